This design comes from an exercise in tuning for small area on the open sky130 flow, not from production work.
Where RTL was checked, it was by simulation tests only, not by an equivalence proof against the original.
Order is by start time. A run may have started before the one above it ended, and the first run may already hold edits.
Not every run is shown, and edits may drop behaviour that the tests do not exercise.
The RTL of runs 5 to 8 was laid out without a check of its function.
No activity file was given, so power comes from the tool's default toggle rates.

--- flow/config.mk ---
export PLATFORM = sky130hd
export DESIGN_NAME = dctqtop
export DESIGN_NICKNAME = dctqtop
export VERILOG_FILES = /design/flow/design.v
export SDC_FILE = /design/flow/constraint.sdc
export NUM_CORES = 4
export LEC_CHECK = 0
export CAP_MARGIN = 20
export CORE_MARGIN = 2
export CORE_UTILIZATION = 40
export SLEW_MARGIN = 20
--- flow/constraint.sdc ---
create_clock -name core_clock -period 8.0 [get_ports {clk}]
set_input_delay 1.6000 -clock core_clock [delete_from_list [all_inputs] [get_ports {clk}]]
set_output_delay 1.6000 -clock core_clock [all_outputs]
set_load 0.01 [all_outputs]
--- flow/design.v ---
module ram_rc(
 clk,
 rnw,
 be,
 ra,
 wa,
 di,
 din_valid,
 dout
 ) ;
 input clk ;
 input rnw ;             
 input [7:0] be ;        
 input [2:0] ra, wa ;    
 input [63:0] di ;
 input din_valid ;
 output [63:0] dout ;    
 reg [63:0] dout ;
 reg [63:0] mem [0:7] ;
 wire [63:0] col ;
 integer k ;
 always @ (posedge clk)
 begin
  if (din_valid && rnw)
   for (k = 0; k < 8; k = k + 1)
    if (be[k])
     mem[wa][8*k +: 8] <= di[8*k +: 8] ;
 end
 genvar r ;
 generate
  for (r = 0; r < 8; r = r + 1) begin : g_col
   wire [63:0] row = mem[r] ;
   assign col[63-8*r -: 8] = row[63-8*ra -: 8] ;
  end
 endgenerate
 always @ (posedge clk)
  dout <= col ;
endmodule
module dualram(
clk,  
 rnw, 
 be, 
 ra, 
 wa, 
 di, 
 din_valid, 
 dout 
 ) ; 
 input clk ;  
 input rnw ;  
 input din_valid ;  
 input [7:0] be ;  
 input [2:0] ra, wa ;  
 input [63:0] di ;  
 output [63:0] dout ;  
 wire switch_bank;  
 wire [63:0] do1 ; 
 wire [63:0] do2 ; 
 wire [63:0] do_next ; 
 reg [63:0] dout;  
reg rnw_delay ; 
assign switch_bank = ~rnw; 
ram_rc ram1 ( .clk(clk),  
 .rnw(rnw),  
 .be(be),  
 .ra(ra), 
 .wa(wa), 
 .di(di), 
 .din_valid(din_valid), 
 .dout(do1) 
 ) ; 
ram_rc ram2( .clk(clk),  
 .rnw(switch_bank),  
.be(be),  
 .ra(ra), 
 .wa(wa), 
 .di(di), 
 .din_valid(din_valid), 
 .dout(do2) 
 ) ; 
assign do_next = (rnw_delay) ? do2 : do1 ;  
always @ (posedge clk) 
begin 
rnw_delay <= rnw ;  
 dout <= do_next ;  
end 
endmodule
module romc(
clk, 
addr1, 
addr2, 
dout1, 
dout2 
); 
input clk ;  
 input [2:0] addr1 ; 
 input [2:0] addr2 ; 
 output [63:0] dout1; 
 output [63:0] dout2; 
 reg [63:0] dout1_next ;
 reg [63:0] dout2_next ; 
 reg [63:0] dout1_reg1 ;  
 reg [63:0] dout2_reg1 ; 
 reg [63:0] dout1;  
 reg [63:0] dout2;  
 wire [63:0] loc0 ;  
 wire [63:0] loc1 ; 
 wire [63:0] loc2 ; 
 wire [63:0] loc3 ; 
 wire [63:0] loc4 ; 
 wire [63:0] loc5 ; 
 wire [63:0] loc6 ; 
 wire [63:0] loc7 ; 
 assign loc0 = 64'h5B5B5B5B5B5B5B5B ;  
 assign loc1 = 64'h7E6A4719E7B99682 ;  
 assign loc2 = 64'h7631CF8A8ACF3176 ;  
 assign loc3 = 64'h6AE782B9477E1996 ;  
 assign loc4 = 64'h5BA5A55B5BA5A55B ; 
 assign loc5 = 64'h4782196A96E77EB9 ; 
 assign loc6 = 64'h318A76CFCF768A31 ; 
 assign loc7 = 64'h19B96A827E9647E7 ; 
 always @ (loc0 or loc1 or loc2 or loc3 or loc4 or loc5 or loc6 or loc7 or 
 addr1 or addr2) 
begin 
 case (addr1)  
 3'b000 : dout1_next = loc0 ; 
 3'b001 : dout1_next = loc1 ; 
 3'b010 : dout1_next = loc2 ; 
 3'b011 : dout1_next = loc3 ; 
 3'b100 : dout1_next = loc4 ; 
 3'b101 : dout1_next = loc5 ; 
 3'b110 : dout1_next = loc6 ; 
 3'b111 : dout1_next = loc7 ; 
 default : dout1_next = loc0 ; 
 endcase 
 case(addr2)  
 3'b000 : dout2_next = loc0 ; 
 3'b001 : dout2_next = loc1 ; 
 3'b010 : dout2_next = loc2 ; 
 3'b011 : dout2_next = loc3 ;
  3'b100 : dout2_next = loc4 ; 
 3'b101 : dout2_next = loc5 ; 
 3'b110 : dout2_next = loc6 ; 
 3'b111 : dout2_next = loc7 ; 
 default : dout2_next = loc0 ; 
endcase 
end 
always @ (posedge clk)  
begin 
 dout1_reg1 <= dout1_next ;  
 dout2_reg1 <= dout2_next ; 
end 
always @ (posedge clk)  
begin 
 dout1 <= dout1_reg1 ;  
 dout2 <= dout2_reg1 ;  
end 
endmodule
module romq(clk,a,d);
input clk;  
 input [5:0] a;  
 output [7:0] d;  
 reg [7:0] d;  
 reg [7:0] d_next ; 
 reg [63:0] mem_data ;  
wire [63:0] loc0 ; 
wire [63:0] loc1 ; 
 wire [63:0] loc2 ; 
 wire [63:0] loc3 ; 
 wire [63:0] loc4 ; 
 wire [63:0] loc5 ; 
 wire [63:0] loc6 ; 
 wire [63:0] loc7 ; 
 assign loc0 = 64'hFF806C5D4F4C473C ; 
 assign loc1 = 64'h80805D554C473C37 ; 
 assign loc2 = 64'h6C5D4F4C473C3C36 ; 
 assign loc3 = 64'h5D5D4F4C473C3733 ; 
 assign loc4 = 64'h5D4F4C47403B332B ; 
 assign loc5 = 64'h4F4C47403B332B23 ; 
 assign loc6 = 64'h4F4C473C362D251E ; 
 assign loc7 = 64'h4C473B362D251E19 ; 
always @ (*) 
begin 
 case (a[5:3])  
 3'd0 : mem_data = loc0 ; 
 3'd1 : mem_data = loc1 ; 
 3'd2 : mem_data = loc2 ; 
 3'd3 : mem_data = loc3 ; 
 3'd4 : mem_data = loc4 ; 
 3'd5 : mem_data = loc5 ; 
 3'd6 : mem_data = loc6 ; 
 default : mem_data = loc7 ; 
 endcase 
 case (a[2:0])  
 3'd0 : d_next = mem_data [63:56] ; 
 3'd1 : d_next = mem_data [55:48] ; 
 3'd2 : d_next = mem_data [47:40] ; 
 3'd3 : d_next = mem_data [39:32] ; 
 3'd4 : d_next = mem_data [31:24] ; 
 3'd5 : d_next = mem_data [23:16] ; 
 3'd6 : d_next = mem_data [15:8] ; 
 default : d_next = mem_data [7:0] ; 
 endcase 
end 
always @ (posedge clk) 
 d <= d_next ;  
endmodule
module mult11sx8s(
clk,  
 n1, 
 n2, 
 result 
 ) ;
 input clk ; 
input [10:0] n1 ; 
input [7:0] n2 ; 
output [18:0] result ; 
wire n1orn2z ;  
wire [10:0] p1 ;  
wire [10:0] p2 ; 
wire [10:0] p3 ; 
wire [10:0] p4 ; 
wire [10:0] p5 ; 
wire [10:0] p6 ; 
wire [10:0] p7 ; 
wire [10:0] p8 ; 
wire [6:0] s11a ; 
wire [6:0] s12a ; 
wire [6:0] s13a ; 
wire [6:0] s14a ; 
wire [5:0] s11b ; 
wire [5:0] s12b ; 
wire [5:0] s13b ; 
wire [5:0] s14b ; 
wire [12:0] s11 ; 
wire [12:0] s12 ; 
wire [12:0] s13 ; 
wire [12:0] s14 ; 
wire [7:0] s21a ; 
wire [7:0] s22a ; 
wire [6:0] s21b ; 
wire [6:0] s22b ;
wire [14:0] s21 ; 
wire [14:0] s22 ; 
wire [8:0] s31a ; 
wire [7:0] s31b ; 
wire [17:0] s31 ; 
wire res_sign ; 
wire [18:0] res ; 
reg [10:0] n1_mag ;  
reg [7:0] n2_mag ; 
reg [10:0] p1_reg1 ; 
reg [10:0] p2_reg1 ; 
reg [10:0] p3_reg1 ; 
reg [10:0] p4_reg1 ; 
reg [10:0] p5_reg1 ; 
reg [10:0] p6_reg1 ; 
reg [10:0] p7_reg1 ; 
reg [10:0] p8_reg1 ; 
reg [6:0] s11a_reg2 ; 
reg [6:0] s12a_reg2 ; 
reg [6:0] s13a_reg2 ; 
reg [6:0] s14a_reg2 ; 
reg n1_reg1; 
reg n1_reg2; 
reg n1_reg3; 
reg n1_reg4; 
reg n1_reg5; 
reg n1_reg6; 
reg n1_reg7; 
reg n2_reg1; 
reg n2_reg2; 
reg n2_reg3; 
reg n2_reg4; 
reg n2_reg5; 
reg n2_reg6; 
reg n2_reg7; 
reg n1orn2z_reg1 ; 
reg n1orn2z_reg2 ; 
reg n1orn2z_reg3 ; 
reg n1orn2z_reg4 ; 
reg n1orn2z_reg5 ; 
reg n1orn2z_reg6 ; 
reg n1orn2z_reg7 ; 
reg [10:0] p1_reg2 ; 
reg [10:0] p2_reg2 ; 
reg [10:0] p3_reg2 ; 
reg [10:0] p4_reg2 ; 
reg [10:0] p5_reg2 ; 
reg [10:0] p6_reg2 ; 
reg [10:0] p7_reg2 ; 
reg [10:0] p8_reg2 ; 
reg [12:0] s11_reg3 ; 
reg [12:0] s12_reg3 ; 
reg [12:0] s13_reg3 ; 
reg [12:0] s14_reg3 ; 
reg [12:0] s11_reg4 ; 
reg [12:0] s12_reg4 ; 
reg [12:0] s13_reg4 ; 
reg [12:0] s14_reg4 ; 
reg [7:0] s21a_reg4 ; 
reg [7:0] s22a_reg4 ; 
reg [14:0] s21_reg5 ; 
reg [14:0] s22_reg5 ; 
reg [14:0] s21_reg6 ; 
reg [14:0] s22_reg6 ; 
reg [8:0] s31a_reg6 ; 
reg [17:0] s31_reg7 ; 
reg [18:0] result ; 
always @(n1) 
begin 
if(n1[10] == 1'b0) 
n1_mag = n1[10:0] ; 
else 
n1_mag = ~n1[10:0] + 1 ;  
end 
always @(n2) 
begin 
if(n2[7] == 1'b0) 
n2_mag = n2[7:0] ; 
else 
n2_mag = ~n2[7:0] + 1 ;  
end 
assign n1orn2z = ((n1 == 11'b0)||(n2 == 7'b0)) ?1'b1:1'b0 ; 
assign p1 = n1_mag[10:0] & {11{n2_mag[0]}}; 
assign p2 = n1_mag[10:0] & {11{n2_mag[1]}} ; 
assign p3 = n1_mag[10:0] & {11{n2_mag[2]}} ; 
assign p4 = n1_mag[10:0] & {11{n2_mag[3]}} ;
assign p5 = n1_mag[10:0] & {11{n2_mag[4]}} ; 
assign p6 = n1_mag[10:0] & {11{n2_mag[5]}} ; 
assign p7 = n1_mag[10:0] & {11{n2_mag[6]}} ; 
assign p8 = n1_mag[10:0] & {11{n2_mag[7]}} ;
always @ (posedge clk)  
begin 
p1_reg1 <= p1 ; 
p2_reg1 <= p2 ; 
p3_reg1 <= p3 ; 
p4_reg1 <= p4 ; 
p5_reg1 <= p5 ; 
p6_reg1 <= p6 ; 
p7_reg1 <= p7 ; 
p8_reg1 <= p8 ; 
n1_reg1 <= n1[10] ;  
n2_reg1 <= n2[7] ; 
n1orn2z_reg1 <= n1orn2z ;  
end
assign s11a[6:0] = p1_reg1[6:1] + p2_reg1[5:0] ; 
assign s12a[6:0] = p3_reg1[6:1] + p4_reg1[5:0] ; 
assign s13a[6:0] = p5_reg1[6:1] + p6_reg1[5:0] ; 
assign s14a[6:0] = p7_reg1[6:1] + p8_reg1[5:0] ; 
always @ (posedge clk)  
begin 
s11a_reg2 <= s11a ;  
s12a_reg2 <= s12a ; 
s13a_reg2 <= s13a ; 
s14a_reg2 <= s14a ; 
p1_reg2[10:7] <= p1_reg1[10:7] ;  
p2_reg2[10:6] <= p2_reg1[10:6] ; 
p3_reg2[10:7] <= p3_reg1[10:7] ; 
p4_reg2[10:6] <= p4_reg1[10:6] ; 
p5_reg2[10:7] <= p5_reg1[10:7] ; 
p6_reg2[10:6] <= p6_reg1[10:6] ; 
p7_reg2[10:7] <= p7_reg1[10:7] ;
p8_reg2[10:6] <= p8_reg1[10:6] ; 
p1_reg2[0] <= p1_reg1[0] ;  
p3_reg2[0] <= p3_reg1[0] ;  
p5_reg2[0] <= p5_reg1[0] ; 
p7_reg2[0] <= p7_reg1[0] ; 
n1_reg2 <= n1_reg1 ;  
n2_reg2 <= n2_reg1 ; 
n1orn2z_reg2 <= n1orn2z_reg1 ; 
end 
assign s11b[5:0] = {1'b0, p1_reg2[10:7]} + p2_reg2[10:6] + s11a_reg2[6] ; 
assign s12b[5:0] = {1'b0, p3_reg2[10:7]} + p4_reg2[10:6] + s12a_reg2[6] ; 
assign s13b[5:0] = {1'b0, p5_reg2[10:7]} + p6_reg2[10:6] + s13a_reg2[6] ; 
assign s14b[5:0] = {1'b0, p7_reg2[10:7]} + p8_reg2[10:6] + s14a_reg2[6] ; 
assign s11[12:0] = {s11b, s11a_reg2[5:0], p1_reg2[0]} ; 
assign s12[12:0] = {s12b, s12a_reg2[5:0], p3_reg2[0]} ; 
assign s13[12:0] = {s13b, s13a_reg2[5:0], p5_reg2[0]} ; 
assign s14[12:0] = {s14b, s14a_reg2[5:0], p7_reg2[0]} ;
always @ (posedge clk) 
begin 
s11_reg3 <= s11;  
s12_reg3 <= s12; 
s13_reg3 <= s13; 
s14_reg3 <= s14; 
n1_reg3 <= n1_reg2; 
n2_reg3 <= n2_reg2; 
n1orn2z_reg3 <= n1orn2z_reg2; 
end 
assign s21a[7:0] = s11_reg3[8:2] + s12_reg3[6:0] ;  
assign s22a[7:0] = s13_reg3[8:2] + s14_reg3[6:0] ;  
always @ (posedge clk)  
begin 
s11_reg4[12:9] <= s11_reg3[12:9] ;  
s11_reg4[1:0] <= s11_reg3[1:0] ; 
s12_reg4[12:7] <= s12_reg3[12:7] ; 
s13_reg4[12:9] <= s13_reg3[12:9] ; 
s13_reg4[1:0] <= s13_reg3[1:0] ; 
s14_reg4[12:7] <= s14_reg3[12:7] ; 
s21a_reg4 <= s21a ; 
s22a_reg4 <= s22a ; 
n1_reg4 <= n1_reg3 ; 
n2_reg4 <= n2_reg3 ; 
n1orn2z_reg4 <= n1orn2z_reg3 ; 
end
assign s21b[6:0] = {2'b0, s11_reg4[12:9]} +s12_reg4[12:7] + s21a_reg4[7]; 
assign s22b[6:0] = {2'b0, s13_reg4[12:9]} +s14_reg4[12:7] + s22a_reg4[7]; 
assign s21[14:0] = {s21b[5:0], s21a_reg4[6:0], s11_reg4[1:0]} ; 
assign s22[14:0] = {s22b[5:0], s22a_reg4[6:0], s13_reg4[1:0]} ; 
always @ (posedge clk)  
begin 
s21_reg5 <= s21 ;  
s22_reg5 <= s22 ; 
n1_reg5 <= n1_reg4 ; 
n2_reg5 <= n2_reg4 ; 
n1orn2z_reg5 <= n1orn2z_reg4 ; 
end
assign s31a[8:0] = s21_reg5[11:4] + s22_reg5[7:0] ; 
always @ (posedge clk)  
begin 
s21_reg6 [14:12] <= s21_reg5[14:12] ;  
s22_reg6 [14:8] <= s22_reg5[14:8] ; 
s21_reg6 [3:0] <= s21_reg5[3:0] ; 
s31a_reg6 <= s31a ;  
n1_reg6 <= n1_reg5 ; 
n2_reg6 <= n2_reg5 ; 
n1orn2z_reg6<= n1orn2z_reg5 ; 
end 
assign s31b[7:0] = {4'b0, s21_reg6[14:12]} + s22_reg6[14:8] + s31a_reg6[8] ; 
assign s31[17:0] = {s31b[5:0], s31a_reg6[7:0], s21_reg6[3:0]} ; 
always @ (posedge clk)  
begin 
n1_reg7 <= n1_reg6 ;  
n2_reg7 <= n2_reg6 ; 
s31_reg7 <= s31 ; 
n1orn2z_reg7 <= n1orn2z_reg6 ; 
end 
assign res_sign = n1_reg7^n2_reg7 ;  
assign res[18:0] = (res_sign ) ? {1'b1, (~s31_reg7 + 1'b1)}:{1'b0, s31_reg7} ; 
always @ (posedge clk)  
begin 
if (n1orn2z_reg7 == 1'b1) 
result[18:0] <= 19'b0 ; 
else 
result[18:0] <= res ;  
end 
endmodule
module mult8ux8s(
 clk,
 n1,
 n2,
 result
 ) ;
 input clk ;
 input [7:0] n1 ;        
 input [7:0] n2 ;        
 output [15:0] result ;
 wire [18:0] res ;
 mult11sx8s u0 ( .clk(clk),
  .n1({3'b000, n1}),
  .n2(n2),
  .result(res)
  ) ;
 assign result = res[15:0] ;
endmodule
module mult12sx8u(
 clk,
 n1,
 n2,
 dctq
 ) ;
 input clk ;
 input [11:0] n1 ;
 input [7:0] n2 ;
 output [8:0] dctq ;
 reg [8:0] dctq ;
 reg [11:0] n1_mag ;
 reg [11:0] n1_mag_reg1 ;
 reg [7:0] n2_reg1 ;
 reg sign_reg1, sign_reg2, sign_reg3 ;
 reg [15:0] pl_reg2 ;        
 reg [15:0] ph_reg2 ;        
 reg [19:0] prod_reg3 ;      
 reg [19:0] res_reg4 ;       
 reg [19:0] res_reg5 ;
 reg [19:0] res_reg6 ;
 reg [19:0] res_reg7 ;
 always @ (n1)
 begin
  if (n1[11] == 1'b0)
   n1_mag = n1 ;
  else
   n1_mag = ~n1 + 1 ;
 end
 always @ (posedge clk)    
 begin
  n1_mag_reg1 <= n1_mag ;
  n2_reg1 <= n2 ;
  sign_reg1 <= n1[11] ;
 end
 always @ (posedge clk)    
 begin
  pl_reg2 <= n1_mag_reg1 * n2_reg1[3:0] ;
  ph_reg2 <= n1_mag_reg1 * n2_reg1[7:4] ;
  sign_reg2 <= sign_reg1 ;
 end
 always @ (posedge clk)    
 begin
  prod_reg3 <= {4'b0, pl_reg2} + {ph_reg2, 4'b0} ;
  sign_reg3 <= sign_reg2 ;
 end
 always @ (posedge clk)    
 begin
  res_reg4 <= sign_reg3 ? (~prod_reg3 + 1'b1) : prod_reg3 ;
  res_reg5 <= res_reg4 ;
  res_reg6 <= res_reg5 ;
  res_reg7 <= res_reg6 ;
 end
 always @ (posedge clk)    
  dctq <= res_reg7[19:11] ;
endmodule
module adder12s(
clk, 
n0, 
n1, 
n2, 
n3, 
n4, 
n5, 
n6, 
n7, 
sum 
) ;
input clk ; 
input [11:0] n0 ; 
input [11:0] n1 ; 
input [11:0] n2 ; 
input [11:0] n3 ; 
input [11:0] n4 ; 
input [11:0] n5 ; 
input [11:0] n6 ; 
input [11:0] n7 ; 
output [14:0] sum ;
wire [7:0] s00_lsb ; 
wire [7:0] s01_lsb ; 
wire [7:0] s02_lsb ; 
wire [7:0] s03_lsb ; 
wire [5:0] s00_msb ; 
wire [5:0] s01_msb ; 
wire [5:0] s02_msb ; 
wire [5:0] s03_msb ; 
wire [7:0] s10_lsb ; 
wire [7:0] s11_lsb ; 
wire [6:0] s10_msb ; 
wire [6:0] s11_msb ; 
wire [7:0] s20_lsb ; 
reg [11:7] n0_reg1 ; 
reg [11:7] n1_reg1 ; 
reg [11:7] n2_reg1 ; 
reg [11:7] n3_reg1 ; 
reg [11:7] n4_reg1 ; 
reg [11:7] n5_reg1 ; 
reg [11:7] n6_reg1 ; 
reg [11:7] n7_reg1 ; 
reg [7:0] s00_lsbreg1 ; 
reg [7:0] s01_lsbreg1 ; 
reg [7:0] s02_lsbreg1 ; 
reg [7:0] s03_lsbreg1 ; 
reg [5:0] s00_msbreg2 ; 
reg [5:0] s01_msbreg2 ; 
reg [5:0] s02_msbreg2 ; 
reg [5:0] s03_msbreg2 ; 
reg [6:0] s00_lsbreg2 ; 
reg [6:0] s01_lsbreg2 ; 
reg [6:0] s02_lsbreg2 ; 
reg [6:0] s03_lsbreg2 ; 
reg [7:0] s10_lsbreg3 ; 
reg [7:0] s11_lsbreg3 ; 
reg [5:0] s00_msbreg3 ;
reg [5:0] s01_msbreg3 ; 
reg [5:0] s02_msbreg3 ; 
reg [5:0] s03_msbreg3 ; 
reg [6:0] s10_lsbreg4 ; 
reg [6:0] s11_lsbreg4 ; 
reg [6:0] s10_msbreg4 ; 
reg [6:0] s11_msbreg4 ; 
reg [6:0] s10_msbreg5 ; 
reg [6:0] s11_msbreg5 ; 
reg s20_lsbreg5cy ; 
reg [6:0] s20_lsbreg5 ; 
assign s00_lsb[7:0] = n0[6:0]+n1[6:0] ; 
assign s01_lsb[7:0] = n2[6:0]+n3[6:0] ; 
assign s02_lsb[7:0] = n4[6:0]+n5[6:0] ; 
assign s03_lsb[7:0] = n6[6:0]+n7[6:0] ; 
always @ (posedge clk) 
begin 
 n0_reg1[11:7] <= n0[11:7] ; 
 n1_reg1[11:7] <= n1[11:7] ; 
 n2_reg1[11:7] <= n2[11:7] ; 
 n3_reg1[11:7] <= n3[11:7] ; 
 n4_reg1[11:7] <= n4[11:7] ; 
 n5_reg1[11:7] <= n5[11:7] ; 
 n6_reg1[11:7] <= n6[11:7] ; 
 n7_reg1[11:7] <= n7[11:7] ; 
 s00_lsbreg1[7:0] <= s00_lsb[7:0] ; 
 s01_lsbreg1[7:0] <= s01_lsb[7:0] ; 
 s02_lsbreg1[7:0] <= s02_lsb[7:0] ; 
 s03_lsbreg1[7:0] <= s03_lsb[7:0] ; 
end 
assign s00_msb[5:0] = {n0_reg1[11], n0_reg1[11:7]}+ 
 {n1_reg1[11], n1_reg1[11:7]}+s00_lsbreg1[7]; 
assign s01_msb[5:0] = {n2_reg1[11], n2_reg1[11:7]}+ 
 {n3_reg1[11], n3_reg1[11:7]}+s01_lsbreg1[7]; 
 assign s02_msb[5:0] = {n4_reg1[11], n4_reg1[11:7]}+ 
 {n5_reg1[11], n5_reg1[11:7]}+s02_lsbreg1[7]; 
assign s03_msb[5:0] = {n6_reg1[11], n6_reg1[11:7]}+ 
 {n7_reg1[11], n7_reg1[11:7]}+s03_lsbreg1[7]; 
always @ (posedge clk) 
begin 
 s00_msbreg2[5:0] <= s00_msb[5:0] ;  
 s01_msbreg2[5:0] <= s01_msb[5:0] ; 
 s02_msbreg2[5:0] <= s02_msb[5:0] ; 
 s03_msbreg2[5:0] <= s03_msb[5:0] ; 
 s00_lsbreg2[6:0] <= s00_lsbreg1[6:0] ;  
 s01_lsbreg2[6:0] <= s01_lsbreg1[6:0] ; 
 s02_lsbreg2[6:0] <= s02_lsbreg1[6:0] ; 
 s03_lsbreg2[6:0] <= s03_lsbreg1[6:0] ; 
end 
assign s10_lsb[7:0] = s00_lsbreg2[6:0]+s01_lsbreg2[6:0] ; 
assign s11_lsb[7:0] = s02_lsbreg2[6:0] +s03_lsbreg2[6:0] ; 
always @ (posedge clk) 
begin 
 s10_lsbreg3[7:0] <= s10_lsb[7:0] ;  
 s11_lsbreg3[7:0] <= s11_lsb[7:0] ; 
 s00_msbreg3[5:0] <= s00_msbreg2[5:0] ;
 s01_msbreg3[5:0] <= s01_msbreg2[5:0] ; 
 s02_msbreg3[5:0] <= s02_msbreg2[5:0] ; 
 s03_msbreg3[5:0] <= s03_msbreg2[5:0] ; 
end 
assign s10_msb[6:0] = {s00_msbreg3[5], 
 s00_msbreg3[5:0]}+{s01_msbreg3[5], 
 s01_msbreg3[5:0]}+s10_lsbreg3[7] ; 
assign s11_msb[6:0] = {s02_msbreg3[5], s02_msbreg3[5:0]}+ 
 {s03_msbreg3[5], s03_msbreg3[5:0]}+ 
 s11_lsbreg3[7] ; 
 always @ (posedge clk)
 begin 
 s10_lsbreg4[6:0] <= s10_lsbreg3[6:0] ;  
 s11_lsbreg4[6:0] <= s11_lsbreg3[6:0] ; 
 s10_msbreg4[6:0] <= s10_msb[6:0] ;  
 s11_msbreg4[6:0] <= s11_msb[6:0] ; 
end
assign s20_lsb[7:0] = s10_lsbreg4[6:0]+ s11_lsbreg4[6:0] ; 
always @ (posedge clk) 
begin 
 s10_msbreg5[6:0] <= s10_msbreg4[6:0];  
 s11_msbreg5[6:0] <= s11_msbreg4[6:0] ; 
 s20_lsbreg5cy <= s20_lsb[7];  
 s20_lsbreg5[6:0] <= s20_lsb[6:0]; 
end 
assign sum[14:0] = {({s10_msbreg5[6], s10_msbreg5[6:0]}+ 
 {s11_msbreg5[6], s11_msbreg5[6:0]}+ 
 s20_lsbreg5cy), s20_lsbreg5[6:0]}; 
endmodule
module Adder14rs ( clk, 
n0, 
n1, 
n2, 
n3, 
n4, 
n5, 
n6, 
n7, 
sum 
 ) ; 
input clk ; 
input [13:0] n0 ; 
input [13:0] n1 ; 
input [13:0] n2 ; 
input [13:0] n3 ; 
input [13:0] n4 ; 
input [13:0] n5 ; 
input [13:0] n6 ; 
input [13:0] n7 ; 
output [16:0] sum ; 
wire [7:0] s00_lsb ; 
wire [7:0] s01_lsb ; 
wire [7:0] s02_lsb ; 
wire [7:0] s03_lsb ; 
wire [7:0] s00_msb ; 
wire [7:0] s01_msb ; 
wire [7:0] s02_msb ; 
wire [7:0] s03_msb ; 
wire [7:0] s10_lsb ; 
wire [7:0] s11_lsb ; 
wire [8:0] s10_msb ; 
wire [8:0] s11_msb ; 
wire [7:0] s20_lsb ; 
reg [13:7] n0_reg1 ; 
reg [13:7] n1_reg1 ; 
reg [13:7] n2_reg1 ; 
reg [13:7] n3_reg1 ; 
reg [13:7] n4_reg1 ; 
reg [13:7] n5_reg1 ; 
reg [13:7] n6_reg1 ; 
reg [13:7] n7_reg1 ; 
reg [7:0] s00_lsbreg1 ; 
reg [7:0] s01_lsbreg1 ; 
reg [7:0] s02_lsbreg1 ; 
reg [7:0] s03_lsbreg1 ; 
reg [7:0] s00_msbreg2 ; 
reg [7:0] s01_msbreg2 ; 
reg [7:0] s02_msbreg2 ; 
reg [7:0] s03_msbreg2 ; 
reg [6:0] s00_lsbreg2 ; 
reg [6:0] s01_lsbreg2 ; 
reg [6:0] s02_lsbreg2 ; 
reg [6:0] s03_lsbreg2 ; 
reg [7:0] s10_lsbreg3 ; 
reg [7:0] s11_lsbreg3 ; 
reg [7:0] s00_msbreg3 ; 
reg [7:0] s01_msbreg3 ; 
reg [7:0] s02_msbreg3 ; 
reg [7:0] s03_msbreg3 ; 
reg [8:0] s10_lsbreg4 ; 
reg [8:0] s11_lsbreg4 ; 
reg [8:0] s10_msbreg4 ; 
reg [8:0] s11_msbreg4 ; 
reg [8:0] s10_msbreg5 ; 
reg [8:0] s11_msbreg5 ; 
reg s20_lsbreg5cy ; 
reg [6:0] s20_lsbreg5 ; 
assign s00_lsb[7:0] = n0[6:0]+n1[6:0] ; 
assign s01_lsb[7:0] = n2[6:0]+n3[6:0] ; 
assign s02_lsb[7:0] = n4[6:0]+n5[6:0] ; 
assign s03_lsb[7:0] = n6[6:0]+n7[6:0] ; 
always @ (posedge clk) 
begin 
 n0_reg1[13:7] <= n0[13:7] ; 
 n1_reg1[13:7] <= n1[13:7] ; 
 n2_reg1[13:7] <= n2[13:7] ; 
 n3_reg1[13:7] <= n3[13:7] ; 
 n4_reg1[13:7] <= n4[13:7] ; 
 n5_reg1[13:7] <= n5[13:7] ; 
 n6_reg1[13:7] <= n6[13:7] ; 
 n7_reg1[13:7] <= n7[13:7] ; 
 s00_lsbreg1[7:0] <= s00_lsb[7:0] ; 
 s01_lsbreg1[7:0] <= s01_lsb[7:0] ; 
 s02_lsbreg1[7:0] <= s02_lsb[7:0] ; 
 s03_lsbreg1[7:0] <= s03_lsb[7:0] ; 
end 
assign s00_msb[7:0] = {n0_reg1[13], n0_reg1[13:7]}+ 
 {n1_reg1[13], n1_reg1[13:7]}+s00_lsbreg1[7]; 
assign s01_msb[7:0] = {n2_reg1[13], n2_reg1[13:7]}+{n3_reg1[13], n3_reg1[13:7]}+s01_lsbreg1[7]; 
assign s02_msb[7:0] = {n4_reg1[13], n4_reg1[13:7]}+ {n5_reg1[13], n5_reg1[13:7]}+s02_lsbreg1[7]; 
assign s03_msb[7:0] = {n6_reg1[13], n6_reg1[13:7]}+ {n7_reg1[13], n7_reg1[13:7]}+s03_lsbreg1[7]; 
always @ (posedge clk) 
begin 
 s00_msbreg2[7:0] <= s00_msb[7:0] ;  
 s01_msbreg2[7:0] <= s01_msb[7:0] ; 
 s02_msbreg2[7:0] <= s02_msb[7:0] ; 
 s03_msbreg2[7:0] <= s03_msb[7:0] ; 
 s00_lsbreg2[6:0] <= s00_lsbreg1[6:0] ;  
 s01_lsbreg2[6:0] <= s01_lsbreg1[6:0] ; 
 s02_lsbreg2[6:0] <= s02_lsbreg1[6:0] ; 
 s03_lsbreg2[6:0] <= s03_lsbreg1[6:0] ; 
end 
assign s10_lsb[7:0] = s00_lsbreg2[6:0]+s01_lsbreg2[6:0] ; 
assign s11_lsb[7:0] = s02_lsbreg2[6:0] +s03_lsbreg2[6:0] ; 
always @ (posedge clk) 
begin 
 s10_lsbreg3[7:0] <= s10_lsb[7:0] ;  
 s11_lsbreg3[7:0] <= s11_lsb[7:0] ; 
 s00_msbreg3[7:0] <= s00_msbreg2[7:0] ;
 s01_msbreg3[7:0] <= s01_msbreg2[7:0] ; 
 s02_msbreg3[7:0] <= s02_msbreg2[7:0] ; 
 s03_msbreg3[7:0] <= s03_msbreg2[7:0] ; 
end 
assign s10_msb[8:0] = {s00_msbreg3[7], s00_msbreg3[7:0]}+{s01_msbreg3[7], s01_msbreg3[7:0]}+s10_lsbreg3[7] ; 
assign s11_msb[8:0] = {s02_msbreg3[7], s02_msbreg3[7:0]}+ {s03_msbreg3[7], s03_msbreg3[7:0]}+ s11_lsbreg3[7] ; 
always @ (posedge clk) 
begin 
 s10_lsbreg4[6:0] <= s10_lsbreg3[6:0] ;  
 s11_lsbreg4[6:0] <= s11_lsbreg3[6:0] ; 
 s10_msbreg4[8:0] <= s10_msb[8:0] ;  
 s11_msbreg4[8:0] <= s11_msb[8:0] ; 
end 
assign s20_lsb[7:0] = s10_lsbreg4[6:0]+ s11_lsbreg4[6:0] ; 
always @ (posedge clk) 
begin 
 s10_msbreg5[8:0] <= s10_msbreg4[8:0];  
 s11_msbreg5[8:0] <= s11_msbreg4[8:0] ; 
 s20_lsbreg5cy <= s20_lsb[7];  
 s20_lsbreg5[6:0] <= s20_lsb[6:0]; 
end 
assign sum[16:0] = {({s10_msbreg5[8], s10_msbreg5[8:0]}+{s11_msbreg5[8], s11_msbreg5[8:0]}+ s20_lsbreg5cy), s20_lsbreg5[6:0]}; 
endmodule 
module adder14sr(
 clk,
 n0,
 n1,
 n2,
 n3,
 n4,
 n5,
 n6,
 n7,
 dct
 ) ;
 input clk ;
 input [13:0] n0 ;
 input [13:0] n1 ;
 input [13:0] n2 ;
 input [13:0] n3 ;
 input [13:0] n4 ;
 input [13:0] n5 ;
 input [13:0] n6 ;
 input [13:0] n7 ;
 output [11:0] dct ;
 reg [11:0] dct ;
 wire [16:0] sum ;
 Adder14rs add0 ( .clk(clk),
  .n0(n0), .n1(n1), .n2(n2), .n3(n3),
  .n4(n4), .n5(n5), .n6(n6), .n7(n7),
  .sum(sum)
  ) ;
 always @ (posedge clk)
  dct <= sum[15:4] ;
endmodule
module dctreg2x8xn(
clk, 
wa,  
din, 
enreg, 
qr0, 
qr1, 
qr2, 
qr3, 
qr4, 
qr5, 
qr6, 
qr7 
); 
parameter WIDTH = 11 ;  
output [(WIDTH-1):0] qr0; 
output [(WIDTH-1):0] qr1; 
output [(WIDTH-1):0] qr2; 
output [(WIDTH-1):0] qr3; 
output [(WIDTH-1):0] qr4; 
output [(WIDTH-1):0] qr5; 
output [(WIDTH-1):0] qr6; 
output [(WIDTH-1):0] qr7; 
input [(WIDTH-1):0] din; 
input [2:0] wa; 
input enreg; 
input clk; 
reg [(WIDTH-1):0] qr0; 
reg [(WIDTH-1):0] qr1; 
reg [(WIDTH-1):0] qr2; 
reg [(WIDTH-1):0] qr3; 
reg [(WIDTH-1):0] qr4; 
reg [(WIDTH-1):0] qr5; 
reg [(WIDTH-1):0] qr6; 
reg [(WIDTH-1):0] qr7; 
reg [(WIDTH-1):0] q0; 
reg [(WIDTH-1):0] q1; 
reg [(WIDTH-1):0] q2; 
reg [(WIDTH-1):0] q3; 
reg [(WIDTH-1):0] q4; 
reg [(WIDTH-1):0] q5; 
reg [(WIDTH-1):0] q6; 
always @ (posedge clk) 
begin 
if (enreg) 
begin 
case (wa) 
3'b000: q0 <= din;  
3'b001: q1 <= din;  
3'b010: q2 <= din;  
3'b011: q3 <= din; 
3'b100: q4 <= din; 
3'b101: q5 <= din; 
3'b110: q6 <= din;  
3'b111: 
 begin 
 qr0 <= q0;  
 qr1 <= q1;  
 qr2 <= q2; 
 qr3 <= q3; 
 qr4 <= q4; 
 qr5 <= q5; 
 qr6 <= q6; 
 qr7 <= din; 
 end 
endcase 
end
end
endmodule
module dctq_controller(
clk,  
 reset_n, 
 start, 
 hold, 
 ready, 
 rnw, 
 dctq_valid, 
 encnt2, 
 cnt1_reg, 
cnt2_reg, 
cnt3_reg, 
 cnt4_reg, 
 addr 
 ); 
 input clk ; 
input reset_n ; 
input start ; 
input hold ; 
output ready ; 
output rnw ; 
output dctq_valid ; 
output encnt2 ; 
output [5:0] cnt1_reg ; 
output [2:0] cnt2_reg ; 
output [2:0] cnt3_reg ; 
output [5:0] cnt4_reg ; 
output [5:0] addr ; 
reg ready ; 
reg rnw ; 
reg dctq_valid ; 
reg dctq_valid_prev ; 
reg start_reg1 ; 
reg cnt_0 ; 
reg [5:0] cnt1_reg ; 
reg [2:0] cnt2_reg ; 
reg [2:0] cnt3_reg ; 
reg [5:0] cnt4_reg ; 
reg [5:0] addr ; 
reg encnt1 ; 
reg encnt2 ; 
reg encnt3 ; 
reg encnt4 ; 
reg encnt5 ; 
wire start_next1 ; 
wire encnt1_next ; 
wire discnt1_next; 
wire swrnw1 ; 
wire swrnw2 ; 
wire swon_ready ; 
wire [5:0] cnt1_next ; 
wire [2:0] cnt2_next ; 
wire [2:0] cnt3_next ; 
wire [5:0] cnt4_next ; 
wire [5:0] cnt5_next ;
assign cnt1_next = cnt1_reg + 1 ;  
assign cnt2_next = cnt2_reg + 1 ; 
assign cnt3_next = cnt3_reg + 1 ; 
assign cnt4_next = cnt4_reg + 1 ; 
assign cnt5_next = addr + 1 ; 
assign encnt1_next = ((start_reg1 == 1'b1)&&(cnt1_reg == 0)) ? 1'b1 : 1'b0 ; 
assign discnt1_next = ((start_reg1 == 1'b0)&&(cnt1_reg == 6'd63)) ? 1'b1:1'b0 ;
always @ (posedge clk or negedge reset_n) 
begin  
 if (reset_n == 1'b0) 
 encnt1 <= 1'b0 ; 
 else if (hold == 1'b1) 
 encnt1 <= encnt1 ; 
 else if (encnt1_next == 1'b1) 
 encnt1 <= 1'b1 ; 
else if (discnt1_next == 1'b1) 
 encnt1 <= 1'b0 ; 
else 
 encnt1 <= encnt1 ; 
 end 
 always @ (posedge clk or negedge reset_n) 
begin  
 if (reset_n == 1'b0) 
 encnt2 <= 1'b0 ; 
 else if (hold == 1'b1) 
 encnt2 <= encnt2 ; 
 else if (discnt1_next == 1'b1) 
 encnt2 <= 1'b0 ; 
 else if (cnt1_reg == 6'd14) 
 encnt2 <= 1'b1 ; 
 else 
 encnt2 <= encnt2 ; 
end 
always @ (posedge clk or negedge reset_n) 
begin  
 if (reset_n == 1'b0) 
 encnt3 <= 1'b0 ; 
 else if (hold == 1'b1) 
 encnt3 <= encnt3 ; 
 else if (discnt1_next == 1'b1 ) 
 encnt3 <= 1'b0 ; 
 else if (cnt1_reg == 6'd20) 
 encnt3 <= 1'b1 ; 
 else
 encnt3 <= encnt3 ; 
 end
 always @ (posedge clk or negedge reset_n) 
begin  
 if (reset_n == 1'b0) 
 encnt4 <= 1'b0 ; 
 else if (hold == 1'b1) 
 encnt4 <= encnt4 ; 
 else if (discnt1_next == 1'b1) 
 encnt4 <= 1'b0 ; 
 else if (cnt1_reg == 6'd35) 
 encnt4 <= 1'b1 ; 
 else 
 encnt4 <= encnt4 ; 
end 
always @ (posedge clk or negedge reset_n) 
begin  
 if (reset_n == 1'b0) 
 encnt5 <= 1'b0 ; 
 else if (hold == 1'b1) 
 encnt5 <= encnt5 ; 
 else if (discnt1_next == 1'b1) 
 encnt5 <= 1'b0 ; 
 else if (cnt1_reg == 6'd44) 
 encnt5 <= 1'b1 ; 
 else 
 encnt5 <= encnt5 ; 
end
always @ (posedge clk or negedge reset_n) 
begin  
 if (reset_n == 1'b0) 
 cnt1_reg <= 6'd00 ; 
 else if (hold == 1'b1) 
 cnt1_reg <= cnt1_reg ; 
 else if (encnt1 == 1'b1) 
 cnt1_reg <= cnt1_next ; 
 else 
 cnt1_reg <= cnt1_reg ; 
end 
always @ (posedge clk or negedge reset_n) 
begin
 if (reset_n == 1'b0) 
 cnt2_reg <= 6'd00 ; 
 else if (hold == 1'b1) 
 cnt2_reg <= cnt2_reg ; 
 else if (encnt2 == 1'b1) 
 cnt2_reg <= cnt2_next ; 
 else 
 cnt2_reg <= cnt2_reg ; 
end 
always @ (posedge clk or negedge reset_n) 
begin  
 if (reset_n == 1'b0) 
 cnt3_reg <= 6'd00 ; 
else if (hold == 1'b1) 
 cnt3_reg <= cnt3_reg ; 
else if (encnt3 == 1'b1) 
 cnt3_reg <= cnt3_next ; 
else 
 cnt3_reg <= cnt3_reg ; 
end 
always @ (posedge clk or negedge reset_n) 
begin  
 if (reset_n == 1'b0) 
 cnt4_reg <= 6'd00 ; 
 else if (hold == 1'b1) 
 cnt4_reg <= cnt4_reg ; 
 else if (encnt4 == 1'b1) 
 cnt4_reg <= cnt4_next ; 
 else 
 cnt4_reg <= cnt4_reg ; 
end 
always @ (posedge clk or negedge reset_n) 
begin  
 if (reset_n == 1'b0) 
 addr <= 6'd00 ; 
 else if (hold == 1'b1) 
 addr <= addr ; 
 else if (encnt5 == 1'b1) 
 addr <= cnt5_next ; 
 else 
 addr <= addr ; 
end 
assign swrnw1 = ((start_reg1 == 1'b1)&&(cnt1_reg == 0)&&(cnt_0 == 1'b1)) 
? 1'b1 : 1'b0 ; 
assign swrnw2 = ((start_reg1 == 1'b1)&&(cnt1_reg == 63)) ?1'b1 : 1'b0 ; 
always @ (posedge clk or negedge reset_n) 
begin 
 if (reset_n == 1'b0) 
 begin 
 cnt_0 <= 1'b1 ; 
 rnw <= 1'b1 ; 
 end 
 else if (hold == 1'b1) 
 rnw <= rnw ; 
 else if (swrnw1) 
 begin 
 cnt_0 <= 1'b0 ; 
 rnw <= !rnw ;  
 end 
 else if (swrnw2) 
 rnw <= !rnw ;  
 else 
 rnw <= rnw ; 
end
assign swon_ready = ((start_reg1 == 1'b1)&&(cnt1_reg ==6'd01)) ? 1'b1 : 1'b0 ; 
always @ (posedge clk or negedge reset_n) 
begin 
 if (reset_n == 1'b0) 
 ready <= 1'b1; 
 else if (hold == 1'b1) 
 ready <= ready ; 
 else if (swon_ready) 
 ready <= 1'b1; 
 else 
 ready <= !start_reg1 ; 
end 
always @ (posedge clk or negedge reset_n) 
begin 
 if (reset_n == 1'b0) 
 begin 
 dctq_valid_prev <= 1'b0 ; 
 dctq_valid <= 1'b0 ; 
 end 
 else if (hold == 1'b1)  
 begin
 dctq_valid <= 1'b0 ;  
 end 
 else if (cnt1_reg == 6'd44)  
 begin 
 dctq_valid <= 1'b1 ; 
 dctq_valid_prev <= 1'b1 ; 
 end 
 else if (hold == 1'b0) 
 dctq_valid <= dctq_valid_prev ; 
 else 
 dctq_valid <= dctq_valid ; 
end 
assign start_next1 = (start == 1'b1)&&(cnt1_reg == 0) ; 
always @ (posedge clk or negedge reset_n) 
begin 
if (reset_n == 1'b0) 
 start_reg1 <= 1'b0 ; 
else if (hold == 1'b1) 
 start_reg1 <= start_reg1 ; 
else if (start_next1) 
 start_reg1 <= 1'b1 ; 
else if ((start == 1'b0)&&(cnt1_reg == 6'd62)) 
 start_reg1 <= 1'b0 ; 
else 
 start_reg1 <= start_reg1 ; 
end 
endmodule
module dctqtop(  
 clk,  
 reset_n, 
 start, 
 di, 
 din_valid, 
 wa, 
 be, 
 hold, 
 ready, 
 dctq, 
 dctq_valid, 
 addr 
 ); 
input clk ; 
input reset_n ; 
input start ; 
input din_valid ; 
input hold ; 
input [63:0] di ; 
input [2:0] wa ; 
input [7:0] be ; 
output ready ; 
output [8:0] dctq ; 
output dctq_valid ; 
output [5:0] addr ; 
wire ready ;  
wire [8:0] dctq ; 
wire dctq_valid ; 
wire [5:0] addr ; 
wire rnw ; 
wire encnt2 ; 
wire [15:0] result1 ; 
wire [15:0] result2 ; 
wire [15:0] result3 ; 
wire [15:0] result4 ; 
wire [15:0] result5 ; 
wire [15:0] result6 ; 
wire [15:0] result7 ; 
wire [15:0] result8 ; 
wire [14:0] sum1 ; 
wire [11:0] dct ; 
wire [63:0] d0 ; 
wire [63:0] d1 ; 
wire [63:0] d2 ; 
wire [10:0] qr0 ; 
wire [10:0] qr1 ; 
wire [10:0] qr2 ; 
wire [10:0] qr3 ; 
wire [10:0] qr4 ; 
wire [10:0] qr5 ; 
wire [10:0] qr6 ; 
wire [10:0] qr7 ; 
wire [18:0] res1 ; 
wire [18:0] res2 ; 
wire [18:0] res3 ; 
wire [18:0] res4 ; 
wire [18:0] res5 ; 
wire [18:0] res6 ; 
wire [18:0] res7 ; 
wire [18:0] res8 ; 
wire [5:0] cnt1_reg ; 
wire [2:0] cnt2_reg ; 
wire [2:0] cnt3_reg ; 
wire [5:0] cnt4_reg ; 
wire [7:0] qout ;
dualram dualram1 ( .clk(clk), 
 .rnw(rnw), 
 .be(be), 
 .ra(cnt1_reg[2:0]), 
 .wa(wa), 
 .di(di), 
 .din_valid(din_valid), 
 .dout(d0) 
 );
 romc romc1 ( .clk(clk), 
 .addr1(cnt1_reg[5:3]), 
 .addr2(cnt3_reg[2:0]), 
 .dout1(d1), 
 .dout2(d2) 
 ) ; 
 mult8ux8s u11( .clk(clk), 
 .n1(d0[63:56]), 
 .n2(d1[63:56]), 
 .result(result1)  
 ) ; 
mult8ux8s u12( .clk(clk), 
 .n1(d0[55:48]), 
 .n2(d1[55:48]), 
 .result(result2)  
 ) ;
 mult8ux8s u13( .clk(clk), 
 .n1(d0[47:40]), 
 .n2(d1[47:40]), 
 .result(result3)  
 ) ; 
mult8ux8s u14( .clk(clk), 
 .n1(d0[39:32]), 
 .n2(d1[39:32]), 
 .result(result4)  
 ) ; 
mult8ux8s u15( .clk(clk), 
 .n1(d0[31:24]), 
 .n2(d1[31:24]), 
 .result(result5)  
 ) ; 
mult8ux8s u16( .clk(clk), 
 .n1(d0[23:16]), 
 .n2(d1[23:16]), 
 .result(result6)  
 ) ; 
mult8ux8s u17( .clk(clk), 
 .n1(d0[15:8]), 
 .n2(d1[15:8]), 
 .result(result7)  
 ) ; 
 mult8ux8s u18( .clk(clk), 
 .n1(d0[7:0]), 
 .n2(d1[7:0]), 
 .result(result8)  
 ) ; 
adder12s adder12s1( 
 .clk(clk), 
 .n0(result1[15:4]),  
 .n1(result2[15:4]),  
 .n2(result3[15:4]),  
 .n3(result4[15:4]), 
 .n4(result5[15:4]), 
 .n5(result6[15:4]), 
 .n6(result7[15:4]), 
 .n7(result8[15:4]), 
 .sum(sum1) 
 ) ;
 dctreg2x8xn #(11) dctreg1(  
 .clk(clk), 
 .din(sum1[14:4]), 
 .wa(cnt2_reg[2:0]), 
 .enreg(encnt2), 
 .qr0(qr0),  
 .qr1(qr1),  
 .qr2(qr2), 
 .qr3(qr3), 
 .qr4(qr4), 
 .qr5(qr5), 
 .qr6(qr6), 
 .qr7(qr7)  
 ); 
mult11sx8s u21( .clk(clk), 
 .n1(qr0), 
 .n2(d2[63:56]),  
 .result(res1)  
 ) ; 
mult11sx8s u22( .clk(clk), 
 .n1(qr1),  
 .n2(d2[55:48]), 
 .result(res2) 
) ; 
mult11sx8s u23( .clk(clk), 
 .n1(qr2),  
 .n2(d2[47:40]), 
 .result(res3) 
 ) ;
mult11sx8s u24( .clk(clk), 
 .n1(qr3),  
 .n2(d2[39:32]), 
 .result (res4) 
 ) ; 
mult11sx8s u25( .clk(clk), 
 .n1(qr4),  
 .n2(d2[31:24]), 
 .result(res5) 
 ) ; 
mult11sx8s u26( .clk(clk), 
 .n1(qr5),  
 .n2(d2[23:16]), 
 .result(res6) 
 ) ; 
mult11sx8s u27( .clk(clk), 
 .n1(qr6),  
 .n2(d2[15:8]), 
 .result(res7) 
 ) ; 
mult11sx8s u28( .clk(clk), 
 .n1(qr7),  
 .n2(d2[7:0]),  
 .result(res8)  
 ) ; 
adder14sr adder14sr1( .clk(clk), 
 .n0(res1[18:5]),  
 .n1(res2[18:5]), 
 .n2(res3[18:5]), 
 .n3(res4[18:5]), 
 .n4(res5[18:5]), 
 .n5(res6[18:5]), 
 .n6(res7[18:5]), 
 .n7(res8[18:5]), 
 .dct(dct[11:0]) 
 ) ;
romq romq1 (  
.clk(clk), 
 .a(cnt4_reg), 
 .d(qout) 
 ); 
mult12sx8u u31 ( .clk(clk), 
 .n1(dct[11:0]), 
 .n2(qout), 
 .dctq(dctq) 
 );
dctq_controller dctq_control1 ( .clk(clk), 
 .reset_n(reset_n), 
 .start(start), 
 .hold(hold), 
 .ready(ready), 
 .rnw(rnw), 
 .dctq_valid(dctq_valid), 
 .encnt2(encnt2), 
 .cnt1_reg(cnt1_reg), 
 .cnt2_reg(cnt2_reg), 
 .cnt3_reg(cnt3_reg), 
 .cnt4_reg(cnt4_reg), 
 .addr(addr)  
 );  
endmodule
--- flow/run.sh ---
#!/bin/bash
# synth_recipe.tcl (not shown) runs the flow's synth.tcl, then flattens the netlist and writes it again
# the make line also repeats each setting of config.mk as NAME=value (left out here)
make -C /OpenROAD-flow-scripts/flow DESIGN_CONFIG=/design/flow/config.mk WORK_HOME=/design/flow/orfs CLKGATE_MAP_FILE= SYNTH_SCRIPT=/design/flow/synth_recipe.tcl finish
==> flow_summary.yaml, run 1 <==
global_route:
  gr-usage-met1: 0.195
  use_met2: 0.279
  grt_pass1_vias: 117250
  overflow: 0
  grt_use_total: 0.161
  busiest_layer: "met2"
  antenna_found_initial: 49
  grt_pass1_wl_um: 697000
  global_route.usage.met3: 0.0299
  grt_max_degree: 91
worst_setup_path:
  reg2reg_from: "dctq_control1.cnt1_reg[0]$_DFFE_PN0P_"
  critPathKind: "flip-flop to flip-flop"
  cp.arrival_ns: 5.05
  start_kind: "flip-flop"
  worstSetupEndpointType: "flip-flop"
  ff2ff_path_depth: 9
  r2r_end: "dualram1.ram2.dout[20]$_DFF_P_"
  reg2reg_slack_ns: 3.82
  cp.required_ns: 8.87
  critPathMaxFanout: 63
final_layout:
  mostFrequentLayoutCells: "5,785 x dfxtp_1, 1,519 x inv_1, 1,344 x nor2_1"
  fillers: 49764
  layout_commonest_cell: "dfxtp_1"
  top_regs: "dualram1.ram1.mem (512), dualram1.ram2.mem (512)"
  fin_cells: 25857
  drive_above_1_share: 0.0824
  fin_nets: 19390
  syn_to_final_growth_pct: 14.7
worst_hold_path:
  hold_path.class: "flip-flop to flip-flop"
  hp-start: "u14.u0.p2_reg1[7]$_DFF_P_"
  hold_path_end: "u14.u0.p2_reg2[7]$_DFF_P_"
  holdPathStages: 0
synth:
  async_reset_ff_frac: 0.00499
  synth-seq-area-share: 0.677
  syn_avg_cell_area_sq_um: 13.1
  ys_seq_elements: 7010
  netlist.area_leader.share: 0.515
  ys_types: 76
  netlist_area_sq_um: 225000
  synth_area_leaders: "dfxtp_1 51%, edfxtp_1 16%, ha_1 6.7%, fa_1 3.1%, xnor2_1 2.7%"
  synth_edf_count: 1189
  yosysWarningCount: 11
  dominantRegCellSynth: "dfxtp_1"
  syn_inst: 17225
  synth_top_area_cell: "dfxtp_1"
clock_network:
  cts_htree_levels: 6
  cts_tree: "built"
  cts_hold_buffers: 0
  ctsResizeCount: 0
  clock_latency_ns: 1.07
  clkTransAtPathRegs_ns: 0.06
  cts_setup_buffers: 0
  cts_max_path_buffers: 4
  clockRootBuffer: "clkbuf_16"
  numCtsBuffers: 688
  cts.sinks: 7010
routing:
  routed_via_density: 4.55
  drc: 0
  num_vias: 117756
  drt_iter0_markers: 7701
  wirelength_um: 466000
  ant_nets: 0
  route.detailed.wl_per_inst_um: 18.0
  first_pass_iters: 6
placement:
  dp.final_hpwl_um: 316000
  dp_cells: 24544
  place.gp.congestion: 0.827
  portBuffers: 96
floorplanning:
  fp-row-count: 275
  io_pins: 97
  die-area_sq_um: 569000
  core_sq_um: 561000
  die_w_um: 754
  start_util: 0.401
  die_y_um: 754
pwr:
  switchingPower_w: 0.0146
  clockPowerShare: 0.466
  combPwrFrac: 0.018
  p_per_area_nw_per_um2: 272
  p_int_w: 0.0557
  p_seq_frac: 0.516
  peakVddDrop_uv: 220
  leakagePower_nw: 110
  p_sw_frac: 0.208
sta:
  setup_viol: 0
  layout_min_cycle_time_ns: 4.18
  slew-limit-headroom: 0.179
  setup_tns_ns: 0
  maxSlewViolCount: 0
  min_period_over_period: 0.522
  skew_ns: 0.0802
  finalHoldViolations: 0
  rsz0062_at_grt: "false"
  max_freq_mhz: 239
  worst_pin_slew_ns: 1.23
flow_run:
  cap_violations: 0
status:
  status: "complete, no violations"
==> power groups by stage <==
stage / combinational [W] / clock, W / sequential [W]
3_5_place_dp: 0.00125 / 0 / 0.0370
6_report: 0.00126 / 0.0328 / 0.0363
4_1_cts: 0.00126 / 0.0335 / 0.0363
3_3_place_gp: 0.00124 / 0 / 0.0370
5_1_grt: 0.00137 / 0.0350 / 0.0363
2_1_floorplan: 0.000707 / 0 / 0.0370
==> critical path, stage by stage, from the launching register on <==
cell	delay [ns]
dfrtp_4	0.43
clkinv_2	0.71
ha_4	1.02
buf_4	0.90
mux2i_1	0.31
nor2_1	0.07
a21oi_1	0.16
nor2_1	0.05
a21oi_1	0.14
o21ai_0	0.09
==> cells by family (layout without fill, tap and decap cells) <==
kind of cell / count (synthesis) / count (layout) / synth area share
simple gates: 2990 / 2990 / 0.0621
compound gates: 2240 / 2240 / 0.0609
buf+inv: 1854 / 2963 / 0.0310
other cells: 1 / 45 / 0.0000167
fa+ha+maj: 1555 / 1555 / 0.0981
mux: 353 / 353 / 0.0232
xor+xnor: 1222 / 1222 / 0.0475
flops: 7010 / 7010 / 0.677
==> layout make-up <==
class,count,area (sq um),share of cell area
multi-input combinational,8363,65900,0.255
timing repair buffer,161,1120,0.00435
tap,7479,9360,0.0362
antenna,42,105,0.000407
inverter,1532,5750,0.0223
clock buffer,941,19300,0.0747
clock inverter,329,4350,0.0168
sequential,7010,152000,0.590
==> layer usage <==
metal | part of all wire | wire, um | up-vias
met5 | 0.00012 | 55 | -
met4 | 0.046 | 21200 | 8
met3 | 0.066 | 30700 | 1009
met2 | 0.49 | 227000 | 3195
met1 | 0.40 | 187000 | 55581
li1 | - | - | 57963
==> metrics by stage <==
step / utilization / instance area (sq um) / total power, W / hold slack (ns) / worst slack (ns)
after global routing: 0.460 / 258000 / 0.0726 / 0.266 / 3.58
after CTS: 0.460 / 258000 / 0.0711 / 0.262 / 3.86
final: 0.461 / 258000 / 0.0703 / 0.284 / 3.82
after detailed placement: 0.418 / 234000 / 0.0383 / 0.312 / 3.11
after global placement: 0.418 / 234000 / 0.0383 / 0.310 / 3.19
after floorplan: - / 225000 / 0.0377 / 0.310 / 4.56
==> how the worst max path moves through the flow <==
stage	startpoint	end	slack [ns]	depth (start not counted)
5_1_grt	dctq_control1.cnt1_reg[0]$_DFFE_PN0P_	dualram1.ram2.dout[20]$_DFF_P_	3.58	9
4_1_cts	dctq_control1.cnt1_reg[0]$_DFFE_PN0P_	dualram1.ram2.dout[20]$_DFF_P_	3.86	9
2_1_floorplan	u31.n2_reg1[3]$_DFF_P_	u31.pl_reg2[13]$_DFF_P_	4.56	12
6_report	dctq_control1.cnt1_reg[0]$_DFFE_PN0P_	dualram1.ram2.dout[20]$_DFF_P_	3.82	9
3_3_place_gp	din_valid	dualram1.ram2.mem[3][20]$_DFFE_PP_	3.19	4
3_5_place_dp	din_valid	dualram1.ram2.mem[6][60]$_DFFE_PP_	3.11	4
==> cell usage after synthesis (all sizes together) (128+ instances only) <==
cell type,number
dfxtp,5786
inv,1523
nor2,1345
ha,1204
edfxtp,1189
a21oi,895
xnor2,703
nand2,548
xor2,519
a21o,458
nor2b,445
o21ai,411
fa,350
and2,288
clkbuf,282
o21bai,218
mux2i,153
mux4,128
==> inputs of run 2 (changes only) <==
==> flow/design.v (replaced) <==
module ram_rc(
 clk,
 we,
 be,
 ra,
 wa,
 di,
 dout
 ) ;
 input clk ;
 input we ;              
 input [7:0] be ;        
 input [2:0] ra, wa ;    
 input [63:0] di ;
 output [63:0] dout ;    
 genvar r, b ;
 generate
  for (r = 0; r < 8; r = r + 1) begin : g_row
   reg [63:0] q ;
   for (b = 0; b < 8; b = b + 1) begin : g_byte
    always @ (posedge clk)
     if (we && (wa == r) && be[b])
      q[8*b +: 8] <= di[8*b +: 8] ;
   end
   assign dout[63-8*r -: 8] = q[63-8*ra -: 8] ;
  end
 endgenerate
endmodule
module dualram(
 clk,
 rnw,
 be,
 ra,
 wa,
 di,
 din_valid,
 dout
 ) ;
 input clk ;
 input rnw ;             
 input din_valid ;
 input [7:0] be ;
 input [2:0] ra, wa ;
 input [63:0] di ;
 output [63:0] dout ;
 wire [63:0] do1 ;
 wire [63:0] do2 ;
 ram_rc ram1 ( .clk(clk), .we(din_valid & rnw), .be(be), .ra(ra), .wa(wa),
  .di(di), .dout(do1) ) ;
 ram_rc ram2 ( .clk(clk), .we(din_valid & ~rnw), .be(be), .ra(ra), .wa(wa),
  .di(di), .dout(do2) ) ;
 assign dout = rnw ? do2 : do1 ;
endmodule
module romc(
 addr,
 dout
 ) ;
 input [2:0] addr ;
 output [63:0] dout ;
 reg [63:0] dout ;
 always @ (*)
  case (addr)
   3'd0 : dout = 64'h5B5B5B5B5B5B5B5B ;
   3'd1 : dout = 64'h7E6A4719E7B99682 ;
   3'd2 : dout = 64'h7631CF8A8ACF3176 ;
   3'd3 : dout = 64'h6AE782B9477E1996 ;
   3'd4 : dout = 64'h5BA5A55B5BA5A55B ;
   3'd5 : dout = 64'h4782196A96E77EB9 ;
   3'd6 : dout = 64'h318A76CFCF768A31 ;
   default : dout = 64'h19B96A827E9647E7 ;
  endcase
endmodule
module romq(a,d);
 input [5:0] a ;
 output [7:0] d ;
 reg [7:0] d ;
 reg [63:0] mem_data ;
 always @ (*)
 begin
  case (a[5:3])
   3'd0 : mem_data = 64'hFF806C5D4F4C473C ;
   3'd1 : mem_data = 64'h80805D554C473C37 ;
   3'd2 : mem_data = 64'h6C5D4F4C473C3C36 ;
   3'd3 : mem_data = 64'h5D5D4F4C473C3733 ;
   3'd4 : mem_data = 64'h5D4F4C47403B332B ;
   3'd5 : mem_data = 64'h4F4C47403B332B23 ;
   3'd6 : mem_data = 64'h4F4C473C362D251E ;
   default : mem_data = 64'h4C473B362D251E19 ;
  endcase
  d = mem_data[63-8*a[2:0] -: 8] ;
 end
endmodule
module mult11sx8s(
 q,
 c,
 odd,
 dct
 ) ;
 input [87:0] q ;
 input [63:0] c ;
 input odd ;
 output [11:0] dct ;
 wire signed [21:0] p ;
 wire [7:0] m ;
 wire signed [22:0] t ;
 wire signed [11:0] u [0:3] ;
 wire [4:0] ml [0:7] ;
 genvar j ;
 generate
  for (j = 0; j < 4; j = j + 1) begin : g_bf
   wire [11:0] a = {q[87-11*j], q[87-11*j -: 11]} ;
   wire [11:0] b = {q[11*j+10], q[11*j +: 11]} ;
   assign u[j] = odd ? a - b : a + b ;
  end
  for (j = 0; j < 8; j = j + 1) begin : g_lo
   assign ml[j] = q[81-11*j -: 5] * c[60-8*j -: 5] ;
  end
 endgenerate
 wire signed [7:0] k0 = c[63:56] ;
 wire signed [7:0] k1 = c[55:48] ;
 wire signed [7:0] k2 = c[47:40] ;
 wire signed [7:0] k3 = c[39:32] ;
 wire signed [8:0] ms ;
 assign p = k0 * u[0] + k1 * u[1] + k2 * u[2] + k3 * u[3] ;
 assign m = ml[0] + ml[1] + ml[2] + ml[3] + ml[4] + ml[5] + ml[6] + ml[7] ;
 assign ms = {1'b0, m} ;
 assign t = p - ms ;
 assign dct = t[20:9] ;
endmodule
module mult8ux8s(
 x,
 c,
 odd,
 din
 ) ;
 input [63:0] x ;
 input [63:0] c ;
 input odd ;
 output [10:0] din ;
 wire signed [19:0] p ;
 wire [6:0] m ;
 wire signed [20:0] t ;
 wire signed [9:0] u [0:3] ;
 wire [3:0] ml [0:7] ;
 genvar r ;
 generate
  for (r = 0; r < 4; r = r + 1) begin : g_bf
   wire [9:0] a = {2'b00, x[63-8*r -: 8]} ;
   wire [9:0] b = {2'b00, x[8*r +: 8]} ;
   assign u[r] = odd ? a - b : a + b ;
  end
  for (r = 0; r < 8; r = r + 1) begin : g_lo
   assign ml[r] = x[59-8*r -: 4] * c[59-8*r -: 4] ;
  end
 endgenerate
 wire signed [7:0] k0 = c[63:56] ;
 wire signed [7:0] k1 = c[55:48] ;
 wire signed [7:0] k2 = c[47:40] ;
 wire signed [7:0] k3 = c[39:32] ;
 wire signed [7:0] ms ;
 assign p = k0 * u[0] + k1 * u[1] + k2 * u[2] + k3 * u[3] ;
 assign m = ml[0] + ml[1] + ml[2] + ml[3] + ml[4] + ml[5] + ml[6] + ml[7] ;
 assign ms = {1'b0, m} ;
 assign t = p - ms ;
 assign din = t[18:8] ;
endmodule
module mult12sx8u(
 n1,
 n2,
 dctq
 ) ;
 input [11:0] n1 ;
 input [7:0] n2 ;
 output [8:0] dctq ;
 wire signed [20:0] prod ;
 wire signed [11:0] a = n1 ;
 wire signed [8:0] b = {1'b0, n2} ;
 assign prod = a * b ;
 assign dctq = prod[19:11] ;
endmodule
module dctreg2x8xn(
clk, 
wa,  
din, 
enreg, 
qr0, 
qr1, 
qr2, 
qr3, 
qr4, 
qr5, 
qr6, 
qr7 
); 
parameter WIDTH = 11 ;  
output [(WIDTH-1):0] qr0; 
output [(WIDTH-1):0] qr1; 
output [(WIDTH-1):0] qr2; 
output [(WIDTH-1):0] qr3; 
output [(WIDTH-1):0] qr4; 
output [(WIDTH-1):0] qr5; 
output [(WIDTH-1):0] qr6; 
output [(WIDTH-1):0] qr7; 
input [(WIDTH-1):0] din; 
input [2:0] wa; 
input enreg; 
input clk; 
reg [(WIDTH-1):0] qr0; 
reg [(WIDTH-1):0] qr1; 
reg [(WIDTH-1):0] qr2; 
reg [(WIDTH-1):0] qr3; 
reg [(WIDTH-1):0] qr4; 
reg [(WIDTH-1):0] qr5; 
reg [(WIDTH-1):0] qr6; 
reg [(WIDTH-1):0] qr7; 
reg [(WIDTH-1):0] q0; 
reg [(WIDTH-1):0] q1; 
reg [(WIDTH-1):0] q2; 
reg [(WIDTH-1):0] q3; 
reg [(WIDTH-1):0] q4; 
reg [(WIDTH-1):0] q5; 
reg [(WIDTH-1):0] q6; 
always @ (posedge clk) 
begin 
if (enreg) 
begin 
case (wa) 
3'b000: q0 <= din;  
3'b001: q1 <= din;  
3'b010: q2 <= din;  
3'b011: q3 <= din; 
3'b100: q4 <= din; 
3'b101: q5 <= din; 
3'b110: q6 <= din;  
3'b111: 
 begin 
 qr0 <= q0;  
 qr1 <= q1;  
 qr2 <= q2; 
 qr3 <= q3; 
 qr4 <= q4; 
 qr5 <= q5; 
 qr6 <= q6; 
 qr7 <= din; 
 end 
endcase 
end
end
endmodule
module dctq_controller(
clk,  
 reset_n, 
 start, 
 hold, 
 ready, 
 rnw, 
 dctq_valid, 
 encnt2, 
 cnt1_reg, 
cnt2_reg, 
cnt3_reg, 
 cnt4_reg, 
 addr 
 ); 
 input clk ; 
input reset_n ; 
input start ; 
input hold ; 
output ready ; 
output rnw ; 
output dctq_valid ; 
output encnt2 ; 
output [5:0] cnt1_reg ; 
output [2:0] cnt2_reg ; 
output [2:0] cnt3_reg ; 
output [5:0] cnt4_reg ; 
output [5:0] addr ; 
reg ready ; 
reg rnw ; 
reg dctq_valid ; 
reg dctq_valid_prev ; 
reg start_reg1 ; 
reg cnt_0 ; 
reg [5:0] cnt1_reg ; 
reg [2:0] cnt2_reg ; 
reg [2:0] cnt3_reg ; 
reg [5:0] cnt4_reg ; 
reg [5:0] addr ; 
reg encnt1 ; 
reg encnt2 ; 
reg encnt3 ; 
reg encnt4 ; 
reg encnt5 ; 
wire start_next1 ; 
wire encnt1_next ; 
wire discnt1_next; 
wire swrnw1 ; 
wire swrnw2 ; 
wire swon_ready ; 
wire [5:0] cnt1_next ; 
wire [2:0] cnt2_next ; 
wire [2:0] cnt3_next ; 
wire [5:0] cnt4_next ; 
wire [5:0] cnt5_next ;
assign cnt1_next = cnt1_reg + 1 ;  
assign cnt2_next = cnt2_reg + 1 ; 
assign cnt3_next = cnt3_reg + 1 ; 
assign cnt4_next = cnt4_reg + 1 ; 
assign cnt5_next = addr + 1 ; 
assign encnt1_next = ((start_reg1 == 1'b1)&&(cnt1_reg == 0)) ? 1'b1 : 1'b0 ; 
assign discnt1_next = ((start_reg1 == 1'b0)&&(cnt1_reg == 6'd63)) ? 1'b1:1'b0 ;
always @ (posedge clk or negedge reset_n) 
begin  
 if (reset_n == 1'b0) 
 encnt1 <= 1'b0 ; 
 else if (hold == 1'b1) 
 encnt1 <= encnt1 ; 
 else if (encnt1_next == 1'b1) 
 encnt1 <= 1'b1 ; 
else if (discnt1_next == 1'b1) 
 encnt1 <= 1'b0 ; 
else 
 encnt1 <= encnt1 ; 
 end 
 always @ (posedge clk or negedge reset_n) 
begin  
 if (reset_n == 1'b0) 
 encnt2 <= 1'b0 ; 
 else if (hold == 1'b1) 
 encnt2 <= encnt2 ; 
 else if (discnt1_next == 1'b1) 
 encnt2 <= 1'b0 ; 
 else if (cnt1_reg == 6'd14) 
 encnt2 <= 1'b1 ; 
 else 
 encnt2 <= encnt2 ; 
end 
always @ (posedge clk or negedge reset_n) 
begin  
 if (reset_n == 1'b0) 
 encnt3 <= 1'b0 ; 
 else if (hold == 1'b1) 
 encnt3 <= encnt3 ; 
 else if (discnt1_next == 1'b1 ) 
 encnt3 <= 1'b0 ; 
 else if (cnt1_reg == 6'd20) 
 encnt3 <= 1'b1 ; 
 else
 encnt3 <= encnt3 ; 
 end
 always @ (posedge clk or negedge reset_n) 
begin  
 if (reset_n == 1'b0) 
 encnt4 <= 1'b0 ; 
 else if (hold == 1'b1) 
 encnt4 <= encnt4 ; 
 else if (discnt1_next == 1'b1) 
 encnt4 <= 1'b0 ; 
 else if (cnt1_reg == 6'd35) 
 encnt4 <= 1'b1 ; 
 else 
 encnt4 <= encnt4 ; 
end 
always @ (posedge clk or negedge reset_n) 
begin  
 if (reset_n == 1'b0) 
 encnt5 <= 1'b0 ; 
 else if (hold == 1'b1) 
 encnt5 <= encnt5 ; 
 else if (discnt1_next == 1'b1) 
 encnt5 <= 1'b0 ; 
 else if (cnt1_reg == 6'd44) 
 encnt5 <= 1'b1 ; 
 else 
 encnt5 <= encnt5 ; 
end
always @ (posedge clk or negedge reset_n) 
begin  
 if (reset_n == 1'b0) 
 cnt1_reg <= 6'd00 ; 
 else if (hold == 1'b1) 
 cnt1_reg <= cnt1_reg ; 
 else if (encnt1 == 1'b1) 
 cnt1_reg <= cnt1_next ; 
 else 
 cnt1_reg <= cnt1_reg ; 
end 
always @ (posedge clk or negedge reset_n) 
begin
 if (reset_n == 1'b0) 
 cnt2_reg <= 6'd00 ; 
 else if (hold == 1'b1) 
 cnt2_reg <= cnt2_reg ; 
 else if (encnt2 == 1'b1) 
 cnt2_reg <= cnt2_next ; 
 else 
 cnt2_reg <= cnt2_reg ; 
end 
always @ (posedge clk or negedge reset_n) 
begin  
 if (reset_n == 1'b0) 
 cnt3_reg <= 6'd00 ; 
else if (hold == 1'b1) 
 cnt3_reg <= cnt3_reg ; 
else if (encnt3 == 1'b1) 
 cnt3_reg <= cnt3_next ; 
else 
 cnt3_reg <= cnt3_reg ; 
end 
always @ (posedge clk or negedge reset_n) 
begin  
 if (reset_n == 1'b0) 
 cnt4_reg <= 6'd00 ; 
 else if (hold == 1'b1) 
 cnt4_reg <= cnt4_reg ; 
 else if (encnt4 == 1'b1) 
 cnt4_reg <= cnt4_next ; 
 else 
 cnt4_reg <= cnt4_reg ; 
end 
always @ (posedge clk or negedge reset_n) 
begin  
 if (reset_n == 1'b0) 
 addr <= 6'd00 ; 
 else if (hold == 1'b1) 
 addr <= addr ; 
 else if (encnt5 == 1'b1) 
 addr <= cnt5_next ; 
 else 
 addr <= addr ; 
end 
assign swrnw1 = ((start_reg1 == 1'b1)&&(cnt1_reg == 0)&&(cnt_0 == 1'b1)) 
? 1'b1 : 1'b0 ; 
assign swrnw2 = ((start_reg1 == 1'b1)&&(cnt1_reg == 63)) ?1'b1 : 1'b0 ; 
always @ (posedge clk or negedge reset_n) 
begin 
 if (reset_n == 1'b0) 
 begin 
 cnt_0 <= 1'b1 ; 
 rnw <= 1'b1 ; 
 end 
 else if (hold == 1'b1) 
 rnw <= rnw ; 
 else if (swrnw1) 
 begin 
 cnt_0 <= 1'b0 ; 
 rnw <= !rnw ;  
 end 
 else if (swrnw2) 
 rnw <= !rnw ;  
 else 
 rnw <= rnw ; 
end
assign swon_ready = ((start_reg1 == 1'b1)&&(cnt1_reg ==6'd01)) ? 1'b1 : 1'b0 ; 
always @ (posedge clk or negedge reset_n) 
begin 
 if (reset_n == 1'b0) 
 ready <= 1'b1; 
 else if (hold == 1'b1) 
 ready <= ready ; 
 else if (swon_ready) 
 ready <= 1'b1; 
 else 
 ready <= !start_reg1 ; 
end 
always @ (posedge clk or negedge reset_n) 
begin 
 if (reset_n == 1'b0) 
 begin 
 dctq_valid_prev <= 1'b0 ; 
 dctq_valid <= 1'b0 ; 
 end 
 else if (hold == 1'b1)  
 begin
 dctq_valid <= 1'b0 ;  
 end 
 else if (cnt1_reg == 6'd44)  
 begin 
 dctq_valid <= 1'b1 ; 
 dctq_valid_prev <= 1'b1 ; 
 end 
 else if (hold == 1'b0) 
 dctq_valid <= dctq_valid_prev ; 
 else 
 dctq_valid <= dctq_valid ; 
end 
assign start_next1 = (start == 1'b1)&&(cnt1_reg == 0) ; 
always @ (posedge clk or negedge reset_n) 
begin 
if (reset_n == 1'b0) 
 start_reg1 <= 1'b0 ; 
else if (hold == 1'b1) 
 start_reg1 <= start_reg1 ; 
else if (start_next1) 
 start_reg1 <= 1'b1 ; 
else if ((start == 1'b0)&&(cnt1_reg == 6'd62)) 
 start_reg1 <= 1'b0 ; 
else 
 start_reg1 <= start_reg1 ; 
end 
endmodule
module dctqtop(
 clk,
 reset_n,
 start,
 di,
 din_valid,
 wa,
 be,
 hold,
 ready,
 dctq,
 dctq_valid,
 addr
 ) ;
 input clk ;
 input reset_n ;
 input start ;
 input din_valid ;
 input hold ;
 input [63:0] di ;
 input [2:0] wa ;
 input [7:0] be ;
 output ready ;
 output [8:0] dctq ;
 output dctq_valid ;
 output [5:0] addr ;
 wire rnw ;
 wire encnt2 ;
 wire [5:0] cnt1_reg ;
 wire [2:0] cnt2_reg ;
 wire [2:0] cnt3_reg ;
 wire [5:0] cnt4_reg ;
 wire [63:0] col ;
 wire [63:0] c1 ;
 wire [63:0] c2 ;
 wire [10:0] din_next ;
 wire [10:0] qr0, qr1, qr2, qr3, qr4, qr5, qr6, qr7 ;
 wire [11:0] dct_next ;
 wire [7:0] qout ;
 wire [8:0] dctq_next ;
 reg [15*11-1:0] din_pipe ;    
 reg [2:0] cnt3_d1, cnt3_d2 ;   
 reg [13*12-1:0] dct_pipe ;    
 reg [9*9-1:0] dctq_pipe ;     
 dualram dualram1 ( .clk(clk), .rnw(rnw), .be(be), .ra(cnt1_reg[2:0]),
  .wa(wa), .di(di), .din_valid(din_valid), .dout(col) ) ;
 romc romc1 ( .addr(cnt1_reg[5:3]), .dout(c1) ) ;
 mult8ux8s first ( .x(col), .c(c1), .odd(cnt1_reg[3]), .din(din_next) ) ;
 always @ (posedge clk)
  din_pipe <= {din_pipe[14*11-1:0], din_next} ;
 dctreg2x8xn #(11) dctreg1 ( .clk(clk), .din(din_pipe[15*11-1 -: 11]),
  .wa(cnt2_reg), .enreg(encnt2),
  .qr0(qr0), .qr1(qr1), .qr2(qr2), .qr3(qr3),
  .qr4(qr4), .qr5(qr5), .qr6(qr6), .qr7(qr7) ) ;
 always @ (posedge clk)
 begin
  cnt3_d1 <= cnt3_reg ;
  cnt3_d2 <= cnt3_d1 ;
 end
 romc romc2 ( .addr(cnt3_d2), .dout(c2) ) ;
 mult11sx8s second ( .q({qr0, qr1, qr2, qr3, qr4, qr5, qr6, qr7}), .c(c2),
  .odd(cnt3_d2[0]), .dct(dct_next) ) ;
 always @ (posedge clk)
  dct_pipe <= {dct_pipe[12*12-1:0], dct_next} ;
 romq romq1 ( .a(cnt4_reg), .d(qout) ) ;
 mult12sx8u quant ( .n1(dct_pipe[13*12-1 -: 12]), .n2(qout), .dctq(dctq_next) ) ;
 always @ (posedge clk)
  dctq_pipe <= {dctq_pipe[8*9-1:0], dctq_next} ;
 assign dctq = dctq_pipe[9*9-1 -: 9] ;
 dctq_controller dctq_control1 ( .clk(clk), .reset_n(reset_n), .start(start),
  .hold(hold), .ready(ready), .rnw(rnw), .dctq_valid(dctq_valid),
  .encnt2(encnt2), .cnt1_reg(cnt1_reg), .cnt2_reg(cnt2_reg),
  .cnt3_reg(cnt3_reg), .cnt4_reg(cnt4_reg), .addr(addr) ) ;
endmodule
==> run 2 against run 1 <==
Effect of this change:
- count of clock-buffer cells in the layout down 734
- clock skew down 0.012 ns
- utilization up 3.1 points
- the layout now fails its checks (negative setup slack)
- final area down 54%
==> flow_summary.yaml, run 2 <==
synth:
  synth_top_family_by_area: "adder cells"
  ys_seq_elements: 1632
  netlist.area_leader.share: 0.367
  netlist_top_cells_count: "1,189 x edfxtp_1, 1,163 x inv_1, 798 x fa_1"
  async_reset_ff_frac: 0.0214
  synth-compound-area-share: 0.0502
  dominantRegCellSynth: "edfxtp_1"
  synth_top_area_cell: "edfxtp_1"
  syn_inst: 7933
  netlist_area_sq_um: 97300
  ys_types: 84
  syn_avg_cell_area_sq_um: 12.3
  synthAdderAreaFrac: 0.245
  synth-seq-area-share: 0.460
  synth-simple-area-share: 0.0873
  synth_area_leaders: "edfxtp_1 37%, fa_1 16%, dfxtp_1 8.4%, ha_1 8.1%, mux4_2 4.5%"
  synth_edf_count: 1189
  synthMuxAreaShare: 0.0615
  synth_xor_area_frac: 0.0400
  yosysWarningCount: 8
  synth.most_common_cell: "edfxtp_1"
worst_setup_path:
  crit_path_top_delay_cell: "dfstp_4"
  ff2ff_path_depth: 46
  cp.required_ns: 8.66
  worstSetupEndpointType: "flip-flop"
  critPathMaxFanout: 8
  path_buf_inv: 9
  critical_path.most_common_cell: "fa_1"
  path_delay_family: "adder cells"
  start_kind: "flip-flop"
  cp.arrival_ns: 11.40
  slowest_delay_ns: 0.67
  critPathKind: "flip-flop to flip-flop"
  cp.depth: 46
sta:
  finalHoldViolations: 0
  rsz0062_at_grt: "true"
  max_freq_mhz: 93.1
  slew-limit-headroom: 0.181
  worst_pin_slew_ns: 1.23
  layout_min_cycle_time_ns: 10.74
  min_period_over_period: 1.34
  setup_slack_ns: -2.74
  setup_viol: 23
  maxSlewViolCount: 0
  skew_ns: 0.0678
routing:
  ant_nets: 0
  num_vias: 63544
  wirelength_um: 258000
  route.met2.wl_um: 126000
  drt_iter0_markers: 5033
  m1WireLength_um: 107000
  top_layer: "met4"
  wl_met3_um: 15700
  routed_via_density: 5.02
  route.detailed.wl_per_inst_um: 20.4
  drc: 0
  first_pass_iters: 5
clock_network:
  cts_tree: "built"
  cts.sinks: 1632
  cts_max_path_buffers: 3
  clkTransAtPathRegs_ns: 0.06
  cts_htree_levels: 4
  clockRootBuffer: "clkbuf_16"
  clock_latency_ns: 0.80
  numCtsBuffers: 164
status:
  failed_checks: "negative setup slack"
  status: "complete, but fails checks"
global_route:
  antenna_found_initial: 10
  grt_use_total: 0.208
  overflow: 0
  grt_pass1_vias: 66396
  grt_max_degree: 66
  grt_pass1_wl_um: 395000
floorplanning:
  die_w_um: 497
  start_util: 0.401
  fp-row-count: 181
  die-area_sq_um: 247000
  die_y_um: 497
  core_sq_um: 243000
  io_pins: 97
final_layout:
  top_regs: "dualram1.ram1.g_row.q (512), dualram1.ram2.g_row.q (512), din_pipe (165)"
  fin_nets: 10828
  multi_input_area_sq_um: 48700
  ff_latch_area_sq_um: 44800
  drive_above_1_share: 0.228
  layout_commonest_cell: "buf_4"
  syn_to_final_growth_pct: 22.4
  postLayoutCoreUtil: 0.491
  final_area_sq_um: 119000
  mostFrequentLayoutCells: "1,298 x buf_4, 1,189 x edfxtp_1, 1,145 x inv_1"
  fillers: 21244
placement:
  place.gp.congestion: 0.905
  placed_area_sq_um: 111000
  portBuffers: 96
  dp.final_hpwl_um: 200000
worst_hold_path:
  hold_path.class: "flip-flop to flip-flop"
  holdPathStages: 0
flow_run:
  cap_violations: 0
run 2: final cells by class:
class                      instances  area share
inverter                        1176      0.0371
sequential                      1632       0.376
multi-input combinational       4881       0.409
clock buffer                     207      0.0368
timing repair buffer            1466       0.100
clock inverter                    94     0.00782
tap                             3202      0.0336
antenna                            8    0.000168
run 2: worst paths after layout:
path / from / end / slack [ns]
max in group asynchronous: reset_n / dctq_control1.cnt1_reg[0]$_DFFE_PN0P_ / 6.45
worst min-delay path: dct_pipe[142]$_DFF_P_ / dct_pipe[154]$_DFF_P_ / 0.27
worst max-delay path: dctq_control1.rnw$_DFFE_PN1P_ / din_pipe[10]$_DFF_P_ / -2.74
worst max register to register: dctq_control1.rnw$_DFFE_PN1P_ / din_pipe[10]$_DFF_P_ / -2.74
min in group asynchronous: reset_n / dctq_control1.dctq_valid$_DFF_PN0_ / 0.94
worst min register to register: dct_pipe[142]$_DFF_P_ / dct_pipe[154]$_DFF_P_ / 0.27
run 2: per-layer routing:
layer  track usage  vias up
met5             0        -
met4        0.0666        0
met3        0.0289      360
met2         0.352     1895
met1         0.276    32081
li1              -    29208
run 2: kinds of logic after synthesis:
| family | after synthesis |
|---|---|
| AOI/OAI and AO/OA | 791 |
| and+or+nand+nor | 1865 |
| xor gates and xnor gates | 441 |
| DFF | 1632 |
| adders and majority gates | 1427 |
| muxes | 354 |
| buffers and inverters | 1421 |
| other | 2 |
run 2: through the flow:
| stage | TNS [ns] | hold WS (ns) | cells | worst slack (ns) |
|---|---|---|---|---|
| after floorplan | -40.70 | 0.310 | 7934 | -2.60 |
| after global placement | -52.67 | 0.310 | 12253 | -3.06 |
| after detailed placement | -55.04 | 0.312 | 12253 | -3.09 |
| after CTS | -48.67 | 0.272 | 12618 | -2.71 |
| after global routing | -57.03 | 0.276 | 12659 | -3.12 |
| final | -48.99 | 0.274 | 12666 | -2.74 |
run 2: timing repair:
| item | 4_1_cts | 5_1_grt |
|---|---|---|
| pin swaps | 94 | 112 |
| hold buffers | 0 | 0 |
| cloned | 4 | 0 |
| setup buffers | 66 | 45 |
| gates resized for setup | 178 | 157 |
| setup endpoints to repair | 23 | 23 |
Power of run 2 is not shown: default switching activity piles up to over one toggle a cycle in this logic, so the estimate is an artifact.
--- run 3: outline of the changes from run 2 ---
flow/design.v: 575 -> 2928 lines; modules unchanged: 4
  mult11sx8s: edited, 37 -> 726 lines, shown in part
  mult8ux8s: edited, 37 -> 629 lines, not shown
  mult12sx8u: edited, 14 -> 176 lines
  adder12s: new, 395 lines, not shown
  adder14rs: new, 536 lines, not shown
  dctqtop: edited, 74 -> 92 lines
  removed: romc, romq
==> module mult11sx8s, changes in run 3, first 62 of 762 lines <==
@@ -1,37 +1,726 @@
-module mult11sx8s(
- q,
- c,
- odd,
- dct
- ) ;
- input [87:0] q ;
- input [63:0] c ;
- input odd ;
+module mult11sx8s(u, msum, k, dct) ;
+ input [47:0] u ;
+ input [7:0] msum ;
+ input [2:0] k ;
  output [11:0] dct ;
- wire signed [21:0] p ;
- wire [7:0] m ;
- wire signed [22:0] t ;
- wire signed [11:0] u [0:3] ;
- wire [4:0] ml [0:7] ;
- genvar j ;
- generate
-  for (j = 0; j < 4; j = j + 1) begin : g_bf
-   wire [11:0] a = {q[87-11*j], q[87-11*j -: 11]} ;
-   wire [11:0] b = {q[11*j+10], q[11*j +: 11]} ;
-   assign u[j] = odd ? a - b : a + b ;
-  end
-  for (j = 0; j < 8; j = j + 1) begin : g_lo
-   assign ml[j] = q[81-11*j -: 5] * c[60-8*j -: 5] ;
-  end
- endgenerate
- wire signed [7:0] k0 = c[63:56] ;
- wire signed [7:0] k1 = c[55:48] ;
- wire signed [7:0] k2 = c[47:40] ;
- wire signed [7:0] k3 = c[39:32] ;
- wire signed [8:0] ms ;
- assign p = k0 * u[0] + k1 * u[1] + k2 * u[2] + k3 * u[3] ;
- assign m = ml[0] + ml[1] + ml[2] + ml[3] + ml[4] + ml[5] + ml[6] + ml[7] ;
- assign ms = {1'b0, m} ;
- assign t = p - ms ;
- assign dct = t[20:9] ;
+ wire bn0_0 = 8'b00111111 >> k ;
+ wire b10_0 = 8'b11110001 >> k ;
+ wire b20_0 = 8'b00001110 >> k ;
+ wire bn0_1 = 8'b10011001 >> k ;
+ wire b10_1 = 8'b00011001 >> k ;
+ wire b20_1 = 8'b10100100 >> k ;
+ wire bn0_2 = 8'b01001100 >> k ;
+ wire b10_2 = 8'b01001100 >> k ;
+ wire b20_2 = 8'b10010001 >> k ;
+ wire b10_3 = 8'b01110001 >> k ;
+ wire b20_3 = 8'b00001110 >> k ;
+ wire bn1_0 = 8'b01101011 >> k ;
+ wire b11_0 = 8'b10011101 >> k ;
+ wire b21_0 = 8'b01100010 >> k ;
+ wire bn1_1 = 8'b11000011 >> k ;
+ wire b11_1 = 8'b01110011 >> k ;
+ wire b21_1 = 8'b10001000 >> k ;
+ wire bn1_2 = 8'b00011110 >> k ;
+ wire b11_2 = 8'b01000110 >> k ;
+ wire b21_2 = 8'b00011001 >> k ;
+ wire bn1_3 = 8'b11110000 >> k ;
==> module mult12sx8u as of run 3 <==
module mult12sx8u(dct, a, dctq) ;
 input [11:0] dct ;
 input [5:0] a ;
 output [8:0] dctq ;
 wire qn0 = 64'h4e95f5ead494a051 >> a ;
 wire q10 = 64'hb665f5ebd716ac59 >> a ;
 wire q20 = 64'h4890000000800000 >> a ;
 wire qn1 = 64'h952a52a52b6b54ac >> a ;
 wire q11 = 64'h356af2e5ab6b5cac >> a ;
 wire q21 = 64'h8a1404085090a040 >> a ;
 wire qn2 = 64'h3870e0c0c0818004 >> a ;
 wire q12 = 64'h193363c6cc8d9834 >> a ;
 wire q22 = 64'he0c0800103020408 >> a ;
 wire qn3 = 64'h0000000000000302 >> a ;
 wire q13 = 64'h3f7ffffffffefcf8 >> a ;
 wire q23 = 64'h0000000000010306 >> a ;
 wire q14 = 64'h0000000000000303 >> a ;
 wire t_w1 = ((q10 & dct[0])) ^ qn0 ;
 wire t_w2 = ((q10 & dct[1]) | (q20 & dct[0])) ^ qn0 ;
 wire t_w3 = ((q10 & dct[2]) | (q20 & dct[1])) ^ qn0 ;
 wire t_w4 = ((q10 & dct[3]) | (q20 & dct[2])) ^ qn0 ;
 wire t_w5 = ((q10 & dct[4]) | (q20 & dct[3])) ^ qn0 ;
 wire t_w6 = ((q10 & dct[5]) | (q20 & dct[4])) ^ qn0 ;
 wire t_w7 = ((q10 & dct[6]) | (q20 & dct[5])) ^ qn0 ;
 wire t_w8 = ((q10 & dct[7]) | (q20 & dct[6])) ^ qn0 ;
 wire t_w9 = ((q10 & dct[8]) | (q20 & dct[7])) ^ qn0 ;
 wire t_w10 = ((q10 & dct[9]) | (q20 & dct[8])) ^ qn0 ;
 wire t_w11 = ((q10 & dct[10]) | (q20 & dct[9])) ^ qn0 ;
 wire t_w12 = ((q10 & dct[11]) | (q20 & dct[10])) ^ qn0 ;
 wire t_w13 = ((q10 & dct[11]) | (q20 & dct[11])) ^ qn0 ;
 wire t_w14 = ~t_w13 ;
 wire t_w15 = ((q11 & dct[0])) ^ qn1 ;
 wire t_w16 = ((q11 & dct[1]) | (q21 & dct[0])) ^ qn1 ;
 wire t_w17 = ((q11 & dct[2]) | (q21 & dct[1])) ^ qn1 ;
 wire t_w18 = ((q11 & dct[3]) | (q21 & dct[2])) ^ qn1 ;
 wire t_w19 = ((q11 & dct[4]) | (q21 & dct[3])) ^ qn1 ;
 wire t_w20 = ((q11 & dct[5]) | (q21 & dct[4])) ^ qn1 ;
 wire t_w21 = ((q11 & dct[6]) | (q21 & dct[5])) ^ qn1 ;
 wire t_w22 = ((q11 & dct[7]) | (q21 & dct[6])) ^ qn1 ;
 wire t_w23 = ((q11 & dct[8]) | (q21 & dct[7])) ^ qn1 ;
 wire t_w24 = ((q11 & dct[9]) | (q21 & dct[8])) ^ qn1 ;
 wire t_w25 = ((q11 & dct[10]) | (q21 & dct[9])) ^ qn1 ;
 wire t_w26 = ((q11 & dct[11]) | (q21 & dct[10])) ^ qn1 ;
 wire t_w27 = ((q11 & dct[11]) | (q21 & dct[11])) ^ qn1 ;
 wire t_w28 = ~t_w27 ;
 wire t_w29 = ((q12 & dct[0])) ^ qn2 ;
 wire t_w30 = ((q12 & dct[1]) | (q22 & dct[0])) ^ qn2 ;
 wire t_w31 = ((q12 & dct[2]) | (q22 & dct[1])) ^ qn2 ;
 wire t_w32 = ((q12 & dct[3]) | (q22 & dct[2])) ^ qn2 ;
 wire t_w33 = ((q12 & dct[4]) | (q22 & dct[3])) ^ qn2 ;
 wire t_w34 = ((q12 & dct[5]) | (q22 & dct[4])) ^ qn2 ;
 wire t_w35 = ((q12 & dct[6]) | (q22 & dct[5])) ^ qn2 ;
 wire t_w36 = ((q12 & dct[7]) | (q22 & dct[6])) ^ qn2 ;
 wire t_w37 = ((q12 & dct[8]) | (q22 & dct[7])) ^ qn2 ;
 wire t_w38 = ((q12 & dct[9]) | (q22 & dct[8])) ^ qn2 ;
 wire t_w39 = ((q12 & dct[10]) | (q22 & dct[9])) ^ qn2 ;
 wire t_w40 = ((q12 & dct[11]) | (q22 & dct[10])) ^ qn2 ;
 wire t_w41 = ((q12 & dct[11]) | (q22 & dct[11])) ^ qn2 ;
 wire t_w42 = ~t_w41 ;
 wire t_w43 = ((q13 & dct[0])) ^ qn3 ;
 wire t_w44 = ((q13 & dct[1]) | (q23 & dct[0])) ^ qn3 ;
 wire t_w45 = ((q13 & dct[2]) | (q23 & dct[1])) ^ qn3 ;
 wire t_w46 = ((q13 & dct[3]) | (q23 & dct[2])) ^ qn3 ;
 wire t_w47 = ((q13 & dct[4]) | (q23 & dct[3])) ^ qn3 ;
 wire t_w48 = ((q13 & dct[5]) | (q23 & dct[4])) ^ qn3 ;
 wire t_w49 = ((q13 & dct[6]) | (q23 & dct[5])) ^ qn3 ;
 wire t_w50 = ((q13 & dct[7]) | (q23 & dct[6])) ^ qn3 ;
 wire t_w51 = ((q13 & dct[8]) | (q23 & dct[7])) ^ qn3 ;
 wire t_w52 = ((q13 & dct[9]) | (q23 & dct[8])) ^ qn3 ;
 wire t_w53 = ((q13 & dct[10]) | (q23 & dct[9])) ^ qn3 ;
 wire t_w54 = ((q13 & dct[11]) | (q23 & dct[10])) ^ qn3 ;
 wire t_w55 = ((q13 & dct[11]) | (q23 & dct[11])) ^ qn3 ;
 wire t_w56 = ~t_w55 ;
 wire t_w57 = (q14 & dct[0]) ;
 wire t_w58 = (q14 & dct[1]) ;
 wire t_w59 = (q14 & dct[2]) ;
 wire t_w60 = (q14 & dct[3]) ;
 wire t_w61 = (q14 & dct[4]) ;
 wire t_w62 = (q14 & dct[5]) ;
 wire t_w63 = (q14 & dct[6]) ;
 wire t_w64 = (q14 & dct[7]) ;
 wire t_w65 = (q14 & dct[8]) ;
 wire t_w66 = (q14 & dct[9]) ;
 wire t_w67 = (q14 & dct[10]) ;
 wire t_w68 = (q14 & dct[11]) ;
 wire t_w69 = (q14 & dct[11]) ;
 wire t_w70 = qn3 ^ t_w43 ;
 wire t_w71 = qn3 & t_w43 ;
 wire t_w72 = t_w44 ^ t_w32 ;
 wire t_w73 = t_w44 & t_w32 ;
 wire t_w74 = t_w57 ^ t_w45 ^ t_w33 ;
 wire t_w75 = (t_w57 & t_w45) | (t_w57 & t_w33) | (t_w45 & t_w33) ;
 wire t_w76 = t_w58 ^ t_w46 ^ t_w34 ;
 wire t_w77 = (t_w58 & t_w46) | (t_w58 & t_w34) | (t_w46 & t_w34) ;
 wire t_w78 = t_w59 ^ t_w47 ^ t_w35 ;
 wire t_w79 = (t_w59 & t_w47) | (t_w59 & t_w35) | (t_w47 & t_w35) ;
 wire t_w80 = t_w60 ^ t_w48 ^ t_w36 ;
 wire t_w81 = (t_w60 & t_w48) | (t_w60 & t_w36) | (t_w48 & t_w36) ;
 wire t_w82 = ~(t_w61 ^ t_w49) ;
 wire t_w83 = t_w61 | t_w49 ;
 wire t_w84 = t_w37 ^ t_w25 ;
 wire t_w85 = t_w37 & t_w25 ;
 wire t_w86 = ~(t_w62 ^ t_w50) ;
 wire t_w87 = t_w62 | t_w50 ;
 wire t_w88 = t_w38 ^ t_w26 ;
 wire t_w89 = t_w38 & t_w26 ;
 wire t_w90 = t_w63 ^ t_w51 ^ t_w39 ;
 wire t_w91 = (t_w63 & t_w51) | (t_w63 & t_w39) | (t_w51 & t_w39) ;
 wire t_w92 = ~t_w64 ;
 wire t_w93 = qn2 ^ t_w29 ;
 wire t_w94 = qn2 & t_w29 ;
 wire t_w95 = t_w30 ^ t_w18 ;
 wire t_w96 = t_w30 & t_w18 ;
 wire t_w97 = t_w70 ^ t_w31 ^ t_w19 ;
 wire t_w98 = (t_w70 & t_w31) | (t_w70 & t_w19) | (t_w31 & t_w19) ;
 wire t_w99 = t_w71 ^ t_w72 ^ t_w20 ;
 wire t_w100 = (t_w71 & t_w72) | (t_w71 & t_w20) | (t_w72 & t_w20) ;
 wire t_w101 = t_w73 ^ t_w74 ^ t_w21 ;
 wire t_w102 = (t_w73 & t_w74) | (t_w73 & t_w21) | (t_w74 & t_w21) ;
 wire t_w103 = t_w75 ^ t_w76 ^ t_w22 ;
 wire t_w104 = (t_w75 & t_w76) | (t_w75 & t_w22) | (t_w76 & t_w22) ;
 wire t_w105 = t_w77 ^ t_w78 ^ t_w23 ;
 wire t_w106 = (t_w77 & t_w78) | (t_w77 & t_w23) | (t_w78 & t_w23) ;
 wire t_w107 = t_w79 ^ t_w80 ^ t_w24 ;
 wire t_w108 = (t_w79 & t_w80) | (t_w79 & t_w24) | (t_w80 & t_w24) ;
 wire t_w109 = t_w81 ^ t_w84 ^ t_w82 ;
 wire t_w110 = (t_w81 & t_w84) | (t_w81 & t_w82) | (t_w84 & t_w82) ;
 wire t_w111 = t_w85 ^ t_w83 ^ t_w88 ;
 wire t_w112 = (t_w85 & t_w83) | (t_w85 & t_w88) | (t_w83 & t_w88) ;
 wire t_w113 = t_w89 ^ t_w87 ^ t_w90 ;
 wire t_w114 = (t_w89 & t_w87) | (t_w89 & t_w90) | (t_w87 & t_w90) ;
 wire t_w115 = t_w91 ^ t_w92 ^ t_w52 ;
 wire t_w116 = (t_w91 & t_w92) | (t_w91 & t_w52) | (t_w92 & t_w52) ;
 wire t_w117 = t_w64 ^ t_w65 ^ t_w53 ;
 wire t_w118 = (t_w64 & t_w65) | (t_w64 & t_w53) | (t_w65 & t_w53) ;
 wire t_w119 = ~t_w66 ;
 wire t_w120 = qn1 ^ t_w15 ;
 wire t_w121 = qn1 & t_w15 ;
 wire t_w122 = t_w16 ^ t_w4 ;
 wire t_w123 = t_w16 & t_w4 ;
 wire t_w124 = t_w93 ^ t_w17 ^ t_w5 ;
 wire t_w125 = (t_w93 & t_w17) | (t_w93 & t_w5) | (t_w17 & t_w5) ;
 wire t_w126 = t_w94 ^ t_w95 ^ t_w6 ;
 wire t_w127 = (t_w94 & t_w95) | (t_w94 & t_w6) | (t_w95 & t_w6) ;
 wire t_w128 = t_w96 ^ t_w97 ^ t_w7 ;
 wire t_w129 = (t_w96 & t_w97) | (t_w96 & t_w7) | (t_w97 & t_w7) ;
 wire t_w130 = t_w98 ^ t_w99 ^ t_w8 ;
 wire t_w131 = (t_w98 & t_w99) | (t_w98 & t_w8) | (t_w99 & t_w8) ;
 wire t_w132 = t_w100 ^ t_w101 ^ t_w9 ;
 wire t_w133 = (t_w100 & t_w101) | (t_w100 & t_w9) | (t_w101 & t_w9) ;
 wire t_w134 = t_w102 ^ t_w103 ^ t_w10 ;
 wire t_w135 = (t_w102 & t_w103) | (t_w102 & t_w10) | (t_w103 & t_w10) ;
 wire t_w136 = t_w104 ^ t_w105 ^ t_w11 ;
 wire t_w137 = (t_w104 & t_w105) | (t_w104 & t_w11) | (t_w105 & t_w11) ;
 wire t_w138 = t_w106 ^ t_w107 ^ t_w12 ;
 wire t_w139 = (t_w106 & t_w107) | (t_w106 & t_w12) | (t_w107 & t_w12) ;
 wire t_w140 = t_w108 ^ t_w109 ^ t_w14 ;
 wire t_w141 = (t_w108 & t_w109) | (t_w108 & t_w14) | (t_w109 & t_w14) ;
 wire t_w142 = t_w110 ^ t_w111 ^ t_w86 ;
 wire t_w143 = (t_w110 & t_w111) | (t_w110 & t_w86) | (t_w111 & t_w86) ;
 wire t_w144 = t_w112 ^ t_w113 ^ t_w28 ;
 wire t_w145 = (t_w112 & t_w113) | (t_w112 & t_w28) | (t_w113 & t_w28) ;
 wire t_w146 = t_w114 ^ t_w115 ^ t_w40 ;
 wire t_w147 = (t_w114 & t_w115) | (t_w114 & t_w40) | (t_w115 & t_w40) ;
 wire t_w148 = t_w116 ^ t_w117 ^ t_w42 ;
 wire t_w149 = (t_w116 & t_w117) | (t_w116 & t_w42) | (t_w117 & t_w42) ;
 wire t_w150 = t_w118 ^ t_w119 ^ t_w54 ;
 wire t_w151 = (t_w118 & t_w119) | (t_w118 & t_w54) | (t_w119 & t_w54) ;
 wire t_w152 = t_w66 ^ t_w67 ^ t_w56 ;
 wire t_w153 = (t_w66 & t_w67) | (t_w66 & t_w56) | (t_w67 & t_w56) ;
 wire t_w154 = ~t_w68 ;
 wire [19:0] t_ra = {t_w154, t_w152, t_w150, t_w148, t_w146, t_w144, t_w142, t_w140, t_w138, t_w136, t_w134, t_w132, t_w130, t_w128, t_w126, t_w124, t_w122, t_w3, t_w2, t_w1} ;
 wire [19:0] t_rb = {t_w153, t_w151, t_w149, t_w147, t_w145, t_w143, t_w141, t_w139, t_w137, t_w135, t_w133, t_w131, t_w129, t_w127, t_w125, t_w123, t_w121, t_w120, 1'b0, qn0} ;
 wire [19:0] t_sum = t_ra + t_rb ;
 assign dctq = t_sum[19:11] ;
endmodule
==> module dctqtop as of run 3 <==
module dctqtop(
 clk,
 reset_n,
 start,
 di,
 din_valid,
 wa,
 be,
 hold,
 ready,
 dctq,
 dctq_valid,
 addr
 ) ;
 input clk ;
 input reset_n ;
 input start ;
 input din_valid ;
 input hold ;
 input [63:0] di ;
 input [2:0] wa ;
 input [7:0] be ;
 output ready ;
 output [8:0] dctq ;
 output dctq_valid ;
 output [5:0] addr ;
 wire rnw ;
 wire encnt2 ;
 wire [5:0] cnt1_reg ;
 wire [2:0] cnt2_reg ;
 wire [2:0] cnt3_reg ;
 wire [5:0] cnt4_reg ;
 wire [63:0] col ;
 wire [39:0] u1 ;
 wire [6:0] ms1 ;
 wire [10:0] din_next ;
 wire [10:0] qr0, qr1, qr2, qr3, qr4, qr5, qr6, qr7 ;
 wire [47:0] u2 ;
 wire [7:0] ms2 ;
 wire [11:0] dct_next ;
 wire [8:0] dctq_next ;
 reg [39:0] u1_reg ;           
 reg [6:0] ms1_reg ;           
 reg [2:0] k1_reg ;            
 reg [14*11-1:0] din_pipe ;    
 reg [2:0] cnt3_d1, cnt3_d2 ;  
 reg [47:0] u2_reg ;           
 reg [7:0] ms2_reg ;           
 reg [2:0] k2_reg ;            
 reg [12*12-1:0] dct_pipe ;    
 reg [9*9-1:0] dctq_pipe ;     
 dualram dualram1 ( .clk(clk), .rnw(rnw), .be(be), .ra(cnt1_reg[2:0]),
  .wa(wa), .di(di), .din_valid(din_valid), .dout(col) ) ;
 adder12s first_a ( .x(col), .k(cnt1_reg[5:3]), .u(u1), .msum(ms1) ) ;
 always @ (posedge clk)
 begin
  u1_reg <= u1 ;
  ms1_reg <= ms1 ;
  k1_reg <= cnt1_reg[5:3] ;
 end
 mult8ux8s first_b ( .u(u1_reg), .msum(ms1_reg), .k(k1_reg), .din(din_next) ) ;
 always @ (posedge clk)
  din_pipe <= {din_pipe[13*11-1:0], din_next} ;
 dctreg2x8xn #(11) dctreg1 ( .clk(clk), .din(din_pipe[14*11-1 -: 11]),
  .wa(cnt2_reg), .enreg(encnt2),
  .qr0(qr0), .qr1(qr1), .qr2(qr2), .qr3(qr3),
  .qr4(qr4), .qr5(qr5), .qr6(qr6), .qr7(qr7) ) ;
 always @ (posedge clk)
 begin
  cnt3_d1 <= cnt3_reg ;
  cnt3_d2 <= cnt3_d1 ;
 end
 adder14rs second_a ( .q({qr0, qr1, qr2, qr3, qr4, qr5, qr6, qr7}),
  .k(cnt3_d2), .u(u2), .msum(ms2) ) ;
 always @ (posedge clk)
 begin
  u2_reg <= u2 ;
  ms2_reg <= ms2 ;
  k2_reg <= cnt3_d2 ;
 end
 mult11sx8s second_b ( .u(u2_reg), .msum(ms2_reg), .k(k2_reg), .dct(dct_next) ) ;
 always @ (posedge clk)
  dct_pipe <= {dct_pipe[11*12-1:0], dct_next} ;
 mult12sx8u quant ( .dct(dct_pipe[12*12-1 -: 12]), .a(cnt4_reg), .dctq(dctq_next) ) ;
 always @ (posedge clk)
  dctq_pipe <= {dctq_pipe[8*9-1:0], dctq_next} ;
 assign dctq = dctq_pipe[9*9-1 -: 9] ;
 dctq_controller dctq_control1 ( .clk(clk), .reset_n(reset_n), .start(start),
  .hold(hold), .ready(ready), .rnw(rnw), .dctq_valid(dctq_valid),
  .encnt2(encnt2), .cnt1_reg(cnt1_reg), .cnt2_reg(cnt2_reg),
  .cnt3_reg(cnt3_reg), .cnt4_reg(cnt4_reg), .addr(addr) ) ;
endmodule
==> run 3 against run 2 <==
Effect of this change:
- the run now finishes clean
- setup slack better by 3.1 ns
- first-iteration DRC count is 11% higher
- count of clock-buffer cells in the layout is 25 higher
- final cell count is 26% lower
- global-route usage is 0.93 points higher
- synthesized cell count is 21% lower
- wire length is 8.1% lower
- sequential cell count is 86 higher
- sequential share of layout area is 11 points higher
- synthesized area is 12% lower
- highest routed layer is now met5
- final area is 19% lower
- worst hold slack better by 0.034 ns
==> flow_summary.yaml, run 3 <==
sta:
  max_freq_mhz: 131
  rsz0062_at_grt: "false"
  setup_viol: 0
  worst_pin_slew_ns: 1.15
  skew_ns: 0.0624
  maxSlewViolCount: 0
  layout_min_cycle_time_ns: 7.65
  setup_slack_ns: 0.348
  slew-limit-headroom: 0.234
  finalHoldViolations: 0
  min_period_over_period: 0.957
  whs_ns: 0.308
  setup_tns_ns: 0
pwr:
  p_seq_frac: 0.531
  p_int_w: 0.0143
  p_sw_frac: 0.206
  combPwrFrac: 0.012
  p_per_area_nw_per_um2: 187
  leakagePower_nw: 36.0
  switchingPower_w: 0.00370
  clockPowerShare: 0.458
  peakVddDrop_uv: 221
worst_setup_path:
  slowest_delay_ns: 0.92
  start_kind: "flip-flop"
  crit_path_top_delay_cell: "dfstp_4"
  r2r_end: "ms1_reg[5]$_DFF_P_"
  cp.required_ns: 8.67
  cp.arrival_ns: 8.32
  critical_path.most_common_cell: "fa_1"
  crit_chain: "mux4_1 -> mux2_2 -> a211oi_1 -> o22ai_1 -> and2_1 -> ha_1 -> inv_1 -> fa_1 -> inv_1 -> fa_1 -> inv_1 -> fa_1 -> fa_1 -> inv_1 -> fa_1 -> fa_1 -> fa_1 -> fa_1 -> fa_1"
  reg2reg_slack_ns: 0.35
  critPathKind: "flip-flop to flip-flop"
  reg2reg_from: "dctq_control1.rnw$_DFFE_PN1P_"
  worstSetupEndpointType: "flip-flop"
  critPathMaxFanout: 25
  ff2ff_path_depth: 19
final_layout:
  top_regs: "dualram1.ram1.g_row.q (512), dualram1.ram2.g_row.q (512), din_pipe (154)"
  fin_cells: 9335
  mostFrequentLayoutCells: "1,189 x edfxtp_1, 740 x inv_1, 527 x fa_1"
  layout_commonest_cell: "edfxtp_1"
  drive_above_1_share: 0.115
  syn_to_final_growth_pct: 11.9
  fin_nets: 7180
  final_area_sq_um: 96300
synth:
  dominantRegCellSynth: "edfxtp_1"
  ys_seq_elements: 1718
  syn_inst: 6277
  syn_avg_cell_area_sq_um: 13.7
  synth_area_leaders: "edfxtp_1 41%, fa_1 12%, dfxtp_1 11%, mux4_2 5.0%, xnor2_1 4.5%"
  netlist_top_cells_count: "1,189 x edfxtp_1, 740 x inv_1, 527 x fa_1"
  synth_edf_count: 1189
  netlist_area_sq_um: 86100
  synth-seq-area-share: 0.540
  netlist.area_leader.share: 0.415
  async_reset_ff_frac: 0.0204
  synth_top_area_cell: "edfxtp_1"
  yosysWarningCount: 4
  synth.most_common_cell: "edfxtp_1"
  ys_types: 93
floorplanning:
  core_sq_um: 214000
  die_w_um: 468
  start_util: 0.402
  die-area_sq_um: 219000
  fp-row-count: 170
  io_pins: 97
  die_y_um: 468
worst_hold_path:
  hp-start: "dctq_pipe[15]$_DFF_P_"
  holdPathStages: 0
  hold_path_end: "dctq_pipe[24]$_DFF_P_"
  hold_path.class: "flip-flop to flip-flop"
flow_run:
  cap_violations: 0
clock_network:
  cts_tree: "built"
  clockRootBuffer: "clkbuf_16"
  clock_latency_ns: 0.86
  cts_htree_levels: 4
  cts_setup_buffers: 0
  clkTransAtPathRegs_ns: 0.06
  cts.sinks: 1718
  cts_max_path_buffers: 3
  numCtsBuffers: 174
  cts_hold_buffers: 0
placement:
  placed_area_sq_um: 90400
  portBuffers: 96
  place.gp.congestion: 0.973
  pre_cts_ws_ns: 0.0549
  dp_cells: 9010
  dp.final_hpwl_um: 174000
global_route:
  antenna_found_initial: 28
  grt_pass1_vias: 51236
  overflow: 0
  grt_pass1_wl_um: 349000
  grt_max_degree: 72
  grt_use_total: 0.217
routing:
  ant_nets: 0
  route.detailed.wl_per_inst_um: 25.4
  drc: 0
  drt_iter0_markers: 5605
  first_pass_iters: 6
  routed_via_density: 5.37
  wirelength_um: 237000
  num_vias: 50131
status:
  status: "complete, no violations"
==> run 3: changes by cell type after synthesis, moves of 52 or more <==
cell and change:
fa_1 -271, nor2_1 -456, nand2b_1 -60, nand2_1 -323, dfxtp_1 +86, ha_1 -404
nor3_1 -52, and2_1 -60, a22oi_1 +325, inv_1 -423, xnor2_1 +110, a21oi_1 -131
o21ai_1 -58, o21bai_1 -61
==> run 3: routing by layer <==
metal,GRT usage,wire length [um]
met5,0,151
met4,0.0705,7940
met3,0.0400,18800
met2,0.335,108000
met1,0.310,102000
==> run 3: timing repair <==
item                                   in CTS  in global routing
resized for setup                           0                  4
setup endpoints to repair                   0                  5
endpoints found under the hold margin       0                  0
==> run 3: through the flow <==
stage          utilization  power (W)
2_1_floorplan            -    0.00975
3_3_place_gp         0.422    0.00993
3_5_place_dp         0.422    0.00994
4_1_cts              0.449     0.0181
5_1_grt              0.450     0.0185
6_report             0.450     0.0180
==> run 3: area by class of cell <==
type                    instances  area (sq um)
clock inverters                88          1050
well taps                    2838          3550
clock buffers                 232          4850
flip-flops and latches       1718         46500
multi-input cells            3421         35100
repair buffers                283          2420
diodes                          5          12.5
fillers                     18977        118000
inverters                     750          2820
==> run 3: cells by family (layout without fill, tap and decap cells) <==
kind of cell	count (synthesis)	in the layout	synth area share
xor+xnor	593	593	0.0605
buf+inv	1138	1353	0.0540
compound gates	889	889	0.0717
flops	1718	1718	0.540
fa+ha+maj	752	752	0.155
simple gates	812	812	0.0458
mux	375	375	0.0728
other cells	0	5	0
==> run 3: power groups by stage <==
| stage | clock (W) | sequential, W | combinational (W) |
|---|---|---|---|
| after detailed placement | 0 | 0.00974 | 0.000208 |
| after global placement | 0 | 0.00973 | 0.000202 |
| after global routing | 0.00871 | 0.00954 | 0.000216 |
| after CTS | 0.00838 | 0.00955 | 0.000208 |
| final | 0.00823 | 0.00955 | 0.000207 |
| after floorplan | 0 | 0.00973 | 0.0000230 |
==> run 3: critical path: cells and delay by family, from the launching register on <==
family                   cells  cell delay (ns)
adder cells (fa/ha/maj)     10             4.47
flip-flops                   1             0.92
buffers and inverters        4             0.24
AO/OA/AOI/OAI                2             0.64
multiplexers                 2             0.96
AND/OR/NAND/NOR              1             0.24
==> run 3: worst max path at each step <==
| stage | start | endpoint | slack, ns | depth (start not counted) |
|---|---|---|---|---|
| final | dctq_control1.rnw$_DFFE_PN1P_ | ms1_reg[5]$_DFF_P_ | 0.35 | 19 |
| after global routing | cnt3_d2[1]$_DFF_P_ | ms2_reg[6]$_DFF_P_ | 0.01 | 24 |
| after CTS | cnt3_d2[1]$_DFF_P_ | ms2_reg[6]$_DFF_P_ | 0.08 | 24 |
| after detailed placement | cnt3_d2[1]$_DFF_P_ | ms2_reg[6]$_DFF_P_ | 0.05 | 24 |
| after global placement | cnt3_d2[1]$_DFF_P_ | ms2_reg[6]$_DFF_P_ | 0.07 | 24 |
| after floorplan | k2_reg[1]$_DFF_P_ | dct_pipe[10]$_DFF_P_ | 0.02 | 30 |
==> inputs of run 4 (changes only) <==
--- a/flow/config.mk
+++ b/flow/config.mk
@@ -7,5 +7,5 @@
 export LEC_CHECK = 0
 export CAP_MARGIN = 20
 export CORE_MARGIN = 2
-export CORE_UTILIZATION = 40
+export CORE_UTILIZATION = 65
 export SLEW_MARGIN = 20
==> run 4 against run 3 <==
Effect of this change:
- count of clock-buffer cells in the layout fell by 21
- first-iteration DRC count increased by 9.9%
- sequential power barely moved
- final cell count down 12%
- global-route usage rose by 12 points
- synthesized cell count did not move
- critical path depth is 1 higher
- via count increased by 1.1%
- total power fell by 1.2%
- highest routed layer unchanged
- largest cell class unchanged
- worst hold slack got worse by 0.047 ns
- synthesized area unchanged
- sequential share of layout area grew 0.79 points
==> flow_summary.yaml, run 4 <==
status:
  status: "complete, no violations"
worst_setup_path:
  reg2reg_from: "dctq_control1.rnw$_DFFE_PN1P_"
  cp.required_ns: 8.67
  cp.arrival_ns: 8.41
  critPathMaxFanout: 23
  worstSetupEndpointType: "flip-flop"
  reg2reg_slack_ns: 0.25
  critPathKind: "flip-flop to flip-flop"
  start_kind: "flip-flop"
  r2r_end: "ms1_reg[5]$_DFF_P_"
  ff2ff_path_depth: 20
synth:
  syn_inst: 6277
  synth-seq-area-share: 0.540
  synth_xor_area_frac: 0.0605
  synth_top_area_cell: "edfxtp_1"
  synth_top_family_by_area: "adder cells"
  synth-compound-area-share: 0.0717
  yosysWarningCount: 4
  netlist.area_leader.share: 0.415
  synthAdderAreaFrac: 0.155
  synth-simple-area-share: 0.0458
  synth_edf_count: 1189
  ys_seq_elements: 1718
  synthMuxAreaShare: 0.0728
  ys_types: 93
  netlist_top_cells_count: "1,189 x edfxtp_1, 740 x inv_1, 527 x fa_1"
  syn_avg_cell_area_sq_um: 13.7
  async_reset_ff_frac: 0.0204
  netlist_area_sq_um: 86100
  synth.most_common_cell: "edfxtp_1"
  dominantRegCellSynth: "edfxtp_1"
  synth_area_leaders: "edfxtp_1 41%, fa_1 12%, dfxtp_1 11%, mux4_2 5.0%, xnor2_1 4.5%"
final_layout:
  layout_commonest_cell: "edfxtp_1"
  top_regs: "dualram1.ram1.g_row.q (512), dualram1.ram2.g_row.q (512), din_pipe (154)"
  drive_above_1_share: 0.113
  fin_cells: 8240
  mostFrequentLayoutCells: "1,189 x edfxtp_1, 740 x inv_1, 527 x fa_1"
  postLayoutCoreUtil: 0.721
  fin_nets: 7169
  syn_to_final_growth_pct: 10.1
sta:
  maxSlewViolCount: 0
  skew_ns: 0.0939
  layout_min_cycle_time_ns: 7.75
  min_period_over_period: 0.968
  rsz0062_at_grt: "false"
  whs_ns: 0.261
  setup_viol: 0
  max_freq_mhz: 129
  worst_pin_slew_ns: 1.31
  slew-limit-headroom: 0.122
  finalHoldViolations: 0
  setup_slack_ns: 0.254
  setup_tns_ns: 0
clock_network:
  ctsResizeCount: 0
  clkTransAtPathRegs_ns: 0.06
  cts_tree: "built"
  cts_max_path_buffers: 3
  cts_hold_buffers: 0
  cts.sinks: 1718
  cts_htree_levels: 4
  numCtsBuffers: 169
  cts_setup_buffers: 0
  clockRootBuffer: "clkbuf_16"
  clock_latency_ns: 0.82
global_route:
  grt_pass1_wl_um: 336000
  antenna_found_initial: 15
  grt_pass1_vias: 51835
  grt_max_degree: 78
  overflow: 0
  grt_use_total: 0.340
pwr:
  p_seq_frac: 0.537
  switchingPower_w: 0.00369
  leakagePower_nw: 35.8
  p_per_area_nw_per_um2: 188
  p_int_w: 0.0141
  peakVddDrop_uv: 221
  clockPowerShare: 0.452
  p_sw_frac: 0.208
  combPwrFrac: 0.011
placement:
  dp.final_hpwl_um: 163000
  pre_cts_ws_ns: 0.315
  dp_cells: 7920
  place.gp.congestion: 0.976
  portBuffers: 96
floorplanning:
  core_sq_um: 131000
  die-area_sq_um: 135000
  fp-row-count: 133
  io_pins: 97
  start_util: 0.655
  die_w_um: 368
  die_y_um: 368
routing:
  route.detailed.wl_per_inst_um: 27.2
  wirelength_um: 224000
  drt_iter0_markers: 6161
  routed_via_density: 6.15
  drc: 0
  first_pass_iters: 9
  num_vias: 50706
  ant_nets: 0
worst_hold_path:
  hp-start: "din_pipe[88]$_DFF_P_"
  holdPathStages: 0
  hold_path_end: "din_pipe[99]$_DFF_P_"
  hold_path.class: "flip-flop to flip-flop"
flow_run:
  cap_violations: 0
-- run 4: worst max path at each step --
stage	depth (start not counted)	endpoint	slack [ns]	startpoint
floorplan	30	dct_pipe[10]$_DFF_P_	0.02	k2_reg[1]$_DFF_P_
global placement	20	ms1_reg[5]$_DFF_P_	0.41	dctq_control1.rnw$_DFFE_PN1P_
detailed placement	20	ms1_reg[5]$_DFF_P_	0.31	dctq_control1.rnw$_DFFE_PN1P_
CTS	20	ms1_reg[5]$_DFF_P_	0.24	dctq_control1.rnw$_DFFE_PN1P_
global route	28	dct_pipe[10]$_DFF_P_	0.007	k2_reg[0]$_DFF_P_
finish	20	ms1_reg[5]$_DFF_P_	0.25	dctq_control1.rnw$_DFFE_PN1P_
-- run 4: worst max-delay path, stage by stage, from the launching register on --
cell	delay [ns]
dfstp_4	0.84
buf_12	0.27
mux4_2	0.53
nor3b_1	0.15
a211oi_1	0.57
o22ai_1	0.30
and2_1	0.22
ha_1	0.27
inv_1	0.05
fa_1	0.51
inv_1	0.06
fa_1	0.53
inv_1	0.05
fa_1	0.50
fa_1	0.49
inv_1	0.05
fa_1	0.49
fa_1	0.45
fa_1	0.39
fa_1	0.41
fa_1	0.44
-- run 4: area by class of cell --
cell class,instances,area (sq um)
multi-input cells,3421,35100
well taps,1755,2200
repair buffers,277,2420
clock inverters,98,1190
fillers,8728,36700
flip-flops and latches,1718,46500
diodes,10,25.0
clock buffers,211,4510
inverters,750,2820
-- run 4: power by group through the flow --
stage	registers (W)	clock network [W]	logic [W]
final	0.00955	0.00803	0.000194
after floorplan	0.00973	0	0.0000230
after detailed placement	0.00974	0	0.000191
after CTS	0.00955	0.00813	0.000192
after global routing	0.00954	0.00846	0.000202
after global placement	0.00973	0	0.000185
-- run 4: metrics by stage --
| stage | power (W) | area, sq um |
|---|---|---|
| 2_1_floorplan | 0.00975 | 86100 |
| 3_3_place_gp | 0.00992 | 89000 |
| 3_5_place_dp | 0.00993 | 89000 |
| 4_1_cts | 0.0179 | 94700 |
| 5_1_grt | 0.0182 | 94700 |
| 6_report | 0.0178 | 94700 |
-- run 4: cell families after synthesis --
kind of cell	count (synthesis)
flip-flops	1718
buffers and inverters	1138
AO/OA/AOI/OAI	889
AND/OR/NAND/NOR	812
adder cells (fa/ha/maj)	752
XOR/XNOR	593
multiplexers	375
-- run 4: layer usage --
metal,global-route usage,vias to the layer above,share of wire
met1,0.475,25766,0.39
li1,-,21873,-
met5,0,-,0.00024
met2,0.531,2649,0.47
met4,0.138,8,0.044
met3,0.0634,410,0.095
--- run 5: outline of the changes from run 4 ---
flow/design.v: 2928 -> 2936 lines; modules unchanged: 4
  mult11sx8s: edited, 726 -> 724 lines, shown in part
  mult8ux8s: edited, 629 -> 629 lines, not shown
  mult12sx8u: edited, 176 -> 186 lines
  adder12s: edited, 395 -> 395 lines
  adder14rs: edited, 536 -> 536 lines
  dctqtop: edited, 92 -> 92 lines
==> module mult11sx8s as of run 5, first 54 of 724 lines <==
module mult11sx8s(u, msum, k, dct) ;
 input [47:0] u ;
 input [2:0] msum ;
 input [2:0] k ;
 output [11:0] dct ;
 wire bn0_0 = 8'b00111111 >> k ;
 wire b10_0 = 8'b11110001 >> k ;
 wire b20_0 = 8'b00001110 >> k ;
 wire bn0_1 = 8'b10011001 >> k ;
 wire b10_1 = 8'b00011001 >> k ;
 wire b20_1 = 8'b10100100 >> k ;
 wire bn0_2 = 8'b01001100 >> k ;
 wire b10_2 = 8'b01001100 >> k ;
 wire b20_2 = 8'b10010001 >> k ;
 wire b10_3 = 8'b01110001 >> k ;
 wire b20_3 = 8'b00001110 >> k ;
 wire bn1_0 = 8'b01101011 >> k ;
 wire b11_0 = 8'b10011101 >> k ;
 wire b21_0 = 8'b01100010 >> k ;
 wire bn1_1 = 8'b11000011 >> k ;
 wire b11_1 = 8'b01110011 >> k ;
 wire b21_1 = 8'b10001000 >> k ;
 wire bn1_2 = 8'b00011110 >> k ;
 wire b11_2 = 8'b01000110 >> k ;
 wire b21_2 = 8'b00011001 >> k ;
 wire bn1_3 = 8'b11110000 >> k ;
 wire b11_3 = 8'b10010101 >> k ;
 wire b21_3 = 8'b01100010 >> k ;
 wire bn2_0 = 8'b11001111 >> k ;
 wire b12_0 = 8'b00110111 >> k ;
 wire b22_0 = 8'b11001000 >> k ;
 wire bn2_1 = 8'b10100001 >> k ;
 wire b12_1 = 8'b10011001 >> k ;
 wire b22_1 = 8'b01100010 >> k ;
 wire bn2_2 = 8'b11010000 >> k ;
 wire b12_2 = 8'b11000100 >> k ;
 wire b22_2 = 8'b00110001 >> k ;
 wire bn2_3 = 8'b00011100 >> k ;
 wire b12_3 = 8'b00010111 >> k ;
 wire b22_3 = 8'b11001000 >> k ;
 wire bn3_0 = 8'b11110101 >> k ;
 wire b13_0 = 8'b01011011 >> k ;
 wire b23_0 = 8'b10100100 >> k ;
 wire bn3_1 = 8'b00111111 >> k ;
 wire b13_1 = 8'b10110101 >> k ;
 wire b23_1 = 8'b00001010 >> k ;
 wire bn3_2 = 8'b00100000 >> k ;
 wire b13_2 = 8'b01100100 >> k ;
 wire b23_2 = 8'b00010011 >> k ;
 wire bn3_3 = 8'b11001100 >> k ;
 wire b13_3 = 8'b01011001 >> k ;
 wire b23_3 = 8'b10100100 >> k ;
 wire t_w1 = ((b10_0 & u[36])) ^ bn0_0 ;
 wire t_w2 = ((b10_0 & u[37]) | (b20_0 & u[36])) ^ bn0_0 ;
==> module mult12sx8u, changes in run 5 <==
@@ -169,8 +169,18 @@
  wire t_w152 = t_w66 ^ t_w67 ^ t_w56 ;
  wire t_w153 = (t_w66 & t_w67) | (t_w66 & t_w56) | (t_w67 & t_w56) ;
  wire t_w154 = ~t_w68 ;
- wire [19:0] t_ra = {t_w154, t_w152, t_w150, t_w148, t_w146, t_w144, t_w142, t_w140, t_w138, t_w136, t_w134, t_w132, t_w130, t_w128, t_w126, t_w124, t_w122, t_w3, t_w2, t_w1} ;
- wire [19:0] t_rb = {t_w153, t_w151, t_w149, t_w147, t_w145, t_w143, t_w141, t_w139, t_w137, t_w135, t_w133, t_w131, t_w129, t_w127, t_w125, t_w123, t_w121, t_w120, 1'b0, qn0} ;
- wire [19:0] t_sum = t_ra + t_rb ;
- assign dctq = t_sum[19:11] ;
+ wire t_w155 = (t_w1 & qn0) | (t_w1 & 1'b0) | (qn0 & 1'b0) ;
+ wire t_w156 = (t_w2 & 1'b0) | (t_w2 & t_w155) | (1'b0 & t_w155) ;
+ wire t_w157 = (t_w3 & t_w120) | (t_w3 & t_w156) | (t_w120 & t_w156) ;
+ wire t_w158 = (t_w122 & t_w121) | (t_w122 & t_w157) | (t_w121 & t_w157) ;
+ wire t_w159 = (t_w124 & t_w123) | (t_w124 & t_w158) | (t_w123 & t_w158) ;
+ wire t_w160 = (t_w126 & t_w125) | (t_w126 & t_w159) | (t_w125 & t_w159) ;
+ wire t_w161 = (t_w128 & t_w127) | (t_w128 & t_w160) | (t_w127 & t_w160) ;
+ wire t_w162 = (t_w130 & t_w129) | (t_w130 & t_w161) | (t_w129 & t_w161) ;
+ wire t_w163 = (t_w132 & t_w131) | (t_w132 & t_w162) | (t_w131 & t_w162) ;
+ wire t_w164 = (t_w134 & t_w133) | (t_w134 & t_w163) | (t_w133 & t_w163) ;
+ wire t_w165 = (t_w136 & t_w135) | (t_w136 & t_w164) | (t_w135 & t_w164) ;
+ wire [8:0] t_ra = {t_w154, t_w152, t_w150, t_w148, t_w146, t_w144, t_w142, t_w140, t_w138} ;
+ wire [8:0] t_rb = {t_w153, t_w151, t_w149, t_w147, t_w145, t_w143, t_w141, t_w139, t_w137} ;
+ assign dctq = t_ra + t_rb + t_w165 ;
 endmodule
==> module adder12s, changes in run 5 <==
@@ -2,7 +2,7 @@
  input [63:0] x ;
  input [2:0] k ;
  output [39:0] u ;    
- output [6:0] msum ;
+ output [2:0] msum ;    
  wire odd = k[0] ;
  wire u0_s0 = x[56] ^ (x[0] ^ odd) ^ odd ;
  wire u0_c0 = (x[56] & (x[0] ^ odd)) | (x[56] & odd) | ((x[0] ^ odd) & odd) ;
@@ -391,5 +391,5 @@
  wire ms_w61 = 1'b0 ^ 1'b0 ^ ms_w60 ;
  wire ms_w62 = (1'b0 & 1'b0) | (1'b0 & ms_w60) | (1'b0 & ms_w60) ;
  wire [6:0] ms_sum = {ms_w61, ms_w59, ms_w57, ms_w55, ms_w53, ms_w51, ms_w49} ;
- assign msum = ms_sum[6:0] ;
+ assign msum = ms_sum[6:4] ;
 endmodule
==> module adder14rs, changes in run 5 <==
@@ -2,7 +2,7 @@
  input [87:0] q ;
  input [2:0] k ;
  output [47:0] u ;    
- output [7:0] msum ;
+ output [2:0] msum ;    
  wire odd = k[0] ;
  wire u0_s0 = q[77] ^ (q[0] ^ odd) ^ odd ;
  wire u0_c0 = (q[77] & (q[0] ^ odd)) | (q[77] & odd) | ((q[0] ^ odd) & odd) ;
@@ -532,5 +532,5 @@
  wire ms_w75 = 1'b0 ^ 1'b0 ^ ms_w74 ;
  wire ms_w76 = (1'b0 & 1'b0) | (1'b0 & ms_w74) | (1'b0 & ms_w74) ;
  wire [7:0] ms_sum = {ms_w75, ms_w73, ms_w71, ms_w69, ms_w67, ms_w65, ms_w63, ms_w61} ;
- assign msum = ms_sum[7:0] ;
+ assign msum = ms_sum[7:5] ;
 endmodule
==> module dctqtop, changes in run 5 <==
@@ -32,20 +32,20 @@
  wire [5:0] cnt4_reg ;
  wire [63:0] col ;
  wire [39:0] u1 ;
- wire [6:0] ms1 ;
+ wire [2:0] ms1 ;
  wire [10:0] din_next ;
  wire [10:0] qr0, qr1, qr2, qr3, qr4, qr5, qr6, qr7 ;
  wire [47:0] u2 ;
- wire [7:0] ms2 ;
+ wire [2:0] ms2 ;
  wire [11:0] dct_next ;
  wire [8:0] dctq_next ;
  reg [39:0] u1_reg ;           
- reg [6:0] ms1_reg ;           
+ reg [2:0] ms1_reg ;           
  reg [2:0] k1_reg ;            
  reg [14*11-1:0] din_pipe ;    
  reg [2:0] cnt3_d1, cnt3_d2 ;  
  reg [47:0] u2_reg ;           
- reg [7:0] ms2_reg ;           
+ reg [2:0] ms2_reg ;           
  reg [2:0] k2_reg ;            
  reg [12*12-1:0] dct_pipe ;    
  reg [9*9-1:0] dctq_pipe ;     
--- a/flow/config.mk
+++ b/flow/config.mk
@@ -8,4 +8,5 @@
 export CAP_MARGIN = 20
 export CORE_MARGIN = 2
 export CORE_UTILIZATION = 65
+export CTS_BUF_LIST = sky130_fd_sc_hd__clkbuf_4 sky130_fd_sc_hd__clkbuf_8
 export SLEW_MARGIN = 20
==> run 5 against run 4 <==
Effect of this change:
- synthesized area down 0.68%
- fmax up 0.70%
- global-route usage down 0.22 points
- wire length down 0.24%
- sequential cell count down 9
- final cell count up 2.0%
- non-clock buffer count up 76
- critical endpoint is now dct_pipe[10]$_DFF_P_
- largest cell class unchanged
- highest routed layer unchanged
==> flow_summary.yaml, run 5 <==
global_route:
  grt_pass1_vias: 51485
  grt_use_total: 0.337
  grt_max_degree: 90
  antenna_found_initial: 20
  overflow: 0
  grt_pass1_wl_um: 331000
pwr:
  peakVddDrop_uv: 208
  leakagePower_nw: 36.2
  p_seq_frac: 0.554
  combPwrFrac: 0.011
  switchingPower_w: 0.00346
  clockPowerShare: 0.435
  p_per_area_nw_per_um2: 181
  p_int_w: 0.0137
  p_sw_frac: 0.201
synth:
  synth.most_common_cell: "edfxtp_1"
  synth_top_area_cell: "edfxtp_1"
  dominantRegCellSynth: "edfxtp_1"
  netlist_top_cells_count: "1,189 x edfxtp_1, 688 x inv_1, 520 x fa_1"
  async_reset_ff_frac: 0.0205
  netlist_area_sq_um: 85500
  syn_avg_cell_area_sq_um: 13.8
  synth_edf_count: 1189
  synth-seq-area-share: 0.542
  ys_types: 94
  ys_seq_elements: 1709
  yosysWarningCount: 4
  syn_inst: 6201
  synth_area_leaders: "edfxtp_1 42%, fa_1 12%, dfxtp_1 11%, mux4_2 4.6%, xnor2_1 4.4%"
  netlist.area_leader.share: 0.418
clock_network:
  cts_htree_levels: 5
  cts_tree: "built"
  cts_max_path_buffers: 4
  clock_latency_ns: 1.00
  clkTransAtPathRegs_ns: 0.06
  numCtsBuffers: 280
  clockRootBuffer: "clkbuf_8"
  cts_hold_buffers: 0
  cts.sinks: 1709
sta:
  min_period_over_period: 0.962
  max_freq_mhz: 130
  skew_ns: 0.0987
  worst_pin_slew_ns: 1.29
  setup_viol: 0
  rsz0062_at_grt: "true"
  maxSlewViolCount: 0
  whs_ns: 0.289
  setup_slack_ns: 0.308
  finalHoldViolations: 0
  layout_min_cycle_time_ns: 7.69
  slew-limit-headroom: 0.140
placement:
  place.gp.congestion: 0.963
  dp.final_hpwl_um: 163000
  pre_cts_ws_ns: 0.0808
  portBuffers: 96
floorplanning:
  fp-row-count: 133
  io_pins: 97
  core_sq_um: 131000
  die-area_sq_um: 134000
  start_util: 0.653
  die_y_um: 367
  die_w_um: 367
worst_setup_path:
  crit_path_top_delay_cell: "fa_1"
  ff2ff_path_depth: 32
  path_buf_inv: 3
  start_kind: "flip-flop"
  critPathKind: "flip-flop to flip-flop"
  slowest_delay_ns: 0.57
  critPathMaxFanout: 7
  cp.arrival_ns: 8.57
  cp.required_ns: 8.88
  worstSetupEndpointType: "flip-flop"
  cp.depth: 32
  path_delay_family: "adder cells"
  critical_path.most_common_cell: "fa_1"
final_layout:
  drive_above_1_share: 0.159
  fin_nets: 7254
  syn_to_final_growth_pct: 10.7
  mostFrequentLayoutCells: "1,189 x edfxtp_1, 685 x inv_1, 517 x fa_1"
  layout_commonest_cell: "edfxtp_1"
  top_regs: "dualram1.ram1.g_row.q (512), dualram1.ram2.g_row.q (512), din_pipe (154)"
status:
  status: "complete, no violations"
routing:
  ant_nets: 0
  routed_via_density: 6.08
  num_vias: 51066
  first_pass_iters: 9
  route.detailed.wl_per_inst_um: 26.6
  wirelength_um: 224000
  drt_iter0_markers: 6130
  drc: 0
worst_hold_path:
  hold_path.class: "flip-flop to flip-flop"
  holdPathStages: 0
flow_run:
  cap_violations: 0
-- run 5: power groups by stage --
stage	clock [W]	combinational, W	sequential [W]
finish	0.00746	0.000197	0.00950
global route	0.00795	0.000202	0.00950
CTS	0.00757	0.000193	0.00950
detailed placement	0	0.000193	0.00969
global placement	0	0.000187	0.00969
floorplan	0	0.0000214	0.00968
-- run 5: cell type report --
cell class / count / area [sq um]
sequential: 1709 / 46300
fill: 8841 / 36300
multi-input combinational: 3399 / 34900
clock buffer: 391 / 4870
timing repair buffer: 353 / 3030
inverter: 704 / 2650
tap: 1755 / 2200
clock inverter: 83 / 601
antenna: 9 / 22.5
timing repair inverter: 1 / 5.00
-- run 5: kinds of logic after synthesis --
family | share of synthesized area
AOI/OAI and AO/OA | 0.0743
xor gates and xnor gates | 0.0589
adders and majority gates | 0.153
buffers and inverters | 0.0530
DFF | 0.542
muxes | 0.0724
and+or+nand+nor | 0.0469
-- run 5: metrics by stage --
step                instance area (sq um)  setup TNS, ns   util  total power [W]  cells
floorplan                           85600        -0.0876      -          0.00970   6201
global placement                    88900              0  0.678          0.00987   7905
detailed placement                  88900              0  0.679          0.00988   7906
CTS                                 94300              0  0.720           0.0173   8380
global route                        94600        -0.0832  0.722           0.0177   8398
finish                              94600              0  0.722           0.0172   8404
-- run 5: path summary, 6_finish.rpt --
path,startpoint,to,slack (ns)
min in group asynchronous,reset_n,dctq_control1.cnt4_reg[5]$_DFFE_PN0P_,0.77
hold / removal,din_pipe[142]$_DFF_P_,din_pipe[153]$_DFF_P_,0.29
setup / recovery,k2_reg[1]$_DFF_P_,dct_pipe[10]$_DFF_P_,0.31
max in group asynchronous,reset_n,dctq_control1.cnt1_reg[0]$_DFFE_PN0P_,6.45
hold reg to reg,din_pipe[142]$_DFF_P_,din_pipe[153]$_DFF_P_,0.29
setup reg to reg,k2_reg[1]$_DFF_P_,dct_pipe[10]$_DFF_P_,0.31
-- run 5: timing repair --
item,in CTS,in global routing
setup endpoints to repair,0,9
gates resized for setup,0,44
endpoints found under the hold margin,0,0
buffers inserted,0,12
-- run 5: metal layers --
metal	global-route usage	routed length (um)	vias to the layer above
li1	-	-	22184
met1	0.467	86600	25718
met2	0.528	105000	2661
met3	0.0633	20800	497
met4	0.151	11200	6
met5	0	47	-
==> inputs of run 6 (changes only) <==
--- a/flow/config.mk
+++ b/flow/config.mk
@@ -8,5 +8,5 @@
 export CAP_MARGIN = 20
 export CORE_MARGIN = 2
 export CORE_UTILIZATION = 65
-export CTS_BUF_LIST = sky130_fd_sc_hd__clkbuf_4 sky130_fd_sc_hd__clkbuf_8
+export CTS_BUF_LIST = sky130_fd_sc_hd__clkbuf_8
 export SLEW_MARGIN = 20
==> run 6 against run 5 <==
Effect of this change:
- critical endpoint unchanged
- global-route usage is essentially flat
- utilization fell by 0.25 points
- total power is 2.2% lower
- wire length hardly changed
- sequential share of layout area is 0.17 points higher
- final cell count hardly changed
- highest routed layer unchanged
- largest cell class unchanged
- still clean on timing, DRC and antenna
- sequential power about the same
- largest power group unchanged
==> flow_summary.yaml, run 6 <==
routing:
  route.detailed.wl_per_inst_um: 26.6
  m1WireLength_um: 86900
  ant_nets: 0
  wirelength_um: 224000
  route.met2.wl_um: 105000
  drt_iter0_markers: 6388
  top_layer: "met5"
  wl_met3_um: 21100
  routed_via_density: 6.08
  first_pass_iters: 8
  num_vias: 51087
  drc: 0
worst_setup_path:
  worstSetupEndpointType: "flip-flop"
  path_delay_family: "adder cells"
  reg2reg_slack_ns: 0.33
  ff2ff_path_depth: 32
  reg2reg_from: "k2_reg[1]$_DFF_P_"
  start_kind: "flip-flop"
  cp.arrival_ns: 8.52
  path_buf_inv: 3
  critPathMaxFanout: 7
  critPathKind: "flip-flop to flip-flop"
  crit_path_end: "dct_pipe[10]$_DFF_P_"
  cp.depth: 32
  critical_path.most_common_cell: "fa_1"
  crit_path_top_delay_cell: "fa_1"
  slowest_delay_ns: 0.57
  cp.required_ns: 8.85
  r2r_end: "dct_pipe[10]$_DFF_P_"
  crit_start: "k2_reg[1]$_DFF_P_"
synth:
  synth_area_leaders: "edfxtp_1 42%, fa_1 12%, dfxtp_1 11%, mux4_2 4.6%, xnor2_1 4.4%"
  netlist.area_leader.share: 0.418
  ys_seq_elements: 1709
  synth_top_area_cell: "edfxtp_1"
  synth-seq-area-share: 0.542
  synth.most_common_cell: "edfxtp_1"
  dominantRegCellSynth: "edfxtp_1"
  netlist_top_cells_count: "1,189 x edfxtp_1, 688 x inv_1, 520 x fa_1"
  syn_inst: 6201
  syn_avg_cell_area_sq_um: 13.8
  ys_types: 94
  async_reset_ff_frac: 0.0205
  synth_edf_count: 1189
  netlist_area_sq_um: 85500
  yosysWarningCount: 4
sta:
  skew_ns: 0.106
  layout_min_cycle_time_ns: 7.67
  worst_pin_slew_ns: 1.28
  finalHoldViolations: 0
  rsz0062_at_grt: "true"
  max_freq_mhz: 130
  min_period_over_period: 0.958
  setup_viol: 0
  slew-limit-headroom: 0.145
  maxSlewViolCount: 0
placement:
  place.gp.congestion: 0.963
  dp.final_hpwl_um: 163000
  portBuffers: 96
  dp_cells: 7906
global_route:
  antenna_found_initial: 22
  grt_max_degree: 90
  grt_pass1_vias: 51469
  overflow: 0
  grt_use_total: 0.337
  grt_pass1_wl_um: 331000
clock_network:
  clockRootBuffer: "clkbuf_8"
  cts_htree_levels: 5
  cts_tree: "built"
  cts.sinks: 1709
  clkTransAtPathRegs_ns: 0.06
  numCtsBuffers: 280
  cts_hold_buffers: 0
  clock_latency_ns: 0.98
  cts_max_path_buffers: 4
pwr:
  p_per_area_nw_per_um2: 178
  leakagePower_nw: 36.3
  total_power_w: 0.0168
  peakVddDrop_uv: 208
worst_hold_path:
  hold_path.class: "flip-flop to flip-flop"
floorplanning:
  io_pins: 97
  core_sq_um: 131000
  die_y_um: 367
  die-area_sq_um: 134000
  fp-row-count: 133
  start_util: 0.653
  die_w_um: 367
final_layout:
  drive_above_1_share: 0.146
  mostFrequentLayoutCells: "1,189 x edfxtp_1, 767 x inv_1, 517 x fa_1"
  syn_to_final_growth_pct: 10.3
  layout_commonest_cell: "edfxtp_1"
  fin_nets: 7251
  postLayoutCoreUtil: 0.720
  fin_cells: 8401
  top_regs: "dualram1.ram1.g_row.q (512), dualram1.ram2.g_row.q (512), din_pipe (154)"
status:
  status: "complete, no violations"
flow_run:
  cap_violations: 0
[run 6: kinds of logic (layout without fill, tap and decap cells)]
group | count (synthesis) | count (layout) | share of synthesized area
simple gates | 841 | 841 | 0.0469
flops | 1709 | 1709 | 0.542
xor+xnor | 573 | 573 | 0.0589
compound gates | 893 | 893 | 0.0743
buf+inv | 1093 | 1529 | 0.0530
mux | 357 | 357 | 0.0724
other cells | 0 | 9 | 0
fa+ha+maj | 735 | 735 | 0.153
[run 6: what timing repair did]
item                                    in CTS  in global routing
buffers inserted                             0                  9
gates resized for setup                      0                 45
endpoints found under the setup margin       0                  8
[run 6: per-layer routing]
layer,up-vias,GRT usage
met5,-,0
li1,22194,-
met2,2698,0.529
met4,6,0.145
met1,25699,0.466
met3,490,0.0631
[run 6: how the worst min path moves through the flow]
| stage | depth (start not counted) | slack [ns] | start | end |
|---|---|---|---|---|
| final | 0 | 0.29 | din_pipe[125]$_DFF_P_ | din_pipe[136]$_DFF_P_ |
| after global routing | 0 | 0.29 | din_pipe[122]$_DFF_P_ | din_pipe[133]$_DFF_P_ |
| after CTS | 0 | 0.28 | din_pipe[122]$_DFF_P_ | din_pipe[133]$_DFF_P_ |
| after detailed placement | 0 | 0.31 | dct_pipe[88]$_DFF_P_ | dct_pipe[100]$_DFF_P_ |
| after global placement | 0 | 0.31 | dctq_pipe[54]$_DFF_P_ | dctq_pipe[63]$_DFF_P_ |
| after floorplan | 0 | 0.31 | cnt3_d1[0]$_DFF_P_ | cnt3_d2[0]$_DFF_P_ |
[run 6: final cells by class]
class                      instances  area [sq um]
antenna                            9          22.5
timing repair buffer             350          3020
fill                            8911         36700
tap                             1755          2200
clock inverter                   165           908
multi-input combinational       3399         34900
inverter                         704          2650
timing repair inverter             1          5.00
sequential                      1709         46300
clock buffer                     309          4250
[run 6: report_power, final]
group | internal, W | switching (W) | leakage [nW]
clock network | 0.00379 | 0.00329 | 2.96
registers | 0.00949 | 0.0000116 | 15.2
logic | 0.0000393 | 0.000158 | 18.1
[run 6: through the flow]
| step | worst slack, ns | TNS (ns) | area [sq um] | hold WS, ns |
|---|---|---|---|---|
| finish | 0.333 | 0 | 94300 | 0.288 |
| global route | -0.0328 | -0.0328 | 94300 | 0.286 |
| CTS | 0.0978 | 0 | 94000 | 0.285 |
| detailed placement | 0.0808 | 0 | 88900 | 0.312 |
| global placement | 0.165 | 0 | 88900 | 0.310 |
| floorplan | -0.0876 | -0.0876 | 85600 | 0.310 |
==> inputs of run 7 (changes only) <==
--- a/flow/config.mk
+++ b/flow/config.mk
@@ -8,5 +8,6 @@
 export CAP_MARGIN = 20
 export CORE_MARGIN = 2
 export CORE_UTILIZATION = 65
-export CTS_BUF_LIST = sky130_fd_sc_hd__clkbuf_8
+export CTS_CLUSTER_DIAMETER = 80
+export CTS_CLUSTER_SIZE = 30
 export SLEW_MARGIN = 20
==> run 7 against run 6 <==
Effect of this change:
- still clean on timing, DRC and antenna
- synthesized cell count did not move
- fmax barely moved
- final area fell by 2.7%
- global-route usage fell by 0.58 points
- setup slack improved by 0.0062 ns
- largest cell class unchanged
- critical path type unchanged
- critical path depth is the same
- wire length is 1.7% lower
- total power shrank 13%
- synthesized area did not move
- sequential share of layout area rose by 1.4 points
==> flow_summary.yaml, run 7 <==
worst_setup_path:
  ff2ff_path_depth: 32
  critPathMaxFanout: 7
  critPathKind: "flip-flop to flip-flop"
  slowest_delay_ns: 0.57
  cp.arrival_ns: 8.29
  worstSetupEndpointType: "flip-flop"
  reg2reg_from: "k2_reg[1]$_DFF_P_"
  critical_path.most_common_cell: "fa_1"
  start_kind: "flip-flop"
  reg2reg_slack_ns: 0.34
  cp.required_ns: 8.63
  crit_path_top_delay_cell: "fa_1"
  r2r_end: "dct_pipe[10]$_DFF_P_"
  crit_start: "k2_reg[1]$_DFF_P_"
  crit_path_end: "dct_pipe[10]$_DFF_P_"
sta:
  max_freq_mhz: 131
  whs_ns: 0.301
  finalHoldViolations: 0
  setup_viol: 0
  layout_min_cycle_time_ns: 7.66
  slew-limit-headroom: 0.168
  maxSlewViolCount: 0
  setup_tns_ns: 0
  skew_ns: 0.0702
  min_period_over_period: 0.958
  worst_pin_slew_ns: 1.24
pwr:
  p_seq_frac: 0.648
  total_power_w: 0.0146
  combPwrFrac: 0.013
  p_sw_frac: 0.206
  peakVddDrop_uv: 189
  p_int_w: 0.0116
  switchingPower_w: 0.00301
  p_per_area_nw_per_um2: 159
  leakagePower_nw: 34.6
  clockPowerShare: 0.338
final_layout:
  mostFrequentLayoutCells: "1,189 x edfxtp_1, 685 x inv_1, 517 x fa_1"
  syn_to_final_growth_pct: 7.33
  top_regs: "dualram1.ram1.g_row.q (512), dualram1.ram2.g_row.q (512), din_pipe (154)"
  layout_commonest_cell: "edfxtp_1"
  fin_nets: 7049
  drive_above_1_share: 0.116
  fillers: 9148
synth:
  synth.most_common_cell: "edfxtp_1"
  netlist_area_sq_um: 85500
  syn_avg_cell_area_sq_um: 13.8
  synth-seq-area-share: 0.542
  yosysWarningCount: 4
  synth_top_area_cell: "edfxtp_1"
  netlist.area_leader.share: 0.418
  async_reset_ff_frac: 0.0205
  syn_inst: 6201
  synth_edf_count: 1189
  ys_types: 94
  ys_seq_elements: 1709
  netlist_top_cells_count: "1,189 x edfxtp_1, 688 x inv_1, 520 x fa_1"
  dominantRegCellSynth: "edfxtp_1"
  synth_area_leaders: "edfxtp_1 42%, fa_1 12%, dfxtp_1 11%, mux4_2 4.6%, xnor2_1 4.4%"
floorplanning:
  start_util: 0.653
  core_sq_um: 131000
  die-area_sq_um: 134000
  fp-row-count: 133
  io_pins: 97
  die_y_um: 367
  die_w_um: 367
worst_hold_path:
  hold_path.class: "flip-flop to flip-flop"
routing:
  ant_nets: 0
  drc: 0
  drt_iter0_markers: 6183
  route.detailed.wl_per_inst_um: 27.3
  num_vias: 49696
  routed_via_density: 6.17
  first_pass_iters: 6
  wirelength_um: 220000
global_route:
  grt_use_total: 0.331
  grt_pass1_vias: 49567
  grt_max_degree: 90
  overflow: 0
  antenna_found_initial: 18
  grt_pass1_wl_um: 325000
placement:
  place.gp.congestion: 0.963
  portBuffers: 96
  dp.final_hpwl_um: 163000
clock_network:
  cts_hold_buffers: 0
  clockRootBuffer: "clkbuf_16"
  clock_latency_ns: 0.74
  cts_tree: "built"
  numCtsBuffers: 79
  cts_max_path_buffers: 3
  cts_htree_levels: 3
  clkTransAtPathRegs_ns: 0.10
  cts.sinks: 1709
flow_run:
  cap_violations: 0
status:
  status: "complete, no violations"
==> run 7: timing repair <==
item	CTS	global route
buffers inserted	0	8
resized for setup	0	42
setup endpoints to repair	0	8
==> run 7: critical path: cells and delay by family (launching register included) <==
family / cells / cell delay, ns
xor gates and xnor gates: 2 / 0.24
adders and majority gates: 11 / 4.67
buffers and inverters: 3 / 0.15
AOI/OAI and AO/OA: 13 / 1.71
DFF: 1 / 0.38
and+or+nand+nor: 3 / 0.46
==> run 7: kinds of logic after synthesis <==
| logic type | share of synthesized area |
|---|---|
| adder cells (fa/ha/maj) | 0.153 |
| XOR/XNOR | 0.0589 |
| AO/OA/AOI/OAI | 0.0743 |
| AND/OR/NAND/NOR | 0.0469 |
| multiplexers | 0.0724 |
| flip-flops | 0.542 |
| buffers and inverters | 0.0530 |
==> run 7: worst min path at each step <==
stage	start	to	slack, ns	depth (start not counted)
2_1_floorplan	cnt3_d1[0]$_DFF_P_	cnt3_d2[0]$_DFF_P_	0.31	0
3_3_place_gp	dctq_pipe[54]$_DFF_P_	dctq_pipe[63]$_DFF_P_	0.31	0
3_5_place_dp	dct_pipe[88]$_DFF_P_	dct_pipe[100]$_DFF_P_	0.31	0
4_1_cts	din_pipe[112]$_DFF_P_	din_pipe[123]$_DFF_P_	0.30	0
5_1_grt	din_pipe[112]$_DFF_P_	din_pipe[123]$_DFF_P_	0.30	0
6_report	din_pipe[112]$_DFF_P_	din_pipe[123]$_DFF_P_	0.30	0
==> run 7: final cells by class <==
class | instances | area (sq um) | share of cell area
repair buffers | 349 | 3000 | 0.0327
clock buffers | 94 | 2090 | 0.0227
multi-input cells | 3399 | 34900 | 0.381
clock inverters | 38 | 568 | 0.00619
well taps | 1755 | 2200 | 0.0239
inverters | 704 | 2650 | 0.0289
diodes | 7 | 17.5 | 0.000191
flip-flops and latches | 1709 | 46300 | 0.505
repair inverters | 1 | 5.00 | 0.0000545
==> run 7: power by group through the flow <==
stage / Clock [W] / Combinational, W / Sequential, W
3_5_place_dp: 0 / 0.000193 / 0.00969
5_1_grt: 0.00530 / 0.000202 / 0.00949
4_1_cts: 0.00502 / 0.000193 / 0.00949
6_report: 0.00495 / 0.000196 / 0.00949
2_1_floorplan: 0 / 0.0000214 / 0.00968
3_3_place_gp: 0 / 0.000187 / 0.00969
==> run 7: metal layers <==
| metal | routed length, um | GRT usage | vias up |
|---|---|---|---|
| met5 | 41 | 0 | - |
| met4 | 9750 | 0.126 | 6 |
| met3 | 19900 | 0.0542 | 369 |
| met2 | 104000 | 0.529 | 2426 |
| met1 | 85600 | 0.463 | 25212 |
| li1 | - | - | 21683 |
==> run 7: per-stage QoR <==
stage | area, sq um | utilization | instances | setup WS (ns)
after floorplan | 85600 | - | 6201 | -0.0876
after CTS | 91500 | 0.699 | 8038 | 0.0843
after global routing | 91700 | 0.700 | 8050 | -0.00953
after detailed placement | 88900 | 0.679 | 7906 | 0.0808
after global placement | 88900 | 0.678 | 7905 | 0.165
final | 91800 | 0.701 | 8056 | 0.339
==> inputs of run 8 (changes only) <==
--- a/flow/config.mk
+++ b/flow/config.mk
@@ -8,6 +8,6 @@
 export CAP_MARGIN = 20
 export CORE_MARGIN = 2
 export CORE_UTILIZATION = 65
-export CTS_CLUSTER_DIAMETER = 80
-export CTS_CLUSTER_SIZE = 30
+export CTS_CLUSTER_DIAMETER = 60
+export CTS_CLUSTER_SIZE = 25
 export SLEW_MARGIN = 20
==> run 8 against run 7 <==
Effect of this change:
- synthesized cell count is the same
- clock power up 23%
- synthesized area stayed put
- critical path depth unchanged
- count of clock-buffer cells in the layout is 22 higher
- sequential share of layout area shrank 0.68 points
- global-route usage increased by 0.24 points
- register-to-register slack got worse by 0.11 ns
- critical path type unchanged
==> flow_summary.yaml, run 8 <==
floorplanning:
  core_sq_um: 131000
  start_util: 0.653
  die_w_um: 367
  fp-row-count: 133
  die-area_sq_um: 134000
  die_y_um: 367
  io_pins: 97
sta:
  maxSlewViolCount: 0
  rsz0062_at_grt: "true"
  slew-limit-headroom: 0.158
  setup_viol: 0
  layout_min_cycle_time_ns: 7.77
  min_period_over_period: 0.971
  worst_pin_slew_ns: 1.26
  whs_ns: 0.322
  skew_ns: 0.103
  max_freq_mhz: 129
  finalHoldViolations: 0
flow_run:
  cap_violations: 0
synth:
  yosysWarningCount: 4
  synth.most_common_cell: "edfxtp_1"
  netlist_top_cells_count: "1,189 x edfxtp_1, 688 x inv_1, 520 x fa_1"
  ys_seq_elements: 1709
  synth_edf_count: 1189
  netlist.area_leader.share: 0.418
  netlist_area_sq_um: 85500
  synth-seq-area-share: 0.542
  synth_top_area_cell: "edfxtp_1"
  syn_inst: 6201
  dominantRegCellSynth: "edfxtp_1"
  async_reset_ff_frac: 0.0205
  syn_avg_cell_area_sq_um: 13.8
  synth_area_leaders: "edfxtp_1 42%, fa_1 12%, dfxtp_1 11%, mux4_2 4.6%, xnor2_1 4.4%"
  ys_types: 94
final_layout:
  mostFrequentLayoutCells: "1,189 x edfxtp_1, 685 x inv_1, 517 x fa_1"
  fin_nets: 7081
  layout_commonest_cell: "edfxtp_1"
  syn_to_final_growth_pct: 8.80
  drive_above_1_share: 0.126
  fillers: 8977
  final_area_sq_um: 93000
  top_regs: "dualram1.ram1.g_row.q (512), dualram1.ram2.g_row.q (512), din_pipe (154)"
pwr:
  total_power_w: 0.0158
  leakagePower_nw: 35.2
  p_per_area_nw_per_um2: 170
  peakVddDrop_uv: 256
routing:
  ant_nets: 0
  drt_iter0_markers: 6102
  route.detailed.wl_per_inst_um: 27.3
  routed_via_density: 6.16
  wirelength_um: 222000
  first_pass_iters: 9
  num_vias: 50075
  drc: 0
global_route:
  grt_pass1_vias: 50200
  overflow: 0
  antenna_found_initial: 17
  grt_use_total: 0.333
  grt_pass1_wl_um: 327000
  grt_max_degree: 90
worst_setup_path:
  cp.arrival_ns: 8.44
  worstSetupEndpointType: "flip-flop"
  critPathMaxFanout: 7
  critical_path.most_common_cell: "fa_1"
  cp.required_ns: 8.67
  start_kind: "flip-flop"
  crit_path_top_delay_cell: "fa_1"
  slowest_delay_ns: 0.57
  critPathKind: "flip-flop to flip-flop"
placement:
  portBuffers: 96
  placed_area_sq_um: 88900
  place.gp.congestion: 0.963
  dp.final_hpwl_um: 163000
clock_network:
  numCtsBuffers: 106
  cts_tree: "built"
  cts.sinks: 1709
  clock_latency_ns: 0.79
  clockRootBuffer: "clkbuf_16"
  cts_max_path_buffers: 3
  clkTransAtPathRegs_ns: 0.09
  cts_hold_buffers: 0
  cts_htree_levels: 3
status:
  status: "complete, no violations"
worst_hold_path:
  hold_path.class: "flip-flop to flip-flop"
run 8: cell counts after synthesis:
No cell type changed its count.
run 8: metal layers:
layer  wire, um  global-route usage
met2     105000               0.530
met4      10600               0.135
met5         60                   0
met1      85700               0.464
met3      20500              0.0558
run 8: cell families after synthesis:
family	after synthesis	synth area share
multiplexers	357	0.0724
adder cells (fa/ha/maj)	735	0.153
XOR/XNOR	573	0.0589
AND/OR/NAND/NOR	841	0.0469
buffers and inverters	1093	0.0530
AO/OA/AOI/OAI	893	0.0743
flip-flops	1709	0.542
run 8: stage by stage:
| stage | worst slack (ns) | TNS, ns | cells | utilization |
|---|---|---|---|---|
| 2_1_floorplan | -0.0876 | -0.0876 | 6201 | - |
| 3_3_place_gp | 0.165 | 0 | 7905 | 0.678 |
| 3_5_place_dp | 0.0808 | 0 | 7906 | 0.679 |
| 4_1_cts | 0.0403 | 0 | 8101 | 0.708 |
| 5_1_grt | -0.0936 | -0.112 | 8120 | 0.710 |
| 6_report | 0.229 | 0 | 8125 | 0.710 |
run 8: path summary, 6_finish.rpt:
path,start,cells past startpoint,end,slack [ns]
max,k2_reg[1]$_DFF_P_,32,dct_pipe[10]$_DFF_P_,0.23
min,din_pipe[82]$_DFF_P_,0,din_pipe[93]$_DFF_P_,0.32
max reg2reg,k2_reg[1]$_DFF_P_,32,dct_pipe[10]$_DFF_P_,0.23
min reg2reg,din_pipe[82]$_DFF_P_,0,din_pipe[93]$_DFF_P_,0.32
max in group asynchronous,reset_n,1,dctq_control1.cnt1_reg[0]$_DFFE_PN0P_,6.30
min in group asynchronous,reset_n,1,dctq_control1.cnt4_reg[5]$_DFFE_PN0P_,0.97
run 8: where the power goes:
| group | internal [W] | leakage (nW) | switching [W] | total (W) |
|---|---|---|---|---|
| Sequential | 0.00947 | 15.2 | 0.0000119 | 0.00949 |
| Combinational | 0.0000393 | 18.1 | 0.000157 | 0.000196 |
| Clock | 0.00288 | 1.85 | 0.00323 | 0.00610 |
| Total | 0.0124 | 35.2 | 0.00340 | 0.0158 |
run 8: cell type report:
| type | count | area [sq um] | share of cell area |
|---|---|---|---|
| timing repair inverter | 1 | 5.00 | 0.0000538 |
| clock inverter | 79 | 1110 | 0.0120 |
| multi-input combinational | 3399 | 34900 | 0.375 |
| tap | 1755 | 2200 | 0.0236 |
| inverter | 704 | 2650 | 0.0285 |
| antenna | 8 | 20.0 | 0.000215 |
| timing repair buffer | 354 | 3040 | 0.0327 |
| sequential | 1709 | 46300 | 0.498 |
| clock buffer | 116 | 2740 | 0.0295 |
run 8: timing repair:
action,in CTS,in global routing
setup endpoints to repair,0,8
setup buffers,0,13
resized for setup,0,46
endpoints found under the hold margin,0,0
run 8: critical path: cells and delay by family, from the launching register on:
family / cells / cell delay, ns
adders and majority gates: 11 / 4.69
AOI/OAI and AO/OA: 13 / 1.81
and+or+nand+nor: 3 / 0.47
DFF: 1 / 0.39
xor gates and xnor gates: 2 / 0.25
buffers and inverters: 3 / 0.15
==> inputs of run 9 (changes only) <==
--- a/flow/design.v
+++ b/flow/design.v
@@ -2,27 +2,26 @@
  clk,
  we,
  be,
- ra,
  wa,
  di,
- dout
+ q
  ) ;
  input clk ;
  input we ;              
  input [7:0] be ;        
- input [2:0] ra, wa ;    
+ input [2:0] wa ;        
  input [63:0] di ;
- output [63:0] dout ;    
+ output [511:0] q ;      
  genvar r, b ;
  generate
   for (r = 0; r < 8; r = r + 1) begin : g_row
-   reg [63:0] q ;
+   reg [63:0] row ;
    for (b = 0; b < 8; b = b + 1) begin : g_byte
     always @ (posedge clk)
      if (we && (wa == r) && be[b])
-      q[8*b +: 8] <= di[8*b +: 8] ;
+      row[8*b +: 8] <= di[8*b +: 8] ;
    end
-   assign dout[63-8*r -: 8] = q[63-8*ra -: 8] ;
+   assign q[511-64*r -: 64] = row ;
   end
  endgenerate
 endmodule
@@ -30,7 +29,7 @@
  clk,
  rnw,
  be,
- ra,
+ sel,
  wa,
  di,
  din_valid,
@@ -40,16 +39,29 @@
  input rnw ;             
  input din_valid ;
  input [7:0] be ;
- input [2:0] ra, wa ;
+ input [15:0] sel ;
+ input [2:0] wa ;
  input [63:0] di ;
- output [63:0] dout ;
- wire [63:0] do1 ;
- wire [63:0] do2 ;
- ram_rc ram1 ( .clk(clk), .we(din_valid & rnw), .be(be), .ra(ra), .wa(wa),
-  .di(di), .dout(do1) ) ;
- ram_rc ram2 ( .clk(clk), .we(din_valid & ~rnw), .be(be), .ra(ra), .wa(wa),
-  .di(di), .dout(do2) ) ;
- assign dout = rnw ? do2 : do1 ;
+ output [63:0] dout ;    
+ wire [511:0] q1 ;
+ wire [511:0] q2 ;
+ ram_rc ram1 ( .clk(clk), .we(din_valid & rnw), .be(be), .wa(wa),
+  .di(di), .q(q1) ) ;
+ ram_rc ram2 ( .clk(clk), .we(din_valid & ~rnw), .be(be), .wa(wa),
+  .di(di), .q(q2) ) ;
+ genvar r, b, c ;
+ generate
+  for (r = 0; r < 8; r = r + 1) begin : g_row
+   for (b = 0; b < 8; b = b + 1) begin : g_bit
+    wire [15:0] cand ;
+    for (c = 0; c < 8; c = c + 1) begin : g_col
+     assign cand[c] = q1[511-64*r-8*c-7+b] ;
+     assign cand[8+c] = q2[511-64*r-8*c-7+b] ;
+    end
+    assign dout[63-8*r-7+b] = |(cand & sel) ;
+   end
+  end
+ endgenerate
 endmodule
 module mult11sx8s(u, msum, k, dct) ;
  input [47:0] u ;
@@ -2603,7 +2615,8 @@
 cnt2_reg, 
 cnt3_reg, 
  cnt4_reg, 
- addr 
+ addr, 
+ rsel 
  ); 
  input clk ; 
 input reset_n ; 
@@ -2618,6 +2631,10 @@
 output [2:0] cnt3_reg ; 
 output [5:0] cnt4_reg ; 
 output [5:0] addr ; 
+output [15:0] rsel ;  
+reg [15:0] rsel ; 
+wire [5:0] cnt1_n ; 
+wire rnw_n ; 
 reg ready ; 
 reg rnw ; 
 reg dctq_valid ; 
@@ -2794,6 +2811,15 @@
  else 
  rnw <= rnw ; 
 end
+assign cnt1_n = (hold == 1'b0 && encnt1 == 1'b1) ? cnt1_next : cnt1_reg ;
+assign rnw_n = (hold == 1'b0 && (swrnw1 || swrnw2)) ? !rnw : rnw ;
+always @ (posedge clk or negedge reset_n) 
+begin 
+ if (reset_n == 1'b0) 
+ rsel <= 16'h0100 ; 
+ else 
+ rsel <= 16'h0001 << {rnw_n, cnt1_n[2:0]} ; 
+end 
 assign swon_ready = ((start_reg1 == 1'b1)&&(cnt1_reg ==6'd01)) ? 1'b1 : 1'b0 ; 
 always @ (posedge clk or negedge reset_n) 
 begin 
@@ -2875,6 +2901,7 @@
  wire [2:0] cnt3_reg ;
  wire [5:0] cnt4_reg ;
  wire [63:0] col ;
+ wire [15:0] rsel ;
  wire [39:0] u1 ;
  wire [2:0] ms1 ;
  wire [10:0] din_next ;
@@ -2893,7 +2920,7 @@
  reg [2:0] k2_reg ;            
  reg [12*12-1:0] dct_pipe ;    
  reg [9*9-1:0] dctq_pipe ;     
- dualram dualram1 ( .clk(clk), .rnw(rnw), .be(be), .ra(cnt1_reg[2:0]),
+ dualram dualram1 ( .clk(clk), .rnw(rnw), .be(be), .sel(rsel),
   .wa(wa), .di(di), .din_valid(din_valid), .dout(col) ) ;
  adder12s first_a ( .x(col), .k(cnt1_reg[5:3]), .u(u1), .msum(ms1) ) ;
  always @ (posedge clk)
@@ -2932,5 +2959,6 @@
  dctq_controller dctq_control1 ( .clk(clk), .reset_n(reset_n), .start(start),
   .hold(hold), .ready(ready), .rnw(rnw), .dctq_valid(dctq_valid),
   .encnt2(encnt2), .cnt1_reg(cnt1_reg), .cnt2_reg(cnt2_reg),
-  .cnt3_reg(cnt3_reg), .cnt4_reg(cnt4_reg), .addr(addr) ) ;
+  .cnt3_reg(cnt3_reg), .cnt4_reg(cnt4_reg), .addr(addr),
+  .rsel(rsel) ) ;
 endmodule
--- a/flow/config.mk
+++ b/flow/config.mk
@@ -8,6 +8,6 @@
 export CAP_MARGIN = 20
 export CORE_MARGIN = 2
 export CORE_UTILIZATION = 65
-export CTS_CLUSTER_DIAMETER = 60
-export CTS_CLUSTER_SIZE = 25
+export CTS_CLUSTER_DIAMETER = 80
+export CTS_CLUSTER_SIZE = 30
 export SLEW_MARGIN = 20
==> run 9 against run 8 <==
Effect of this change:
- synthesized area decreased by 3.2%
- final cell count fell by 1.4%
- highest routed layer unchanged
- still clean on timing, DRC and antenna
- utilization is 0.14 points lower
==> flow_summary.yaml, run 9 <==
global_route:
  antenna_found_initial: 18
  grt_max_degree: 70
  grt_use_total: 0.388
  overflow: 0
  grt_pass1_wl_um: 362000
  grt_pass1_vias: 52884
final_layout:
  layout_commonest_cell: "edfxtp_1"
  top_regs: "dualram1.ram1.g_row.row (512), dualram1.ram2.g_row.row (512), din_pipe (154)"
  mostFrequentLayoutCells: "1,189 x edfxtp_1, 677 x inv_1, 521 x a22oi_1"
  drive_above_1_share: 0.0858
  syn_to_final_growth_pct: 7.89
  fin_cells: 8012
  final_area_sq_um: 89200
  fin_nets: 7102
pwr:
  p_sw_frac: 0.213
  p_int_w: 0.0116
  switchingPower_w: 0.00314
  combPwrFrac: 0.022
  p_seq_frac: 0.650
  p_per_area_nw_per_um2: 165
  leakagePower_nw: 34.2
  peakVddDrop_uv: 193
  total_power_w: 0.0147
  clockPowerShare: 0.328
placement:
  placed_area_sq_um: 86300
  dp.final_hpwl_um: 171000
  place.gp.congestion: 0.965
  portBuffers: 96
  pre_cts_ws_ns: -0.0285
  dp_cells: 7842
synth:
  ys_types: 87
  async_reset_ff_frac: 0.0296
  syn_avg_cell_area_sq_um: 13.3
  dominantRegCellSynth: "edfxtp_1"
  synthMuxAreaShare: 0.00408
  synth_edf_count: 1189
  syn_inst: 6212
  synth.most_common_cell: "edfxtp_1"
  ys_seq_elements: 1725
  synth-compound-area-share: 0.110
  netlist_top_cells_count: "1,189 x edfxtp_1, 681 x inv_1, 526 x a22oi_1"
  synth_area_leaders: "edfxtp_1 43%, fa_1 13%, dfxtp_1 12%, a22oi_1 4.8%, xnor2_1 4.6%"
  synth_xor_area_frac: 0.0609
  synth_top_family_by_area: "adder cells"
  synth-seq-area-share: 0.565
  synthAdderAreaFrac: 0.158
  netlist_area_sq_um: 82700
  netlist.area_leader.share: 0.432
  synth-simple-area-share: 0.0508
  synth_top_area_cell: "edfxtp_1"
  yosysWarningCount: 4
sta:
  setup_slack_ns: 0.168
  slew-limit-headroom: 0.0664
  maxSlewViolCount: 0
  whs_ns: 0.312
  rsz0062_at_grt: "true"
  setup_viol: 0
  finalHoldViolations: 0
  worst_pin_slew_ns: 1.40
  layout_min_cycle_time_ns: 7.83
  max_freq_mhz: 128
  min_period_over_period: 0.979
  skew_ns: 0.0654
worst_setup_path:
  worstSetupEndpointType: "flip-flop"
  r2r_end: "dct_pipe[10]$_DFF_P_"
  cp.required_ns: 8.60
  crit_path_end: "dct_pipe[10]$_DFF_P_"
  crit_path_top_delay_cell: "fa_1"
  reg2reg_slack_ns: 0.17
  ff2ff_path_depth: 30
  cp.arrival_ns: 8.43
  slowest_delay_ns: 0.56
  crit_start: "k2_reg[1]$_DFF_P_"
  critPathMaxFanout: 7
  reg2reg_from: "k2_reg[1]$_DFF_P_"
  start_kind: "flip-flop"
  critical_path.most_common_cell: "fa_1"
  critPathKind: "flip-flop to flip-flop"
clock_network:
  cts_hold_buffers: 0
  cts_max_path_buffers: 3
  clkTransAtPathRegs_ns: 0.11
  cts_tree: "built"
  numCtsBuffers: 76
  cts_htree_levels: 3
  cts.sinks: 1725
  clockRootBuffer: "clkbuf_16"
  clock_latency_ns: 0.76
flow_run:
  cap_violations: 0
floorplanning:
  core_sq_um: 126000
  start_util: 0.657
  die_w_um: 361
  die_y_um: 361
  io_pins: 97
  die-area_sq_um: 130000
  fp-row-count: 130
worst_hold_path:
  hold_path.class: "flip-flop to flip-flop"
routing:
  num_vias: 52894
  drt_iter0_markers: 7279
  first_pass_iters: 9
  drc: 0
  wirelength_um: 251000
  routed_via_density: 6.60
  route.detailed.wl_per_inst_um: 31.3
  ant_nets: 0
status:
  status: "complete, no violations"
==> run 9: cell count changes after synthesis, sizes merged, moves of 51 or more <==
cell	change
mux2i	-69
mux4	-191
nand2	-110
a22oi	+181
a22o	+167
a221oi	+117
mux2	-69
nand4	+51
==> run 9: repair_timing <==
action                                  4_1_cts  5_1_grt
buffers inserted                              0       27
gates cloned                                  0        1
resized for setup                             1       51
endpoints found under the setup margin        2       10
endpoints found under the hold margin         0        0
pin swaps                                     0        8
==> run 9: how the worst min path moves through the flow <==
stage | depth (start not counted) | start | slack, ns | endpoint
floorplan | 0 | cnt3_d1[0]$_DFF_P_ | 0.31 | cnt3_d2[0]$_DFF_P_
global placement | 0 | dctq_pipe[12]$_DFF_P_ | 0.31 | dctq_pipe[21]$_DFF_P_
detailed placement | 0 | cnt3_d1[1]$_DFF_P_ | 0.31 | cnt3_d2[1]$_DFF_P_
CTS | 0 | din_pipe[91]$_DFF_P_ | 0.32 | din_pipe[102]$_DFF_P_
global route | 0 | din_pipe[1]$_DFF_P_ | 0.33 | din_pipe[12]$_DFF_P_
finish | 0 | din_pipe[121]$_DFF_P_ | 0.31 | din_pipe[132]$_DFF_P_
==> run 9: area by class of cell <==
cell class / instances / area (sq um)
clock buffer: 99 / 2020
clock inverter: 32 / 508
timing repair buffer: 402 / 3300
inverter: 690 / 2610
antenna: 11 / 27.5
fill: 8680 / 36700
timing repair inverter: 1 / 5.00
multi-input combinational: 3402 / 32000
sequential: 1725 / 46700
tap: 1650 / 2060
==> run 9: per-layer routing <==
| metal | track usage | up-vias | part of all wire |
|---|---|---|---|
| met2 | 0.609 | 3752 | 0.46 |
| met5 | 0 | - | 0.00021 |
| li1 | - | 21962 | - |
| met4 | 0.223 | 6 | 0.074 |
| met3 | 0.0827 | 886 | 0.12 |
| met1 | 0.505 | 26288 | 0.35 |
==> run 9: cell families (layout without fill, tap and decap cells) <==
logic type	Yosys count	count (layout)
XOR/XNOR	575	575
multiplexers	28	28
adder cells (fa/ha/maj)	734	734
AND/OR/NAND/NOR	850	850
other	0	11
flip-flops	1725	1725
buffers and inverters	1085	1224
AO/OA/AOI/OAI	1215	1215
==> run 9: critical path, delay by kind of cell, from the launching register on <==
family          cells  cell delay (ns)
compound gates     11             1.92
buf+inv             3             0.16
xor+xnor            1             0.11
simple gates        4             0.54
flops               1             0.41
fa+ha+maj          11             4.58
==> run 9: per-stage QoR <==
step                 util  setup TNS (ns)
floorplan               -         -0.0483
global placement    0.686               0
detailed placement  0.686         -0.0381
CTS                 0.706               0
global route        0.709          -0.192
finish              0.709               0
==> run 9: power groups by stage <==
stage                     clock [W]  combinational, W  sequential, W
after floorplan                   0         0.0000217        0.00977
after global placement            0          0.000298        0.00977
after detailed placement          0          0.000301        0.00977
after CTS                   0.00483          0.000301        0.00957
after global routing        0.00514          0.000307        0.00957
final                       0.00482          0.000328        0.00957
==> inputs of run 10 (changes only) <==
--- a/flow/config.mk
+++ b/flow/config.mk
@@ -10,4 +10,5 @@
 export CORE_UTILIZATION = 65
 export CTS_CLUSTER_DIAMETER = 80
 export CTS_CLUSTER_SIZE = 30
+export GPL_TIMING_DRIVEN = 0
 export SLEW_MARGIN = 20
==> run 10 against run 9 <==
Effect of this change:
- now fails the layout checks on negative setup slack
- wire length rose by 4.4%
- register-to-register slack got worse by 0.30 ns
- critical path depth rose by 2
- first-iteration DRC count rose by 6.1%
- count of clock-buffer cells in the layout fell by 2
- synthesized cell count did not move
==> flow_summary.yaml, run 10 <==
sta:
  finalHoldViolations: 0
  setup_viol: 3
  max_freq_mhz: 123
  rsz0062_at_grt: "true"
  slew-limit-headroom: 0.111
  whs_ns: 0.308
  skew_ns: 0.0880
  worst_pin_slew_ns: 1.33
  layout_min_cycle_time_ns: 8.13
  min_period_over_period: 1.02
  setup_slack_ns: -0.130
  maxSlewViolCount: 0
clock_network:
  cts_max_path_buffers: 3
  cts_hold_buffers: 0
  cts.sinks: 1725
  cts_htree_levels: 3
  cts_tree: "built"
  clkTransAtPathRegs_ns: 0.11
  clock_latency_ns: 0.80
  numCtsBuffers: 75
  clockRootBuffer: "clkbuf_16"
global_route:
  overflow: 0
  grt_pass1_wl_um: 373000
  grt_max_degree: 60
  grt_use_total: 0.404
  antenna_found_initial: 4
  grt_pass1_vias: 54060
floorplanning:
  fp-row-count: 130
  die_w_um: 361
  die_y_um: 361
  core_sq_um: 126000
  io_pins: 97
  die-area_sq_um: 130000
  start_util: 0.657
worst_setup_path:
  critPathKind: "flip-flop to flip-flop"
  slowest_delay_ns: 0.53
  cp.arrival_ns: 8.77
  start_kind: "flip-flop"
  cp.required_ns: 8.64
  worstSetupEndpointType: "flip-flop"
  critical_path.most_common_cell: "fa_1"
  crit_path_top_delay_cell: "fa_1"
  critPathMaxFanout: 10
final_layout:
  fillers: 8600
  top_regs: "dualram1.ram1.g_row.row (512), dualram1.ram2.g_row.row (512), din_pipe (154)"
  syn_to_final_growth_pct: 8.49
  fin_nets: 7260
  mostFrequentLayoutCells: "1,189 x edfxtp_1, 673 x inv_1, 515 x a22oi_1"
  layout_commonest_cell: "edfxtp_1"
  drive_above_1_share: 0.0868
synth:
  syn_avg_cell_area_sq_um: 13.3
  netlist.area_leader.share: 0.432
  yosysWarningCount: 4
  netlist_area_sq_um: 82700
  syn_inst: 6212
  dominantRegCellSynth: "edfxtp_1"
  synth_top_area_cell: "edfxtp_1"
  synth-seq-area-share: 0.565
  synth.most_common_cell: "edfxtp_1"
  ys_seq_elements: 1725
  synth_area_leaders: "edfxtp_1 43%, fa_1 13%, dfxtp_1 12%, a22oi_1 4.8%, xnor2_1 4.6%"
  synth_edf_count: 1189
  async_reset_ff_frac: 0.0296
  ys_types: 87
  netlist_top_cells_count: "1,189 x edfxtp_1, 681 x inv_1, 526 x a22oi_1"
routing:
  ant_nets: 0
  wirelength_um: 262000
  drc: 0
  num_vias: 54071
  routed_via_density: 6.63
  first_pass_iters: 9
  drt_iter0_markers: 7724
  route.detailed.wl_per_inst_um: 32.1
placement:
  place.gp.congestion: 1.04
  dp.final_hpwl_um: 185000
  pre_cts_ws_ns: -1.66
  portBuffers: 96
pwr:
  leakagePower_nw: 34.4
  total_power_w: 0.0146
  p_per_area_nw_per_um2: 163
  peakVddDrop_uv: 282
status:
  failed_checks: "negative setup slack"
  status: "complete, but fails checks"
worst_hold_path:
  hold_path.class: "flip-flop to flip-flop"
flow_run:
  cap_violations: 0
-- run 10: cell counts after synthesis --
No cell type changed its count.
-- run 10: report_power, final --
part           leakage (nW)  internal (W)  switching [W]
logic                  17.7     0.0000382       0.000224
clock network          1.17       0.00191        0.00289
registers              15.5       0.00956      0.0000133
total                  34.4        0.0115        0.00313
-- run 10: logic make-up (layout without fill, tap and decap cells) --
group,Yosys count,count (layout),share of synthesized area
flip-flops,1725,1725,0.565
AO/OA/AOI/OAI,1215,1215,0.110
buffers and inverters,1085,1374,0.0518
AND/OR/NAND/NOR,850,850,0.0508
adder cells (fa/ha/maj),734,734,0.158
XOR/XNOR,575,575,0.0609
multiplexers,28,28,0.00408
other,0,7,0
-- run 10: metrics by stage --
stage / cells / setup TNS [ns] / utilization / area (sq um)
3_3_place_gp: 7958 / -16.37 / 0.682 / 85900
5_1_grt: 8151 / -1.10 / 0.713 / 89700
2_1_floorplan: 6212 / -0.0483 / - / 82900
3_5_place_dp: 7962 / -16.89 / 0.683 / 85900
4_1_cts: 8126 / -0.355 / 0.709 / 89200
6_report: 8158 / -0.204 / 0.713 / 89700
-- run 10: repair_timing --
action	in CTS	in global routing
pin swaps	28	59
setup buffers	51	35
cloned	0	0
gates resized for setup	165	133
endpoints found under the setup margin	23	18
-- run 10: path summary, 6_finish.rpt --
check | startpoint | endpoint | slack [ns] | cells past startpoint
max in group asynchronous | reset_n | dctq_control1.rsel[8]$_DFF_PN1_ | 6.86 | 2
max reg2reg | k2_reg[1]$_DFF_P_ | dct_pipe[10]$_DFF_P_ | -0.13 | 32
min | dct_pipe[95]$_DFF_P_ | dct_pipe[107]$_DFF_P_ | 0.31 | 0
min reg2reg | dct_pipe[95]$_DFF_P_ | dct_pipe[107]$_DFF_P_ | 0.31 | 0
min in group asynchronous | reset_n | dctq_control1.dctq_valid$_DFF_PN0_ | 0.66 | 1
max | k2_reg[1]$_DFF_P_ | dct_pipe[10]$_DFF_P_ | -0.13 | 32
-- run 10: routing by layer --
layer	share of wire	up-vias	GRT usage
li1	-	22290	-
met1	0.34	26602	0.508
met2	0.45	4177	0.630
met3	0.13	998	0.108
met4	0.079	4	0.250
met5	0.000057	-	0
-- run 10: final cells by class --
class | count | area (sq um) | share of cell area
inverter | 690 | 2620 | 0.0292
multi-input combinational | 3402 | 32300 | 0.360
timing repair buffer | 183 | 1610 | 0.0179
clock buffer | 97 | 1970 | 0.0219
antenna | 7 | 17.5 | 0.000195
tap | 1650 | 2060 | 0.0230
buffer | 379 | 1920 | 0.0214
sequential | 1725 | 46700 | 0.521
clock inverter | 25 | 513 | 0.00572
-- run 10: worst max-delay path: cells and delay by family, from the launching register on --
kind                     cells  cell delay [ns]
AO/OA/AOI/OAI               10             1.80
flip-flops                   1             0.38
XOR/XNOR                     1             0.20
adder cells (fa/ha/maj)     11             4.73
AND/OR/NAND/NOR              3             0.22
buffers and inverters        7             0.71
==> run 11: too many edits to list; what changed since run 10 <==
flow/design.v: 2964 -> 3029 lines; modules unchanged: 5
  mult11sx8s: edited, 724 -> 728 lines, shown in part
  mult8ux8s: edited, 629 -> 633 lines, not shown
  mult12sx8u: edited, 186 -> 185 lines
  adder12s: edited, 395 -> 414 lines, not shown
  adder14rs: edited, 536 -> 563 lines, not shown
  bfa: new, 6 lines
  bha: new, 6 lines
==> module mult11sx8s as of run 11, first 54 of 728 lines <==
module mult11sx8s(u, msum, k, dct) ;
 input [47:0] u ;
 input [2:0] msum ;
 input [2:0] k ;
 output [11:0] dct ;
 wire bn0_0 = 8'b00111111 >> k ;
 wire b10_0 = 8'b11110001 >> k ;
 wire b20_0 = 8'b00001110 >> k ;
 wire bn0_1 = 8'b10011001 >> k ;
 wire b10_1 = 8'b00011001 >> k ;
 wire b20_1 = 8'b10100100 >> k ;
 wire bn0_2 = 8'b01001100 >> k ;
 wire b10_2 = 8'b01001100 >> k ;
 wire b20_2 = 8'b10010001 >> k ;
 wire b10_3 = 8'b01110001 >> k ;
 wire b20_3 = 8'b00001110 >> k ;
 wire bn1_0 = 8'b01101011 >> k ;
 wire b11_0 = 8'b10011101 >> k ;
 wire b21_0 = 8'b01100010 >> k ;
 wire bn1_1 = 8'b11000011 >> k ;
 wire b11_1 = 8'b01110011 >> k ;
 wire b21_1 = 8'b10001000 >> k ;
 wire bn1_2 = 8'b00011110 >> k ;
 wire b11_2 = 8'b01000110 >> k ;
 wire b21_2 = 8'b00011001 >> k ;
 wire bn1_3 = 8'b11110000 >> k ;
 wire b11_3 = 8'b10010101 >> k ;
 wire b21_3 = 8'b01100010 >> k ;
 wire bn2_0 = 8'b11001111 >> k ;
 wire b12_0 = 8'b00110111 >> k ;
 wire b22_0 = 8'b11001000 >> k ;
 wire bn2_1 = 8'b10100001 >> k ;
 wire b12_1 = 8'b10011001 >> k ;
 wire b22_1 = 8'b01100010 >> k ;
 wire bn2_2 = 8'b11010000 >> k ;
 wire b12_2 = 8'b11000100 >> k ;
 wire b22_2 = 8'b00110001 >> k ;
 wire bn2_3 = 8'b00011100 >> k ;
 wire b12_3 = 8'b00010111 >> k ;
 wire b22_3 = 8'b11001000 >> k ;
 wire bn3_0 = 8'b11110101 >> k ;
 wire b13_0 = 8'b01011011 >> k ;
 wire b23_0 = 8'b10100100 >> k ;
 wire bn3_1 = 8'b00111111 >> k ;
 wire b13_1 = 8'b10110101 >> k ;
 wire b23_1 = 8'b00001010 >> k ;
 wire bn3_2 = 8'b00100000 >> k ;
 wire b13_2 = 8'b01100100 >> k ;
 wire b23_2 = 8'b00010011 >> k ;
 wire bn3_3 = 8'b11001100 >> k ;
 wire b13_3 = 8'b01011001 >> k ;
 wire b23_3 = 8'b10100100 >> k ;
 wire t_w1 = ((b10_0 & u[36])) ^ bn0_0 ;
 wire t_w2 = ((b10_0 & u[37]) | (b20_0 & u[36])) ^ bn0_0 ;
==> module mult12sx8u as of run 11 <==
module mult12sx8u(dct, a, dctq) ;
 input [11:0] dct ;
 input [5:0] a ;
 output [8:0] dctq ;
 wire qn0 = 64'h4e95f5ead494a051 >> a ;
 wire q10 = 64'hb665f5ebd716ac59 >> a ;
 wire q20 = 64'h4890000000800000 >> a ;
 wire qn1 = 64'h952a52a52b6b54ac >> a ;
 wire q11 = 64'h356af2e5ab6b5cac >> a ;
 wire q21 = 64'h8a1404085090a040 >> a ;
 wire qn2 = 64'h3870e0c0c0818004 >> a ;
 wire q12 = 64'h193363c6cc8d9834 >> a ;
 wire q22 = 64'he0c0800103020408 >> a ;
 wire qn3 = 64'h0000000000000302 >> a ;
 wire q13 = 64'h3f7ffffffffefcf8 >> a ;
 wire q23 = 64'h0000000000010306 >> a ;
 wire q14 = 64'h0000000000000303 >> a ;
 wire t_w1 = ((q10 & dct[0])) ^ qn0 ;
 wire t_w2 = ((q10 & dct[1]) | (q20 & dct[0])) ^ qn0 ;
 wire t_w3 = ((q10 & dct[2]) | (q20 & dct[1])) ^ qn0 ;
 wire t_w4 = ((q10 & dct[3]) | (q20 & dct[2])) ^ qn0 ;
 wire t_w5 = ((q10 & dct[4]) | (q20 & dct[3])) ^ qn0 ;
 wire t_w6 = ((q10 & dct[5]) | (q20 & dct[4])) ^ qn0 ;
 wire t_w7 = ((q10 & dct[6]) | (q20 & dct[5])) ^ qn0 ;
 wire t_w8 = ((q10 & dct[7]) | (q20 & dct[6])) ^ qn0 ;
 wire t_w9 = ((q10 & dct[8]) | (q20 & dct[7])) ^ qn0 ;
 wire t_w10 = ((q10 & dct[9]) | (q20 & dct[8])) ^ qn0 ;
 wire t_w11 = ((q10 & dct[10]) | (q20 & dct[9])) ^ qn0 ;
 wire t_w12 = ((q10 & dct[11]) | (q20 & dct[10])) ^ qn0 ;
 wire t_w13 = ((q10 & dct[11]) | (q20 & dct[11])) ^ qn0 ;
 wire t_w14 = ((q11 & dct[0])) ^ qn1 ;
 wire t_w15 = ((q11 & dct[1]) | (q21 & dct[0])) ^ qn1 ;
 wire t_w16 = ((q11 & dct[2]) | (q21 & dct[1])) ^ qn1 ;
 wire t_w17 = ((q11 & dct[3]) | (q21 & dct[2])) ^ qn1 ;
 wire t_w18 = ((q11 & dct[4]) | (q21 & dct[3])) ^ qn1 ;
 wire t_w19 = ((q11 & dct[5]) | (q21 & dct[4])) ^ qn1 ;
 wire t_w20 = ((q11 & dct[6]) | (q21 & dct[5])) ^ qn1 ;
 wire t_w21 = ((q11 & dct[7]) | (q21 & dct[6])) ^ qn1 ;
 wire t_w22 = ((q11 & dct[8]) | (q21 & dct[7])) ^ qn1 ;
 wire t_w23 = ((q11 & dct[9]) | (q21 & dct[8])) ^ qn1 ;
 wire t_w24 = ((q11 & dct[10]) | (q21 & dct[9])) ^ qn1 ;
 wire t_w25 = ((q11 & dct[11]) | (q21 & dct[10])) ^ qn1 ;
 wire t_w26 = ((q11 & dct[11]) | (q21 & dct[11])) ^ qn1 ;
 wire t_w27 = ((q12 & dct[0])) ^ qn2 ;
 wire t_w28 = ((q12 & dct[1]) | (q22 & dct[0])) ^ qn2 ;
 wire t_w29 = ((q12 & dct[2]) | (q22 & dct[1])) ^ qn2 ;
 wire t_w30 = ((q12 & dct[3]) | (q22 & dct[2])) ^ qn2 ;
 wire t_w31 = ((q12 & dct[4]) | (q22 & dct[3])) ^ qn2 ;
 wire t_w32 = ((q12 & dct[5]) | (q22 & dct[4])) ^ qn2 ;
 wire t_w33 = ((q12 & dct[6]) | (q22 & dct[5])) ^ qn2 ;
 wire t_w34 = ((q12 & dct[7]) | (q22 & dct[6])) ^ qn2 ;
 wire t_w35 = ((q12 & dct[8]) | (q22 & dct[7])) ^ qn2 ;
 wire t_w36 = ((q12 & dct[9]) | (q22 & dct[8])) ^ qn2 ;
 wire t_w37 = ((q12 & dct[10]) | (q22 & dct[9])) ^ qn2 ;
 wire t_w38 = ((q12 & dct[11]) | (q22 & dct[10])) ^ qn2 ;
 wire t_w39 = ((q12 & dct[11]) | (q22 & dct[11])) ^ qn2 ;
 wire t_w40 = ((q13 & dct[0])) ^ qn3 ;
 wire t_w41 = ((q13 & dct[1]) | (q23 & dct[0])) ^ qn3 ;
 wire t_w42 = ((q13 & dct[2]) | (q23 & dct[1])) ^ qn3 ;
 wire t_w43 = ((q13 & dct[3]) | (q23 & dct[2])) ^ qn3 ;
 wire t_w44 = ((q13 & dct[4]) | (q23 & dct[3])) ^ qn3 ;
 wire t_w45 = ((q13 & dct[5]) | (q23 & dct[4])) ^ qn3 ;
 wire t_w46 = ((q13 & dct[6]) | (q23 & dct[5])) ^ qn3 ;
 wire t_w47 = ((q13 & dct[7]) | (q23 & dct[6])) ^ qn3 ;
 wire t_w48 = ((q13 & dct[8]) | (q23 & dct[7])) ^ qn3 ;
 wire t_w49 = ((q13 & dct[9]) | (q23 & dct[8])) ^ qn3 ;
 wire t_w50 = ((q13 & dct[10]) | (q23 & dct[9])) ^ qn3 ;
 wire t_w51 = ((q13 & dct[11]) | (q23 & dct[10])) ^ qn3 ;
 wire t_w52 = ((q13 & dct[11]) | (q23 & dct[11])) ^ qn3 ;
 wire t_w53 = (q14 & dct[0]) ;
 wire t_w54 = (q14 & dct[1]) ;
 wire t_w55 = (q14 & dct[2]) ;
 wire t_w56 = (q14 & dct[3]) ;
 wire t_w57 = (q14 & dct[4]) ;
 wire t_w58 = (q14 & dct[5]) ;
 wire t_w59 = (q14 & dct[6]) ;
 wire t_w60 = (q14 & dct[7]) ;
 wire t_w61 = (q14 & dct[8]) ;
 wire t_w62 = (q14 & dct[9]) ;
 wire t_w63 = (q14 & dct[10]) ;
 wire t_w64 = (q14 & dct[11]) ;
 wire t_w65 = (q14 & dct[11]) ;
 wire t_s66, t_c66 ;
 bha t_a66 ( .a(qn3), .b(t_w40), .s(t_s66), .co(t_c66) ) ;
 wire t_s67, t_c67 ;
 bha t_a67 ( .a(t_w41), .b(t_w30), .s(t_s67), .co(t_c67) ) ;
 wire t_s68, t_c68 ;
 bfa t_a68 ( .a(t_w53), .b(t_w42), .c(t_w31), .s(t_s68), .co(t_c68) ) ;
 wire t_s69, t_c69 ;
 bfa t_a69 ( .a(t_w54), .b(t_w43), .c(t_w32), .s(t_s69), .co(t_c69) ) ;
 wire t_s70, t_c70 ;
 bfa t_a70 ( .a(t_w55), .b(t_w44), .c(t_w33), .s(t_s70), .co(t_c70) ) ;
 wire t_s71, t_c71 ;
 bfa t_a71 ( .a(t_w56), .b(t_w45), .c(t_w34), .s(t_s71), .co(t_c71) ) ;
 wire t_s72, t_c72 ;
 bfa t_a72 ( .a(t_w57), .b(t_w46), .c(t_w35), .s(t_s72), .co(t_c72) ) ;
 wire t_s73, t_c73 ;
 bfa t_a73 ( .a(t_w58), .b(t_w47), .c(t_w36), .s(t_s73), .co(t_c73) ) ;
 wire t_s74, t_c74 ;
 bfa t_a74 ( .a(t_w59), .b(t_w48), .c(t_w37), .s(t_s74), .co(t_c74) ) ;
 wire t_s75, t_c75 ;
 bha t_a75 ( .a(t_w60), .b(t_w49), .s(t_s75), .co(t_c75) ) ;
 wire t_s76, t_c76 ;
 bha t_a76 ( .a(qn2), .b(t_w27), .s(t_s76), .co(t_c76) ) ;
 wire t_s77, t_c77 ;
 bha t_a77 ( .a(t_w28), .b(t_w17), .s(t_s77), .co(t_c77) ) ;
 wire t_s78, t_c78 ;
 bfa t_a78 ( .a(t_s66), .b(t_w29), .c(t_w18), .s(t_s78), .co(t_c78) ) ;
 wire t_s79, t_c79 ;
 bfa t_a79 ( .a(t_c66), .b(t_s67), .c(t_w19), .s(t_s79), .co(t_c79) ) ;
 wire t_s80, t_c80 ;
 bfa t_a80 ( .a(t_c67), .b(t_s68), .c(t_w20), .s(t_s80), .co(t_c80) ) ;
 wire t_s81, t_c81 ;
 bfa t_a81 ( .a(t_c68), .b(t_s69), .c(t_w21), .s(t_s81), .co(t_c81) ) ;
 wire t_s82, t_c82 ;
 bfa t_a82 ( .a(t_c69), .b(t_s70), .c(t_w22), .s(t_s82), .co(t_c82) ) ;
 wire t_s83, t_c83 ;
 bfa t_a83 ( .a(t_c70), .b(t_s71), .c(t_w23), .s(t_s83), .co(t_c83) ) ;
 wire t_s84, t_c84 ;
 bfa t_a84 ( .a(t_c71), .b(t_w13), .c(t_s72), .s(t_s84), .co(t_c84) ) ;
 wire t_w85 = ~t_w13 ;
 wire t_w86 = t_c72 ^ t_w85 ^ t_s73 ;
 wire t_w87 = (t_c72 & t_w85) | (t_c72 & t_s73) | (t_w85 & t_s73) ;
 wire t_s88, t_c88 ;
 bfa t_a88 ( .a(t_w25), .b(t_c73), .c(t_s74), .s(t_s88), .co(t_c88) ) ;
 wire t_s89, t_c89 ;
 bfa t_a89 ( .a(t_c74), .b(t_s75), .c(t_w38), .s(t_s89), .co(t_c89) ) ;
 wire t_s90, t_c90 ;
 bfa t_a90 ( .a(t_c75), .b(t_w61), .c(t_w50), .s(t_s90), .co(t_c90) ) ;
 wire t_s91, t_c91 ;
 bha t_a91 ( .a(t_w62), .b(t_w51), .s(t_s91), .co(t_c91) ) ;
 wire t_s92, t_c92 ;
 bha t_a92 ( .a(qn1), .b(t_w14), .s(t_s92), .co(t_c92) ) ;
 wire t_s93, t_c93 ;
 bha t_a93 ( .a(t_w15), .b(t_w4), .s(t_s93), .co(t_c93) ) ;
 wire t_s94, t_c94 ;
 bfa t_a94 ( .a(t_s76), .b(t_w16), .c(t_w5), .s(t_s94), .co(t_c94) ) ;
 wire t_s95, t_c95 ;
 bfa t_a95 ( .a(t_c76), .b(t_s77), .c(t_w6), .s(t_s95), .co(t_c95) ) ;
 wire t_s96, t_c96 ;
 bfa t_a96 ( .a(t_c77), .b(t_s78), .c(t_w7), .s(t_s96), .co(t_c96) ) ;
 wire t_s97, t_c97 ;
 bfa t_a97 ( .a(t_c78), .b(t_s79), .c(t_w8), .s(t_s97), .co(t_c97) ) ;
 wire t_s98, t_c98 ;
 bfa t_a98 ( .a(t_c79), .b(t_s80), .c(t_w9), .s(t_s98), .co(t_c98) ) ;
 wire t_s99, t_c99 ;
 bfa t_a99 ( .a(t_c80), .b(t_s81), .c(t_w10), .s(t_s99), .co(t_c99) ) ;
 wire t_s100, t_c100 ;
 bfa t_a100 ( .a(t_c81), .b(t_s82), .c(t_w11), .s(t_s100), .co(t_c100) ) ;
 wire t_s101, t_c101 ;
 bfa t_a101 ( .a(t_c82), .b(t_s83), .c(t_w12), .s(t_s101), .co(t_c101) ) ;
 wire t_s102, t_c102 ;
 bfa t_a102 ( .a(t_c83), .b(t_s84), .c(t_w24), .s(t_s102), .co(t_c102) ) ;
 wire t_w103 = ~t_w25 ;
 wire t_w104 = t_c84 ^ t_w86 ^ t_w103 ;
 wire t_w105 = (t_c84 & t_w86) | (t_c84 & t_w103) | (t_w86 & t_w103) ;
 wire t_w106 = ~t_w26 ;
 wire t_w107 = t_w87 ^ t_s88 ^ t_w106 ;
 wire t_w108 = (t_w87 & t_s88) | (t_w87 & t_w106) | (t_s88 & t_w106) ;
 wire t_w109 = t_c88 ^ t_s89 ^ 1'b1 ;
 wire t_w110 = (t_c88 & t_s89) | (t_c88 & 1'b1) | (t_s89 & 1'b1) ;
 wire t_w111 = ~t_w39 ;
 wire t_w112 = t_c89 ^ t_s90 ^ t_w111 ;
 wire t_w113 = (t_c89 & t_s90) | (t_c89 & t_w111) | (t_s90 & t_w111) ;
 wire t_w114 = t_c90 ^ t_s91 ^ 1'b1 ;
 wire t_w115 = (t_c90 & t_s91) | (t_c90 & 1'b1) | (t_s91 & 1'b1) ;
 wire t_w116 = ~t_w52 ;
 wire t_w117 = t_c91 ^ t_w63 ^ t_w116 ;
 wire t_w118 = (t_c91 & t_w63) | (t_c91 & t_w116) | (t_w63 & t_w116) ;
 wire t_w119 = ~t_w64 ;
 wire t_w120 = (t_w1 & qn0) | (t_w1 & 1'b0) | (qn0 & 1'b0) ;
 wire t_w121 = (t_w2 & 1'b0) | (t_w2 & t_w120) | (1'b0 & t_w120) ;
 wire t_w122 = (t_w3 & t_s92) | (t_w3 & t_w121) | (t_s92 & t_w121) ;
 wire t_w123 = (t_s93 & t_c92) | (t_s93 & t_w122) | (t_c92 & t_w122) ;
 wire t_w124 = (t_s94 & t_c93) | (t_s94 & t_w123) | (t_c93 & t_w123) ;
 wire t_w125 = (t_s95 & t_c94) | (t_s95 & t_w124) | (t_c94 & t_w124) ;
 wire t_w126 = (t_s96 & t_c95) | (t_s96 & t_w125) | (t_c95 & t_w125) ;
 wire t_w127 = (t_s97 & t_c96) | (t_s97 & t_w126) | (t_c96 & t_w126) ;
 wire t_w128 = (t_s98 & t_c97) | (t_s98 & t_w127) | (t_c97 & t_w127) ;
 wire t_w129 = (t_s99 & t_c98) | (t_s99 & t_w128) | (t_c98 & t_w128) ;
 wire t_w130 = (t_s100 & t_c99) | (t_s100 & t_w129) | (t_c99 & t_w129) ;
 wire [8:0] t_ra = {t_w119, t_w117, t_w114, t_w112, t_w109, t_w107, t_w104, t_s102, t_s101} ;
 wire [8:0] t_rb = {t_w118, t_w115, t_w113, t_w110, t_w108, t_w105, t_c102, t_c101, t_c100} ;
 assign dctq = t_ra + t_rb + t_w130 ;
endmodule
==> module bfa as of run 11 <==
module bfa(a, b, c, s, co) ;
 input a, b, c ;
 output s, co ;
 assign s = a ^ b ^ c ;
 assign co = (a & b) | (a & c) | (b & c) ;
endmodule
==> module bha as of run 11 <==
module bha(a, b, s, co) ;
 input a, b ;
 output s, co ;
 assign s = a ^ b ;
 assign co = a & b ;
endmodule
--- a/flow/config.mk
+++ b/flow/config.mk
@@ -10,5 +10,4 @@
 export CORE_UTILIZATION = 65
 export CTS_CLUSTER_DIAMETER = 80
 export CTS_CLUSTER_SIZE = 30
-export GPL_TIMING_DRIVEN = 0
 export SLEW_MARGIN = 20
==> run 11 against run 10 <==
Effect of this change:
- the run now finishes clean
- fmax increased by 6.2%
- synthesized area decreased by 0.54%
- wire length decreased by 4.7%
- setup slack improved by 0.47 ns
- die area decreased by 0.54%
- worst hold slack improved by 0.016 ns
- synthesized cell count decreased by 1.4%
- non-clock buffer count decreased by 195
==> flow_summary.yaml, run 11 <==
synth:
  syn_avg_cell_area_sq_um: 13.4
  syn_inst: 6124
  synth_edf_count: 1189
  ys_types: 82
  synth_top_area_cell: "edfxtp_1"
  async_reset_ff_frac: 0.0296
  yosysWarningCount: 4
  netlist_area_sq_um: 82300
  netlist_top_cells_count: "1,189 x edfxtp_1, 639 x inv_1, 530 x a22oi_1"
  netlist.area_leader.share: 0.434
  ys_seq_elements: 1725
  synth-seq-area-share: 0.568
  synth_area_leaders: "edfxtp_1 43%, fa_1 13%, dfxtp_1 12%, a22oi_1 4.8%, xnor2_1 4.6%"
  synth.most_common_cell: "edfxtp_1"
  dominantRegCellSynth: "edfxtp_1"
final_layout:
  drive_above_1_share: 0.0819
  fillers: 8668
  fin_nets: 6972
  mostFrequentLayoutCells: "1,189 x edfxtp_1, 638 x inv_1, 523 x a22oi_1"
  layout_commonest_cell: "edfxtp_1"
  syn_to_final_growth_pct: 7.81
  fin_cells: 7913
  final_area_sq_um: 88700
  top_regs: "dualram1.ram1.g_row.row (512), dualram1.ram2.g_row.row (512), din_pipe (154)"
sta:
  worst_pin_slew_ns: 1.35
  maxSlewViolCount: 0
  finalHoldViolations: 0
  rsz0062_at_grt: "true"
  max_freq_mhz: 131
  min_period_over_period: 0.957
  layout_min_cycle_time_ns: 7.66
  slew-limit-headroom: 0.0984
  setup_viol: 0
  skew_ns: 0.0951
routing:
  drc: 0
  routed_via_density: 6.60
  ant_nets: 0
  num_vias: 52204
  route.detailed.wl_per_inst_um: 31.5
  drt_iter0_markers: 7402
  wirelength_um: 249000
  first_pass_iters: 6
clock_network:
  cts.sinks: 1725
  clkTransAtPathRegs_ns: 0.11
  cts_htree_levels: 3
  cts_tree: "built"
  clockRootBuffer: "clkbuf_16"
  clock_latency_ns: 0.78
  cts_max_path_buffers: 3
  numCtsBuffers: 76
worst_hold_path:
  hold_path.class: "flip-flop to flip-flop"
placement:
  place.gp.congestion: 0.969
  dp.final_hpwl_um: 168000
  placed_area_sq_um: 85700
  portBuffers: 96
  dp_cells: 7739
global_route:
  grt_pass1_vias: 52462
  grt_pass1_wl_um: 361000
  grt_use_total: 0.391
  overflow: 0
  grt_max_degree: 89
  antenna_found_initial: 14
floorplanning:
  die_y_um: 360
  io_pins: 97
  core_sq_um: 126000
  fp-row-count: 130
  die_w_um: 360
  die-area_sq_um: 129000
  start_util: 0.655
worst_setup_path:
  cp.arrival_ns: 8.30
  start_kind: "flip-flop"
  critPathMaxFanout: 5
  cp.required_ns: 8.64
  worstSetupEndpointType: "flip-flop"
  crit_path_top_delay_cell: "fa_1"
  critPathKind: "flip-flop to flip-flop"
  slowest_delay_ns: 0.53
status:
  status: "complete, no violations"
flow_run:
  cap_violations: 0
==> run 11: changes by cell type after synthesis, sizes merged, moves of 11 or more <==
cell / before / now
clkbuf: 255 / 296
o22ai: 8 / 25
and2: 166 / 177
buf: 140 / 96
o21ai: 116 / 96
nor3: 24 / 11
inv: 685 / 647
nor2: 204 / 184
==> run 11: metal layers <==
layer  vias to the layer above  part of all wire  track usage
met5                         -          0.000028            0
met4                         2             0.087        0.271
met3                       912              0.12       0.0874
met2                      3695              0.45        0.608
met1                     25936              0.34        0.492
li1                      21659                 -            -
==> run 11: path summary, 6_finish.rpt <==
check                                      startpoint                           endpoint  slack [ns]  cells past startpoint
min in group asynchronous                     reset_n  dctq_control1.addr[5]$_DFFE_PN0P_        1.02                      2
max in group asynchronous                     reset_n    dctq_control1.rsel[5]$_DFF_PN0_        6.32                      2
worst min-delay path            din_pipe[108]$_DFF_P_              din_pipe[119]$_DFF_P_        0.32                      0
worst max-delay path                k2_reg[1]$_DFF_P_               dct_pipe[10]$_DFF_P_        0.34                     33
worst max register to register      k2_reg[1]$_DFF_P_               dct_pipe[10]$_DFF_P_        0.34                     33
worst min register to register  din_pipe[108]$_DFF_P_              din_pipe[119]$_DFF_P_        0.32                      0
==> run 11: timing repair <==
item | in CTS | in global routing
buffers inserted | 2 | 6
hold buffers | 0 | 0
setup endpoints to repair | 2 | 7
pin swaps | 5 | 42
resized for setup | 7 | 59
gates cloned | 0 | 0
==> run 11: final cells by class <==
cell class | count | area (sq um) | area share
well taps | 1650 | 2060 | 0.0233
diodes | 26 | 65.1 | 0.000734
clock buffers | 111 | 2040 | 0.0230
flip-flops and latches | 1725 | 46700 | 0.527
clock inverters | 28 | 542 | 0.00611
repair buffers | 367 | 3060 | 0.0345
inverters | 650 | 2440 | 0.0276
multi-input cells | 3356 | 31700 | 0.358
==> run 11: logic make-up (layout without fill, tap and decap cells) <==
logic type / after synthesis / in the layout / synth area share
DFF: 1725 / 1725 / 0.568
buffers and inverters: 1043 / 1156 / 0.0494
muxes: 37 / 37 / 0.00526
xor gates and xnor gates: 583 / 583 / 0.0621
AOI/OAI and AO/OA: 1205 / 1205 / 0.110
other: 0 / 26 / 0
adders and majority gates: 726 / 726 / 0.158
and+or+nand+nor: 805 / 805 / 0.0482
==> run 11: worst max-delay path, delay by kind of cell (launching register included) <==
kind | cells | cell delay [ns]
flops | 1 | 0.40
simple gates | 4 | 0.42
buf+inv | 4 | 0.42
fa+ha+maj | 11 | 4.21
xor+xnor | 2 | 0.30
compound gates | 12 | 1.82
==> run 11: per-stage QoR <==
stage	setup slack, ns	hold WS [ns]	TNS [ns]	utilization
finish	0.341	0.324	0	0.706
CTS	0.0502	0.317	0	0.703
global placement	0.00192	0.310	0	0.682
global route	-0.0585	0.312	-0.0585	0.706
detailed placement	-0.0510	0.312	-0.0510	0.682
floorplan	0.0258	0.310	0	-
Power of run 11 is not shown: the default activity estimate is doubtful for this run.
==> inputs of run 12 (changes only) <==
--- a/flow/config.mk
+++ b/flow/config.mk
@@ -5,6 +5,7 @@
 export SDC_FILE = /design/flow/constraint.sdc
 export NUM_CORES = 4
 export LEC_CHECK = 0
+export ABC_AREA = 1
 export CAP_MARGIN = 20
 export CORE_MARGIN = 2
 export CORE_UTILIZATION = 65
==> run 12 against run 11 <==
Effect of this change:
- still clean
- worst hold slack got worse by 0.0070 ns
- synthesized cell count is 6.1% higher
- wire length rose by 2.2%
- clock skew fell by 0.032 ns
- count of clock-buffer cells in the layout fell by 11
- setup slack better by 0.058 ns
- register-to-register slack better by 0.06 ns
- via count grew 0.91%
- critical path depth is the same
- final cell count rose by 5.0%
- global-route usage is 1.1 points higher
- utilization shrank 0.59 points
==> flow_summary.yaml, run 12 <==
final_layout:
  mostFrequentLayoutCells: "1,189 x edfxtp_1, 907 x inv_1, 664 x nand2_1"
  fillers: 8756
  fin_nets: 7395
  postLayoutCoreUtil: 0.700
  multi_input_area_sq_um: 30400
  syn_to_final_growth_pct: 7.35
  ff_latch_area_sq_um: 46700
  drive_above_1_share: 0.0573
  final_area_sq_um: 87700
  top_regs: "dualram1.ram1.g_row.row (512), dualram1.ram2.g_row.row (512), din_pipe (154)"
  layout_commonest_cell: "edfxtp_1"
synth:
  synth.most_common_cell: "edfxtp_1"
  synth_top_area_cell: "edfxtp_1"
  netlist_top_cells_count: "1,189 x edfxtp_1, 909 x inv_1, 666 x nand2_1"
  yosysWarningCount: 4
  ys_types: 64
  async_reset_ff_frac: 0.0296
  ys_seq_elements: 1725
  syn_avg_cell_area_sq_um: 12.6
  synth_edf_count: 1189
  netlist.area_leader.share: 0.437
  synth_area_leaders: "edfxtp_1 44%, fa_1 13%, dfxtp_1 12%, xor2_1 4.9%, inv_1 4.2%"
  netlist_area_sq_um: 81700
  synth-seq-area-share: 0.571
  dominantRegCellSynth: "edfxtp_1"
  syn_inst: 6496
routing:
  route.detailed.wl_per_inst_um: 30.7
  ant_nets: 0
  num_vias: 52681
  drt_iter0_markers: 7405
  routed_via_density: 6.34
  drc: 0
  wirelength_um: 255000
  first_pass_iters: 7
global_route:
  antenna_found_initial: 14
  busiest_layer: "met2"
  grt_pass1_vias: 52292
  gr-usage-met1: 0.517
  grt_max_degree: 59
  overflow: 0
  grt_pass1_wl_um: 362000
  grt_use_total: 0.402
  global_route.usage.met3: 0.0786
  use_met2: 0.619
worst_setup_path:
  cp.arrival_ns: 8.25
  cp.required_ns: 8.65
  critPathKind: "flip-flop to flip-flop"
  worstSetupEndpointType: "flip-flop"
  crit_path_top_delay_cell: "fa_1"
  start_kind: "flip-flop"
  critical_path.most_common_cell: "fa_1"
  slowest_delay_ns: 0.59
  critPathMaxFanout: 10
sta:
  slew-limit-headroom: 0.121
  min_period_over_period: 0.950
  layout_min_cycle_time_ns: 7.60
  setup_viol: 0
  rsz0062_at_grt: "false"
  worst_pin_slew_ns: 1.32
  finalHoldViolations: 0
  setup_tns_ns: 0
  skew_ns: 0.0635
  setup_slack_ns: 0.399
  maxSlewViolCount: 0
  max_freq_mhz: 132
floorplanning:
  io_pins: 97
  start_util: 0.652
  die_w_um: 359
  die-area_sq_um: 129000
  core_sq_um: 125000
  die_y_um: 359
  fp-row-count: 130
flow_run:
  cap_violations: 0
placement:
  pre_cts_ws_ns: 0.192
  dp.final_hpwl_um: 184000
  place.gp.congestion: 1.02
  placed_area_sq_um: 84900
  portBuffers: 96
clock_network:
  cts_tree: "built"
  cts_max_path_buffers: 3
  cts.sinks: 1725
  clockRootBuffer: "clkbuf_16"
  clock_latency_ns: 0.76
  clkTransAtPathRegs_ns: 0.10
  cts_htree_levels: 3
  numCtsBuffers: 81
status:
  status: "complete, no violations"
worst_hold_path:
  hold_path.class: "flip-flop to flip-flop"
[run 12: cell count changes in the layout (fill, tap and decap cells not counted), sizes merged, moves of 26 or more]
cell	before	now
a211oi	28	2
a22o	162	222
a22oi	530	7
and2	177	1
buf	284	168
inv	664	946
nand2	214	670
nor2	184	434
nor2b	38	0
o21ai	96	152
o22ai	25	295
xnor2	435	118
xor2	148	458
[run 12: through the flow]
step                      instances  hold WS (ns)
after CTS                      8296         0.318
after floorplan                6496         0.310
after global routing           8302         0.328
after global placement         8158         0.310
final                          8309         0.317
after detailed placement       8160         0.312
[run 12: cell type report]
class,count,area share
clock inverter,36,0.00690
antenna,7,0.000200
multi-input combinational,3587,0.347
inverter,946,0.0406
tap,1650,0.0235
sequential,1725,0.533
timing repair buffer,258,0.0251
clock buffer,100,0.0244
[run 12: path summary, 6_finish.rpt]
path                                        from                                  to  slack, ns  cells past startpoint
max in group asynchronous                reset_n     dctq_control1.rsel[7]$_DFF_PN0_       6.30                      2
setup / recovery               k1_reg[0]$_DFF_P_                din_pipe[10]$_DFF_P_       0.40                     33
hold reg to reg            dctq_pipe[51]$_DFF_P_               dctq_pipe[60]$_DFF_P_       0.32                      0
min in group asynchronous                reset_n  dctq_control1.dctq_valid$_DFF_PN0_       1.04                      2
setup reg to reg               k1_reg[0]$_DFF_P_                din_pipe[10]$_DFF_P_       0.40                     33
hold / removal             dctq_pipe[51]$_DFF_P_               dctq_pipe[60]$_DFF_P_       0.32                      0
[run 12: critical path: cells and delay by family, from the launching register on]
kind | cells | cell delay (ns)
AO/OA/AOI/OAI | 9 | 1.42
adder cells (fa/ha/maj) | 9 | 4.05
XOR/XNOR | 2 | 0.34
flip-flops | 1 | 0.40
buffers and inverters | 7 | 0.67
AND/OR/NAND/NOR | 6 | 0.61
[run 12: timing repair]
item	in CTS	in global routing
gates resized for setup	0	16
buffers inserted	0	0
endpoints found under the setup margin	0	4
hold buffers	0	0
[run 12: cells by family after synthesis]
kind of cell / after synthesis / share of synthesized area
buffers and inverters: 1184 / 0.0573
AO/OA/AOI/OAI: 1011 / 0.0877
AND/OR/NAND/NOR: 1278 / 0.0635
multiplexers: 2 / 0.000276
flip-flops: 1725 / 0.571
XOR/XNOR: 576 / 0.0618
adder cells (fa/ha/maj): 720 / 0.158
[run 12: layer usage]
layer | routed length, um | vias to the layer above
met5 | 71 | -
met4 | 22100 | 8
met3 | 27300 | 772
met2 | 116000 | 3531
met1 | 89800 | 26080
li1 | - | 22290
Power of run 12 is left out: the tool's default activity adds up to more than one toggle a clock period on the data nets, which glitch-free logic cannot reach.
==> inputs of run 13 (changes only) <==
--- a/flow/config.mk
+++ b/flow/config.mk
@@ -12,3 +12,4 @@
 export CTS_CLUSTER_DIAMETER = 80
 export CTS_CLUSTER_SIZE = 30
 export SLEW_MARGIN = 20
+export TNS_END_PERCENT = 5
==> run 13 against run 12 <==
Effect of this change:
- die area stayed put
- utilization is the same
- highest routed layer unchanged
- non-clock buffer count did not move
- wire length did not move
- global-route usage did not move
- fmax unchanged
- setup slack stayed put
- critical path type unchanged
- sequential share of layout area is the same
==> flow_summary.yaml, run 13 <==
final_layout:
  mostFrequentLayoutCells: "1,189 x edfxtp_1, 907 x inv_1, 664 x nand2_1"
  top_regs: "dualram1.ram1.g_row.row (512), dualram1.ram2.g_row.row (512), din_pipe (154)"
  fin_nets: 7395
  fillers: 8756
  drive_above_1_share: 0.0573
  ff_latch_area_sq_um: 46700
  syn_to_final_growth_pct: 7.35
  layout_commonest_cell: "edfxtp_1"
  multi_input_area_sq_um: 30400
sta:
  setup_tns_ns: 0
  maxSlewViolCount: 0
  slew-limit-headroom: 0.121
  rsz0062_at_grt: "false"
  max_freq_mhz: 132
  skew_ns: 0.0635
  setup_viol: 0
  min_period_over_period: 0.950
  finalHoldViolations: 0
  worst_pin_slew_ns: 1.32
  layout_min_cycle_time_ns: 7.60
routing:
  routed_via_density: 6.34
  drc: 0
  num_vias: 52681
  ant_nets: 0
  first_pass_iters: 7
  drt_iter0_markers: 7405
  wirelength_um: 255000
  route.detailed.wl_per_inst_um: 30.7
worst_setup_path:
  cp.arrival_ns: 8.25
  critical_path.most_common_cell: "fa_1"
  crit_start: "k1_reg[0]$_DFF_P_"
  slowest_delay_ns: 0.59
  ff2ff_path_depth: 33
  critPathKind: "flip-flop to flip-flop"
  reg2reg_from: "k1_reg[0]$_DFF_P_"
  worstSetupEndpointType: "flip-flop"
  crit_path_top_delay_cell: "fa_1"
  reg2reg_slack_ns: 0.40
  start_kind: "flip-flop"
  cp.required_ns: 8.65
  critPathMaxFanout: 10
  r2r_end: "din_pipe[10]$_DFF_P_"
synth:
  synth_edf_count: 1189
  synth-seq-area-share: 0.571
  ys_types: 64
  netlist_area_sq_um: 81700
  ys_seq_elements: 1725
  syn_inst: 6496
  dominantRegCellSynth: "edfxtp_1"
  synth.most_common_cell: "edfxtp_1"
  netlist.area_leader.share: 0.437
  async_reset_ff_frac: 0.0296
  syn_avg_cell_area_sq_um: 12.6
  synth_area_leaders: "edfxtp_1 44%, fa_1 13%, dfxtp_1 12%, xor2_1 4.9%, inv_1 4.2%"
  yosysWarningCount: 4
  netlist_top_cells_count: "1,189 x edfxtp_1, 909 x inv_1, 666 x nand2_1"
  synth_top_area_cell: "edfxtp_1"
clock_network:
  cts_setup_buffers: 0
  ctsResizeCount: 0
  cts_htree_levels: 3
  numCtsBuffers: 81
  clkTransAtPathRegs_ns: 0.10
  cts_tree: "built"
  cts_max_path_buffers: 3
  clock_latency_ns: 0.76
  clockRootBuffer: "clkbuf_16"
  cts.sinks: 1725
  cts_hold_buffers: 0
global_route:
  grt_pass1_vias: 52292
  grt_max_degree: 59
  antenna_found_initial: 14
  grt_pass1_wl_um: 362000
  grt_use_total: 0.402
  overflow: 0
floorplanning:
  core_sq_um: 125000
  fp-row-count: 130
  start_util: 0.652
  die-area_sq_um: 129000
  io_pins: 97
  die_y_um: 359
  die_w_um: 359
status:
  status: "complete, no violations"
placement:
  dp.final_hpwl_um: 184000
  place.gp.congestion: 1.02
  portBuffers: 96
flow_run:
  cap_violations: 0
worst_hold_path:
  hold_path_end: "dctq_pipe[60]$_DFF_P_"
  hp-start: "dctq_pipe[51]$_DFF_P_"
  hold_path.class: "flip-flop to flip-flop"
  holdPathStages: 0
[run 13: area by class of cell]
cell class / count / area share
clock inverter: 36 / 0.00690
clock buffer: 100 / 0.0244
sequential: 1725 / 0.533
tap: 1650 / 0.0235
inverter: 946 / 0.0406
timing repair buffer: 258 / 0.0251
antenna: 7 / 0.000200
multi-input combinational: 3587 / 0.347
[run 13: through the flow]
stage	utilization	setup WS [ns]	cells	area [sq um]	hold slack [ns]
after floorplan	-	0.494	6496	81700	0.310
after global routing	0.700	0.0276	8302	87700	0.328
final	0.700	0.399	8309	87700	0.317
after detailed placement	0.677	0.192	8160	84900	0.312
after global placement	0.677	0.350	8158	84800	0.310
after CTS	0.699	0.164	8296	87600	0.318
[run 13: cells by family after synthesis]
logic type               after synthesis  synth area share
flip-flops                          1725             0.571
AND/OR/NAND/NOR                     1278            0.0635
buffers and inverters               1184            0.0573
AO/OA/AOI/OAI                       1011            0.0877
adder cells (fa/ha/maj)              720             0.158
XOR/XNOR                             576            0.0618
multiplexers                           2          0.000276
[run 13: worst max-delay path: cells and delay by family, from the launching register on]
kind | cells | cell delay [ns]
fa+ha+maj | 9 | 4.05
xor+xnor | 2 | 0.34
buf+inv | 7 | 0.67
flops | 1 | 0.40
simple gates | 6 | 0.61
compound gates | 9 | 1.42
[run 13: how the worst max path moves through the flow]
stage	to	slack [ns]	cells past startpoint
after global placement	dct_pipe[10]$_DFF_P_	0.35	29
final	din_pipe[10]$_DFF_P_	0.40	33
after detailed placement	dct_pipe[10]$_DFF_P_	0.19	29
after CTS	dct_pipe[10]$_DFF_P_	0.16	29
after floorplan	din_pipe[10]$_DFF_P_	0.49	36
after global routing	dct_pipe[10]$_DFF_P_	0.03	32
[run 13: routing by layer]
| layer | up-vias | GRT usage | share of wire |
|---|---|---|---|
| met3 | 772 | 0.0786 | 0.11 |
| met2 | 3531 | 0.619 | 0.45 |
| li1 | 22290 | - | - |
| met5 | - | 0 | 0.00028 |
| met1 | 26080 | 0.517 | 0.35 |
| met4 | 8 | 0.285 | 0.087 |
Power of run 13 is left out for the same reason.
==> inputs of run 14 (changes only) <==
--- a/flow/config.mk
+++ b/flow/config.mk
@@ -11,5 +11,5 @@
 export CORE_UTILIZATION = 65
 export CTS_CLUSTER_DIAMETER = 80
 export CTS_CLUSTER_SIZE = 30
+export PLACE_DENSITY = 0.8
 export SLEW_MARGIN = 20
-export TNS_END_PERCENT = 5
==> run 14 against run 13 <==
Effect of this change:
- still clean on timing, DRC and antenna
- count of clock-buffer cells in the layout up 5
- non-clock buffer count fell by 8
- sequential cell count unchanged
- first-iteration DRC count grew 1.3%
- critical path depth stayed put
- critical endpoint is now dct_pipe[10]$_DFF_P_
==> flow_summary.yaml, run 14 <==
clock_network:
  clock_latency_ns: 0.78
  cts_max_path_buffers: 3
  cts_tree: "built"
  cts_hold_buffers: 0
  cts_htree_levels: 3
  numCtsBuffers: 79
  clockRootBuffer: "clkbuf_16"
  clkTransAtPathRegs_ns: 0.11
  cts.sinks: 1725
final_layout:
  fin_cells: 8301
  syn_to_final_growth_pct: 7.05
  drive_above_1_share: 0.0561
  fin_nets: 7385
  layout_commonest_cell: "edfxtp_1"
  postLayoutCoreUtil: 0.698
  fillers: 8615
  top_regs: "dualram1.ram1.g_row.row (512), dualram1.ram2.g_row.row (512), din_pipe (154)"
  mostFrequentLayoutCells: "1,189 x edfxtp_1, 907 x inv_1, 663 x nand2_1"
floorplanning:
  die-area_sq_um: 129000
  io_pins: 97
  core_sq_um: 125000
  die_w_um: 359
  fp-row-count: 130
  start_util: 0.652
  die_y_um: 359
worst_hold_path:
  holdPathStages: 0
  hp-start: "din_pipe[52]$_DFF_P_"
  hold_path.class: "flip-flop to flip-flop"
sta:
  maxSlewViolCount: 0
  skew_ns: 0.111
  slew-limit-headroom: 0.0915
  setup_tns_ns: 0
  setup_slack_ns: 0.462
  rsz0062_at_grt: "false"
  setup_viol: 0
  finalHoldViolations: 0
  min_period_over_period: 0.942
  max_freq_mhz: 133
  layout_min_cycle_time_ns: 7.54
  worst_pin_slew_ns: 1.36
routing:
  first_pass_iters: 7
  drc: 0
  routed_via_density: 6.38
  route.detailed.wl_per_inst_um: 29.3
  ant_nets: 0
  wirelength_um: 243000
  drt_iter0_markers: 7502
  num_vias: 52970
worst_setup_path:
  cp.arrival_ns: 8.22
  slowest_delay_ns: 0.52
  ff2ff_path_depth: 33
  cp.required_ns: 8.68
  crit_start: "k2_reg[0]$_DFF_P_"
  critPathKind: "flip-flop to flip-flop"
  critPathMaxFanout: 11
  start_kind: "flip-flop"
  worstSetupEndpointType: "flip-flop"
  crit_path_top_delay_cell: "fa_1"
  reg2reg_from: "k2_reg[0]$_DFF_P_"
flow_run:
  cap_violations: 0
synth:
  netlist_top_cells_count: "1,189 x edfxtp_1, 909 x inv_1, 666 x nand2_1"
  synth.most_common_cell: "edfxtp_1"
  syn_inst: 6496
  async_reset_ff_frac: 0.0296
  dominantRegCellSynth: "edfxtp_1"
  netlist_area_sq_um: 81700
  netlist.area_leader.share: 0.437
  synth_area_leaders: "edfxtp_1 44%, fa_1 13%, dfxtp_1 12%, xor2_1 4.9%, inv_1 4.2%"
  synth_top_area_cell: "edfxtp_1"
  yosysWarningCount: 4
  ys_types: 64
  synth-seq-area-share: 0.571
  synth_edf_count: 1189
  syn_avg_cell_area_sq_um: 12.6
  ys_seq_elements: 1725
global_route:
  antenna_found_initial: 24
  grt_pass1_wl_um: 350000
  grt_pass1_vias: 52658
  grt_max_degree: 64
  overflow: 0
  grt_use_total: 0.382
placement:
  dp_cells: 8158
  place.gp.congestion: 1.01
  pre_cts_ws_ns: 0.318
  dp.final_hpwl_um: 174000
  portBuffers: 96
status:
  status: "complete, no violations"
run 14: changes by cell type in the layout (fill, tap and decap cells not counted), sizes merged:
cell	before	now
buf	168	173
bufinv	1	0
clkbuf	101	105
clkdlybuf4s50	89	77
clkinv	34	37
clkinvlp	1	2
diode	7	4
inv	946	941
run 14: stage by stage:
stage,hold WS [ns],instance area [sq um]
3_5_place_dp,0.312,84800
4_1_cts,0.312,87500
6_report,0.310,87500
5_1_grt,0.314,87500
2_1_floorplan,0.310,81700
3_3_place_gp,0.310,84800
run 14: cells by family (layout without fill, tap and decap cells):
logic type	count (synthesis)	in the layout	synth area share
flops	1725	1725	0.571
compound gates	1011	1011	0.0877
other cells	0	4	0
fa+ha+maj	720	720	0.158
xor+xnor	576	576	0.0618
simple gates	1278	1278	0.0635
buf+inv	1184	1335	0.0573
mux	2	2	0.000276
run 14: path summary, 6_finish.rpt:
| kind | endpoint | slack (ns) |
|---|---|---|
| min in group asynchronous | dctq_control1.addr[2]$_DFFE_PN0P_ | 1.00 |
| min reg2reg | din_pipe[63]$_DFF_P_ | 0.31 |
| max reg2reg | dct_pipe[10]$_DFF_P_ | 0.46 |
| max | dct_pipe[10]$_DFF_P_ | 0.46 |
| min | din_pipe[63]$_DFF_P_ | 0.31 |
| max in group asynchronous | dctq_control1.rsel[0]$_DFF_PN0_ | 6.35 |
run 14: worst max-delay path: cells and delay by family (launching register included):
| family | cells | cell delay (ns) |
|---|---|---|
| AOI/OAI and AO/OA | 6 | 0.88 |
| and+or+nand+nor | 8 | 1.13 |
| xor gates and xnor gates | 2 | 0.32 |
| buffers and inverters | 8 | 0.70 |
| adders and majority gates | 9 | 4.00 |
| DFF | 1 | 0.40 |
run 14: final cells by class:
class	instances	area (sq um)	area share
well taps	1650	2060	0.0236
clock buffers	105	2070	0.0237
diodes	4	10.0	0.000114
multi-input cells	3587	30400	0.347
clock inverters	34	626	0.00715
repair buffers	250	2050	0.0234
inverters	946	3560	0.0407
flip-flops and latches	1725	46700	0.534
run 14: repair_timing:
| item | CTS | global route |
|---|---|---|
| resized for setup | 0 | 16 |
| setup buffers | 0 | 0 |
| setup endpoints to repair | 0 | 4 |
run 14: layer usage:
layer / vias up / GRT usage / share of wire
li1: 22247 / - / -
met1: 25983 / 0.513 / 0.36
met2: 3856 / 0.564 / 0.44
met3: 870 / 0.0912 / 0.13
met4: 14 / 0.243 / 0.080
met5: - / 0 / 0.00040
Power of run 14 is left out for the same reason.
==> inputs of run 15 (changes only) <==
--- a/flow/config.mk
+++ b/flow/config.mk
@@ -8,7 +8,7 @@
 export ABC_AREA = 1
 export CAP_MARGIN = 20
 export CORE_MARGIN = 2
-export CORE_UTILIZATION = 65
+export CORE_UTILIZATION = 72
 export CTS_CLUSTER_DIAMETER = 80
 export CTS_CLUSTER_SIZE = 30
 export PLACE_DENSITY = 0.8
==> run 15 against run 14 <==
Effect of this change:
- sequential share of layout area up 0.18 points
- final area down 0.35%
- fmax down 1.8%
- setup slack worse by 0.14 ns
- wire length up 6.7%
- count of clock-buffer cells in the layout up 5
- largest cell class unchanged
- highest routed layer unchanged
==> flow_summary.yaml, run 15 <==
status:
  status: "complete, no violations"
clock_network:
  clockRootBuffer: "clkbuf_16"
  cts_max_path_buffers: 3
  cts.sinks: 1725
  numCtsBuffers: 75
  cts_htree_levels: 3
  clock_latency_ns: 0.73
  clkTransAtPathRegs_ns: 0.11
  cts_tree: "built"
synth:
  synth-compound-area-share: 0.0877
  synth.most_common_cell: "edfxtp_1"
  synth_xor_area_frac: 0.0618
  ys_seq_elements: 1725
  synth_top_family_by_area: "adder cells"
  syn_inst: 6496
  synthAdderAreaFrac: 0.158
  netlist.area_leader.share: 0.437
  syn_avg_cell_area_sq_um: 12.6
  synthMuxAreaShare: 0.000276
  synth_area_leaders: "edfxtp_1 44%, fa_1 13%, dfxtp_1 12%, xor2_1 4.9%, inv_1 4.2%"
  synth-simple-area-share: 0.0635
  synth_top_area_cell: "edfxtp_1"
  netlist_top_cells_count: "1,189 x edfxtp_1, 909 x inv_1, 666 x nand2_1"
  yosysWarningCount: 4
  dominantRegCellSynth: "edfxtp_1"
  synth_edf_count: 1189
  ys_types: 64
  synth-seq-area-share: 0.571
  async_reset_ff_frac: 0.0296
  netlist_area_sq_um: 81700
routing:
  drc: 0
  num_vias: 54695
  wirelength_um: 259000
  first_pass_iters: 7
  route.detailed.wl_per_inst_um: 31.8
  ant_nets: 0
  drt_iter0_markers: 8725
  routed_via_density: 6.71
floorplanning:
  die_w_um: 341
  die_y_um: 341
  start_util: 0.726
  die-area_sq_um: 116000
  io_pins: 97
  fp-row-count: 123
  core_sq_um: 112000
worst_setup_path:
  crit_path_end: "dct_pipe[10]$_DFF_P_"
  crit_path_top_delay_cell: "fa_1"
  critPathKind: "flip-flop to flip-flop"
  cp.required_ns: 8.64
  slowest_delay_ns: 0.53
  start_kind: "flip-flop"
  cp.arrival_ns: 8.32
  r2r_end: "dct_pipe[10]$_DFF_P_"
  worstSetupEndpointType: "flip-flop"
  critical_path.most_common_cell: "fa_1"
  critPathMaxFanout: 13
  reg2reg_from: "k2_reg[0]$_DFF_P_"
  crit_start: "k2_reg[0]$_DFF_P_"
  ff2ff_path_depth: 32
  cp.depth: 32
  reg2reg_slack_ns: 0.32
  path_delay_family: "adder cells"
  path_buf_inv: 5
sta:
  layout_min_cycle_time_ns: 7.68
  finalHoldViolations: 0
  worst_pin_slew_ns: 1.41
  whs_ns: 0.319
  skew_ns: 0.0490
  slew-limit-headroom: 0.0596
  setup_tns_ns: 0
  min_period_over_period: 0.960
  max_freq_mhz: 130
  maxSlewViolCount: 0
  setup_viol: 0
  rsz0062_at_grt: "true"
worst_hold_path:
  hold_path.class: "flip-flop to flip-flop"
global_route:
  antenna_found_initial: 24
  grt_pass1_wl_um: 371000
  grt_use_total: 0.450
  overflow: 0
  grt_max_degree: 71
  grt_pass1_vias: 55513
placement:
  dp_cells: 8007
  place.gp.congestion: 1.01
  portBuffers: 96
  dp.final_hpwl_um: 183000
final_layout:
  fin_nets: 7390
  top_regs: "dualram1.ram1.g_row.row (512), dualram1.ram2.g_row.row (512), din_pipe (154)"
  mostFrequentLayoutCells: "1,189 x edfxtp_1, 907 x inv_1, 662 x nand2_1"
  layout_commonest_cell: "edfxtp_1"
  drive_above_1_share: 0.0550
  fin_cells: 8157
  syn_to_final_growth_pct: 6.68
flow_run:
  cap_violations: 0
run 15: timing repair:
action / 4_1_cts / 5_1_grt
gates resized for setup: 0 / 10
setup endpoints to repair: 0 / 3
setup buffers: 0 / 2
hold buffers: 0 / 0
run 15: routing by layer:
layer  wire length, um  vias to the layer above  global-route usage
met5                90                        -                   0
met3             38300                     1120               0.139
li1                  -                    22269                   -
met4             21500                       14               0.292
met1             87400                    26497               0.588
met2            112000                     4795               0.660
run 15: cell type report:
type / count / area, sq um
diodes: 7 / 17.5
clock buffers: 110 / 2070
clock inverters: 23 / 348
fillers: 6661 / 25300
inverters: 946 / 3560
multi-input cells: 3587 / 30400
flip-flops and latches: 1725 / 46700
well taps: 1500 / 1880
repair buffers: 259 / 2170
run 15: kinds of logic (layout without fill, tap and decap cells):
logic type | Yosys count | after routing
buf+inv | 1184 | 1338
flops | 1725 | 1725
compound gates | 1011 | 1011
simple gates | 1278 | 1278
mux | 2 | 2
other cells | 0 | 7
xor+xnor | 576 | 576
fa+ha+maj | 720 | 720
run 15: worst min path at each step:
stage	slack, ns	to	cells past startpoint	start
2_1_floorplan	0.31	cnt3_d2[0]$_DFF_P_	0	cnt3_d1[0]$_DFF_P_
3_3_place_gp	0.31	dct_pipe[137]$_DFF_P_	0	dct_pipe[125]$_DFF_P_
3_5_place_dp	0.31	dct_pipe[56]$_DFF_P_	0	dct_pipe[44]$_DFF_P_
4_1_cts	0.32	din_pipe[34]$_DFF_P_	0	din_pipe[23]$_DFF_P_
5_1_grt	0.33	dct_pipe[96]$_DFF_P_	0	dct_pipe[84]$_DFF_P_
6_report	0.32	din_pipe[138]$_DFF_P_	0	din_pipe[127]$_DFF_P_
run 15: per-stage QoR:
step | utilization | instance area (sq um) | setup WS (ns)
2_1_floorplan | - | 81700 | 0.494
3_3_place_gp | 0.752 | 84600 | 0.490
3_5_place_dp | 0.752 | 84600 | 0.258
4_1_cts | 0.774 | 87100 | 0.228
5_1_grt | 0.775 | 87200 | -0.0100
6_report | 0.775 | 87200 | 0.324
Power of run 15 is left out for the same reason.
==> inputs of run 16 (changes only) <==
--- a/flow/config.mk
+++ b/flow/config.mk
@@ -8,8 +8,7 @@
 export ABC_AREA = 1
 export CAP_MARGIN = 20
 export CORE_MARGIN = 2
-export CORE_UTILIZATION = 72
+export CORE_UTILIZATION = 76
 export CTS_CLUSTER_DIAMETER = 80
 export CTS_CLUSTER_SIZE = 30
-export PLACE_DENSITY = 0.8
 export SLEW_MARGIN = 20
==> run 16 against run 15 <==
Effect of this change:
- synthesized cell count stayed put
- sequential share of layout area is 0.21 points higher
- first-iteration DRC count is 7.7% higher
- still clean on timing, DRC and antenna
- setup slack worse by 0.16 ns
- worst hold slack better by 0.0047 ns
==> flow_summary.yaml, run 16 <==
sta:
  finalHoldViolations: 0
  layout_min_cycle_time_ns: 7.84
  rsz0062_at_grt: "true"
  worst_pin_slew_ns: 1.42
  maxSlewViolCount: 0
  setup_viol: 0
  max_freq_mhz: 128
  slew-limit-headroom: 0.0537
  min_period_over_period: 0.980
  skew_ns: 0.0542
worst_hold_path:
  holdPathStages: 0
  hold_path.class: "flip-flop to flip-flop"
  hp-start: "dct_pipe[17]$_DFF_P_"
  hold_path_end: "dct_pipe[29]$_DFF_P_"
synth:
  netlist_top_cells_count: "1,189 x edfxtp_1, 909 x inv_1, 666 x nand2_1"
  synth_edf_count: 1189
  dominantRegCellSynth: "edfxtp_1"
  syn_avg_cell_area_sq_um: 12.6
  yosysWarningCount: 4
  netlist_area_sq_um: 81700
  synth-seq-area-share: 0.571
  synth_area_leaders: "edfxtp_1 44%, fa_1 13%, dfxtp_1 12%, xor2_1 4.9%, inv_1 4.2%"
  ys_types: 64
  async_reset_ff_frac: 0.0296
  netlist.area_leader.share: 0.437
  synth.most_common_cell: "edfxtp_1"
  ys_seq_elements: 1725
  syn_inst: 6496
  synth_top_area_cell: "edfxtp_1"
routing:
  drt_iter0_markers: 9396
  route.detailed.wl_per_inst_um: 32.4
  wirelength_um: 260000
  ant_nets: 0
  first_pass_iters: 9
  routed_via_density: 6.89
  drc: 0
  num_vias: 55410
clock_network:
  cts_max_path_buffers: 3
  cts.sinks: 1725
  clkTransAtPathRegs_ns: 0.11
  cts_htree_levels: 3
  cts_tree: "built"
  cts_setup_buffers: 0
  cts_hold_buffers: 0
  numCtsBuffers: 75
  clock_latency_ns: 0.74
  clockRootBuffer: "clkbuf_16"
floorplanning:
  fp-row-count: 120
  die_y_um: 332
  core_sq_um: 107000
  die-area_sq_um: 110000
  start_util: 0.764
  io_pins: 97
  die_w_um: 332
final_layout:
  top_regs: "dualram1.ram1.g_row.row (512), dualram1.ram2.g_row.row (512), din_pipe (154)"
  drive_above_1_share: 0.0517
  mostFrequentLayoutCells: "1,189 x edfxtp_1, 903 x inv_1, 662 x nand2_1"
  fillers: 5652
  syn_to_final_growth_pct: 6.26
  ff_latch_area_sq_um: 46700
  layout_commonest_cell: "edfxtp_1"
  fin_cells: 8041
  multi_input_area_sq_um: 30400
  fin_nets: 7352
  postLayoutCoreUtil: 0.812
worst_setup_path:
  critPathKind: "flip-flop to flip-flop"
  reg2reg_slack_ns: 0.16
  r2r_end: "ms1_reg[1]$_DFF_P_"
  cp.required_ns: 8.59
  critPathMaxFanout: 30
  crit_path_top_delay_cell: "nor2_1"
  start_kind: "flip-flop"
  path_delay_family: "adder cells"
  ff2ff_path_depth: 21
  cp.arrival_ns: 8.43
  slowest_delay_ns: 0.85
  worstSetupEndpointType: "flip-flop"
  path_buf_inv: 5
  reg2reg_from: "dctq_control1.rsel[0]$_DFF_PN0_"
  critical_path.most_common_cell: "fa_1"
  crit_chain: "buf_4 -> a22o_1 -> nor2_1 -> nand4_1 -> nor2_1 -> nor2_1 -> ha_1 -> inv_1 -> fa_1 -> xnor2_1 -> xor2_1 -> xnor2_1 -> fa_1 -> inv_1 -> fa_1 -> inv_1 -> fa_1 -> inv_1 -> fa_1 -> fa_1 -> fa_1"
global_route:
  grt_max_degree: 63
  grt_pass1_wl_um: 377000
  grt_use_total: 0.480
  overflow: 0
  antenna_found_initial: 22
  grt_pass1_vias: 56602
status:
  status: "complete, no violations"
placement:
  dp_cells: 7875
  place.gp.congestion: 1.02
  portBuffers: 96
  dp.final_hpwl_um: 180000
flow_run:
  cap_violations: 0
## run 16: cell counts after synthesis
Identical to the previous run, type by type.
## run 16: final cells by class
| class | instances | area share |
|---|---|---|
| sequential | 1725 | 0.538 |
| multi-input combinational | 3587 | 0.351 |
| inverter | 946 | 0.0410 |
| clock buffer | 117 | 0.0239 |
| timing repair buffer | 221 | 0.0214 |
| tap | 1403 | 0.0202 |
| clock inverter | 20 | 0.00416 |
| antenna | 22 | 0.000634 |
## run 16: repair_timing
action	in CTS	in global routing
pin swaps	0	1
setup endpoints to repair	1	4
gates resized for setup	6	21
## run 16: how the worst max path moves through the flow
stage / start / cells past startpoint / slack (ns) / endpoint
2_1_floorplan: k1_reg[1]$_DFF_P_ / 36 / 0.49 / din_pipe[10]$_DFF_P_
5_1_grt: k2_reg[0]$_DFF_P_ / 32 / -0.03 / dct_pipe[10]$_DFF_P_
6_report: dctq_control1.rsel[0]$_DFF_PN0_ / 21 / 0.16 / ms1_reg[1]$_DFF_P_
3_3_place_gp: k2_reg[0]$_DFF_P_ / 32 / 0.37 / dct_pipe[10]$_DFF_P_
3_5_place_dp: k2_reg[0]$_DFF_P_ / 32 / -0.06 / dct_pipe[10]$_DFF_P_
4_1_cts: k2_reg[0]$_DFF_P_ / 32 / 0.07 / dct_pipe[10]$_DFF_P_
## run 16: stage by stage
stage          cell area, sq um  hold WS, ns  TNS (ns)  setup slack (ns)
3_5_place_dp              84200        0.312   -0.0639           -0.0639
5_1_grt                   86800        0.330   -0.0327           -0.0265
2_1_floorplan             81700        0.310         0             0.494
6_report                  86800        0.323         0             0.159
4_1_cts                   86700        0.321         0            0.0719
3_3_place_gp              84200        0.310         0             0.366
## run 16: kinds of logic (layout without fill, tap and decap cells)
logic type               count (synthesis)  in the layout  share of synthesized area
flip-flops                            1725           1725                      0.571
AND/OR/NAND/NOR                       1278           1278                     0.0635
buffers and inverters                 1184           1304                     0.0573
AO/OA/AOI/OAI                         1011           1011                     0.0877
adder cells (fa/ha/maj)                720            720                      0.158
XOR/XNOR                               576            576                     0.0618
multiplexers                             2              2                   0.000276
other                                    0             22                          0
## run 16: metal layers
layer	wire length [um]	part of all wire	GRT usage	up-vias
met2	112000	0.43	0.699	5404
met4	24800	0.095	0.352	10
met5	66	0.00025	0	-
met1	82100	0.32	0.594	26431
li1	-	-	-	22197
met3	41300	0.16	0.179	1368
Power of run 16 is left out for the same reason.
==> inputs of run 17 (changes only) <==
--- a/flow/config.mk
+++ b/flow/config.mk
@@ -8,7 +8,7 @@
 export ABC_AREA = 1
 export CAP_MARGIN = 20
 export CORE_MARGIN = 2
-export CORE_UTILIZATION = 76
+export CORE_UTILIZATION = 72
 export CTS_CLUSTER_DIAMETER = 80
 export CTS_CLUSTER_SIZE = 30
 export SLEW_MARGIN = 20
==> run 17 against run 16 <==
Effect of this change:
- still clean
- register-to-register slack improved by 0.21 ns
- sequential share of layout area decreased by 0.13 points
- sequential cell count unchanged
- fmax increased by 2.8%
- final cell count increased by 1.1%
- final area increased by 0.23%
- critical path type unchanged
==> flow_summary.yaml, run 17 <==
status:
  status: "complete, no violations"
worst_setup_path:
  crit_path_top_delay_cell: "fa_1"
  r2r_end: "dct_pipe[10]$_DFF_P_"
  worstSetupEndpointType: "flip-flop"
  path_buf_inv: 6
  reg2reg_slack_ns: 0.37
  slowest_delay_ns: 0.51
  cp.arrival_ns: 8.26
  path_delay_family: "adder cells"
  ff2ff_path_depth: 31
  critical_path.most_common_cell: "fa_1"
  critPathMaxFanout: 20
  start_kind: "flip-flop"
  reg2reg_from: "k2_reg[0]$_DFF_P_"
  critPathKind: "flip-flop to flip-flop"
  cp.required_ns: 8.63
routing:
  drt_iter0_markers: 8134
  ant_nets: 0
  route.detailed.wl_per_inst_um: 29.9
  wirelength_um: 243000
  num_vias: 53023
  first_pass_iters: 7
  drc: 0
  routed_via_density: 6.52
placement:
  portBuffers: 96
  place.gp.congestion: 1.04
  dp.final_hpwl_um: 175000
  pre_cts_ws_ns: 0.236
synth:
  async_reset_ff_frac: 0.0296
  synth-seq-area-share: 0.571
  synth-compound-area-share: 0.0877
  synthAdderAreaFrac: 0.158
  syn_avg_cell_area_sq_um: 12.6
  synth_xor_area_frac: 0.0618
  synth_top_area_cell: "edfxtp_1"
  dominantRegCellSynth: "edfxtp_1"
  synth-simple-area-share: 0.0635
  ys_seq_elements: 1725
  synth.most_common_cell: "edfxtp_1"
  ys_types: 64
  synth_edf_count: 1189
  syn_inst: 6496
  netlist_top_cells_count: "1,189 x edfxtp_1, 909 x inv_1, 666 x nand2_1"
  synth_area_leaders: "edfxtp_1 44%, fa_1 13%, dfxtp_1 12%, xor2_1 4.9%, inv_1 4.2%"
  synthMuxAreaShare: 0.000276
  yosysWarningCount: 4
  netlist_area_sq_um: 81700
  netlist.area_leader.share: 0.437
  synth_top_family_by_area: "adder cells"
global_route:
  grt_use_total: 0.425
  grt_max_degree: 66
  antenna_found_initial: 18
  use_met2: 0.617
  gr-usage-met1: 0.557
  grt_pass1_wl_um: 352000
  global_route.usage.met3: 0.131
  busiest_layer: "met2"
  grt_pass1_vias: 53331
  overflow: 0
worst_hold_path:
  holdPathStages: 0
  hp-start: "din_pipe[85]$_DFF_P_"
  hold_path_end: "din_pipe[96]$_DFF_P_"
  hold_path.class: "flip-flop to flip-flop"
sta:
  layout_min_cycle_time_ns: 7.63
  setup_viol: 0
  maxSlewViolCount: 0
  skew_ns: 0.0439
  worst_pin_slew_ns: 1.33
  setup_slack_ns: 0.373
  slew-limit-headroom: 0.114
  setup_tns_ns: 0
  max_freq_mhz: 131
  rsz0062_at_grt: "false"
  min_period_over_period: 0.953
  finalHoldViolations: 0
  whs_ns: 0.324
clock_network:
  clockRootBuffer: "clkbuf_16"
  cts_setup_buffers: 0
  cts.sinks: 1725
  numCtsBuffers: 76
  cts_tree: "built"
  cts_htree_levels: 3
  clock_latency_ns: 0.74
  cts_max_path_buffers: 3
  cts_hold_buffers: 0
  clkTransAtPathRegs_ns: 0.11
final_layout:
  syn_to_final_growth_pct: 6.50
  layout_commonest_cell: "edfxtp_1"
  mostFrequentLayoutCells: "1,189 x edfxtp_1, 907 x inv_1, 664 x nand2_1"
  drive_above_1_share: 0.0519
  fillers: 6817
  fin_nets: 7363
  top_regs: "dualram1.ram1.g_row.row (512), dualram1.ram2.g_row.row (512), din_pipe (154)"
flow_run:
  cap_violations: 0
floorplanning:
  io_pins: 97
  start_util: 0.726
  fp-row-count: 123
  core_sq_um: 112000
  die_y_um: 341
  die_w_um: 341
  die-area_sq_um: 116000
[run 17: cell counts after synthesis]
No cell type changed its count.
[run 17: timing repair]
item | in CTS | in global routing
gates resized for setup | 0 | 16
endpoints found under the setup margin | 0 | 4
hold endpoints to repair | 0 | 0
[run 17: layout make-up]
| class | count | area [sq um] | area share |
|---|---|---|---|
| timing repair buffer | 231 | 1950 | 0.0224 |
| clock buffer | 107 | 2050 | 0.0236 |
| tap | 1500 | 1880 | 0.0216 |
| sequential | 1725 | 46700 | 0.537 |
| clock inverter | 26 | 453 | 0.00520 |
| inverter | 946 | 3560 | 0.0409 |
| multi-input combinational | 3587 | 30400 | 0.349 |
| antenna | 5 | 12.5 | 0.000144 |
[run 17: worst max-delay path by stage]
| stage | startpoint | endpoint | slack (ns) | depth (start not counted) |
|---|---|---|---|---|
| 4_1_cts | k2_reg[0]$_DFF_P_ | dct_pipe[10]$_DFF_P_ | 0.21 | 32 |
| 3_5_place_dp | k2_reg[0]$_DFF_P_ | dct_pipe[10]$_DFF_P_ | 0.24 | 32 |
| 5_1_grt | k2_reg[1]$_DFF_P_ | dct_pipe[10]$_DFF_P_ | 0.0003 | 31 |
| 6_report | k2_reg[0]$_DFF_P_ | dct_pipe[10]$_DFF_P_ | 0.37 | 31 |
| 3_3_place_gp | k2_reg[0]$_DFF_P_ | dct_pipe[10]$_DFF_P_ | 0.47 | 32 |
| 2_1_floorplan | k1_reg[1]$_DFF_P_ | din_pipe[10]$_DFF_P_ | 0.49 | 36 |
[run 17: through the flow]
| stage | util | instance area, sq um | std cells |
|---|---|---|---|
| floorplan | - | 81700 | 6496 |
| CTS | 0.773 | 87000 | 8117 |
| global route | 0.773 | 87000 | 8122 |
| global placement | 0.751 | 84500 | 7984 |
| finish | 0.774 | 87000 | 8127 |
| detailed placement | 0.751 | 84400 | 7984 |
[run 17: metal layers]
layer,routed length (um),vias up
met3,33600,927
li1,-,22184
met5,212,-
met4,20000,12
met1,84200,25773
met2,105000,4127
[run 17: kinds of logic (layout without fill, tap and decap cells)]
kind of cell | Yosys count | after routing
muxes | 2 | 2
adders and majority gates | 720 | 720
other | 0 | 5
buffers and inverters | 1184 | 1310
and+or+nand+nor | 1278 | 1278
DFF | 1725 | 1725
xor gates and xnor gates | 576 | 576
AOI/OAI and AO/OA | 1011 | 1011
Power of run 17 is left out for the same reason.
==> inputs of run 18 (changes only) <==
--- a/flow/config.mk
+++ b/flow/config.mk
@@ -9,6 +9,7 @@
 export CAP_MARGIN = 20
 export CORE_MARGIN = 2
 export CORE_UTILIZATION = 72
+export CTS_BUF_LIST = sky130_fd_sc_hd__clkbuf_8 sky130_fd_sc_hd__clkbuf_16
 export CTS_CLUSTER_DIAMETER = 80
 export CTS_CLUSTER_SIZE = 30
 export SLEW_MARGIN = 20
==> run 18 against run 17 <==
Effect of this change:
- first-iteration DRC count up 0.64%
- non-clock buffer count is the same
- critical path depth stayed put
- clock skew rose by 0.0073 ns
- highest routed layer unchanged
- final area barely moved
- fmax down 0.15%
- still clean on timing, DRC and antenna
- synthesized area is the same
- utilization barely moved
- critical path type unchanged
- via count is 0.11% higher
- sequential share of layout area is essentially flat
- final cell count is essentially flat
==> flow_summary.yaml, run 18 <==
status:
  status: "complete, no violations"
final_layout:
  top_regs: "dualram1.ram1.g_row.row (512), dualram1.ram2.g_row.row (512), din_pipe (154)"
  syn_to_final_growth_pct: 6.51
  fin_nets: 7363
  layout_commonest_cell: "edfxtp_1"
  mostFrequentLayoutCells: "1,189 x edfxtp_1, 936 x inv_1, 664 x nand2_1"
  drive_above_1_share: 0.0518
  postLayoutCoreUtil: 0.774
sta:
  skew_ns: 0.0512
  setup_viol: 0
  worst_pin_slew_ns: 1.32
  min_period_over_period: 0.955
  maxSlewViolCount: 0
  slew-limit-headroom: 0.117
  max_freq_mhz: 131
  finalHoldViolations: 0
  setup_tns_ns: 0
  layout_min_cycle_time_ns: 7.64
  rsz0062_at_grt: "false"
  whs_ns: 0.324
global_route:
  busiest_layer: "met2"
  antenna_found_initial: 18
  overflow: 0
  grt_pass1_vias: 53331
  grt_use_total: 0.425
  use_met2: 0.617
  grt_max_degree: 66
  grt_pass1_wl_um: 352000
  gr-usage-met1: 0.557
  global_route.usage.met3: 0.131
worst_setup_path:
  path_delay_family: "adder cells"
  critical_path.most_common_cell: "fa_1"
  worstSetupEndpointType: "flip-flop"
  cp.required_ns: 8.63
  path_buf_inv: 6
  critPathKind: "flip-flop to flip-flop"
  start_kind: "flip-flop"
  slowest_delay_ns: 0.54
  critPathMaxFanout: 16
  crit_path_top_delay_cell: "fa_1"
  cp.arrival_ns: 8.27
routing:
  first_pass_iters: 7
  routed_via_density: 6.53
  ant_nets: 0
  wirelength_um: 244000
  num_vias: 53083
  route.detailed.wl_per_inst_um: 30.0
  drc: 0
  drt_iter0_markers: 8186
synth:
  netlist.area_leader.share: 0.437
  yosysWarningCount: 4
  synth-seq-area-share: 0.571
  synth_area_leaders: "edfxtp_1 44%, fa_1 13%, dfxtp_1 12%, xor2_1 4.9%, inv_1 4.2%"
  netlist_area_sq_um: 81700
  synth_top_area_cell: "edfxtp_1"
  async_reset_ff_frac: 0.0296
  ys_types: 64
  synth_edf_count: 1189
  synth.most_common_cell: "edfxtp_1"
  syn_inst: 6496
  netlist_top_cells_count: "1,189 x edfxtp_1, 909 x inv_1, 666 x nand2_1"
  syn_avg_cell_area_sq_um: 12.6
  dominantRegCellSynth: "edfxtp_1"
  ys_seq_elements: 1725
clock_network:
  cts.sinks: 1725
  cts_hold_buffers: 0
  numCtsBuffers: 76
  clkTransAtPathRegs_ns: 0.11
  clockRootBuffer: "clkbuf_16"
  cts_htree_levels: 3
  clock_latency_ns: 0.74
  cts_tree: "built"
  cts_max_path_buffers: 3
flow_run:
  cap_violations: 0
floorplanning:
  io_pins: 97
  core_sq_um: 112000
  die-area_sq_um: 116000
  die_w_um: 341
  start_util: 0.726
  die_y_um: 341
  fp-row-count: 123
placement:
  place.gp.congestion: 1.04
  dp.final_hpwl_um: 175000
  portBuffers: 96
worst_hold_path:
  hold_path.class: "flip-flop to flip-flop"
==> run 18: routing by layer <==
| layer | share of wire | up-vias | wire, um |
|---|---|---|---|
| li1 | - | 22197 | - |
| met1 | 0.35 | 25749 | 84300 |
| met2 | 0.43 | 4170 | 105000 |
| met3 | 0.14 | 953 | 33500 |
| met4 | 0.083 | 14 | 20300 |
| met5 | 0.00090 | - | 220 |
==> run 18: final timing paths <==
path | startpoint | to | slack (ns) | cells past startpoint
max in group asynchronous | reset_n | dctq_control1.rsel[3]$_DFF_PN0_ | 6.38 | 2
hold / removal | din_pipe[85]$_DFF_P_ | din_pipe[96]$_DFF_P_ | 0.32 | 0
setup / recovery | k2_reg[1]$_DFF_P_ | dct_pipe[10]$_DFF_P_ | 0.36 | 31
min in group asynchronous | reset_n | dctq_control1.dctq_valid$_DFF_PN0_ | 1.04 | 2
setup reg to reg | k2_reg[1]$_DFF_P_ | dct_pipe[10]$_DFF_P_ | 0.36 | 31
hold reg to reg | din_pipe[85]$_DFF_P_ | din_pipe[96]$_DFF_P_ | 0.32 | 0
==> run 18: final cells by class <==
type | count | area (sq um)
clock inverter | 55 | 562
fill | 6818 | 25500
sequential | 1725 | 46700
tap | 1500 | 1880
multi-input combinational | 3587 | 30400
clock buffer | 78 | 1940
antenna | 6 | 15.0
inverter | 946 | 3560
timing repair buffer | 231 | 1950
==> run 18: cell families after synthesis <==
logic type / after synthesis / share of synthesized area
DFF: 1725 / 0.571
and+or+nand+nor: 1278 / 0.0635
buffers and inverters: 1184 / 0.0573
adders and majority gates: 720 / 0.158
xor gates and xnor gates: 576 / 0.0618
AOI/OAI and AO/OA: 1011 / 0.0877
muxes: 2 / 0.000276
==> run 18: timing repair <==
| action | 4_1_cts | 5_1_grt |
|---|---|---|
| hold endpoints to repair | 0 | 0 |
| gates resized for setup | 0 | 16 |
| setup buffers | 0 | 0 |
| endpoints found under the setup margin | 0 | 4 |
==> run 18: stage by stage <==
| step | instances | worst slack (ns) | instance area, sq um |
|---|---|---|---|
| 6_report | 8128 | 0.362 | 87000 |
| 3_5_place_dp | 7984 | 0.236 | 84400 |
| 5_1_grt | 8122 | 0.000334 | 87000 |
| 3_3_place_gp | 7984 | 0.472 | 84500 |
| 2_1_floorplan | 6496 | 0.494 | 81700 |
| 4_1_cts | 8117 | 0.213 | 87000 |
Power of run 18 is left out for the same reason.
==> inputs of run 19 (changes only) <==
--- a/flow/config.mk
+++ b/flow/config.mk
@@ -9,7 +9,7 @@
 export CAP_MARGIN = 20
 export CORE_MARGIN = 2
 export CORE_UTILIZATION = 72
-export CTS_BUF_LIST = sky130_fd_sc_hd__clkbuf_8 sky130_fd_sc_hd__clkbuf_16
 export CTS_CLUSTER_DIAMETER = 80
 export CTS_CLUSTER_SIZE = 30
+export GPL_ROUTABILITY_DRIVEN = 0
 export SLEW_MARGIN = 20
==> run 19 against run 18 <==
Effect of this change:
- global-route usage decreased by 0.73 points
- final cell count about the same
- non-clock buffer count increased by 2
- wire length decreased by 1.5%
- utilization decreased by 0.21 points
- count of clock-buffer cells in the layout increased by 27
- clock skew increased by 0.0042 ns
- critical endpoint unchanged
==> flow_summary.yaml, run 19 <==
worst_setup_path:
  r2r_end: "dct_pipe[10]$_DFF_P_"
  start_kind: "flip-flop"
  crit_start: "k2_reg[0]$_DFF_P_"
  path_buf_inv: 6
  worstSetupEndpointType: "flip-flop"
  cp.depth: 31
  critPathKind: "flip-flop to flip-flop"
  crit_path_end: "dct_pipe[10]$_DFF_P_"
  cp.arrival_ns: 8.23
  reg2reg_slack_ns: 0.37
  path_delay_family: "adder cells"
  critical_path.most_common_cell: "fa_1"
  crit_path_top_delay_cell: "fa_1"
  reg2reg_from: "k2_reg[0]$_DFF_P_"
  ff2ff_path_depth: 31
  cp.required_ns: 8.60
  slowest_delay_ns: 0.55
  critPathMaxFanout: 12
global_route:
  grt_use_total: 0.417
  overflow: 0
  grt_pass1_wl_um: 347000
  grt_max_degree: 63
  antenna_found_initial: 22
  grt_pass1_vias: 52930
final_layout:
  layout_commonest_cell: "edfxtp_1"
  fin_nets: 7363
  fillers: 7063
  drive_above_1_share: 0.0497
  syn_to_final_growth_pct: 6.22
  fin_cells: 8122
  top_regs: "dualram1.ram1.g_row.row (512), dualram1.ram2.g_row.row (512), din_pipe (154)"
  mostFrequentLayoutCells: "1,189 x edfxtp_1, 909 x inv_1, 663 x nand2_1"
synth:
  ys_seq_elements: 1725
  ys_types: 64
  async_reset_ff_frac: 0.0296
  dominantRegCellSynth: "edfxtp_1"
  netlist_area_sq_um: 81700
  yosysWarningCount: 4
  netlist.area_leader.share: 0.437
  synth_area_leaders: "edfxtp_1 44%, fa_1 13%, dfxtp_1 12%, xor2_1 4.9%, inv_1 4.2%"
  synth_top_area_cell: "edfxtp_1"
  synth-seq-area-share: 0.571
  synth.most_common_cell: "edfxtp_1"
  synth_edf_count: 1189
  syn_inst: 6496
  syn_avg_cell_area_sq_um: 12.6
  netlist_top_cells_count: "1,189 x edfxtp_1, 909 x inv_1, 666 x nand2_1"
routing:
  wirelength_um: 240000
  drc: 0
  routed_via_density: 6.54
  route.detailed.wl_per_inst_um: 29.5
  num_vias: 53123
  first_pass_iters: 8
  drt_iter0_markers: 8365
  ant_nets: 0
clock_network:
  clock_latency_ns: 0.71
  cts_htree_levels: 3
  cts_max_path_buffers: 3
  numCtsBuffers: 74
  clockRootBuffer: "clkbuf_16"
  cts_tree: "built"
  clkTransAtPathRegs_ns: 0.10
  cts_setup_buffers: 0
  cts.sinks: 1725
sta:
  worst_pin_slew_ns: 1.38
  min_period_over_period: 0.953
  layout_min_cycle_time_ns: 7.63
  skew_ns: 0.0554
  maxSlewViolCount: 0
  rsz0062_at_grt: "false"
  whs_ns: 0.302
  finalHoldViolations: 0
  max_freq_mhz: 131
  slew-limit-headroom: 0.0754
  setup_tns_ns: 0
  setup_viol: 0
placement:
  portBuffers: 96
  dp.final_hpwl_um: 171000
  dp_cells: 7988
floorplanning:
  start_util: 0.726
  die_w_um: 341
  die_y_um: 341
  io_pins: 97
  fp-row-count: 123
  core_sq_um: 112000
  die-area_sq_um: 116000
worst_hold_path:
  hold_path.class: "flip-flop to flip-flop"
flow_run:
  cap_violations: 0
status:
  status: "complete, no violations"
-- run 19: metrics by stage --
| step | instance area, sq um | setup slack (ns) | utilization |
|---|---|---|---|
| finish | 86800 | 0.374 | 0.771 |
| floorplan | 81700 | 0.494 | - |
| detailed placement | 84500 | 0.244 | 0.751 |
| CTS | 86800 | 0.159 | 0.771 |
| global placement | 84500 | 0.510 | 0.751 |
| global route | 86800 | 0.00987 | 0.771 |
-- run 19: worst min path at each step --
stage	end	cells past startpoint	startpoint
CTS	din_pipe[14]$_DFF_P_	0	din_pipe[3]$_DFF_P_
global route	din_pipe[14]$_DFF_P_	0	din_pipe[3]$_DFF_P_
finish	din_pipe[14]$_DFF_P_	0	din_pipe[3]$_DFF_P_
global placement	din_pipe[120]$_DFF_P_	0	din_pipe[109]$_DFF_P_
detailed placement	dct_pipe[118]$_DFF_P_	0	dct_pipe[106]$_DFF_P_
floorplan	cnt3_d2[0]$_DFF_P_	0	cnt3_d1[0]$_DFF_P_
-- run 19: cells by family (layout without fill, tap and decap cells) --
logic type,count (synthesis),in the layout,synth area share
flip-flops,1725,1725,0.571
AND/OR/NAND/NOR,1278,1278,0.0635
buffers and inverters,1184,1304,0.0573
AO/OA/AOI/OAI,1011,1011,0.0877
adder cells (fa/ha/maj),720,720,0.158
XOR/XNOR,576,576,0.0618
multiplexers,2,2,0.000276
other,0,6,0
-- run 19: cell type report --
class | count | area [sq um] | area share
flip-flops and latches | 1725 | 46700 | 0.538
multi-input cells | 3587 | 30400 | 0.350
inverters | 946 | 3560 | 0.0410
clock buffers | 105 | 1990 | 0.0229
repair buffers | 233 | 1960 | 0.0225
well taps | 1500 | 1880 | 0.0216
clock inverters | 20 | 305 | 0.00352
diodes | 6 | 15.0 | 0.000173
-- run 19: metal layers --
| metal | global-route usage | vias to the layer above | part of all wire |
|---|---|---|---|
| met5 | 0 | - | 0.00042 |
| met1 | 0.556 | 25821 | 0.34 |
| li1 | - | 22182 | - |
| met2 | 0.621 | 4159 | 0.44 |
| met3 | 0.0964 | 947 | 0.13 |
| met4 | 0.283 | 14 | 0.086 |
-- run 19: what timing repair did --
action / CTS / global route
setup endpoints to repair: 0 / 5
gates resized for setup: 0 / 12
endpoints found under the hold margin: 0 / 0
hold buffers: 0 / 0
Power of run 19 is left out for the same reason.

==> port drivers added, routing unchanged <==
In the flow no input, the clock included, has a driving cell. The finished layouts below were timed again as built, in two steps.
Step 1 assumes that a clkbuf_16 drives the clock port and a buf_2 every other input.
Step 2 times the ports against the registers' clock, not the clock port: input delays grow and output delays shrink by t, the midpoint of the rising clock arrivals with the driver on.
a / b / c = ideal / step 1 / step 2; a / b = the first two.
| run | t, ns | setup WS [ns] | hold WS [ns] | worst setup path at the end | slew at the worst register clock pin (ns) |
|---|---|---|---|---|---|
| run 1 | 1.164 | 3.823 / 3.823 / 3.121 | 0.284 / 0.284 / 0.284 | input to register | 0.07 / 0.07 |
| run 2 | 0.871 | -2.741 / -2.741 / -2.741 | 0.274 / 0.274 / 0.274 | register to register | 0.08 / 0.08 |
| run 3 | 0.915 | 0.348 / 0.348 / 0.348 | 0.308 / 0.308 / 0.308 | register to register | 0.07 / 0.07 |
| run 4 | 0.859 | 0.254 / 0.254 / 0.254 | 0.261 / 0.261 / 0.261 | register to register | 0.07 / 0.07 |
| run 5 | 1.018 | 0.308 / 0.308 / 0.308 | 0.289 / 0.289 / 0.289 | register to register | 0.08 / 0.08 |
| run 6 | 1.000 | 0.333 / 0.333 / 0.333 | 0.288 / 0.288 / 0.288 | register to register | 0.08 / 0.08 |
| run 7 | 0.780 | 0.339 / 0.339 / 0.339 | 0.301 / 0.301 / 0.301 | register to register | 0.11 / 0.11 |
| run 8 | 0.821 | 0.229 / 0.229 / 0.229 | 0.322 / 0.322 / 0.322 | register to register | 0.10 / 0.10 |
| run 9 | 0.798 | 0.168 / 0.168 / 0.168 | 0.312 / 0.312 / 0.312 | register to register | 0.12 / 0.12 |
| run 10 | 0.829 | -0.130 / -0.130 / -0.130 | 0.308 / 0.308 / 0.308 | register to register | 0.12 / 0.12 |
| run 11 | 0.815 | 0.341 / 0.341 / 0.341 | 0.324 / 0.324 / 0.324 | register to register | 0.12 / 0.12 |
| run 12 | 0.808 | 0.399 / 0.399 / 0.399 | 0.317 / 0.317 / 0.317 | register to register | 0.12 / 0.12 |
| run 13 | 0.808 | 0.399 / 0.399 / 0.399 | 0.317 / 0.317 / 0.317 | register to register | 0.12 / 0.12 |
| run 14 | 0.804 | 0.462 / 0.462 / 0.462 | 0.310 / 0.310 / 0.310 | register to register | 0.12 / 0.12 |
| run 15 | 0.785 | 0.324 / 0.324 / 0.324 | 0.319 / 0.319 / 0.319 | register to register | 0.12 / 0.12 |
| run 16 | 0.793 | 0.159 / 0.159 / 0.159 | 0.323 / 0.323 / 0.323 | register to register | 0.12 / 0.12 |
| run 17 | 0.791 | 0.373 / 0.373 / 0.373 | 0.324 / 0.324 / 0.324 | register to register | 0.11 / 0.11 |
| run 18 | 0.795 | 0.362 / 0.362 / 0.362 | 0.324 / 0.324 / 0.324 | register to register | 0.12 / 0.12 |
| run 19 | 0.756 | 0.374 / 0.374 / 0.374 | 0.302 / 0.302 / 0.302 | register to register | 0.12 / 0.12 |
The setup slack of run 1, which loses most, moves by 0.000 ns with the drivers and by -0.702 ns with both steps.
